From an optimization exercise on the open Yosys and OpenROAD flow, aimed at small area; shortcuts taken in it are not production practice.
RTL that was checked went through simulation tests only; none was proved equivalent to the original.
Runs are listed by start time; runs that overlapped did not see each other's results, and the first one shown may already differ from the original design.
The series may have gaps, and a smaller design here may also do less where the tests do not look.
No functional check of the RTL was part of runs 1, 5 to 7, 12, 14, 17 and 18.
Power and IR drop assume default switching activity.

==> design.v <==
module dcpu16_alu ( 
   f_dto, g_dto, rwd, regR, regO, CC,
   regA, regB, opc, clk, rst, ena, pha
   );
   output [15:0] f_dto,
		 g_dto,
		 rwd;
   output [15:0] regR,
		 regO;
   output 	 CC;   
   input [15:0]  regA,
		 regB;   
   input [3:0] 	 opc;
   input 	 clk,
		 rst,
		 ena;
   input [1:0] 	 pha;   
   wire [15:0] 	 src,  
		 tgt;  
   reg			CC;
   reg [15:0]		regO;
   reg [15:0]		regR;
   reg 		c;
   reg [15:0] 	add;
   reg [33:0] 	mul;	
   reg [31:0] 	shl,
		shr;   
   assign f_dto = regR;
   assign g_dto = regR;   
   assign rwd = regR;   
   assign src = regA;
   assign tgt = regB;   
   always @( opc or src or tgt) begin
      {c,add} <= (~opc[0]) ? (src + tgt) : (src - tgt);
      mul <= {1'b0,src} * {1'b0,tgt};
      shl <= src << tgt;
      shr <= src >> tgt;      
   end
   always @(posedge clk)
     if (rst) begin
	CC <= 1'h0;
	regO <= 16'h0;
	regR <= 16'h0;
     end else if (ena) begin
	if (pha == 2'o0)
	  case (opc)
	    4'h2: regO <= {15'd0,c};
	    4'h3: regO <= {(16){c}};
	    4'h4: regO <= mul[31:16];
	    4'h7: regO <= shl[31:16];
	    4'h8: regO <= shr[15:0];
	    default: regO <= regO;	    
	  endcase  
	if (pha == 2'o0)
	  case (opc)
	    4'h0: regR <= src;
	    4'h1: regR <= tgt;
	    4'h2: regR <= add;
	    4'h3: regR <= add;
	    4'h4: regR <= mul[15:0];
	    4'h7: regR <= shl[15:0];
	    4'h8: regR <= shr[31:16];
	    4'h9: regR <= src & tgt;
	    4'hA: regR <= src | tgt;
	    4'hB: regR <= src ^ tgt;
	    default: regR <= 16'h0;	    
	  endcase  
	if (pha == 2'o0)
	  case (opc)
	    4'hC: CC <= (src == tgt);
	    4'hD: CC <= (src != tgt);
	    4'hE: CC <= (src > tgt);
	    4'hF: CC <= |(src & tgt);
	    default: CC <= 1'b1;	  
	  endcase  
     end
endmodule  
module dcpu16_ctl ( 
   ireg, pha, opc, rra, rwa, rwe, bra,
   CC, wpc, f_dti, f_ack, clk, ena, rst
   );
   output [15:0] ireg;   
   output [1:0]  pha;
   output [3:0]  opc;
   output [2:0]  rra,
		 rwa;
   output 	 rwe;
   output 	 bra;
   input 	 CC;   
   input 	 wpc;
   input [15:0]  f_dti;   
   input 	 f_ack;   
   input 	 clk,
		 ena,
		 rst;
   reg			bra;
   reg [15:0]		ireg;
   reg [3:0]		opc;
   reg [1:0]		pha;
   reg [2:0]		rra;
   reg [2:0]		rwa;
   reg			rwe;
   wire [5:0] 		decA, decB;
   wire [3:0] 		decO;   
   assign {decB, decA, decO} = ireg;   
   wire 		nop = 16'd1;  
   wire 		_skp = (decO == 4'h0);
   wire 		Fbra = (ireg[4:0] == 5'h10);   
   always @(posedge clk)
     if (rst) begin
	pha <= 2'h0;
     end else if (ena) begin
	pha <= pha + 1;		
     end
   always @(posedge clk)
     if (rst) begin
	ireg <= 16'h0;
	opc <= 4'h0;
     end else if (ena) begin
	case (pha)
	  2'o2: ireg <= (wpc | Fbra) ? nop : f_dti;  
	  default: ireg <= ireg;	  
	endcase  
	case (pha)
	  2'o2: opc <= ireg[3:0];	  
	  default: opc <= opc;
	endcase  
     end
   reg _bra;   
   always @(posedge clk)
     if (rst) begin
	_bra <= 1'h0;
	bra <= 1'h0;
     end else if (ena) begin
	case (pha)
	  2'o0: {bra, _bra} <= {_bra & CC, (ireg[5:0] == 5'h10)};	  
	  default: {bra, _bra} <= {1'b0, _bra};	  
	endcase  
     end
   reg [2:0] _rwa;
   reg 	     _rwe;   
   always @(posedge clk)
     if (rst) begin
	_rwa <= 3'h0;
	_rwe <= 1'h0;
	rra <= 3'h0;
	rwa <= 3'h0;
	rwe <= 1'h0;
     end else if (ena) begin
	case (pha)
	  2'o3: rra <= decA[2:0];
	  2'o1: rra <= decA[2:0];
	  2'o2: rra <= decB[2:0];
	  2'o0: rra <= decB[2:0];	  
	endcase  
	case (pha)
	  2'o0: {rwe} <= _rwe & CC & (opc[3:2] != 2'o3);	  
	  default: {rwe} <= {1'b0};	  
	endcase  
	case (pha)
	  2'o1: {rwa} <= {_rwa};	  
	  default: {rwa} <= {rwa};	  
	endcase  
	case (pha)
	  2'o0: begin
	     _rwa <= decA[2:0];
	     _rwe <= (decA[5:3] == 3'o0) & !_skp;	     
	  end
	  default: {_rwa, _rwe} <= {_rwa, _rwe};	  
	endcase  
     end
endmodule  
module dcpu16_mbus ( 
   g_adr, g_stb, g_wre, f_adr, f_stb, f_wre, ena, wpc, regA, regB,
   g_dti, g_ack, f_dti, f_ack, bra, CC, regR, rrd, ireg, regO, pha,
   clk, rst
   );
   output [15:0] g_adr;
   output 	 g_stb,
		 g_wre;
   input [15:0]  g_dti;
   input 	 g_ack;   
   output [15:0] f_adr;
   output 	 f_stb,
		 f_wre;
   input [15:0]  f_dti;
   input 	 f_ack;   
   output 	 ena;
   output 	 wpc;   
   output [15:0] regA,
		 regB;
   input 	 bra;
   input 	 CC;   
   input [15:0]  regR;   
   input [15:0]  rrd;
   input [15:0]  ireg;   
   input [15:0]  regO;   
   input [1:0] 	 pha;   
   input 	 clk,
		 rst;
   reg [15:0]		f_adr;
   reg			f_stb;
   reg			f_wre;
   reg [15:0]		g_adr;
   reg			g_stb;
   reg [15:0]		regA;
   reg [15:0]		regB;
   reg			wpc;
   reg 			wsp;   
   reg [15:0] 		regSP,
			regPC;
   assign ena = (f_stb ~^ f_ack) & (g_stb ~^ g_ack);  
   wire [5:0] 		decA, decB;
   wire [3:0] 		decO;   
   assign {decB, decA, decO} = ireg;   
   wire 		Fjsr = (ireg [4:0] == 5'h10);   
   wire [5:0] 		ed = (pha[0]) ? decB : decA;   
   wire 		Eind = (ed[5:3] == 3'o1);  
   wire 		Enwr = (ed[5:3] == 3'o2);  
   wire 		Epop = (ed[5:0] == 6'h18);  
   wire 		Epek = (ed[5:0] == 6'h19);  
   wire 		Epsh = (ed[5:0] == 6'h1A);  
   wire 		Ersp = (ed[5:0] == 6'h1B);  
   wire 		Erpc = (ed[5:0] == 6'h1C);  
   wire 		Erro = (ed[5:0] == 6'h1D);  
   wire 		Enwi = (ed[5:0] == 6'h1E);  
   wire 		Esht = ed[5];  
   wire [5:0] 		fg = (pha[0]) ? decA : decB;   
   wire 		Fdir = (fg[5:3] == 3'o0);  
   wire 		Find = (fg[5:3] == 3'o1);  
   wire 		Fnwr = (fg[5:3] == 3'o2);  
   wire 		Fspi = (fg[5:0] == 6'h18);  
   wire 		Fspr = (fg[5:0] == 6'h19);  
   wire 		Fspd = (fg[5:0] == 6'h1A);  
   wire 		Frsp = (fg[5:0] == 6'h1B);  
   wire 		Frpc = (fg[5:0] == 6'h1C);  
   wire 		Fnwi = (fg[5:0] == 6'h1E);  
   wire 		Fnwl = (fg[5:0] == 6'h1F);  
   reg [15:0] 		rpc;
   reg 			lpc;  
   always @(posedge clk)
     if (rst) begin
	regPC <= 16'h0;
	wpc <= 1'h0;
     end else if (ena) begin
	if (lpc)
	  regPC <= rpc;
	else
	  regPC <= regPC + 1;
       	case (pha)
	  2'o1: wpc <= Frpc & CC;
	  default: wpc <= wpc;	  
	endcase  
     end  
   always @( Fnwi or Fnwl or Fnwr or bra or pha or regB
	    or regPC or regR or wpc) begin      
      case (pha)
	2'o1: rpc <= (wpc) ? regR :
		     (bra) ? regB :
		     regPC;
	default: rpc <= regPC;	
      endcase  
      case (pha)
	2'o3: lpc <= ~(Fnwr | Fnwi | Fnwl);
	2'o0: lpc <= ~(Fnwr | Fnwi | Fnwl);
	2'o1: lpc <= 1'b1;	
	default: lpc <= 1'b0;	
      endcase  
   end  
   reg [15:0] _rSP;
   reg 	      lsp;
   reg [15:0] rsp;
   always @(posedge clk)
     if (rst) begin
	regSP <= 16'hFFFF;
	_rSP <= 16'h0;
	wsp <= 1'h0;
     end else if (ena) begin
	_rSP <= regSP;  
	if (lsp)  
	  regSP <= rsp;
	else if (fg[1] | Fjsr)
	  regSP <= regSP - 1;
	else
	  regSP <= regSP + 1;
	case (pha)  
	  2'o1: wsp <= Frsp & CC;	  
	  default: wsp <= wsp;	  
	endcase  
     end  
   always @( Fjsr or Fspd or Fspi or pha or regR or regSP
	    or wsp) begin
      case (pha)
	2'o3: lsp <= ~(Fspi | Fspd | Fjsr);	
	2'o0: lsp <= ~(Fspi | Fspd);
	default: lsp <= 1'b1;	
      endcase  
      case (pha)
	2'o1: rsp <= (wsp) ? regR :
		     regSP;	
	default: rsp <= regSP;	
      endcase  
   end  
   wire [15:0] 		nwr = rrd + g_dti;    
   reg [15:0] 		ea, 
			eb;
   reg [15:0] 		ec;  
   always @(posedge clk)
     if (rst) begin
	ea <= 16'h0;
	eb <= 16'h0;
     end else if (ena) begin
	case (pha)
	  2'o0: ea <= (Fjsr) ? regSP : ec;	  
	  default: ea <= ea;	  
	endcase  
	case (pha)
	  2'o1: eb <= ec;	  
	  default: eb <= eb;	  
	endcase  
     end  
   always @( Eind or Enwi or Enwr or Epek or Epop or Epsh
	    or _rSP or g_dti or nwr or regSP or rrd) begin
      ec <= (Eind) ? rrd :
	    (Enwr) ? nwr :
	    (Epsh) ? regSP :
	    (Epop | Epek) ? _rSP :
	    (Enwi) ? g_dti :
	    16'h0;      
   end
   assign g_wre = 1'b0;
   always @(posedge clk)
     if (rst) begin
	g_adr <= 16'h0;
	g_stb <= 1'h0;
     end else if (ena) begin
	case (pha)
	  2'o1: g_adr <= ea;
	  2'o2: g_adr <= eb;	  
	  default: g_adr <= regPC;	  
	endcase  
	case (pha)
	  2'o3: g_stb <= Fnwr | Fnwi | Fnwl;
	  2'o0: g_stb <= Fnwr | Fnwi | Fnwl;
	  2'o1: g_stb <= Find | Fnwr | Fspr | Fspi | Fspd | Fnwi;
	  2'o2: g_stb <= Find | Fnwr | Fspr | Fspi | Fspd | Fnwi;	  
	endcase  
     end  
   reg [15:0] _adr;
   reg 	      _stb, _wre;   
   always @(posedge clk)
     if (rst) begin
	_adr <= 16'h0;
	_stb <= 1'h0;
	_wre <= 1'h0;
     end else if (ena) begin
	case (pha)
	  2'o2: begin
	     _adr <= g_adr;
	     _stb <= g_stb | Fjsr;
	  end
	  default:begin
	     _adr <= _adr;
	     _stb <= _stb;	     
	  end
	endcase  
	case (pha)
	  2'o1: _wre <= Find | Fnwr | Fspr | Fspi | Fspd | Fnwi | Fjsr;	     
	  default: _wre <= _wre;	  
	endcase  
     end  
   always @(posedge clk)
     if (rst) begin
	f_adr <= 16'h0;
	f_stb <= 1'h0;
	f_wre <= 1'h0;
     end else if (ena) begin
	case (pha)
	  2'o1: f_adr <= (wpc) ? regR :
			 (bra) ? regB :
			 regPC;
	  2'o0: f_adr <= _adr;	  
	  default: f_adr <= 16'h0;	  
	endcase  
	case (pha)
	  2'o1: {f_stb,f_wre} <= (Fjsr) ? 2'o0 : 2'o2;
	  2'o0: {f_stb,f_wre} <= {_stb, _wre & CC};	  
	  default: {f_stb,f_wre} <= 2'o0;	  
	endcase  
     end  
   reg 			_rd;
   reg [15:0] 		opr;
   always @(posedge clk)
     if (rst) begin
	_rd <= 1'h0;
     end else if (ena)
       	case (pha)
	  2'o1: _rd <= Fdir;
	  2'o2: _rd <= Fdir;	  
	  default: _rd <= 1'b0;	  
	endcase  
   always @(posedge clk)
     if (rst) begin
	regA <= 16'h0;
	regB <= 16'h0;
     end else if (ena) begin
	case (pha)
	  2'o0: regA <= opr;	  
	  2'o2: regA <= (g_stb) ? g_dti :
			(Fjsr) ? regPC :
			(_rd) ? rrd :
			regA;	     
	  default: regA <= regA;
	endcase  
	case (pha)
	  2'o1: regB <= opr;	  
	  2'o3: regB <= (g_stb) ? g_dti :
			(_rd) ? rrd :
			regB;
	  default: regB <= regB;	  
	endcase  
     end  
   always @( Erpc or Erro or Ersp or Esht or ed or g_dti
	    or g_stb or regO or regPC or regSP) begin
      opr <= (g_stb) ? g_dti :
	     (Ersp) ? regSP :
	     (Erpc) ? regPC :
	     (Erro) ? regO :
	     (Esht) ? {11'd0,ed[4:0]} :
	     16'h0;
   end
endmodule  
module dcpu16_regs ( 
   rrd,
   rwd, rra, rwa, rwe, rst, ena, clk
   );
   output [15:0] rrd;  
   input [15:0]  rwd;  
   input [2:0] 	 rra,  
		 rwa;  
   input 	 rwe;  
   input 	 rst,
		 ena,
		 clk;      
   reg [15:0] 	 file [0:7];  
   reg [2:0] 	 r;
   assign rrd = file[rra];   
   always @(posedge clk)
     if (ena) begin
	r <= rra;	
	if (rwe) begin
	   file[rwa] <= rwd;	
	end
     end
endmodule  
module dcpu16_cpu ( 
   g_wre, g_stb, g_dto, g_adr, f_wre, f_stb, f_dto, f_adr,
   rst, g_dti, g_ack, f_dti, f_ack, clk
   );
   output [15:0]	f_adr;			 
   output [15:0]	f_dto;			 
   output		f_stb;			 
   output		f_wre;			 
   output [15:0]	g_adr;			 
   output [15:0]	g_dto;			 
   output		g_stb;			 
   output		g_wre;			 
   input		clk;			 
   input		f_ack;			 
   input [15:0]		f_dti;			 
   input		g_ack;			 
   input [15:0]		g_dti;			 
   input		rst;			 
   wire			CC;			 
   wire			bra;			 
   wire			ena;			 
   wire [15:0]		ireg;			 
   wire [3:0]		opc;			 
   wire [1:0]		pha;			 
   wire [15:0]		regA;			 
   wire [15:0]		regB;			 
   wire [15:0]		regO;			 
   wire [15:0]		regR;			 
   wire [2:0]		rra;			 
   wire [15:0]		rrd;			 
   wire [2:0]		rwa;			 
   wire [15:0]		rwd;			 
   wire			rwe;			 
   wire			wpc;			 
   dcpu16_ctl
     c0 ( 
	 .ireg				(ireg[15:0]),
	 .pha				(pha[1:0]),
	 .opc				(opc[3:0]),
	 .rra				(rra[2:0]),
	 .rwa				(rwa[2:0]),
	 .rwe				(rwe),
	 .bra				(bra),
	 .CC				(CC),
	 .wpc				(wpc),
	 .f_dti				(f_dti[15:0]),
	 .f_ack				(f_ack),
	 .clk				(clk),
	 .ena				(ena),
	 .rst				(rst));   
   dcpu16_mbus
     m0 ( 
	 .g_adr				(g_adr[15:0]),
	 .g_stb				(g_stb),
	 .g_wre				(g_wre),
	 .f_adr				(f_adr[15:0]),
	 .f_stb				(f_stb),
	 .f_wre				(f_wre),
	 .ena				(ena),
	 .wpc				(wpc),
	 .regA				(regA[15:0]),
	 .regB				(regB[15:0]),
	 .g_dti				(g_dti[15:0]),
	 .g_ack				(g_ack),
	 .f_dti				(f_dti[15:0]),
	 .f_ack				(f_ack),
	 .bra				(bra),
	 .CC				(CC),
	 .regR				(regR[15:0]),
	 .rrd				(rrd[15:0]),
	 .ireg				(ireg[15:0]),
	 .regO				(regO[15:0]),
	 .pha				(pha[1:0]),
	 .clk				(clk),
	 .rst				(rst));
   dcpu16_alu
     x0 ( 
	 .f_dto				(f_dto[15:0]),
	 .g_dto				(g_dto[15:0]),
	 .rwd				(rwd[15:0]),
	 .regR				(regR[15:0]),
	 .regO				(regO[15:0]),
	 .CC				(CC),
	 .regA				(regA[15:0]),
	 .regB				(regB[15:0]),
	 .opc				(opc[3:0]),
	 .clk				(clk),
	 .rst				(rst),
	 .ena				(ena),
	 .pha				(pha[1:0]));
   dcpu16_regs
     r0 ( 
	 .rrd				(rrd[15:0]),
	 .rwd				(rwd[15:0]),
	 .rra				(rra[2:0]),
	 .rwa				(rwa[2:0]),
	 .rwe				(rwe),
	 .rst				(rst),
	 .ena				(ena),
	 .clk				(clk));
endmodule  
==> run.sh <==
#!/bin/bash
# synth_recipe.tcl (not shown) runs the flow's synth.tcl, then flattens the netlist and writes it again
# the make line also repeats each setting of config.mk as NAME=value (left out here)
make -C /OpenROAD-flow-scripts/flow DESIGN_CONFIG=/design/flow/config.mk WORK_HOME=/design/flow/orfs CLKGATE_MAP_FILE= SYNTH_SCRIPT=/design/flow/synth_recipe.tcl finish
==> config.mk <==
export PLATFORM = sky130hd
export DESIGN_NAME = dcpu16_cpu
export DESIGN_NICKNAME = dcpu16_cpu
export VERILOG_FILES = /design/flow/design.v
export SDC_FILE = /design/flow/constraint.sdc
export NUM_CORES = 4
export LEC_CHECK = 0
export CAP_MARGIN = 20
export CORE_MARGIN = 2
export CORE_UTILIZATION = 40
export SLEW_MARGIN = 20
==> constraint.sdc <==
create_clock -name core_clock -period 10.0 [get_ports {clk}]
set_input_delay 2.0000 -clock core_clock [delete_from_list [all_inputs] [get_ports {clk}]]
set_output_delay 2.0000 -clock core_clock [all_outputs]
set_load 0.01 [all_outputs]
==> flow_summary_export.csv, run 1 <==
group,metric,value,unit
clocking,clock_latency,0.57,ns
sta,setup_viol,0,
logic_synthesis,syn_inst,3570,
power,p_per_area,155,mW/mm²
layout,fillCellCount,7604,
sta,rsz0062_at_grt,"false",
layout,regArea,0.00864,mm²
sta,skew,0.0294,ns
drt,vias,28000,
clocking,holdBufCountCts,0,
logic_synthesis,synth_cell_types,92,
logic_synthesis,synth_edf_count,128,
sta,fin_tns_setup,0,ns
sta,relSlewSlack,7.80,%
global_route,grt_pass1_wl,176,mm
global_route,grt_pass1_vias,26500,
sta,period_share,72.2,%
logic_synthesis,netlist_area,0.0307,mm²
critical_path,worstPathMaxFanout,38,
global_route,grt_overflow,0,
place,gp_congestion,1.00,
power,total_power,5.26,mW
clocking,clkSinkCount,367,
critical_path,criticalPathCategory,"reg2reg",
global_route,grt_start_max_net_pins,104,
global_route,grt_usage,29.8,%
logic_synthesis,ys_top_cells_by_area,"dfxtp_1 (16%), fa_1 (13%), edfxtp_1 (13%)",
die,dieHeight,281,µm
clocking,cts_tree,"done",
logic_synthesis,synth_area_leader_cell,"dfxtp_1",
critical_path,crit_arrival,7.65,ns
drt,drtIter0Drc,3823,
die,die_w,281,µm
power,leakagePower,12.9,nW
drt,ant_nets,0,
critical_path,endpoint_kind,"register",
sta,fmaxAchievable,139,MHz
layout,n_antenna_cell,0,
clocking,cts_setup_buffers,0,
global_route,antenna_found_initial,2,
logic_synthesis,ys_ff_latch,367,
drt,firstDrtPassIters,9,
die,io_pins,104,
layout,syn_to_final_growth,10.3,%
layout,multi_input_area,0.0197,mm²
critical_path,required,10.43,ns
drt,avgViaCountPerCell,6.12,
sta,drv_slew,0,
logic_synthesis,synth_top_area_share,15.6,%
logic_synthesis,async_flop_share,0,%
clocking,cts_buffers,40,
clocking,clockBufferDepth,3,
logic_synthesis,synth_flop_cell,"dfxtp_1",
outcome,status,"complete, no violations",
layout,utilization,44.6,%
sta,finalHoldViolCount,0,
die,die_area,0.0791,mm²
hold_path,hold_path.class,"reg2reg",
layout,num-nets-final,3940,
layout,drive_gt1_share,7.43,%
die,start_util,40.4,%
logic_synthesis,syn-num-nets,3990,
clocking,ctsResizeCount,0,
power,peakVddDrop,0.123,mV
logic_synthesis,postSynthAreaPerCell,8.61,µm²
place,io_buffers,102,
drt,finalWirelength,119,mm
sta,fin_crit,7.22,ns
flow_run,maxCapViolations,0,
drt,avgRoutedWirePerCell,25.9,µm
logic_synthesis,yosysWarningCount,4,
sta,holdWs,0.450,ns
place,dp.cells,4508,
clocking,cts-htree-levels,2,
clocking,clkSlewWorstSetupHoldPaths,0.07,ns
clocking,cts-root-buf,"clkbuf_16",
layout,final_cell_count_no_fill,4582,
place,dp_hpwl,85.9,mm
critical_path,cp-start-kind,"register",
die,coreArea,0.0761,mm²
drt,drc,0,
die,rows,101,
logic_synthesis,synth_sequential_area_ratio,28.1,%
sta,tightest_slew,1.37,ns
cell usage in the layout (no fill, tap or decap), types with 64 or more instances in the layout:
| cell type | count |
|---|---|
| a211oi_1 | 67 |
| fa_1 | 198 |
| edfxtp_1 | 128 |
| dfxtp_1 | 233 |
| nor2_1 | 370 |
| o211ai_1 | 64 |
| clkdlybuf4s50_1 | 101 |
| mux2i_1 | 75 |
| nand2_1 | 441 |
| buf_4 | 90 |
| nor3_1 | 92 |
| a22oi_1 | 71 |
| o21ai_0 | 143 |
| a21oi_1 | 256 |
| inv_1 | 320 |
| ha_1 | 185 |
cell usage after synthesis, types with 18 or more instances:
| library cell | count |
|---|---|
| xor2_1 | 20 |
| nor3_1 | 96 |
| a222oi_1 | 32 |
| buf_4 | 27 |
| inv_1 | 320 |
| a22oi_1 | 71 |
| a31oi_1 | 22 |
| dfxtp_1 | 239 |
| xnor2_1 | 36 |
| nand2_1 | 444 |
| buf_2 | 33 |
| edfxtp_1 | 128 |
| nor2_1 | 371 |
| a211oi_1 | 67 |
| a21o_1 | 33 |
| a221oi_1 | 35 |
| ha_1 | 186 |
| a21oi_1 | 256 |
| o21bai_1 | 18 |
| o21ai_0 | 143 |
| nand2b_1 | 34 |
| fa_1 | 198 |
| nand3_1 | 31 |
| mux2i_1 | 75 |
| o211ai_1 | 64 |
| nor4_1 | 22 |
| buf_1 | 27 |
| clkbuf_1 | 196 |
| mux4_2 | 51 |
state kept, by name (all words and copies together), names as in the netlist, 2 cells and up, named ones only:
| signal | flops |
|---|---|
| c0.pha | 2 |
| c0.ireg | 16 |
| m0.regPC | 16 |
| x0.regO | 16 |
| m0.regSP | 16 |
| m0._adr | 16 |
| x0.regR | 16 |
| m0.regB | 16 |
| c0.rra | 3 |
| m0.g_adr | 16 |
| m0._rSP | 16 |
| m0.regA | 16 |
| c0.rwa | 3 |
| c0._rwa | 3 |
| m0.f_adr | 16 |
| m0.ea | 16 |
| c0.opc | 4 |
| r0.file | 128 |
| m0.eb | 16 |
per-stage QoR:
step,worst slack [ns],area [µm²]
floorplan,3.32,30700
global placement,2.95,32600
detailed placement,2.90,32600
CTS,2.87,33900
global route,2.39,33900
finish,2.78,33900
final timing paths:
check,start,endpoint,slack [ns],cells after the start
min reg2reg,c0._rwa[1],c0.rwa[1],0.45,2
min,c0._rwa[1],c0.rwa[1],0.45,2
max reg2reg,m0.regB[1],x0.regO[13],2.78,21
max,m0.regB[1],x0.regO[13],2.78,21
report_power, final:
part / internal (mW) / total (mW) / switching [mW]
clock: 0.880 / 1.53 / 0.646
sequential: 1.64 / 1.80 / 0.162
combinational: 0.651 / 1.94 / 1.29
layout make-up:
type	count	share of cell area (%)
clock buffers	54	3.23
flip-flops and latches	367	25.5
multi-input cells	2590	58.2
inverters	329	3.64
well taps	1030	3.80
repair buffers	192	5.01
clock inverters	20	0.668
critical path, stage by stage (launching register included):
cell and delay [ns]:
dfxtp_2 0.74, buf_4 0.56, nand2_1 0.16, fa_1 0.53, fa_1 0.51, fa_1 0.51
inv_1 0.05, fa_1 0.48, fa_1 0.49, inv_1 0.05, fa_1 0.47, inv_1 0.04
ha_1 0.39, a21oi_1 0.20, o21bai_1 0.08, a41oi_1 0.19, o31ai_2 0.17, a311oi_1 0.66
o21ai_0 0.24, a21boi_0 0.26, xor2_1 0.16, o21ai_0 0.08
per-layer routing:
layer / track usage (%) / vias up / part of all wire (%)
met4: 11.2 / 2 / 4.3
li1: - / 12400 / -
met1: 42.2 / 13700 / 42
met2: 43.3 / 1629 / 42
met3: 7.71 / 291 / 11
met5: 0 / - / 0.0093
kinds of logic after synthesis:
kind of cell | count (synthesis) | share of synthesized area, %
AO/OA/AOI/OAI | 885 | 19.1
XOR/XNOR | 56 | 1.60
adder cells (fa/ha/maj) | 384 | 20.5
buffers and inverters | 613 | 7.95
flip-flops | 367 | 28.1
multiplexers | 135 | 6.51
other | 1 | 0.0122
AND/OR/NAND/NOR | 1129 | 16.3
==> run 2: changes to the inputs <==
==> design.v (replaced) <==
module dcpu16_alu ( 
   m,
   x, y, z
   );
   output [23:0] m;
   input [15:0]  x;
   input [7:0] 	 y;
   input [15:0]  z;
   assign m = x * y + z;
endmodule  
module dcpu16_ctl ( 
   ireg, pha, opc, rra, rwa, rwe, bra,
   CC, wpc, f_dti, clk, ena, rst
   );
   output [15:0] ireg;
   output [1:0]  pha;
   output [3:0]  opc;
   output [2:0]  rra,
		 rwa;
   output 	 rwe;
   output 	 bra;
   input 	 CC;
   input 	 wpc;
   input [15:0]  f_dti;
   input 	 clk,
		 ena,
		 rst;
   reg 			bra;
   reg [15:0] 		ireg;
   reg [3:0] 		opc;
   reg [1:0] 		pha;
   reg [2:0] 		rra;
   reg [2:0] 		rwa;
   reg 			rwe;
   wire [5:0] 		decA, decB;
   wire [3:0] 		decO;
   assign {decB, decA, decO} = ireg;
   wire 		Fbra = (ireg[4:0] == 5'h10);
   always @(posedge clk)
     if (rst)
       pha <= 2'h0;
     else if (ena)
       pha <= pha + 1;
   always @(posedge clk)
     if (rst) begin
	ireg <= 16'h0;
	opc <= 4'h0;
     end else if (ena & (pha == 2'o2)) begin
	ireg <= (wpc | Fbra) ? 16'd1 : f_dti;
	opc <= ireg[3:0];
     end
   reg _bra;
   always @(posedge clk)
     if (rst) begin
	_bra <= 1'h0;
	bra <= 1'h0;
     end else if (ena) begin
	if (pha == 2'o0)
	  {bra, _bra} <= {_bra & CC, (ireg[5:0] == 6'h10)};
	else
	  bra <= 1'b0;
     end
   reg _rwe;
   always @(posedge clk)
     if (rst) begin
	_rwe <= 1'h0;
	rra <= 3'h0;
	rwa <= 3'h0;
	rwe <= 1'h0;
     end else if (ena) begin
	rra <= pha[0] ? decA[2:0] : decB[2:0];
	rwe <= (pha == 2'o0) & _rwe & CC & (opc[3:2] != 2'o3);
	if (pha == 2'o2) begin
	   rwa <= decA[2:0];
	   _rwe <= (decA[5:3] == 3'o0) & (decO != 4'h0);
	end
     end
endmodule  
module dcpu16_mbus ( 
   g_adr, g_stb, g_wre, f_adr, f_stb, f_wre, f_dto, ena, wpc, rwd,
   g_dti, g_ack, f_dti, f_ack, bra, rrd, ireg, opc, pha, clk, rst, CC
   );
   output [15:0] g_adr;
   output 	 g_stb,
		 g_wre;
   input [15:0]  g_dti;
   input 	 g_ack;
   output [15:0] f_adr;
   output 	 f_stb,
		 f_wre;
   output [15:0] f_dto;
   input [15:0]  f_dti;
   input 	 f_ack;
   output 	 ena;
   output 	 wpc;
   output [15:0] rwd;
   output 	 CC;
   input 	 bra;
   input [15:0]  rrd;
   input [15:0]  ireg;
   input [3:0] 	 opc;
   input [1:0] 	 pha;
   input 	 clk,
		 rst;
   reg 			g_stb;
   reg 			f_stb;
   reg 			f_wre;
   reg [15:0] 		regA;
   reg [15:0] 		regB;
   reg 			wpc;
   reg 			wsp;
   reg [15:0] 		regSP,
			regPC;
   reg 			CC;
   reg [15:0] 		regO;
   reg [15:0] 		regR;
   assign ena = (f_stb ~^ f_ack) & (g_stb ~^ g_ack);  
   wire [5:0] 		decA, decB;
   wire [3:0] 		decO;
   assign {decB, decA, decO} = ireg;
   wire 		Fjsr = (ireg[4:0] == 5'h10);
   wire [5:0] 		ed = (pha[0]) ? decB : decA;
   wire 		Eind = (ed[5:3] == 3'o1);  
   wire 		Enwr = (ed[5:3] == 3'o2);  
   wire 		Epop = (ed[5:0] == 6'h18);  
   wire 		Epek = (ed[5:0] == 6'h19);  
   wire 		Epsh = (ed[5:0] == 6'h1A);  
   wire 		Ersp = (ed[5:0] == 6'h1B);  
   wire 		Erpc = (ed[5:0] == 6'h1C);  
   wire 		Erro = (ed[5:0] == 6'h1D);  
   wire 		Enwi = (ed[5:0] == 6'h1E);  
   wire 		Esht = ed[5];  
   wire [5:0] 		fg = (pha[0]) ? decA : decB;
   wire 		Fdir = (fg[5:3] == 3'o0);  
   wire 		Find = (fg[5:3] == 3'o1);  
   wire 		Fnwr = (fg[5:3] == 3'o2);  
   wire 		Fspi = (fg[5:0] == 6'h18);  
   wire 		Fspr = (fg[5:0] == 6'h19);  
   wire 		Fspd = (fg[5:0] == 6'h1A);  
   wire 		Frsp = (fg[5:0] == 6'h1B);  
   wire 		Frpc = (fg[5:0] == 6'h1C);  
   wire 		Fnwi = (fg[5:0] == 6'h1E);  
   wire 		Fnwl = (fg[5:0] == 6'h1F);  
   wire 		Fnw = Fnwr | Fnwi | Fnwl;  
   wire 		Fmem = Find | Fnwr | Fspr | Fspi | Fspd | Fnwi;
   wire [15:0] 		pcInc = regPC + 16'd1;
   wire [15:0] 		pcDec = regPC - 16'd1;
   wire [15:0] 		rpc = (wpc) ? regR : (bra) ? regB : regPC;
   always @(posedge clk)
     if (rst) begin
	regPC <= 16'h0;
	wpc <= 1'h0;
     end else if (ena) begin
	case (pha)
	  2'o1: regPC <= rpc;
	  2'o2: regPC <= pcInc;
	  default: if (Fnw) regPC <= pcInc;
	endcase
	if (pha == 2'o1)
	  wpc <= Frpc & CC;
     end
   wire [15:0] 		spInc = regSP + 16'd1;
   wire [15:0] 		spDec = regSP - 16'd1;
   always @(posedge clk)
     if (rst) begin
	regSP <= 16'hFFFF;
	wsp <= 1'h0;
     end else if (ena) begin
	case (pha)
	  2'o1: if (wsp) regSP <= regR;
	  2'o3: if (Fspi | Fspd | Fjsr) regSP <= (fg[1] | Fjsr) ? spDec : spInc;
	  2'o0: if (Fspi | Fspd) regSP <= (fg[1] | Fjsr) ? spDec : spInc;
	  default: ;
	endcase
	if (pha == 2'o1)
	  wsp <= Frsp & CC;
     end
   wire 		spUp = (ed == 6'h18) & ~(pha[0] & Fjsr);
   wire 		spDn = Fjsr & (pha[0] ? (ed == 6'h18) : (ed == 6'h19));
   wire [15:0] 		spPrev = spUp ? spDec : spDn ? spInc : regSP;
   wire [15:0] 		nxB = (g_stb) ? g_dti : (_rd) ? rrd : regB;
   wire 		sub = pha[1] & (opc[0] | opc[2]);
   wire [15:0] 		adA = (pha[1]) ? regA : rrd;
   wire [15:0] 		adB = nxB ^ {(16){sub}};
   wire [16:0] 		adS = {1'b0, adA} + {1'b0, adB} + {16'd0, sub};
   reg [15:0] 		ec;
   always @* begin
      ec = (Eind) ? rrd :
	   (Enwr) ? adS[15:0] :
	   (Epsh) ? regSP :
	   (Epop | Epek) ? spPrev :
	   (Enwi) ? g_dti :
	   16'h0;
   end
   reg [15:0] 		eaN, eaF;
   always @(posedge clk)
     if (rst) begin
	eaN <= 16'h0;
	eaF <= 16'h0;
     end else if (ena) begin
	case (pha)
	  2'o0: eaN <= (Fjsr) ? regSP : ec;
	  2'o1: begin
	     eaN <= ec;
	     eaF <= eaN;
	  end
	  default: ;
	endcase
     end
   assign g_wre = 1'b0;
   assign g_adr = (pha == 2'o2) ? eaF :
		  (pha == 2'o3) ? eaN :
		  pcDec;
   always @(posedge clk)
     if (rst)
       g_stb <= 1'h0;
     else if (ena)
       g_stb <= (pha[0] ^ pha[1]) ? Fmem : Fnw;
   reg 			_wre;
   always @(posedge clk)
     if (rst) begin
	_wre <= 1'h0;
	f_stb <= 1'h0;
	f_wre <= 1'h0;
     end else if (ena) begin
	if (pha == 2'o1)
	  _wre <= Fmem | Fjsr;
	case (pha)
	  2'o1: {f_stb,f_wre} <= (Fjsr) ? 2'o0 : 2'o2;
	  2'o0: {f_stb,f_wre} <= {_wre, _wre & CC};
	  default: {f_stb,f_wre} <= 2'o0;
	endcase
     end
   assign f_adr = (pha == 2'o1) ? eaF : regPC;
   reg 			_rd;
   reg [15:0] 		opr;
   always @(posedge clk)
     if (rst)
       _rd <= 1'h0;
     else if (ena)
       _rd <= (pha[0] ^ pha[1]) & Fdir;
   always @(posedge clk)
     if (rst) begin
	regA <= 16'h0;
	regB <= 16'h0;
     end else if (ena) begin
	case (pha)
	  2'o0: regA <= opr;
	  2'o2: regA <= (g_stb) ? g_dti :
			(Fjsr) ? regPC :
			(_rd) ? rrd :
			regA;
	  default: ;
	endcase
	case (pha)
	  2'o1: regB <= opr;
	  2'o3: regB <= nxB;
	  default: ;
	endcase
     end
   always @* begin
      opr = (g_stb) ? g_dti :
	    (Ersp) ? regSP :
	    (Erpc) ? regPC :
	    (Erro) ? regO :
	    (Esht) ? {11'd0,ed[4:0]} :
	    16'h0;
   end
   wire 		oShl = (opc == 4'h7);
   wire 		oShr = (opc == 4'h8);
   wire [3:0] 		sht = (pha[1]) ? nxB[3:0] : regB[3:0];
   wire [3:0] 		shs = (oShr) ? -sht : sht;
   wire [7:0] 		yOh = (8'd1 << shs[2:0]) & {(8){shs[3] ^ pha[1]}};
   wire [7:0] 		yB = (pha[1]) ? nxB[7:0] : regB[15:8];
   wire [7:0] 		mY = (oShl | oShr) ? yOh : yB;
   reg [23:0] 		P;
   wire [23:0] 		mM;
   dcpu16_alu
     x0 (.m(mM), .x(regA), .y(mY), .z((pha[1]) ? 16'd0 : P[23:8]));
   wire [31:0] 		prod = {mM, P[7:0]};
   wire 		addOp = (opc[3:1] == 3'b001) | (opc[3:2] == 2'b11);
   always @(posedge clk)
     if (ena & (pha == 2'o3))
       P <= (addOp) ? {7'd0, adS[16] ^ sub, adS[15:0]} : mM;
   wire 		c = P[16];
   wire 		z16 = (P[15:0] == 16'd0);
   wire 		shlBig = |regB[15:5];
   wire 		shrBig = |regB[15:4];
   assign f_dto = regR;
   assign rwd = regR;
   always @(posedge clk)
     if (rst) begin
	CC <= 1'h0;
	regO <= 16'h0;
	regR <= 16'h0;
     end else if (ena & (pha == 2'o0)) begin
	case (opc)
	  4'h2: regO <= {15'd0,c};
	  4'h3: regO <= {(16){c}};
	  4'h4: regO <= prod[31:16];
	  4'h7: regO <= (shlBig) ? 16'd0 : (regB[4]) ? prod[15:0] : prod[31:16];
	  4'h8: regO <= (shrBig) ? 16'd0 : (regB[3:0] == 4'd0) ? prod[15:0] : prod[31:16];
	  default: ;
	endcase
	case (opc)
	  4'h0: regR <= regA;
	  4'h1: regR <= regB;
	  4'h2: regR <= P[15:0];
	  4'h3: regR <= P[15:0];
	  4'h4: regR <= prod[15:0];
	  4'h7: regR <= (shlBig | regB[4]) ? 16'd0 : prod[15:0];
	  4'h9: regR <= regA & regB;
	  4'hA: regR <= regA | regB;
	  4'hB: regR <= regA ^ regB;
	  default: regR <= 16'h0;
	endcase
	case (opc)
	  4'hC: CC <= z16;
	  4'hD: CC <= ~z16;
	  4'hE: CC <= ~c & ~z16;
	  4'hF: CC <= |(regA & regB);
	  default: CC <= 1'b1;
	endcase
     end
endmodule  
module dcpu16_regs ( 
   rrd,
   rwd, rra, rwa, rwe, ena, clk
   );
   output [15:0] rrd;  
   input [15:0]  rwd;  
   input [2:0] 	 rra,  
		 rwa;  
   input 	 rwe;  
   input 	 ena,
		 clk;
   reg [15:0] 	 file [0:7];
   assign rrd = file[rra];
   always @(posedge clk)
     if (ena & rwe)
       file[rwa] <= rwd;
endmodule  
module dcpu16_cpu ( 
   g_wre, g_stb, g_dto, g_adr, f_wre, f_stb, f_dto, f_adr,
   rst, g_dti, g_ack, f_dti, f_ack, clk
   );
   output [15:0] f_adr;
   output [15:0] f_dto;
   output 	 f_stb;
   output 	 f_wre;
   output [15:0] g_adr;
   output [15:0] g_dto;
   output 	 g_stb;
   output 	 g_wre;
   input 	 clk;
   input 	 f_ack;
   input [15:0]  f_dti;
   input 	 g_ack;
   input [15:0]  g_dti;
   input 	 rst;
   wire 	 CC, bra, ena, rwe, wpc;
   wire [15:0] 	 ireg, rrd, rwd;
   wire [3:0] 	 opc;
   wire [1:0] 	 pha;
   wire [2:0] 	 rra, rwa;
   assign g_dto = f_dto;
   dcpu16_ctl
     c0 (.ireg(ireg), .pha(pha), .opc(opc), .rra(rra), .rwa(rwa), .rwe(rwe),
	 .bra(bra), .CC(CC), .wpc(wpc), .f_dti(f_dti), .clk(clk), .ena(ena),
	 .rst(rst));
   dcpu16_mbus
     m0 (.g_adr(g_adr), .g_stb(g_stb), .g_wre(g_wre), .f_adr(f_adr),
	 .f_stb(f_stb), .f_wre(f_wre), .f_dto(f_dto), .ena(ena), .wpc(wpc),
	 .rwd(rwd), .g_dti(g_dti), .g_ack(g_ack), .f_dti(f_dti), .f_ack(f_ack),
	 .bra(bra), .rrd(rrd), .ireg(ireg), .opc(opc), .pha(pha), .clk(clk),
	 .rst(rst), .CC(CC));
   dcpu16_regs
     r0 (.rrd(rrd), .rwd(rwd), .rra(rra), .rwa(rwa), .rwe(rwe), .ena(ena),
	 .clk(clk));
endmodule  
==> flow_summary_export.csv, run 2 <==
group,metric,value,unit
outcome,status,"complete, no violations",
clocking,cts_tree,"done",
die,die_w,251,µm
drt,avgRoutedWirePerCell,26.6,µm
logic_synthesis,synth_flop_cell,"dfxtp_1",
logic_synthesis,synth_area_leader_cell,"edfxtp_1",
logic_synthesis,ys_ff_latch,323,
layout,num-nets-final,3092,
sta,tightest_slew,1.11,ns
clocking,cts-root-buf,"clkbuf_16",
layout,layout_common_cells,"nand2_1 (341), nor2_1 (308), inv_1 (188)",
drt,top_layer,"met5",
sta,skew,0.0156,ns
clocking,clockBufferDepth,3,
critical_path,criticalPathCategory,"in2reg",
logic_synthesis,synth_edf_count,152,
logic_synthesis,postSynthAreaPerCell,8.60,µm²
place,dpl_worst_slack,-0.0814,ns
global_route,grt_overflow,0,
clocking,clock_latency,0.57,ns
clocking,clkSlewWorstSetupHoldPaths,0.06,ns
power,switchingPower,1.79,mW
global_route,grt_start_max_net_pins,74,
drt,wl_met1,40.5,mm
sta,finalHoldViolCount,0,
drt,vias,22800,
drt,wl_met2,42.7,mm
drt,wl_met3,8.97,mm
logic_synthesis,ys_top_cells_by_area,"edfxtp_1 (19%), dfxtp_1 (14%), fa_1 (8.3%)",
sta,fin_crit,9.35,ns
layout,final_cell_count_no_fill,3668,
die,rows,90,
sta,fin_tns_setup,0,ns
layout,top_regs,"r0.file: 128 flops, m0.P: 24 flops",
power,p_per_area,169,mW/mm²
logic_synthesis,synth_common_cells,"nand2_1 (341), nor2_1 (308), inv_1 (188), a21oi_1 (172), dfxtp_1 (171)",
sta,period_share,93.5,%
layout,drive_gt1_share,8.70,%
critical_path,endpoint_kind,"register",
logic_synthesis,async_flop_share,0,%
global_route,grt_pass1_wl,145,mm
die,coreArea,0.0605,mm²
logic_synthesis,yosysWarningCount,3,
layout,syn_to_final_growth,12.9,%
critical_path,cp_slowest_cell,"a31oi_1",
logic_synthesis,synth_cell_types,80,
logic_synthesis,yosysMostFrequentCell,"nand2_1",
flow_run,maxCapViolations,0,
clocking,cts_buffers,37,
sta,drv_slew,0,
die,dieHeight,251,µm
critical_path,cp-start-kind,"primary input",
logic_synthesis,netlist_area,0.0245,mm²
critical_path,required,10.45,ns
logic_synthesis,syn-num-nets,3084,
global_route,grt_pass1_vias,21800,
place,io_buffers,102,
critical_path,path_common_cell,"fa_1",
critical_path,slowest_delay,0.65,ns
die,start_util,40.5,%
critical_path,worstPathMaxFanout,16,
sta,setup_viol,0,
layout,largest_reg_flops,128,
drt,finalWirelength,97.6,mm
drt,firstDrtPassIters,6,
drt,drtIter0Drc,2512,
layout,utilization,45.7,%
clocking,cts-htree-levels,2,
drt,avgViaCountPerCell,6.22,
power,p_int,2.89,mW
power,clock_power_share,32.1,%
drt,drc,0,
power,power_frac_comb,34.9,%
clocking,clkSinkCount,323,
global_route,antenna_found_initial,3,
logic_synthesis,synth_sequential_area_ratio,32.6,%
power,seq_power_share,33.1,%
sta,setup_slack,0.654,ns
hold_path,hold_path.class,"reg2reg",
die,io_pins,104,
power,sw_frac_of_total,38.3,%
place,dp_hpwl,73.1,mm
layout,mostFrequentLayoutCell,"nand2_1",
global_route,grt_usage,30.7,%
place,gp_congestion,1.02,
power,leakagePower,10.4,nW
die,die_area,0.0632,mm²
logic_synthesis,syn_inst,2847,
power,peakVddDrop,0.115,mV
sta,fmaxAchievable,107,MHz
logic_synthesis,synth_top_area_share,18.6,%
place,dp.cells,3597,
critical_path,crit_arrival,9.79,ns
sta,rsz0062_at_grt,"false",
sta,relSlewSlack,23.7,%
hold_path,hold_start,"m0.f_wre",
layout,top_register,"r0.file",
critical_path,critPathLaunch,"g_dti[0]",
critical_path,rrSetupSlack,1.20,ns
drt,ant_nets,0,
## run 2: what timing repair did
action                                  4_1_cts  5_1_grt
resized for setup                             0        1
hold buffers                                  0        0
endpoints found under the setup margin        0        2
buffers inserted                              0        0
hold endpoints to repair                      0        0
## run 2: worst max-delay path: cells and delay by family
kind,cells,cell delay [ns]
buffers and inverters,5,0.95
adder cells (fa/ha/maj),6,2.56
AO/OA/AOI/OAI,11,3.16
AND/OR/NAND/NOR,7,1.11
## run 2: per-stage QoR
stage	power (mW)	instance area, µm²	hold WS, ns
finish	4.68	27600	0.457
floorplan	2.53	24500	0.432
global route	4.87	27600	0.496
CTS	4.65	27600	0.461
detailed placement	3.15	26300	0.449
global placement	3.14	26300	0.440
## run 2: cell families after synthesis
logic type	synth area share, %
flops	32.6
fa+ha+maj	13.4
xor+xnor	2.33
other cells	0.0153
buf+inv	6.60
simple gates	18.3
mux	6.34
compound gates	20.4
## run 2: path summary, 6_finish.rpt
kind / endpoint / cells past startpoint
setup reg to reg: m0.regO[12] / 27
setup / recovery: m0.regO[12] / 29
hold / removal: m0.f_wre / 2
hold reg to reg: m0.f_wre / 2
## run 2: final cells by class
type	instances	area, µm²
fill	5839	32800
clock buffer	44	993
timing repair buffer	188	1660
inverter	188	706
multi-input combinational	2117	15000
clock inverter	24	330
sequential	323	7990
antenna	2	5.00
tap	782	978
## run 2: per-layer routing
metal / global-route usage, % / vias to the layer above
met5: 0 / -
met4: 15.6 / 4
met3: 6.03 / 246
met2: 46.5 / 1176
met1: 41.7 / 11200
li1: - / 10200
## run 2: power groups by stage
stage	Sequential (mW)	Combinational (mW)	Clock (mW)
after CTS	1.54	1.59	1.52
after detailed placement	1.57	1.58	0
after global placement	1.57	1.57	0
after global routing	1.55	1.75	1.57
final	1.55	1.63	1.50
after floorplan	1.50	1.03	0
==> run 3: changes to the inputs <==
--- a/design.v
+++ b/design.v
@@ -146,4 +146,4 @@
    wire [15:0] 		pcInc = regPC + 16'd1;
-   wire [15:0] 		pcDec = regPC - 16'd1;
-   wire [15:0] 		rpc = (wpc) ? regR : (bra) ? regB : regPC;
+   wire 		pcUp = (pha == 2'o2) | (g_stb & ~pha[1]);
+   wire [15:0] 		rpc = (wpc) ? regR : (bra) ? regB : (pcUp) ? pcInc : regPC;
    always @(posedge clk)
@@ -153,7 +153,3 @@
      end else if (ena) begin
-	case (pha)
-	  2'o1: regPC <= rpc;
-	  2'o2: regPC <= pcInc;
-	  default: if (Fnw) regPC <= pcInc;
-	endcase
+	regPC <= (pha == 2'o1) ? rpc : (pcUp) ? pcInc : regPC;
 	if (pha == 2'o1)
@@ -161,4 +157,4 @@
      end
-   wire [15:0] 		spInc = regSP + 16'd1;
-   wire [15:0] 		spDec = regSP - 16'd1;
+   wire 		spDn = (pha == 2'o1) ? ~Fjsr : (fg[1] | Fjsr);
+   wire [15:0] 		spAdj = regSP + {{(15){spDn}}, 1'b1};
    always @(posedge clk)
@@ -170,4 +166,4 @@
 	  2'o1: if (wsp) regSP <= regR;
-	  2'o3: if (Fspi | Fspd | Fjsr) regSP <= (fg[1] | Fjsr) ? spDec : spInc;
-	  2'o0: if (Fspi | Fspd) regSP <= (fg[1] | Fjsr) ? spDec : spInc;
+	  2'o3: if (Fspi | Fspd | Fjsr) regSP <= spAdj;
+	  2'o0: if (Fspi | Fspd) regSP <= spAdj;
 	  default: ;
@@ -177,5 +173,2 @@
      end
-   wire 		spUp = (ed == 6'h18) & ~(pha[0] & Fjsr);
-   wire 		spDn = Fjsr & (pha[0] ? (ed == 6'h18) : (ed == 6'h19));
-   wire [15:0] 		spPrev = spUp ? spDec : spDn ? spInc : regSP;
    wire [15:0] 		nxB = (g_stb) ? g_dti : (_rd) ? rrd : regB;
@@ -189,4 +182,4 @@
 	   (Enwr) ? adS[15:0] :
-	   (Epsh) ? regSP :
-	   (Epop | Epek) ? spPrev :
+	   (Epsh | Epek) ? regSP :
+	   (Epop) ? spAdj :
 	   (Enwi) ? g_dti :
@@ -195,9 +188,8 @@
    reg [15:0] 		eaN, eaF;
+   wire 		aStk = (decA[5:1] == 5'b01100) & ~Fjsr;  
    always @(posedge clk)
-     if (rst) begin
-	eaN <= 16'h0;
-	eaF <= 16'h0;
-     end else if (ena) begin
+     if (ena) begin
 	case (pha)
-	  2'o0: eaN <= (Fjsr) ? regSP : ec;
+	  2'o3: eaN <= regSP;
+	  2'o0: if (~aStk) eaN <= (Fjsr) ? regSP : ec;
 	  2'o1: begin
@@ -212,3 +204,3 @@
 		  (pha == 2'o3) ? eaN :
-		  pcDec;
+		  regPC;
    always @(posedge clk)
==> flow_summary_export.csv, run 3 <==
group,metric,value,unit
die,die_area,0.0615,mm²
sta,skew,0.0375,ns
die,dieHeight,248,µm
drt,drc,0,
flow_run,maxCapViolations,0,
clocking,clkSinkCount,323,
layout,largest_reg_flops,128,
global_route,grt_pass1_wl,137,mm
critical_path,slowest_delay,0.70,ns
logic_synthesis,ys_ff_latch,323,
power,power_frac_comb,44.4,%
logic_synthesis,synth_area_leader_cell,"edfxtp_1",
logic_synthesis,syn-num-nets,2850,
logic_synthesis,postSynthAreaPerCell,9.15,µm²
clocking,cts-htree-levels,2,
sta,fmaxAchievable,104,MHz
place,dp_hpwl,71.9,mm
die,coreArea,0.0589,mm²
power,p_per_area,211,mW/mm²
logic_synthesis,yosysMostFrequentCell,"nand2_1",
logic_synthesis,yosysWarningCount,3,
drt,ant_nets,0,
clocking,cts_setup_buffers,0,
place,io_buffers,102,
die,io_pins,104,
power,peakVddDrop,0.108,mV
sta,finalHoldViolCount,0,
critical_path,required,10.31,ns
power,seq_power_share,30.4,%
global_route,grt_pass1_vias,19800,
logic_synthesis,synth_common_cells,"nand2_1 (317), nor2_1 (215), inv_1 (192), a21oi_1 (185), edfxtp_1 (184)",
outcome,status,"complete, no violations",
clocking,clock_latency,0.61,ns
layout,fin_area,0.0270,mm²
drt,avgViaCountPerCell,6.17,
clocking,cts_buffers,38,
clocking,cts-root-buf,"clkbuf_16",
sta,rsz0062_at_grt,"false",
logic_synthesis,synth_cell_types,87,
drt,drtIter0Drc,3094,
sta,period_share,96.1,%
sta,setup_viol,0,
power,p_int,3.17,mW
layout,drive_gt1_share,9.72,%
clocking,clockBufferDepth,3,
critical_path,criticalPathCategory,"in2reg",
clocking,ctsResizeCount,0,
logic_synthesis,synth_flop_cell,"edfxtp_1",
power,leakagePower,10.4,nW
global_route,grt_overflow,0,
place,dpl_cell_area,0.0257,mm²
logic_synthesis,async_flop_share,0,%
drt,finalWirelength,94.7,mm
die,die_w,248,µm
drt,vias,21200,
drt,firstDrtPassIters,7,
critical_path,worstPathMaxFanout,10,
layout,top_register,"r0.file",
critical_path,cp-start-kind,"primary input",
logic_synthesis,syn_inst,2601,
critical_path,endpoint_kind,"register",
global_route,grt_start_max_net_pins,56,
layout,num-nets-final,2884,
critical_path,crit_arrival,9.92,ns
hold_path,hold_path.class,"reg2reg",
logic_synthesis,synth_edf_count,184,
die,start_util,40.4,%
sta,drv_slew,0,
clocking,cts_tree,"done",
layout,mostFrequentLayoutCell,"nand2_1",
logic_synthesis,synth_top_area_share,23.2,%
power,total_power,5.68,mW
drt,avgRoutedWirePerCell,27.5,µm
logic_synthesis,synth_sequential_area_ratio,34.9,%
clocking,clkSlewWorstSetupHoldPaths,0.06,ns
critical_path,cp_slowest_cell,"a21boi_1",
layout,syn_to_final_growth,13.2,%
sta,tightest_slew,1.20,ns
layout,top_regs,"r0.file: 128 flops, m0.P: 24 flops",
place,gp_congestion,1.04,
sta,fin_crit,9.61,ns
global_route,grt_usage,30.9,%
logic_synthesis,ys_top_cells_by_area,"edfxtp_1 (23%), dfxtp_1 (12%), fa_1 (8.6%)",
power,switchingPower,2.51,mW
power,clock_power_share,25.3,%
die,rows,89,
logic_synthesis,netlist_area,0.0238,mm²
sta,relSlewSlack,19.5,%
power,sw_frac_of_total,44.2,%
clocking,holdBufCountCts,0,
global_route,antenna_found_initial,7,
layout,layout_common_cells,"nand2_1 (317), nor2_1 (213), inv_1 (192)",
layout,utilization,45.8,%
## run 3: cell count changes after synthesis, moves of 23 or more
cell      change
nand2_1      -24
nor2_1       -93
clkbuf_1     -33
nand3_1      -25
nor3_1       -34
and2_1       +23
dfxtp_1      -32
edfxtp_1     +32
## run 3: path summary, 6_finish.rpt
path	startpoint	to	slack [ns]	cells after the start
hold / removal	m0.eaN[4]	m0.eaF[4]	0.45	0
hold reg to reg	m0.eaN[4]	m0.eaF[4]	0.45	0
setup reg to reg	register	m0.P[23]	1.14	30
setup / recovery	g_dti[0]	m0.P[23]	0.39	30
## run 3: metrics by stage
step | setup TNS, ns | setup WS, ns | hold slack, ns | instances
2_1_floorplan | 0 | 1.41 | 0.425 | 2601
3_3_place_gp | 0 | 0.0752 | 0.433 | 3368
3_5_place_dp | -0.0398 | -0.0398 | 0.438 | 3368
4_1_cts | 0 | 0.519 | 0.451 | 3438
5_1_grt | 0 | 0.0555 | 0.464 | 3439
6_report | 0 | 0.391 | 0.448 | 3440
## run 3: cell type report
cell class              count  area [µm²]
diodes                      2        5.00
flip-flops and latches    323        8310
clock inverters            18         255
inverters                 195         732
clock buffers              52        1020
fillers                  5573       32000
repair buffers            182        1620
well taps                 773         967
multi-input cells        1895       14000
## run 3: kinds of logic (layout without fill, tap and decap cells)
group           after synthesis  after routing  share of synthesized area, %
compound gates              707            707                          19.5
buf+inv                     383            447                          6.49
simple gates                781            781                          14.9
flops                       323            323                          34.9
fa+ha+maj                   213            213                          14.4
xor+xnor                     69             69                          2.62
other cells                   1              3                        0.0158
mux                         124            124                          7.19
## run 3: critical path: cells and delay by family
kind,cells,cell delay (ns)
compound gates,11,3.35
xor+xnor,2,0.30
fa+ha+maj,6,2.56
buf+inv,6,1.03
simple gates,5,0.66
## run 3: power groups by stage
stage / clock, mW / sequential, mW / combinational (mW)
finish: 1.43 / 1.72 / 2.52
global route: 1.49 / 1.73 / 2.68
CTS: 1.44 / 1.72 / 2.42
detailed placement: 0 / 1.74 / 2.41
global placement: 0 / 1.74 / 2.39
floorplan: 0 / 1.60 / 1.57
## run 3: metal layers
metal,GRT usage [%],wire [µm]
met4,15.9,5380
met2,41.6,37500
met1,44.3,40400
met3,8.88,11400
met5,1.27,92
==> run 4: changes to the inputs <==
--- a/config.mk
+++ b/config.mk
@@ -10,2 +10,3 @@
 export CORE_UTILIZATION = 40
+export CTS_BUF_LIST = sky130_fd_sc_hd__clkbuf_4
 export SLEW_MARGIN = 20
==> flow_summary_export.csv, run 4 <==
group,metric,value,unit
drt,finalWirelength,95.5,mm
layout,utilization,45.6,%
sta,tightest_slew,1.24,ns
drt,top_layer,"met5",
die,die_area,0.0615,mm²
global_route,antenna_found_initial,8,
hold_path,hold_path.class,"reg2reg",
power,clock_power_share,22.8,%
clocking,clkSinkCount,323,
power,switchingPower,2.50,mW
critical_path,worst-path-buf-inv,6,
die,rows,89,
clocking,cts-root-buf,"clkbuf_4",
hold_path,hold_start,"m0.eaN[4]",
clocking,holdBufCountCts,0,
hold_path,min_to,"m0.eaF[4]",
critical_path,rr_endpoint,"m0.P[23]",
logic_synthesis,synth_sequential_area_ratio,34.9,%
layout,mostFrequentLayoutCell,"nand2_1",
place,dp.cells,3368,
place,io_buffers,102,
layout,drive_gt1_share,12.8,%
die,start_util,40.4,%
critical_path,worstRegToRegCells,29,
layout,syn_to_final_growth,12.9,%
logic_synthesis,yosysWarningCount,3,
sta,relSlewSlack,16.9,%
layout,largest_reg_flops,128,
clocking,cts_tree,"done",
die,die_w,248,µm
clocking,clkSlewWorstSetupHoldPaths,0.07,ns
sta,setup_slack,0.592,ns
place,dpl_cell_area,0.0257,mm²
sta,period_share,94.1,%
critical_path,endpoint_kind,"register",
logic_synthesis,synth_edf_count,184,
layout,num-nets-final,2937,
global_route,grt_overflow,0,
place,gp_congestion,1.04,
sta,fin_crit,9.41,ns
critical_path,criticalPathCategory,"in2reg",
die,coreArea,0.0589,mm²
outcome,status,"complete, no violations",
logic_synthesis,synth_area_leader_cell,"edfxtp_1",
logic_synthesis,synth_cell_types,87,
clocking,cts_setup_buffers,0,
sta,drv_slew,0,
clocking,ctsResizeCount,0,
drt,avgViaCountPerCell,6.11,
sta,fmaxAchievable,106,MHz
die,io_pins,104,
sta,rsz0062_at_grt,"false",
global_route,grt_start_max_net_pins,56,
place,dpl_worst_slack,-0.0398,ns
power,p_int,2.99,mW
hold_path,holdPathStages,0,
drt,wl_met3,12.2,mm
logic_synthesis,synth_top_area_share,23.2,%
layout,top_register,"r0.file",
drt,firstDrtPassIters,6,
clocking,cts-htree-levels,3,
critical_path,cp_slowest_cell,"a21boi_1",
logic_synthesis,netlist_area,0.0238,mm²
critical_path,required,10.55,ns
layout,layout_common_cells,"nand2_1 (317), nor2_1 (213), inv_1 (192)",
layout,final_cell_count_no_fill,3544,
sta,fin_tns_setup,0,ns
critical_path,crit_arrival,9.96,ns
logic_synthesis,async_flop_share,0,%
logic_synthesis,ys_top_cells_by_area,"edfxtp_1 (23%), dfxtp_1 (12%), fa_1 (8.6%)",
drt,drc,0,
drt,avgRoutedWirePerCell,26.9,µm
power,peakVddDrop,0.0873,mV
logic_synthesis,synth_flop_cell,"edfxtp_1",
drt,wl_met1,39.9,mm
critical_path,cp-start-kind,"primary input",
power,seq_power_share,31.4,%
power,total_power,5.49,mW
place,dp_hpwl,71.9,mm
die,dieHeight,248,µm
critical_path,rrSetupSlack,1.05,ns
critical_path,worstPathMaxFanout,10,
logic_synthesis,postSynthAreaPerCell,9.15,µm²
power,leakagePower,10.5,nW
sta,skew,0.0986,ns
power,sw_frac_of_total,45.6,%
global_route,grt_pass1_vias,20200,
global_route,grt_pass1_wl,138,mm
logic_synthesis,ys_ff_latch,323,
logic_synthesis,syn-num-nets,2850,
logic_synthesis,syn_inst,2601,
drt,wl_met2,37.9,mm
critical_path,slowest_delay,0.71,ns
sta,finalHoldViolCount,0,
layout,fin_area,0.0269,mm²
critical_path,crit_family,"compound AO/OA/AOI/OAI gates",
clocking,clockBufferDepth,3,
clocking,cts_buffers,91,
sta,setup_viol,0,
clocking,clock_latency,0.93,ns
drt,drtIter0Drc,3277,
flow_run,maxCapViolations,0,
sta,holdWs,0.431,ns
power,p_per_area,204,mW/mm²
layout,top_regs,"r0.file: 128 flops, m0.P: 24 flops",
logic_synthesis,yosysMostFrequentCell,"nand2_1",
drt,ant_nets,0,
power,power_frac_comb,45.8,%
logic_synthesis,synth_common_cells,"nand2_1 (317), nor2_1 (215), inv_1 (192), a21oi_1 (185), edfxtp_1 (184)",
drt,vias,21600,
global_route,grt_usage,31.2,%
run 4: changes by cell type in the layout (fill, tap and decap cells not counted), sizes merged:
cell and change:
clkbuf +85, clkinv +17, diode +4, bufinv -3, inv +2, clkinvlp -1
run 4: power groups by stage:
stage	Combinational [mW]	Sequential, mW	Clock [mW]
after floorplan	1.57	1.60	0
after global placement	2.39	1.74	0
after detailed placement	2.41	1.74	0
after CTS	2.42	1.72	1.28
after global routing	2.68	1.73	1.34
final	2.52	1.72	1.25
run 4: cell type report:
cell class	instances	area, µm²
fill	5636	32000
multi-input combinational	1895	14000
sequential	323	8310
timing repair buffer	182	1620
clock buffer	137	1030
tap	773	967
inverter	195	732
clock inverter	33	158
antenna	6	15.0
run 4: logic make-up (layout without fill, tap and decap cells):
logic type,after synthesis,after routing,share of synthesized area [%]
compound gates,707,707,19.5
xor+xnor,69,69,2.62
fa+ha+maj,213,213,14.4
buf+inv,383,547,6.49
flops,323,323,34.9
mux,124,124,7.19
other cells,1,7,0.0158
simple gates,781,781,14.9
run 4: worst max path at each step:
| stage | start | to | slack (ns) | depth (start not counted) |
|---|---|---|---|---|
| after floorplan | g_dti[0] | m0.P[23] | 1.41 | 29 |
| after global placement | g_dti[0] | m0.P[23] | 0.08 | 30 |
| after detailed placement | g_dti[0] | m0.P[23] | -0.04 | 30 |
| after CTS | g_dti[0] | m0.P[23] | 0.80 | 30 |
| after global routing | g_dti[0] | m0.P[23] | 0.33 | 30 |
| final | g_dti[0] | m0.P[23] | 0.59 | 30 |
run 4: routing by layer:
layer,global-route usage (%),up-vias
met2,41.9,1398
li1,-,9486
met1,44.2,10500
met4,15.9,6
met5,1.43,-
met3,9.92,275
==> run 5: changes to the inputs <==
--- a/design.v
+++ b/design.v
@@ -53,6 +53,3 @@
    always @(posedge clk)
-     if (rst) begin
-	_bra <= 1'h0;
-	bra <= 1'h0;
-     end else if (ena) begin
+     if (ena) begin
 	if (pha == 2'o0)
@@ -64,10 +61,9 @@
    always @(posedge clk)
-     if (rst) begin
-	_rwe <= 1'h0;
-	rra <= 3'h0;
-	rwa <= 3'h0;
-	rwe <= 1'h0;
-     end else if (ena) begin
+     if (rst)
+       rwe <= 1'h0;
+     else if (ena)
+       rwe <= (pha == 2'o0) & _rwe & CC & (opc[3:2] != 2'o3);
+   always @(posedge clk)
+     if (ena) begin
 	rra <= pha[0] ? decA[2:0] : decB[2:0];
-	rwe <= (pha == 2'o0) & _rwe & CC & (opc[3:2] != 2'o3);
 	if (pha == 2'o2) begin
@@ -174,6 +170,3 @@
    wire [15:0] 		nxB = (g_stb) ? g_dti : (_rd) ? rrd : regB;
-   wire 		sub = pha[1] & (opc[0] | opc[2]);
-   wire [15:0] 		adA = (pha[1]) ? regA : rrd;
-   wire [15:0] 		adB = nxB ^ {(16){sub}};
-   wire [16:0] 		adS = {1'b0, adA} + {1'b0, adB} + {16'd0, sub};
+   wire [15:0] 		nwr = rrd + g_dti;
    reg [15:0] 		ec;
@@ -181,3 +174,3 @@
       ec = (Eind) ? rrd :
-	   (Enwr) ? adS[15:0] :
+	   (Enwr) ? nwr :
 	   (Epsh | Epek) ? regSP :
@@ -229,11 +222,8 @@
    always @(posedge clk)
-     if (rst)
-       _rd <= 1'h0;
-     else if (ena)
+     if (ena)
        _rd <= (pha[0] ^ pha[1]) & Fdir;
    always @(posedge clk)
-     if (rst) begin
-	regA <= 16'h0;
-	regB <= 16'h0;
-     end else if (ena) begin
+     if (rst)
+       regA <= 16'h0;
+     else if (ena) begin
 	case (pha)
@@ -262,2 +252,6 @@
    wire 		oShr = (opc == 4'h8);
+   wire 		oMul = (opc == 4'h4);
+   wire 		oSub = (opc == 4'h3) | (opc[3:2] == 2'b11);
+   wire 		oOne = (opc == 4'h2) | oSub;
+   wire 		oZb = oOne;
    wire [3:0] 		sht = (pha[1]) ? nxB[3:0] : regB[3:0];
@@ -266,3 +260,7 @@
    wire [7:0] 		yB = (pha[1]) ? nxB[7:0] : regB[15:8];
-   wire [7:0] 		mY = (oShl | oShr) ? yOh : yB;
+   wire [7:0] 		mY = (oShl | oShr) ? yOh :
+			     (oMul) ? yB :
+			     {7'd0, oOne & pha[1]};
+   wire [15:0] 		mX = regA ^ {(16){oSub & pha[1]}};
+   wire [15:0] 		mZ = (pha[1]) ? (nxB & {(16){oZb}}) : P[23:8];
    reg [23:0] 		P;
@@ -270,10 +268,9 @@
    dcpu16_alu
-     x0 (.m(mM), .x(regA), .y(mY), .z((pha[1]) ? 16'd0 : P[23:8]));
+     x0 (.m(mM), .x(mX), .y(mY), .z(mZ));
    wire [31:0] 		prod = {mM, P[7:0]};
-   wire 		addOp = (opc[3:1] == 3'b001) | (opc[3:2] == 2'b11);
    always @(posedge clk)
      if (ena & (pha == 2'o3))
-       P <= (addOp) ? {7'd0, adS[16] ^ sub, adS[15:0]} : mM;
-   wire 		c = P[16];
-   wire 		z16 = (P[15:0] == 16'd0);
+       P <= mM;
+   wire 		c = prod[16];
+   wire 		zz = (prod[15:0] == 16'hFFFF);  
    wire 		shlBig = |regB[15:5];
@@ -299,5 +296,4 @@
 	  4'h1: regR <= regB;
-	  4'h2: regR <= P[15:0];
-	  4'h3: regR <= P[15:0];
-	  4'h4: regR <= prod[15:0];
+	  4'h2, 4'h4: regR <= prod[15:0];
+	  4'h3: regR <= ~prod[15:0];
 	  4'h7: regR <= (shlBig | regB[4]) ? 16'd0 : prod[15:0];
@@ -309,5 +305,5 @@
 	case (opc)
-	  4'hC: CC <= z16;
-	  4'hD: CC <= ~z16;
-	  4'hE: CC <= ~c & ~z16;
+	  4'hC: CC <= zz;
+	  4'hD: CC <= ~zz;
+	  4'hE: CC <= ~c & ~zz;
 	  4'hF: CC <= |(regA & regB);
==> flow/run.sh (new file) <==
#!/bin/bash
# Standard ORFS layout, with the port buffers made from the smallest buffer
# cell instead of the platform default. Each tool's output is logged by ORFS
# under orfs/logs; this script's own output goes to run_flow.log.
set -e
export BUFFER_PORTS_ARGS="-buffer_cell sky130_fd_sc_hd__buf_1"
bash standard.sh > run_flow.log 2>&1
==> standard.sh (new file) <==
#!/bin/bash
# synth_recipe.tcl (not shown) runs the flow's synth.tcl, then flattens the netlist and writes it again
# the make line also repeats each setting of config.mk as NAME=value (left out here)
make -C /OpenROAD-flow-scripts/flow DESIGN_CONFIG=/design/flow/config.mk WORK_HOME=/design/flow/orfs CLKGATE_MAP_FILE= SYNTH_SCRIPT=/design/flow/synth_recipe.tcl "${@:-finish}"
--- a/config.mk
+++ b/config.mk
@@ -10,3 +10,2 @@
 export CORE_UTILIZATION = 40
-export CTS_BUF_LIST = sky130_fd_sc_hd__clkbuf_4
 export SLEW_MARGIN = 20
removed: run.sh
==> flow_summary_export.csv, run 5 <==
group,metric,value,unit
outcome,status,"complete, no violations",
logic_synthesis,synth_xor_xnor_area_share,3.33,%
power,peakVddDrop,0.108,mV
logic_synthesis,synth_edf_count,210,
logic_synthesis,synth_common_cells,"nor2_1 (262), edfxtp_1 (210), nand2_1 (209), inv_1 (194), a21oi_1 (186)",
drt,ant_nets,0,
power,leakagePower,9.67,nW
logic_synthesis,postSynthAreaPerCell,9.60,µm²
clocking,cts_buffers,37,
layout,mostFrequentLayoutCell,"nor2_1",
sta,rsz0062_at_grt,"false",
hold_path,hold_path.class,"reg2reg",
logic_synthesis,synth_flop_cell,"edfxtp_1",
die,io_pins,104,
global_route,grt_pass1_vias,19700,
power,switchingPower,1.72,mW
logic_synthesis,synth_area_leader_cell,"edfxtp_1",
logic_synthesis,netlist_area,0.0234,mm²
layout,syn_to_final_growth,10.6,%
place,dp_hpwl,64.0,mm
logic_synthesis,synth_top_family_by_area,"compound AO/OA/AOI/OAI gates",
power,total_power,4.57,mW
clocking,cts-root-buf,"clkbuf_16",
critical_path,cp_slowest_cell,"o221ai_2",
sta,finalHoldViolCount,0,
clocking,clock_latency,0.57,ns
global_route,busiest_layer,"met2",
sta,fin_crit,8.91,ns
logic_synthesis,ys_top_cells_by_area,"edfxtp_1 (27%), dfxtp_1 (9.7%), fa_1 (8.7%)",
clocking,clkSlewWorstSetupHoldPaths,0.06,ns
clocking,cts_setup_buffers,0,
clocking,holdBufCountCts,0,
global_route,gr-usage-met1,38.0,%
layout,largest_reg_flops,128,
global_route,grt_overflow,0,
critical_path,path_common_cell,"fa_1",
critical_path,criticalPathCategory,"in2reg",
place,io_buffers,102,
critical_path,slowest_delay,0.69,ns
die,rows,88,
critical_path,cp-start-kind,"primary input",
layout,n_antenna_cell,0,
die,coreArea,0.0578,mm²
logic_synthesis,synth_cell_types,82,
sta,drv_slew,0,
critical_path,crit_family,"compound AO/OA/AOI/OAI gates",
logic_synthesis,yosysMostFrequentCell,"nor2_1",
critical_path,endpoint_kind,"register",
die,start_util,40.5,%
power,seq_power_share,35.6,%
global_route,grt_usage,28.4,%
clocking,cts-htree-levels,2,
drt,firstDrtPassIters,6,
global_route,grt_start_max_net_pins,70,
drt,drc,0,
layout,utilization,44.8,%
logic_synthesis,ys_ff_latch,323,
drt,vias,19900,
die,die_w,246,µm
drt,drtIter0Drc,2261,
die,dieHeight,246,µm
sta,fmaxAchievable,112,MHz
clocking,ctsResizeCount,0,
sta,skew,0.0148,ns
die,die_area,0.0605,mm²
global_route,grt_pass1_wl,128,mm
power,clock_power_share,30.1,%
layout,drive_gt1_share,9.62,%
flow_run,maxCapViolations,0,
layout,layout_common_cells,"nor2_1 (261), edfxtp_1 (210), nand2_1 (209)",
logic_synthesis,synthMuxAreaShare,7.36,%
logic_synthesis,synthAdderAreaFrac,14.7,%
clocking,clockBufferDepth,3,
power,p_per_area,177,mW/mm²
layout,top_regs,"r0.file: 128 flops, m0.P: 24 flops",
layout,top_register,"r0.file",
sta,tightest_slew,1.04,ns
drt,finalWirelength,85.5,mm
logic_synthesis,synth_sequential_area_ratio,36.6,%
layout,num-nets-final,2736,
logic_synthesis,syn-num-nets,2686,
logic_synthesis,synth-compound-area-share,18.5,%
critical_path,crit_arrival,9.37,ns
critical_path,worst-path-buf-inv,5,
drt,avgViaCountPerCell,6.07,
logic_synthesis,yosysWarningCount,3,
clocking,cts_tree,"done",
place,gp_congestion,0.995,
global_route,antenna_found_initial,0,
global_route,use_met3,3.94,%
power,sw_frac_of_total,37.5,%
critical_path,required,10.46,ns
sta,setup_viol,0,
sta,relSlewSlack,30.3,%
sta,fin_tns_setup,0,ns
logic_synthesis,yosys.area_share.simple,13.3,%
global_route,grt_use_met2,46.2,%
layout,fillCellCount,5554,
logic_synthesis,synth_top_area_share,26.9,%
sta,period_share,89.1,%
clocking,clkSinkCount,323,
critical_path,worstPathMaxFanout,16,
drt,avgRoutedWirePerCell,26.0,µm
logic_synthesis,syn_inst,2437,
power,power_frac_comb,34.3,%
logic_synthesis,async_flop_share,0,%
power,p_int,2.86,mW
==> run 5: power groups by stage <==
stage	Clock [mW]	Sequential (mW)	Combinational, mW
2_1_floorplan	0	1.58	1.10
3_3_place_gp	0	1.65	1.51
3_5_place_dp	0	1.65	1.53
4_1_cts	1.40	1.62	1.54
5_1_grt	1.44	1.63	1.70
6_report	1.38	1.63	1.57
==> run 5: cell families after synthesis <==
group	after synthesis
buffers and inverters	357
AOI/OAI and AO/OA	633
DFF	323
and+or+nand+nor	696
other	1
muxes	125
xor gates and xnor gates	89
adders and majority gates	213
==> run 5: per-stage QoR <==
stage	cell area, µm²	instances	setup WS [ns]	hold slack (ns)
global route	25900	3281	0.552	0.455
finish	25900	3281	1.09	0.446
floorplan	23400	2437	1.89	0.415
CTS	25900	3280	1.10	0.445
detailed placement	24600	3212	0.513	0.434
global placement	24600	3211	0.664	0.427
==> run 5: area by class of cell <==
type / instances / area [µm²] / area share [%]
clock inverters: 16 / 189 / 0.730
flip-flops and latches: 323 / 8570 / 33.1
repair buffers: 171 / 902 / 3.49
clock buffers: 52 / 1030 / 3.99
multi-input cells: 1757 / 13500 / 52.1
inverters: 197 / 739 / 2.86
well taps: 765 / 957 / 3.70
==> run 5: final timing paths <==
| path | endpoint | startpoint | slack (ns) | cells after the start |
|---|---|---|---|---|
| setup / recovery | m0.regO[15] | g_dti[0] | 1.09 | 26 |
| hold reg to reg | m0.eaF[7] | m0.eaN[7] | 0.45 | 0 |
| hold / removal | m0.eaF[7] | m0.eaN[7] | 0.45 | 0 |
| setup reg to reg | m0.regO[15] | register | 1.50 | 26 |
==> run 5: routing by layer <==
metal | share of wire (%) | routed length [µm]
met1 | 42 | 35700
met2 | 46 | 39700
met3 | 7.5 | 6400
met4 | 4.3 | 3680
met5 | 0 | 0
==> run 5: worst reg2reg max path, stage by stage, from the launching register on <==
cell	delay, ns
dfxtp_2	0.57
mux4_2	0.56
mux2i_1	0.68
o21ai_2	0.21
clkinv_1	0.23
ha_1	0.27
nand2_1	0.07
o21a_1	0.25
nand2_1	0.10
o221ai_2	0.71
nand2b_1	0.17
fa_1	0.55
inv_1	0.05
fa_1	0.50
fa_1	0.55
inv_1	0.05
fa_1	0.48
inv_1	0.04
ha_1	0.33
and3_1	0.25
and3_1	0.19
a211oi_1	0.19
o21ai_0	0.21
a41oi_1	0.45
a21boi_0	0.22
mux2i_1	0.16
a221o_1	0.34
==> run 6: changes to the inputs <==
==> run.sh (new file) <==
#!/bin/bash
# synth_recipe.tcl (not shown) runs the flow's synth.tcl, then flattens the netlist and writes it again
# the make line also repeats each setting of config.mk as NAME=value (left out here)
make -C /OpenROAD-flow-scripts/flow DESIGN_CONFIG=/design/flow/config.mk WORK_HOME=/design/flow/orfs CLKGATE_MAP_FILE= SYNTH_SCRIPT=/design/flow/synth_recipe.tcl finish
--- a/config.mk
+++ b/config.mk
@@ -10,2 +10,5 @@
 export CORE_UTILIZATION = 40
+export CTS_BUF_LIST = sky130_fd_sc_hd__clkbuf_16
+export CTS_CLUSTER_DIAMETER = 100
+export CTS_CLUSTER_SIZE = 20
 export SLEW_MARGIN = 20
removed: flow/run.sh
removed: standard.sh
==> flow_summary_export.csv, run 6 <==
group,metric,value,unit
power,total_power,4.13,mW
critical_path,cp-start-kind,"primary input",
drt,drc,0,
logic_synthesis,synth_top_area_share,26.9,%
logic_synthesis,syn-num-nets,2686,
die,start_util,40.5,%
sta,drv_slew,0,
layout,utilization,44.8,%
logic_synthesis,synth-compound-area-share,18.5,%
global_route,antenna_found_initial,0,
layout,syn_to_final_growth,10.6,%
logic_synthesis,yosys.area_share.simple,13.3,%
critical_path,crit_arrival,9.76,ns
logic_synthesis,ys_top_cells_by_area,"edfxtp_1 (27%), dfxtp_1 (9.7%), fa_1 (8.7%)",
clocking,cts-root-buf,"clkbuf_16",
drt,firstDrtPassIters,9,
logic_synthesis,synth_xor_xnor_area_share,3.33,%
logic_synthesis,yosysWarningCount,3,
logic_synthesis,synth_cell_types,82,
clocking,cts-htree-levels,1,
critical_path,worstPathMaxFanout,16,
drt,avgRoutedWirePerCell,26.3,µm
logic_synthesis,async_flop_share,0,%
logic_synthesis,synth_area_leader_cell,"edfxtp_1",
sta,tightest_slew,1.17,ns
clocking,cts_setup_buffers,0,
logic_synthesis,synth_edf_count,210,
global_route,grt_pass1_wl,127,mm
die,io_pins,104,
power,leakagePower,9.65,nW
clocking,cts_tree,"done",
clocking,cts_buffers,21,
sta,finalHoldViolCount,0,
drt,ant_nets,0,
sta,period_share,93.0,%
layout,fin_area,0.0259,mm²
logic_synthesis,synth_common_cells,"nor2_1 (262), edfxtp_1 (210), nand2_1 (209), inv_1 (194), a21oi_1 (186)",
place,dpl_cell_area,0.0253,mm²
logic_synthesis,synth_sequential_area_ratio,36.6,%
layout,final_cell_count_no_fill,3246,
logic_synthesis,synth_top_family_by_area,"compound AO/OA/AOI/OAI gates",
drt,vias,19900,
global_route,grt_usage,28.1,%
logic_synthesis,syn_inst,2437,
place,dp_hpwl,63.5,mm
layout,mostFrequentLayoutCell,"nor2_1",
clocking,clkSinkCount,323,
die,dieHeight,246,µm
die,die_w,246,µm
critical_path,endpoint_kind,"register",
global_route,grt_overflow,0,
power,peakVddDrop,0.141,mV
critical_path,rrSetupSlack,1.20,ns
logic_synthesis,synthMuxAreaShare,7.36,%
clocking,ctsResizeCount,0,
logic_synthesis,netlist_area,0.0234,mm²
drt,drtIter0Drc,2487,
sta,skew,0.0501,ns
layout,n_antenna_cell,0,
die,coreArea,0.0578,mm²
sta,fin_tns_setup,0,ns
flow_run,maxCapViolations,0,
power,p_per_area,160,mW/mm²
logic_synthesis,synth_flop_cell,"edfxtp_1",
layout,layout_common_cells,"nor2_1 (259), edfxtp_1 (210), nand2_1 (209)",
logic_synthesis,ys_ff_latch,323,
global_route,grt_start_max_net_pins,78,
sta,rsz0062_at_grt,"false",
place,gp_congestion,0.984,
sta,setup_viol,0,
logic_synthesis,synthAdderAreaFrac,14.7,%
global_route,grt_pass1_vias,19300,
die,die_area,0.0605,mm²
place,io_buffers,102,
layout,top_regs,"r0.file: 128 flops, m0.P: 24 flops",
sta,fin_crit,9.30,ns
clocking,clock_latency,0.58,ns
critical_path,criticalPathCategory,"in2reg",
critical_path,required,10.46,ns
sta,fmaxAchievable,107,MHz
logic_synthesis,postSynthAreaPerCell,9.60,µm²
layout,top_register,"r0.file",
logic_synthesis,yosysMostFrequentCell,"nor2_1",
outcome,status,"complete, no violations",
place,dp.cells,3208,
layout,num-nets-final,2715,
clocking,clkSlewWorstSetupHoldPaths,0.08,ns
layout,drive_gt1_share,8.54,%
drt,finalWirelength,85.3,mm
drt,avgViaCountPerCell,6.14,
layout,largest_reg_flops,128,
hold_path,hold_path.class,"reg2reg",
clocking,holdBufCountCts,0,
sta,relSlewSlack,21.6,%
clocking,clockBufferDepth,3,
die,rows,88,
==> run 6: cell count changes in the layout (fill, tap and decap cells not counted), moves of 5 or more <==
cell             previous run  this run
clkbuf_8                    5         0
buf_1                     101         0
clkdlybuf4s50_1             0       101
inv_1                     194       205
clkbuf_1                   10         0
clkbuf_16                  37        21
==> run 6: cells by family after synthesis <==
family	Yosys count
xor+xnor	89
fa+ha+maj	213
other cells	1
flops	323
buf+inv	357
mux	125
simple gates	696
compound gates	633
==> run 6: final timing paths <==
path	startpoint	to	cells after the start
min	c0.rra[2]	register	2
min reg2reg	c0.rra[2]	register	2
max reg2reg	register	m0.regO[15]	26
max	g_dti[0]	m0.regO[15]	27
==> run 6: routing by layer <==
metal	routed length (µm)	share of wire (%)	track usage, %	vias to the layer above
met5	0	0	0	-
met4	3900	4.6	11.0	0
met3	6950	8.1	2.95	176
met2	39700	47	46.4	1054
met1	34800	41	37.7	9846
li1	-	-	-	8847
==> run 6: per-stage QoR <==
step / setup slack (ns) / hold slack [ns]
global route: 0.225 / 0.471
CTS: 0.780 / 0.449
floorplan: 1.89 / 0.415
global placement: 0.327 / 0.422
detailed placement: 0.204 / 0.427
finish: 0.698 / 0.448
==> run 6: layout make-up <==
type / instances / area [µm²]
tap: 765 / 957
inverter: 197 / 739
sequential: 323 / 8570
clock buffer: 21 / 526
timing repair buffer: 166 / 1500
clock inverter: 17 / 98.8
multi-input combinational: 1757 / 13500
fill: 5486 / 31900
==> run 6: critical path, stage by stage <==
cell	delay, ns
clkdlybuf4s50_1	0.63
nand2_1	0.19
a2bb2oi_1	0.19
o21ai_2	0.13
clkinv_1	0.31
ha_1	0.29
nor2_1	0.12
xor2_1	0.29
nand2b_4	0.12
o221ai_2	0.69
nand2b_1	0.17
fa_1	0.54
inv_1	0.06
fa_1	0.48
fa_1	0.56
inv_1	0.05
fa_1	0.48
inv_1	0.04
ha_1	0.34
and3_1	0.24
and3_1	0.19
a211oi_1	0.21
o21ai_0	0.24
a41oi_1	0.46
a21boi_0	0.23
mux2i_1	0.15
a221o_1	0.34
==> run 6: report_power, final <==
part,internal [mW],leakage [nW],switching [mW]
clock network,0.394,0.346,0.503
logic,0.616,6.40,0.988
registers,1.50,2.91,0.132
total,2.51,9.65,1.62
==> run 7: changes to the inputs <==
--- a/design.v
+++ b/design.v
@@ -257,3 +257,3 @@
    wire [3:0] 		sht = (pha[1]) ? nxB[3:0] : regB[3:0];
-   wire [3:0] 		shs = (oShr) ? -sht : sht;
+   wire [3:0] 		shs = sht ^ {(4){oShr}};
    wire [7:0] 		yOh = (8'd1 << shs[2:0]) & {(8){shs[3] ^ pha[1]}};
@@ -290,3 +290,3 @@
 	  4'h7: regO <= (shlBig) ? 16'd0 : (regB[4]) ? prod[15:0] : prod[31:16];
-	  4'h8: regO <= (shrBig) ? 16'd0 : (regB[3:0] == 4'd0) ? prod[15:0] : prod[31:16];
+	  4'h8: regO <= (shrBig) ? 16'd0 : prod[30:15];
 	  default: ;
==> flow/run.sh (new file) <==
#!/bin/bash
# Standard ORFS layout, with the port buffers made from the smallest buffer
# cell instead of the platform default. Each tool's output is logged by ORFS
# under orfs/logs; this script's own output goes to run_flow.log.
set -e
export BUFFER_PORTS_ARGS="-buffer_cell sky130_fd_sc_hd__buf_1"
bash standard.sh > run_flow.log 2>&1
==> standard.sh (new file) <==
#!/bin/bash
# synth_recipe.tcl (not shown) runs the flow's synth.tcl, then flattens the netlist and writes it again
# the make line also repeats each setting of config.mk as NAME=value (left out here)
make -C /OpenROAD-flow-scripts/flow DESIGN_CONFIG=/design/flow/config.mk WORK_HOME=/design/flow/orfs CLKGATE_MAP_FILE= SYNTH_SCRIPT=/design/flow/synth_recipe.tcl "${@:-finish}"
removed: run.sh
==> flow_summary_export.csv, run 7 <==
group,metric,value,unit
outcome,status,"complete, no violations",
sta,period_share,84.4,%
drt,avgViaCountPerCell,6.06,
clocking,cts-root-buf,"clkbuf_16",
layout,layout_common_cells,"nand2_1 (248), nor2_1 (241), inv_1 (212)",
clocking,holdBufCountCts,0,
power,clock_power_share,20.8,%
sta,relSlewSlack,18.6,%
logic_synthesis,syn-num-nets,2733,
hold_path,hold_path.class,"reg2reg",
logic_synthesis,synth_common_cells,"nand2_1 (248), nor2_1 (243), edfxtp_1 (210), inv_1 (201), a21oi_1 (161)",
critical_path,crit_arrival,8.91,ns
critical_path,worstPathMaxFanout,12,
sta,skew,0.0547,ns
logic_synthesis,yosysMostFrequentCell,"nand2_1",
layout,largest_reg_flops,128,
logic_synthesis,async_flop_share,0,%
logic_synthesis,synth_sequential_area_ratio,36.3,%
clocking,clkSlewWorstSetupHoldPaths,0.09,ns
place,dp_hpwl,64.3,mm
global_route,grt_pass1_vias,19200,
drt,drc,0,
power,seq_power_share,39.1,%
clocking,clock_latency,0.58,ns
sta,fin_tns_setup,0,ns
logic_synthesis,synth_area_leader_cell,"edfxtp_1",
drt,vias,20000,
sta,rsz0062_at_grt,"false",
logic_synthesis,ys_ff_latch,323,
critical_path,required,10.47,ns
logic_synthesis,synth_top_area_share,26.7,%
clocking,clkSinkCount,323,
place,io_buffers,102,
clocking,cts_buffers,21,
drt,finalWirelength,84.7,mm
power,leakagePower,9.51,nW
layout,syn_to_final_growth,7.45,%
critical_path,slowest_delay,0.61,ns
critical_path,worstPathCellList,"buf_1 -> nand2_1 -> a2bb2oi_1 -> o21a_1 -> nor4_1 -> nand2b_1 -> o221ai_2 -> nand2_1 -> fa_1 -> inv_1 -> fa_1 -> fa_1 -> inv_1 -> fa_1 -> inv_1 -> ha_1 -> o211ai_1 -> o211ai_1 -> a41o_1 -> a21o_1 -> a21oi_1 -> o311ai_0 -> o21ai_0 -> a221oi_1",
sta,setup_viol,0,
die,rows,89,
die,die_w,247,µm
layout,top_regs,"r0.file: 128 flops, m0.P: 24 flops",
sta,drv_slew,0,
layout,num-nets-final,2751,
logic_synthesis,postSynthAreaPerCell,9.50,µm²
layout,fin_area,0.0254,mm²
global_route,grt_pass1_wl,125,mm
clocking,cts-htree-levels,1,
logic_synthesis,netlist_area,0.0236,mm²
logic_synthesis,synth_edf_count,210,
drt,ant_nets,0,
power,switchingPower,1.79,mW
drt,avgRoutedWirePerCell,25.7,µm
critical_path,cp_slowest_cell,"o221ai_2",
drt,firstDrtPassIters,9,
global_route,antenna_found_initial,3,
die,dieHeight,247,µm
drt,drtIter0Drc,2770,
critical_path,cp-start-kind,"primary input",
logic_synthesis,yosysWarningCount,3,
power,p_per_area,169,mW/mm²
die,coreArea,0.0587,mm²
critical_path,path_common_cell,"fa_1",
power,p_int,2.50,mW
global_route,grt_usage,27.5,%
critical_path,criticalPathCategory,"in2reg",
sta,fin_crit,8.44,ns
die,io_pins,104,
place,dpl_cell_area,0.0247,mm²
logic_synthesis,synth_flop_cell,"edfxtp_1",
sta,finalHoldViolCount,0,
clocking,cts_setup_buffers,0,
flow_run,maxCapViolations,0,
logic_synthesis,syn_inst,2485,
die,start_util,40.2,%
logic_synthesis,ys_top_cells_by_area,"edfxtp_1 (27%), dfxtp_1 (9.6%), fa_1 (8.6%)",
sta,fmaxAchievable,118,MHz
power,power_frac_comb,40.1,%
logic_synthesis,synth_cell_types,90,
place,gp_congestion,1.01,
layout,mostFrequentLayoutCell,"nand2_1",
global_route,grt_overflow,0,
clocking,cts_tree,"done",
clocking,clockBufferDepth,3,
global_route,grt_start_max_net_pins,63,
critical_path,endpoint_kind,"register",
layout,top_register,"r0.file",
layout,drive_gt1_share,7.70,%
die,die_area,0.0610,mm²
power,peakVddDrop,0.198,mV
sta,tightest_slew,1.22,ns
clocking,ctsResizeCount,0,
power,sw_frac_of_total,41.7,%
-- run 7: cell types whose count changed after synthesis, sizes merged, moves of 7 or more --
cell and change:
nor2 -20, xnor2 +7, mux2i +12, a21oi -25, nand2 +39, nor3 -19
o21ai +55, mux2 -7, o211ai +20, xor2 -9, a221o +14, inv +8
and2 -7, a222oi -8
-- run 7: worst paths after layout --
check | start | endpoint | slack [ns] | depth (start not counted)
worst max-delay path | g_dti[2] | m0.regO[8] | 1.56 | 24
worst min-delay path | m0.eaN[7] | m0.eaF[7] | 0.45 | 0
worst max register to register | register | m0.regO[8] | 1.56 | 24
worst min register to register | m0.eaN[7] | m0.eaF[7] | 0.45 | 0
-- run 7: power by group through the flow --
stage	sequential [mW]	clock, mW	combinational (mW)
6_report	1.68	0.893	1.72
5_1_grt	1.68	0.944	1.83
4_1_cts	1.67	0.903	1.67
3_5_place_dp	1.70	0	1.66
3_3_place_gp	1.70	0	1.64
2_1_floorplan	1.61	0	1.12
-- run 7: per-layer routing --
layer,GRT usage (%),share of wire (%)
met1,38.6,43
met2,42.7,44
met3,4.92,9.1
met4,8.91,3.9
met5,0,0.034
-- run 7: cell families (layout without fill, tap and decap cells) --
family                   Yosys count  after routing  synth area share (%)
buffers and inverters            371            404                  6.40
AND/OR/NAND/NOR                  694            694                  13.0
XOR/XNOR                          87             87                  3.26
multiplexers                     130            130                  7.50
AO/OA/AOI/OAI                    667            667                  19.0
flip-flops                       323            323                  36.3
other                              1              2                0.0159
adder cells (fa/ha/maj)          212            212                  14.5
-- run 7: area by class of cell --
type,count,area [µm²]
clock inverters,17,97.6
fillers,5650,33300
diodes,1,2.50
inverters,207,777
clock buffers,21,526
multi-input cells,1791,13600
flip-flops and latches,323,8570
repair buffers,159,815
well taps,773,967
-- run 7: metrics by stage --
step	cells	hold slack, ns	util (%)	power, mW	setup slack (ns)
after floorplan	2485	0.418	-	2.73	2.34
after global placement	3253	0.428	42.2	3.34	1.21
after detailed placement	3253	0.435	42.2	3.36	1.07
after CTS	3291	0.455	43.2	4.24	1.58
after global routing	3291	0.471	43.2	4.45	1.03
final	3292	0.453	43.2	4.29	1.56
-- run 7: worst max-delay path: cells and delay by family --
kind,cells,cell delay (ns)
AO/OA/AOI/OAI,11,3.08
AND/OR/NAND/NOR,4,0.99
buffers and inverters,4,0.43
adder cells (fa/ha/maj),5,2.39
==> run 8: changes to the inputs <==
--- a/design.v
+++ b/design.v
@@ -1,11 +1,19 @@
-module dcpu16_alu ( 
-   m,
-   x, y, z
-   );
-   output [23:0] m;
-   input [15:0]  x;
-   input [7:0] 	 y;
-   input [15:0]  z;
-   assign m = x * y + z;
-endmodule  
+module dcpu16_alu(output [23:0] m, input [15:0] x, input [7:0] y, input [15:0] z);
+  wire [23:0] s [0:8];
+  wire [23:0] c [0:8];
+  assign s[0] = {8'd0, z};
+  assign c[0] = 24'd0;
+  genvar j, i;
+  generate
+    for (j = 0; j < 8; j = j + 1) begin : row
+      wire [23:0] pp = {8'd0, x & {16{y[j]}}} << j;
+      for (i = 0; i < 24; i = i + 1) begin : col
+        wire a = s[j][i], b = pp[i], ci = (i > 0) ? c[j][i-1] : 1'b0;
+        assign s[j+1][i] = a ^ b ^ ci;
+        assign c[j+1][i] = (a & b) | (a & ci) | (b & ci);
+      end
+    end
+  endgenerate
+  assign m = s[8] + {c[8][22:0], 1'b0};
+endmodule
 module dcpu16_ctl ( 
==> flow_summary_export.csv, run 8 <==
group,metric,value,unit
critical_path,rr_endpoint,"m0.regO[14]",
drt,wl_met3,6.50,mm
clocking,cts_buffers,20,
power,peakVddDrop,0.114,mV
critical_path,rrSetupSlack,0.60,ns
drt,finalWirelength,83.6,mm
logic_synthesis,netlist_area,0.0227,mm²
logic_synthesis,syn_inst,2291,
drt,top_layer,"met5",
die,io_pins,104,
sta,period_share,95.7,%
layout,final_cell_count_no_fill,3160,
critical_path,endpoint_kind,"register",
clocking,cts_tree,"done",
logic_synthesis,syn-num-nets,2539,
drt,vias,19300,
sta,tightest_slew,1.09,ns
critical_path,worstRegToRegCells,29,
layout,layout_common_cells,"nor2_1 (284), edfxtp_1 (210), nand2_1 (184)",
power,p_per_area,163,mW/mm²
die,rows,87,
layout,top_register,"r0.file",
critical_path,cp_slowest_cell,"fa_1",
layout,num-nets-final,2637,
die,coreArea,0.0563,mm²
layout,top_regs,"r0.file: 128 flops, m0.P: 24 flops",
place,dp_hpwl,63.3,mm
flow_run,maxCapViolations,0,
logic_synthesis,ys_top_cells_by_area,"edfxtp_1 (28%), dfxtp_1 (10%), fa_1 (9.5%)",
logic_synthesis,ys_ff_latch,323,
sta,setup_viol,0,
die,start_util,40.4,%
clocking,cts-root-buf,"clkbuf_16",
clocking,clock_latency,0.58,ns
drt,ant_nets,0,
place,io_buffers,102,
hold_path,holdPathStages,2,
sta,fmaxAchievable,105,MHz
place,dp.cells,3123,
critical_path,criticalPathCategory,"in2reg",
logic_synthesis,synth_flop_cell,"edfxtp_1",
sta,fin_crit,9.57,ns
logic_synthesis,synth_top_area_share,27.8,%
global_route,grt_pass1_wl,124,mm
clocking,clkSlewWorstSetupHoldPaths,0.09,ns
critical_path,worstPathMaxFanout,4,
clocking,cts-htree-levels,1,
die,die_w,242,µm
clocking,holdBufCountCts,0,
sta,holdWs,0.456,ns
power,seq_power_share,39.9,%
critical_path,path_common_cell,"fa_1",
logic_synthesis,synth_edf_count,210,
drt,wl_met1,34.9,mm
drt,drtIter0Drc,2314,
logic_synthesis,yosysWarningCount,4,
logic_synthesis,postSynthAreaPerCell,9.91,µm²
power,p_int,2.45,mW
logic_synthesis,async_flop_share,0,%
sta,drv_slew,0,
logic_synthesis,yosysMostFrequentCell,"nor2_1",
logic_synthesis,synth_cell_types,79,
layout,mostFrequentLayoutCell,"nor2_1",
global_route,grt_overflow,0,
global_route,grt_start_max_net_pins,63,
clocking,cts_setup_buffers,0,
drt,avgViaCountPerCell,6.10,
power,leakagePower,9.53,nW
drt,avgRoutedWirePerCell,26.5,µm
clocking,clockBufferDepth,3,
power,switchingPower,1.63,mW
sta,skew,0.0355,ns
power,sw_frac_of_total,39.9,%
die,dieHeight,242,µm
global_route,antenna_found_initial,2,
hold_path,hold_start,"c0.rra[2]",
sta,rsz0062_at_grt,"false",
critical_path,required,10.46,ns
critical_path,slowest_delay,0.55,ns
layout,largest_reg_flops,128,
logic_synthesis,synth_area_leader_cell,"edfxtp_1",
outcome,status,"complete, no violations",
place,gp_congestion,0.981,
hold_path,hold_path.class,"reg2reg",
layout,fillCellCount,5425,
sta,finalHoldViolCount,0,
layout,syn_to_final_growth,10.3,%
logic_synthesis,synth_common_cells,"nor2_1 (286), edfxtp_1 (210), nand2_1 (184), a21oi_1 (139), inv_1 (122)",
critical_path,crit_arrival,10.02,ns
drt,wl_met2,38.8,mm
sta,relSlewSlack,27.2,%
global_route,grt_usage,28.0,%
drt,firstDrtPassIters,9,
power,clock_power_share,21.0,%
die,die_area,0.0587,mm²
drt,drc,0,
critical_path,cp-start-kind,"primary input",
global_route,grt_pass1_vias,18800,
logic_synthesis,synth_sequential_area_ratio,37.7,%
clocking,ctsResizeCount,0,
clocking,clkSinkCount,323,
power,power_frac_comb,39.1,%
layout,drive_gt1_share,11.2,%
-- run 8: cell count changes after synthesis, moves of 17 or more --
cell      previous run  this run
inv_1              201       122
nand2_1            248       184
o21ai_0            159       104
nor2_1             243       286
xnor2_1             70        47
a21oi_1            161       139
a221oi_1            23        41
nand2b_1            36        19
-- run 8: area by class of cell --
| class | instances | area [µm²] | area share, % |
|---|---|---|---|
| clock buffers | 20 | 500 | 2.00 |
| multi-input cells | 1687 | 13100 | 52.3 |
| diodes | 1 | 2.50 | 0.00999 |
| clock inverters | 16 | 97.6 | 0.390 |
| inverters | 125 | 469 | 1.87 |
| repair buffers | 232 | 1360 | 5.44 |
| flip-flops and latches | 323 | 8570 | 34.2 |
| well taps | 756 | 946 | 3.78 |
-- run 8: power groups by stage --
stage | combinational [mW] | clock, mW | sequential (mW)
2_1_floorplan | 1.06 | 0 | 1.58
3_3_place_gp | 1.53 | 0 | 1.65
3_5_place_dp | 1.54 | 0 | 1.65
4_1_cts | 1.55 | 0.866 | 1.62
5_1_grt | 1.70 | 0.911 | 1.63
6_report | 1.59 | 0.855 | 1.63
-- run 8: cells by family after synthesis --
group	share of synthesized area, %
AND/OR/NAND/NOR	13.0
AO/OA/AOI/OAI	19.2
other	0.0165
XOR/XNOR	2.51
buffers and inverters	5.05
multiplexers	7.27
flip-flops	37.7
adder cells (fa/ha/maj)	15.2
-- run 8: worst max-delay path: cells and delay by family --
kind,cells,cell delay [ns]
simple gates,4,0.55
compound gates,10,2.27
buf+inv,7,0.74
fa+ha+maj,10,4.45
-- run 8: through the flow --
stage	utilization, %	setup slack, ns	total power, mW	instance area (µm²)	setup TNS [ns]
6_report	44.5	0.434	4.07	25000	0
5_1_grt	44.5	0.00499	4.24	25000	0
3_5_place_dp	43.4	-0.340	3.20	24400	-0.895
2_1_floorplan	-	0.137	2.64	22700	0
3_3_place_gp	43.4	-0.195	3.18	24400	-0.338
4_1_cts	44.5	0.252	4.04	25000	0
-- run 8: layer usage --
metal	track usage (%)	vias up
li1	-	8596
met1	37.7	9664
met2	46.0	877
met3	3.98	143
met4	10.4	2
met5	0	-
-- run 8: worst max path at each step --
| stage | startpoint | to | cells past startpoint |
|---|---|---|---|
| global placement | g_dti[0] | m0.regO[15] | 34 |
| detailed placement | g_dti[0] | m0.regO[15] | 34 |
| finish | g_dti[3] | m0.regO[15] | 31 |
| CTS | g_dti[0] | m0.regO[15] | 34 |
| global route | g_dti[0] | m0.regO[15] | 34 |
| floorplan | g_dti[0] | m0.regO[15] | 32 |
==> run 9: changes to the inputs <==
--- a/config.mk
+++ b/config.mk
@@ -7,5 +7,5 @@
 export LEC_CHECK = 0
-export CAP_MARGIN = 20
+export CAP_MARGIN = 0
 export CORE_MARGIN = 2
-export CORE_UTILIZATION = 40
+export CORE_UTILIZATION = 60
 export CTS_BUF_LIST = sky130_fd_sc_hd__clkbuf_16
@@ -13,2 +13,2 @@
 export CTS_CLUSTER_SIZE = 20
-export SLEW_MARGIN = 20
+export SLEW_MARGIN = 0
==> flow_summary_export.csv, run 9 <==
group,metric,value,unit
outcome,status,"complete, no violations",
critical_path,rrSetupSlack,0.65,ns
critical_path,crit_path_end,"m0.regO[15]",
layout,top_regs,"r0.file: 128 flops, m0.P: 24 flops",
clocking,cts_setup_buffers,0,
sta,holdWs,0.454,ns
critical_path,endpoint_kind,"register",
place,dp.cells,2858,
drt,vias,19500,
sta,drv_slew,0,
drt,top_layer,"met4",
global_route,grt_start_max_net_pins,63,
logic_synthesis,synthAdderAreaFrac,15.2,%
layout,fin_area,0.0246,mm²
logic_synthesis,synth_sequential_area_ratio,37.7,%
logic_synthesis,synth_flop_cell,"edfxtp_1",
layout,num-nets-final,2617,
layout,n_antenna_cell,0,
power,total_power,4.11,mW
logic_synthesis,synth_area_leader_cell,"edfxtp_1",
clocking,cts_buffers,20,
die,io_pins,104,
clocking,clockBufferDepth,3,
global_route,grt_pass1_wl,118,mm
drt,avgRoutedWirePerCell,27.6,µm
logic_synthesis,synth_top_family_by_area,"compound AO/OA/AOI/OAI gates",
sta,fmaxAchievable,105,MHz
drt,wl_met1,30.8,mm
die,start_util,60.6,%
logic_synthesis,netlist_area,0.0227,mm²
layout,largest_reg_flops,128,
drt,wl_met3,8.53,mm
die,die_area,0.0394,mm²
logic_synthesis,ys_top_cells_by_area,"edfxtp_1 (28%), dfxtp_1 (10%), fa_1 (9.5%)",
layout,top_register,"r0.file",
place,dpl_cell_area,0.0240,mm²
critical_path,slowest_delay,0.54,ns
logic_synthesis,synth_cell_types,79,
layout,drive_gt1_share,10.3,%
sta,finalHoldViolCount,0,
drt,firstDrtPassIters,9,
sta,relSlewSlack,19.7,%
die,die_w,199,µm
critical_path,required,10.47,ns
drt,drtIter0Drc,2294,
logic_synthesis,synth-compound-area-share,19.2,%
layout,mostFrequentLayoutCell,"nor2_1",
sta,period_share,95.5,%
power,peakVddDrop,0.216,mV
place,dp_hpwl,59.7,mm
drt,finalWirelength,79.9,mm
sta,fin_crit,9.55,ns
die,rows,71,
logic_synthesis,synthMuxAreaShare,7.27,%
sta,rsz0062_at_grt,"false",
layout,syn_to_final_growth,8.25,%
logic_synthesis,synth_common_cells,"nor2_1 (286), edfxtp_1 (210), nand2_1 (184), a21oi_1 (139), inv_1 (122)",
die,dieHeight,199,µm
place,io_buffers,102,
logic_synthesis,yosys.area_share.simple,13.0,%
clocking,holdBufCountCts,0,
clocking,cts-htree-levels,1,
sta,setup_slack,0.451,ns
sta,tightest_slew,1.20,ns
clocking,clkSinkCount,323,
clocking,clock_latency,0.57,ns
logic_synthesis,syn-num-nets,2539,
sta,skew,0.0390,ns
logic_synthesis,ys_ff_latch,323,
flow_run,maxCapViolations,0,
hold_path,hold_path.class,"reg2reg",
clocking,ctsResizeCount,0,
power,p_per_area,167,mW/mm²
logic_synthesis,yosysWarningCount,4,
critical_path,path_common_cell,"fa_1",
critical_path,cp-start-kind,"primary input",
layout,final_cell_count_no_fill,2894,
critical_path,rr_endpoint,"m0.regO[15]",
clocking,clkSlewWorstSetupHoldPaths,0.10,ns
drt,drc,0,
critical_path,cp_slowest_cell,"fa_1",
global_route,grt_usage,40.8,%
drt,avgViaCountPerCell,6.72,
layout,layout_common_cells,"nor2_1 (286), edfxtp_1 (210), nand2_1 (184)",
logic_synthesis,syn_inst,2291,
logic_synthesis,synth_top_area_share,27.8,%
logic_synthesis,synth_xor_xnor_area_share,2.51,%
critical_path,worstRegToRegCells,32,
sta,setup_viol,0,
global_route,antenna_found_initial,2,
drt,wl_met2,35.3,mm
clocking,cts-root-buf,"clkbuf_16",
logic_synthesis,yosysMostFrequentCell,"nor2_1",
critical_path,criticalPathCategory,"in2reg",
critical_path,worstPathMaxFanout,6,
logic_synthesis,synth_edf_count,210,
critical_path,critPathLaunch,"g_dti[0]",
place,dpl_worst_slack,-0.264,ns
global_route,grt_pass1_vias,18400,
logic_synthesis,postSynthAreaPerCell,9.91,µm²
place,gp_congestion,1.04,
clocking,cts_tree,"done",
die,coreArea,0.0375,mm²
logic_synthesis,async_flop_share,0,%
critical_path,crit_arrival,10.02,ns
drt,ant_nets,0,
global_route,grt_overflow,0,
power,leakagePower,9.44,nW
run 9: cell counts after synthesis:
No cell type changed its count.
run 9: cell families (layout without fill, tap and decap cells):
logic type / count (synthesis) / count (layout)
adders and majority gates: 212 / 212
buffers and inverters: 281 / 373
AOI/OAI and AO/OA: 621 / 621
xor gates and xnor gates: 65 / 65
other: 1 / 1
DFF: 323 / 323
and+or+nand+nor: 667 / 667
muxes: 121 / 121
run 9: how the worst min path moves through the flow:
stage	start	endpoint	slack, ns	depth (start not counted)
floorplan	c0.rra[0]	register	0.42	2
global placement	m0.eaN[2]	m0.eaF[2]	0.43	0
detailed placement	m0.eaN[4]	m0.eaF[4]	0.44	0
CTS	m0.eaN[4]	m0.eaF[4]	0.45	0
global route	m0.eaN[2]	m0.eaF[2]	0.47	0
finish	m0.eaN[4]	m0.eaF[4]	0.45	0
run 9: final cells by class:
class | count | area (µm²)
clock inverter | 16 | 85.1
fill | 3001 | 12900
tap | 511 | 639
sequential | 323 | 8570
multi-input combinational | 1687 | 13100
timing repair buffer | 212 | 1230
inverter | 125 | 469
clock buffer | 20 | 500
run 9: report_power, final:
part	switching (mW)	leakage (nW)	internal [mW]	total (mW)
sequential	0.126	2.83	1.50	1.63
combinational	1.08	6.27	0.570	1.65
clock	0.466	0.330	0.371	0.837
total	1.67	9.44	2.44	4.11
run 9: critical path, delay by kind of cell:
kind | cells | cell delay (ns)
AO/OA/AOI/OAI | 10 | 2.32
adder cells (fa/ha/maj) | 10 | 4.40
buffers and inverters | 9 | 0.66
AND/OR/NAND/NOR | 4 | 0.62
run 9: metrics by stage:
stage | setup TNS, ns | util, %
after floorplan | 0 | -
after global placement | -0.0944 | 63.9
after detailed placement | -0.609 | 63.9
after CTS | 0 | 65.5
after global routing | 0 | 65.6
final | 0 | 65.6
run 9: metal layers:
metal | up-vias | GRT usage (%)
met5 | - | 0
met4 | 0 | 22.2
met3 | 263 | 7.80
met2 | 1131 | 63.2
met1 | 9485 | 54.3
li1 | 8572 | -
==> run 10: changes to the inputs <==
--- a/config.mk
+++ b/config.mk
@@ -9,3 +9,3 @@
 export CORE_MARGIN = 2
-export CORE_UTILIZATION = 60
+export CORE_UTILIZATION = 70
 export CTS_BUF_LIST = sky130_fd_sc_hd__clkbuf_16
==> flow_summary_export.csv, run 10 <==
group,metric,value,unit
outcome,status,"complete, no violations",
logic_synthesis,synth_top_area_share,27.8,%
power,peakVddDrop,0.194,mV
critical_path,crit_arrival,10.20,ns
layout,fillCellCount,2144,
critical_path,criticalPathCategory,"in2reg",
place,dpl_worst_slack,-0.399,ns
drt,drc,0,
logic_synthesis,synth_cell_types,79,
drt,vias,20200,
layout,syn_to_final_growth,7.33,%
logic_synthesis,netlist_area,0.0227,mm²
global_route,grt_overflow,0,
logic_synthesis,synthAdderAreaFrac,15.2,%
die,rows,65,
logic_synthesis,postSynthAreaPerCell,9.91,µm²
power,leakagePower,9.37,nW
layout,num-nets-final,2600,
die,io_pins,104,
logic_synthesis,yosys.area_share.simple,13.0,%
layout,mostFrequentLayoutCell,"nor2_1",
layout,layout_common_cells,"nor2_1 (286), edfxtp_1 (210), nand2_1 (183)",
global_route,grt_pass1_wl,117,mm
place,io_buffers,102,
sta,rsz0062_at_grt,"true",
logic_synthesis,syn_inst,2291,
logic_synthesis,synth-compound-area-share,19.2,%
clocking,cts-root-buf,"clkbuf_16",
sta,drv_slew,0,
sta,setup_slack,0.229,ns
die,start_util,71.6,%
sta,fmaxAchievable,102,MHz
critical_path,path_common_cell,"fa_1",
logic_synthesis,synth_flop_cell,"edfxtp_1",
sta,finalHoldViolCount,0,
sta,setup_viol,0,
drt,ant_nets,0,
logic_synthesis,synth_sequential_area_ratio,37.7,%
clocking,clkSlewWorstSetupHoldPaths,0.09,ns
drt,avgViaCountPerCell,7.30,
drt,avgRoutedWirePerCell,28.5,µm
clocking,clock_latency,0.54,ns
global_route,grt_usage,46.9,%
layout,drive_gt1_share,9.85,%
global_route,antenna_found_initial,2,
place,gp_congestion,1.07,
drt,finalWirelength,79.0,mm
clocking,clkSinkCount,323,
logic_synthesis,synth_edf_count,210,
sta,tightest_slew,1.39,ns
critical_path,endpoint_kind,"register",
clocking,cts_tree,"done",
logic_synthesis,ys_ff_latch,323,
critical_path,cp-start-kind,"primary input",
critical_path,required,10.43,ns
power,p_per_area,168,mW/mm²
drt,firstDrtPassIters,7,
die,die_area,0.0339,mm²
clocking,cts_buffers,20,
hold_path,hold_path.class,"reg2reg",
layout,top_regs,"r0.file: 128 flops, m0.P: 24 flops",
layout,top_register,"r0.file",
sta,skew,0.0227,ns
logic_synthesis,synth_common_cells,"nor2_1 (286), edfxtp_1 (210), nand2_1 (184), a21oi_1 (139), inv_1 (122)",
clocking,clockBufferDepth,3,
logic_synthesis,async_flop_share,0,%
logic_synthesis,yosysMostFrequentCell,"nor2_1",
critical_path,cp_slowest_cell,"fa_1",
place,dp_hpwl,58.3,mm
logic_synthesis,ys_top_cells_by_area,"edfxtp_1 (28%), dfxtp_1 (10%), fa_1 (9.5%)",
sta,period_share,97.7,%
sta,fin_crit,9.77,ns
drt,drtIter0Drc,3375,
sta,holdWs,0.455,ns
layout,largest_reg_flops,128,
logic_synthesis,synthMuxAreaShare,7.27,%
sta,fin_tns_setup,0,ns
critical_path,slowest_delay,0.60,ns
logic_synthesis,synth_xor_xnor_area_share,2.51,%
logic_synthesis,yosysWarningCount,4,
logic_synthesis,synth_top_family_by_area,"compound AO/OA/AOI/OAI gates",
die,dieHeight,184,µm
global_route,grt_pass1_vias,19200,
global_route,grt_start_max_net_pins,65,
sta,relSlewSlack,6.92,%
die,die_w,184,µm
logic_synthesis,synth_area_leader_cell,"edfxtp_1",
die,coreArea,0.0317,mm²
logic_synthesis,syn-num-nets,2539,
clocking,cts-htree-levels,1,
critical_path,worstPathMaxFanout,5,
flow_run,maxCapViolations,0,
[run 10: cell counts after synthesis]
Identical to the previous run, type by type.
[run 10: repair_timing]
action	4_1_cts	5_1_grt
endpoints found under the setup margin	0	11
hold buffers	0	0
setup buffers	0	1
endpoints found under the hold margin	0	0
gates resized for setup	0	11
[run 10: final cells by class]
type / instances / area (µm²) / share of cell area [%]
Multi-Input combinational cell: 1687 / 13100 / 53.8
Sequential cell: 323 / 8570 / 35.2
Timing Repair Buffer: 195 / 1120 / 4.59
Clock buffer: 21 / 526 / 2.16
Tap cell: 402 / 503 / 2.06
Inverter: 125 / 469 / 1.92
Clock inverter: 15 / 67.6 / 0.277
Antenna cell: 2 / 5.00 / 0.0205
[run 10: cell families (layout without fill, tap and decap cells)]
group                    count (synthesis)  count (layout)
flip-flops                             323             323
multiplexers                           121             121
buffers and inverters                  281             356
AO/OA/AOI/OAI                          621             621
AND/OR/NAND/NOR                        667             667
XOR/XNOR                                65              65
other                                    1               3
adder cells (fa/ha/maj)                212             212
[run 10: through the flow]
step	util, %	total power [mW]	std cells	area, µm²
after global routing	76.8	4.22	2768	24400
after global placement	74.8	3.14	2731	23700
final	76.9	4.10	2770	24400
after floorplan	-	2.64	2291	22700
after detailed placement	74.8	3.19	2731	23700
after CTS	76.6	4.01	2767	24300
[run 10: final timing paths]
check,from,to,slack (ns),cells past startpoint
worst max-delay path,g_dti[0],m0.regO[14],0.23,31
worst min-delay path,m0.eaN[0],m0.eaF[0],0.45,0
worst min register to register,m0.eaN[0],m0.eaF[0],0.45,0
worst max register to register,register,m0.regO[14],0.44,30
[run 10: per-layer routing]
metal	track usage, %	wire, µm	up-vias	share of wire [%]
li1	-	-	8548	-
met1	60.9	27500	9578	35
met2	69.6	33300	1687	42
met3	12.9	11400	405	14
met4	30.5	6690	0	8.5
met5	0	0	-	0
[run 10: power by group]
| group | switching (mW) | internal, mW | total (mW) |
|---|---|---|---|
| sequential | 0.128 | 1.50 | 1.63 |
| combinational | 1.06 | 0.570 | 1.63 |
| clock | 0.459 | 0.385 | 0.844 |
| total | 1.65 | 2.46 | 4.10 |
[run 10: worst max-delay path, delay by kind of cell]
kind,cells,cell delay [ns]
compound gates,9,2.09
buf+inv,8,0.77
fa+ha+maj,9,4.37
simple gates,5,0.98
==> run 11: changes to the inputs <==
==> flow/run.sh (replaced) <==
#!/bin/bash
# Standard ORFS layout (standard.sh) with two changes:
#  - port buffers use the smallest buffer cell instead of the platform default
#  - timing-driven global placement does not keep its virtual resizing
# Each tool's output is logged by ORFS under orfs/logs; this script's own
# output goes to run_flow.log.
set -e
export BUFFER_PORTS_ARGS="-buffer_cell sky130_fd_sc_hd__buf_1"
export GPL_KEEP_OVERFLOW=0
bash standard.sh > run_flow.log 2>&1
--- a/config.mk
+++ b/config.mk
@@ -9,3 +9,3 @@
 export CORE_MARGIN = 2
-export CORE_UTILIZATION = 70
+export CORE_UTILIZATION = 60
 export CTS_BUF_LIST = sky130_fd_sc_hd__clkbuf_16
==> flow_summary_export.csv, run 11 <==
group,metric,value,unit
critical_path,required,10.46,ns
clocking,cts_tree,"done",
logic_synthesis,postSynthAreaPerCell,9.91,µm²
place,dp_hpwl,57.8,mm
sta,relSlewSlack,-0.388,%
clocking,clkSlewWorstSetupHoldPaths,0.09,ns
logic_synthesis,syn-num-nets,2539,
logic_synthesis,synth_area_leader_cell,"edfxtp_1",
critical_path,slowest_delay,0.56,ns
global_route,grt_start_max_net_pins,61,
place,gp_congestion,1.05,
drt,drtIter0Drc,2346,
clocking,cts-htree-levels,1,
power,peakVddDrop,0.193,mV
logic_synthesis,yosysMostFrequentCell,"nor2_1",
clocking,holdBufCountCts,0,
global_route,busiest_layer,"met2",
global_route,grt_pass1_vias,18000,
die,io_pins,104,
logic_synthesis,syn_inst,2291,
layout,multi_input_area,0.0133,mm²
power,power_frac_comb,38.3,%
logic_synthesis,synth_top_area_share,27.8,%
layout,fin_area,0.0245,mm²
critical_path,path_common_cell,"fa_1",
power,clock_power_share,21.2,%
place,io_buffers,102,
logic_synthesis,synth_flop_cell,"edfxtp_1",
outcome,status,"failed layout checks",
global_route,grt_pass1_wl,115,mm
global_route,antenna_found_initial,3,
critical_path,crit_arrival,10.18,ns
sta,period_share,97.2,%
logic_synthesis,async_flop_share,0,%
clocking,cts_buffers,20,
logic_synthesis,synth_edf_count,210,
sta,drv_slew,1,
sta,fin_crit,9.72,ns
global_route,grt_use_met2,60.1,%
layout,regArea,0.00858,mm²
flow_run,maxCapViolations,1,
sta,setup_viol,0,
critical_path,worst-path-buf-inv,9,
die,rows,71,
critical_path,worstPathMaxFanout,5,
global_route,gr-usage-met1,52.5,%
logic_synthesis,ys_ff_latch,323,
clocking,clockBufferDepth,3,
layout,layout_common_cells,"nor2_1 (284), edfxtp_1 (210), nand2_1 (181)",
drt,finalWirelength,78.8,mm
sta,tightest_slew,1.46,ns
place,dpl_cell_area,0.0235,mm²
drt,drc,0,
drt,avgRoutedWirePerCell,27.9,µm
sta,skew,0.0315,ns
power,seq_power_share,40.5,%
power,p_int,2.47,mW
clocking,clkSinkCount,323,
logic_synthesis,synth_cell_types,79,
die,die_w,199,µm
power,leakagePower,9.23,nW
critical_path,criticalPathCategory,"in2reg",
layout,fillCellCount,3053,
die,dieHeight,199,µm
global_route,grt_usage,39.7,%
drt,vias,19400,
power,switchingPower,1.66,mW
global_route,use_met3,9.58,%
critical_path,cp-start-kind,"primary input",
power,p_per_area,169,mW/mm²
layout,n_antenna_cell,0,
die,start_util,60.6,%
clocking,cts-root-buf,"clkbuf_16",
logic_synthesis,synth_common_cells,"nor2_1 (286), edfxtp_1 (210), nand2_1 (184), a21oi_1 (139), inv_1 (122)",
critical_path,cp_slowest_cell,"fa_1",
critical_path,endpoint_kind,"register",
hold_path,hold_path.class,"reg2reg",
power,sw_frac_of_total,40.3,%
layout,top_regs,"r0.file: 128 flops, m0.P: 24 flops",
logic_synthesis,synth_sequential_area_ratio,37.7,%
logic_synthesis,yosysWarningCount,4,
sta,fin_tns_setup,0,ns
layout,largest_reg_flops,128,
clocking,clock_latency,0.57,ns
global_route,grt_overflow,0,
drt,avgViaCountPerCell,6.86,
die,die_area,0.0394,mm²
drt,firstDrtPassIters,6,
layout,syn_to_final_growth,7.84,%
logic_synthesis,netlist_area,0.0227,mm²
layout,num-nets-final,2544,
layout,top_register,"r0.file",
power,total_power,4.13,mW
sta,finalHoldViolCount,0,
layout,utilization,65.3,%
die,coreArea,0.0375,mm²
sta,fmaxAchievable,103,MHz
logic_synthesis,ys_top_cells_by_area,"edfxtp_1 (28%), dfxtp_1 (10%), fa_1 (9.5%)",
critical_path,crit_family,"adder cells",
layout,mostFrequentLayoutCell,"nor2_1",
outcome,so.violations,"capacitance limit, slew limit",
layout,drive_gt1_share,8.79,%
sta,holdWs,0.449,ns
drt,ant_nets,0,
[run 11: cell counts after synthesis]
Identical to the previous run, type by type.
[run 11: cells by family after synthesis]
| logic type | Yosys count | synth area share, % |
|---|---|---|
| and+or+nand+nor | 667 | 13.0 |
| adders and majority gates | 212 | 15.2 |
| DFF | 323 | 37.7 |
| muxes | 121 | 7.27 |
| buffers and inverters | 281 | 5.05 |
| xor gates and xnor gates | 65 | 2.51 |
| other | 1 | 0.0165 |
| AOI/OAI and AO/OA | 621 | 19.2 |
[run 11: tightest hold or removal path, delay by kind of cell (launching register included)]
kind | cells | cell delay [ns]
AND/OR/NAND/NOR | 1 | 0.04
flip-flops | 1 | 0.33
AO/OA/AOI/OAI | 1 | 0.05
[run 11: path summary, 6_finish.rpt]
| kind | depth (start not counted) | slack, ns | start | to |
|---|---|---|---|---|
| setup reg to reg | 32 | 0.37 | register | m0.regO[15] |
| hold reg to reg | 2 | 0.45 | c0.rra[1] | register |
| hold / removal | 2 | 0.45 | c0.rra[1] | register |
| setup / recovery | 33 | 0.28 | g_dti[0] | m0.regO[15] |
[run 11: per-stage QoR]
| stage | setup slack, ns | cells |
|---|---|---|
| 2_1_floorplan | 0.137 | 2291 |
| 5_1_grt | -0.0808 | 2821 |
| 3_3_place_gp | -2.32 | 2748 |
| 3_5_place_dp | -1.02 | 2768 |
| 4_1_cts | -0.0225 | 2806 |
| 6_report | 0.280 | 2821 |
[run 11: timing repair]
item | CTS | global route
gates resized for setup | 16 | 25
setup buffers | 2 | 11
gates cloned | 0 | 2
pin swaps | 1 | 6
endpoints found under the setup margin | 20 | 17
[run 11: power by group through the flow]
stage / sequential, mW / clock, mW / combinational (mW)
after detailed placement: 1.70 / 0 / 1.48
after floorplan: 1.58 / 0 / 1.06
final: 1.67 / 0.875 / 1.58
after global placement: 1.72 / 0 / 1.43
after CTS: 1.67 / 0.876 / 1.50
after global routing: 1.68 / 0.918 / 1.68
[run 11: cell type report]
type | count | share of cell area, %
multi-input combinational | 1688 | 54.4
sequential | 323 | 35.0
timing repair buffer | 137 | 3.49
tap | 511 | 2.61
clock buffer | 22 | 2.25
inverter | 125 | 1.94
clock inverter | 14 | 0.281
timing repair inverter | 1 | 0.0204
[run 11: layer usage]
metal	vias up	wire length, µm
li1	8442	-
met1	9487	30000
met2	1180	34400
met3	246	9030
met4	0	5350
met5	-	0
==> run 12: changes to the inputs <==
--- a/design.v
+++ b/design.v
@@ -18,2 +18,16 @@
 endmodule
+module dcpu16_add (s, a, b, ci);
+   output [15:0] s;
+   input [15:0]  a, b;
+   input 	 ci;
+   wire [16:0] 	 c;
+   assign c[0] = ci;
+   genvar 	 i;
+   generate
+      for (i = 0; i < 16; i = i + 1) begin : fa
+	 assign s[i] = a[i] ^ b[i] ^ c[i];
+	 assign c[i+1] = (a[i] & b[i]) | (a[i] & c[i]) | (b[i] & c[i]);
+      end
+   endgenerate
+endmodule  
 module dcpu16_ctl ( 
@@ -149,3 +163,4 @@
    wire 		Fmem = Find | Fnwr | Fspr | Fspi | Fspd | Fnwi;
-   wire [15:0] 		pcInc = regPC + 16'd1;
+   wire [15:0] 		pcInc;
+   dcpu16_add pc0 (.s(pcInc), .a(regPC), .b(16'd0), .ci(1'b1));
    wire 		pcUp = (pha == 2'o2) | (g_stb & ~pha[1]);
@@ -162,3 +177,4 @@
    wire 		spDn = (pha == 2'o1) ? ~Fjsr : (fg[1] | Fjsr);
-   wire [15:0] 		spAdj = regSP + {{(15){spDn}}, 1'b1};
+   wire [15:0] 		spAdj;
+   dcpu16_add sp0 (.s(spAdj), .a(regSP), .b({(16){spDn}}), .ci(~spDn));
    always @(posedge clk)
@@ -178,3 +194,4 @@
    wire [15:0] 		nxB = (g_stb) ? g_dti : (_rd) ? rrd : regB;
-   wire [15:0] 		nwr = rrd + g_dti;
+   wire [15:0] 		nwr;
+   dcpu16_add ea0 (.s(nwr), .a(rrd), .b(g_dti), .ci(1'b0));
    reg [15:0] 		ec;
==> flow/run.sh (replaced) <==
#!/bin/bash
# Standard ORFS layout, with the port buffers made from the smallest buffer
# cell instead of the platform default. Each tool's output is logged by ORFS
# under orfs/logs; this script's own output goes to run_flow.log.
set -e
export BUFFER_PORTS_ARGS="-buffer_cell sky130_fd_sc_hd__buf_1"
bash standard.sh > run_flow.log 2>&1
==> flow_summary_export.csv, run 12 <==
group,metric,value,unit
outcome,status,"complete, no violations",
critical_path,required,10.48,ns
die,io_pins,104,
layout,syn_to_final_growth,6.65,%
critical_path,rr_endpoint,"m0.regO[14]",
logic_synthesis,synthAdderAreaFrac,16.5,%
sta,finalHoldViolCount,0,
die,start_util,61.0,%
sta,period_share,94.7,%
layout,layout_common_cells,"nor2_1 (285), nand2_1 (241), edfxtp_1 (210)",
logic_synthesis,ys_ff_latch,323,
logic_synthesis,synth_top_family_by_area,"compound AO/OA/AOI/OAI gates",
drt,firstDrtPassIters,7,
layout,n_antenna_cell,0,
critical_path,worstPathMaxFanout,12,
place,gp_congestion,1.04,
critical_path,rrSetupSlack,0.62,ns
die,coreArea,0.0378,mm²
power,p_per_area,168,mW/mm²
global_route,grt_overflow,0,
global_route,grt_pass1_vias,18300,
logic_synthesis,synth_sequential_area_ratio,37.2,%
clocking,clkSlewWorstSetupHoldPaths,0.09,ns
drt,finalWirelength,78.0,mm
global_route,antenna_found_initial,1,
logic_synthesis,yosysWarningCount,4,
die,die_w,200,µm
logic_synthesis,yosysMostFrequentCell,"nor2_1",
sta,relSlewSlack,15.6,%
layout,multi_input_area,0.0132,mm²
die,die_area,0.0400,mm²
logic_synthesis,synth_edf_count,210,
layout,regArea,0.00857,mm²
layout,drive_gt1_share,8.61,%
drt,vias,19300,
power,peakVddDrop,0.195,mV
place,dp.cells,2879,
sta,fmaxAchievable,106,MHz
drt,avgViaCountPerCell,6.61,
place,dp_hpwl,58.7,mm
sta,setup_viol,0,
global_route,grt_start_max_net_pins,72,
sta,rsz0062_at_grt,"false",
layout,top_register,"r0.file",
drt,drtIter0Drc,2377,
clocking,clkSinkCount,323,
sta,fin_crit,9.47,ns
logic_synthesis,yosys.area_share.simple,12.3,%
logic_synthesis,syn-num-nets,2608,
global_route,grt_usage,39.3,%
layout,num-nets-final,2650,
hold_path,hold_start,"c0.rra[1]",
sta,tightest_slew,1.26,ns
logic_synthesis,synth_top_area_share,27.4,%
critical_path,crit_arrival,9.95,ns
logic_synthesis,synth-compound-area-share,18.7,%
drt,avgRoutedWirePerCell,26.7,µm
power,leakagePower,9.27,nW
critical_path,criticalPathCategory,"in2reg",
drt,drc,0,
clocking,clock_latency,0.56,ns
clocking,cts-root-buf,"clkbuf_16",
critical_path,cp-start-kind,"primary input",
logic_synthesis,synth_cell_types,92,
sta,drv_slew,0,
logic_synthesis,synthMuxAreaShare,8.11,%
logic_synthesis,ys_top_cells_by_area,"edfxtp_1 (27%), fa_1 (12%), dfxtp_1 (9.8%)",
clocking,cts-htree-levels,1,
logic_synthesis,synth_flop_cell,"edfxtp_1",
logic_synthesis,synth_common_cells,"nor2_1 (286), nand2_1 (241), edfxtp_1 (210), o21ai_0 (168), inv_1 (151)",
critical_path,worstRegToRegCells,25,
critical_path,endpoint_kind,"register",
die,dieHeight,200,µm
layout,fillCellCount,3087,
layout,mostFrequentLayoutCell,"nor2_1",
die,rows,71,
hold_path,holdPathStages,2,
place,dpl_worst_slack,0.0747,ns
clocking,cts_tree,"done",
layout,top_regs,"r0.file: 128 flops, m0.P: 24 flops",
sta,holdWs,0.452,ns
clocking,cts_buffers,20,
clocking,holdBufCountCts,0,
clocking,cts_setup_buffers,0,
sta,skew,0.0235,ns
logic_synthesis,synth_xor_xnor_area_share,1.37,%
flow_run,maxCapViolations,0,
layout,largest_reg_flops,128,
sta,setup_slack,0.525,ns
critical_path,critPathLaunch,"g_dti[0]",
layout,final_cell_count_no_fill,2915,
logic_synthesis,async_flop_share,0,%
logic_synthesis,synth_area_leader_cell,"edfxtp_1",
logic_synthesis,syn_inst,2348,
hold_path,hold_path.class,"reg2reg",
drt,ant_nets,0,
place,io_buffers,102,
logic_synthesis,netlist_area,0.0230,mm²
sta,fin_tns_setup,0,ns
clocking,clockBufferDepth,3,
logic_synthesis,postSynthAreaPerCell,9.80,µm²
global_route,grt_pass1_wl,116,mm
## run 12: worst max-delay path by stage
stage,to,slack (ns)
after CTS,m0.regO[14],0.57
after detailed placement,m0.regO[14],0.07
after floorplan,m0.eaN[15],0.84
after global placement,m0.regO[14],0.23
after global routing,m0.regO[14],0.03
final,m0.regO[14],0.53
## run 12: logic make-up (layout without fill, tap and decap cells)
group | Yosys count | count (layout)
AOI/OAI and AO/OA | 638 | 638
xor gates and xnor gates | 36 | 36
adders and majority gates | 224 | 224
buffers and inverters | 313 | 369
DFF | 323 | 323
muxes | 144 | 144
other | 1 | 1
and+or+nand+nor | 669 | 669
## run 12: metrics by stage
stage / cell area (µm²) / power, mW / utilization [%]
2_1_floorplan: 23000 / 2.74 / -
3_3_place_gp: 24000 / 3.24 / 63.5
3_5_place_dp: 24000 / 3.28 / 63.5
4_1_cts: 24600 / 4.10 / 65.0
5_1_grt: 24600 / 4.34 / 65.0
6_report: 24600 / 4.14 / 65.0
## run 12: final cells by class
cell class                      count  area share [%]
Sequential cell                   323            34.9
Clock buffer                       20            2.04
Clock inverter                     16           0.331
Timing Repair Buffer              176            3.89
Inverter                          157            2.40
Tap cell                          511            2.60
Multi-Input combinational cell   1712            53.8
## run 12: routing by layer
layer,wire length (µm),up-vias,track usage (%)
met5,0,-,0
met4,4610,0,20.7
met3,7930,222,6.80
met2,34500,1152,60.1
met1,30900,9379,54.1
li1,-,8518,-
## run 12: report_power, final
group | switching [mW] | internal, mW
sequential | 0.173 | 1.54
clock | 0.468 | 0.371
combinational | 0.997 | 0.591
total | 1.64 | 2.50
## run 12: repair_timing
| action | CTS | global route |
|---|---|---|
| setup endpoints to repair | 0 | 1 |
| gates resized for setup | 0 | 1 |
| hold endpoints to repair | 0 | 0 |
## run 12: worst max-delay path, stage by stage
cell and delay, ns:
buf_1 0.21, inv_1 0.20, a2bb2oi_2 0.12, o31ai_1 0.25, o221ai_1 0.31, nor2_4 0.49, nor2_1 0.11, ha_1 0.32
inv_1 0.05, fa_1 0.54, inv_1 0.06, fa_1 0.50, fa_1 0.52, fa_1 0.52, fa_1 0.52, fa_1 0.52
fa_1 0.54, ha_1 0.32, a21o_1 0.16, a21oi_1 0.29, o21ba_2 0.24, a2111oi_0 0.12, a211oi_1 0.60, a221oi_1 0.20
a211oi_1 0.23
==> run 13: changes to the inputs <==
--- a/design.v
+++ b/design.v
@@ -18,16 +18,2 @@
 endmodule
-module dcpu16_add (s, a, b, ci);
-   output [15:0] s;
-   input [15:0]  a, b;
-   input 	 ci;
-   wire [16:0] 	 c;
-   assign c[0] = ci;
-   genvar 	 i;
-   generate
-      for (i = 0; i < 16; i = i + 1) begin : fa
-	 assign s[i] = a[i] ^ b[i] ^ c[i];
-	 assign c[i+1] = (a[i] & b[i]) | (a[i] & c[i]) | (b[i] & c[i]);
-      end
-   endgenerate
-endmodule  
 module dcpu16_ctl ( 
@@ -163,4 +149,3 @@
    wire 		Fmem = Find | Fnwr | Fspr | Fspi | Fspd | Fnwi;
-   wire [15:0] 		pcInc;
-   dcpu16_add pc0 (.s(pcInc), .a(regPC), .b(16'd0), .ci(1'b1));
+   wire [15:0] 		pcInc = regPC + 16'd1;
    wire 		pcUp = (pha == 2'o2) | (g_stb & ~pha[1]);
@@ -177,4 +162,3 @@
    wire 		spDn = (pha == 2'o1) ? ~Fjsr : (fg[1] | Fjsr);
-   wire [15:0] 		spAdj;
-   dcpu16_add sp0 (.s(spAdj), .a(regSP), .b({(16){spDn}}), .ci(~spDn));
+   wire [15:0] 		spAdj = regSP + {{(15){spDn}}, 1'b1};
    always @(posedge clk)
@@ -194,4 +178,3 @@
    wire [15:0] 		nxB = (g_stb) ? g_dti : (_rd) ? rrd : regB;
-   wire [15:0] 		nwr;
-   dcpu16_add ea0 (.s(nwr), .a(rrd), .b(g_dti), .ci(1'b0));
+   wire [15:0] 		nwr = rrd + g_dti;
    reg [15:0] 		ec;
==> flow/run.sh (replaced) <==
#!/bin/bash
# Standard ORFS layout (standard.sh) with two changes:
#  - port buffers use the smallest buffer cell instead of the platform default
#  - timing-driven global placement does not keep its virtual resizing
# Each tool's output is logged by ORFS under orfs/logs; this script's own
# output goes to run_flow.log.
set -e
export BUFFER_PORTS_ARGS="-buffer_cell sky130_fd_sc_hd__buf_1"
export GPL_KEEP_OVERFLOW=0
bash standard.sh > run_flow.log 2>&1
--- a/config.mk
+++ b/config.mk
@@ -7,3 +7,3 @@
 export LEC_CHECK = 0
-export CAP_MARGIN = 0
+export CAP_MARGIN = 20
 export CORE_MARGIN = 2
@@ -13,2 +13,2 @@
 export CTS_CLUSTER_SIZE = 20
-export SLEW_MARGIN = 0
+export SLEW_MARGIN = 20
==> flow_summary_export.csv, run 13 <==
group,metric,value,unit
die,coreArea,0.0375,mm²
power,clock_power_share,21.1,%
power,seq_power_share,40.5,%
logic_synthesis,postSynthAreaPerCell,9.91,µm²
power,switchingPower,1.67,mW
hold_path,hold_path.class,"reg2reg",
die,die_area,0.0394,mm²
die,die_w,199,µm
critical_path,rrSetupSlack,0.33,ns
logic_synthesis,synth_top_area_share,27.8,%
layout,num-nets-final,2554,
power,p_per_area,169,mW/mm²
place,dp_hpwl,57.8,mm
power,power_frac_comb,38.3,%
drt,finalWirelength,79.2,mm
place,dpl_cell_area,0.0235,mm²
sta,relSlewSlack,20.6,%
flow_run,maxCapViolations,0,
layout,syn_to_final_growth,7.82,%
layout,final_cell_count_no_fill,2832,
power,leakagePower,9.24,nW
place,dp.cells,2774,
sta,fmaxAchievable,103,MHz
power,sw_frac_of_total,40.3,%
sta,setup_viol,0,
critical_path,cp-start-kind,"primary input",
power,p_int,2.47,mW
logic_synthesis,synth_sequential_area_ratio,37.7,%
logic_synthesis,netlist_area,0.0227,mm²
die,start_util,60.6,%
critical_path,criticalPathCategory,"in2reg",
sta,tightest_slew,1.16,ns
drt,ant_nets,0,
critical_path,required,10.45,ns
clocking,clockBufferDepth,3,
layout,drive_gt1_share,9.70,%
sta,fin_crit,9.73,ns
drt,avgRoutedWirePerCell,28.0,µm
logic_synthesis,async_flop_share,0,%
power,total_power,4.14,mW
drt,avgViaCountPerCell,6.81,
critical_path,crit_arrival,10.18,ns
drt,firstDrtPassIters,7,
drt,drc,0,
layout,fin_area,0.0245,mm²
clocking,cts-root-buf,"clkbuf_16",
drt,drtIter0Drc,2587,
global_route,grt_pass1_wl,116,mm
layout,top_regs,"r0.file: 128 flops, m0.P: 24 flops",
sta,holdWs,0.450,ns
sta,period_share,97.3,%
power,peakVddDrop,0.181,mV
logic_synthesis,ys_ff_latch,323,
clocking,cts-htree-levels,1,
sta,setup_slack,0.273,ns
global_route,grt_usage,40.0,%
sta,drv_slew,0,
place,io_buffers,102,
critical_path,worstPathMaxFanout,6,
die,io_pins,104,
drt,vias,19300,
place,gp_congestion,1.05,
layout,mostFrequentLayoutCell,"nor2_1",
logic_synthesis,syn_inst,2291,
logic_synthesis,yosysWarningCount,4,
logic_synthesis,syn-num-nets,2539,
layout,layout_common_cells,"nor2_1 (278), edfxtp_1 (210), nand2_1 (180)",
logic_synthesis,synth_edf_count,210,
global_route,antenna_found_initial,5,
logic_synthesis,synth_cell_types,79,
logic_synthesis,synth_common_cells,"nor2_1 (286), edfxtp_1 (210), nand2_1 (184), a21oi_1 (139), inv_1 (122)",
place,dpl_worst_slack,-0.949,ns
clocking,clkSlewWorstSetupHoldPaths,0.09,ns
logic_synthesis,yosysMostFrequentCell,"nor2_1",
logic_synthesis,ys_top_cells_by_area,"edfxtp_1 (28%), dfxtp_1 (10%), fa_1 (9.5%)",
layout,top_register,"r0.file",
global_route,grt_overflow,0,
logic_synthesis,synth_flop_cell,"edfxtp_1",
global_route,grt_pass1_vias,18300,
outcome,status,"complete, no violations",
die,rows,71,
critical_path,endpoint_kind,"register",
clocking,cts_buffers,20,
clocking,clock_latency,0.56,ns
sta,skew,0.0263,ns
layout,largest_reg_flops,128,
sta,finalHoldViolCount,0,
global_route,grt_start_max_net_pins,66,
logic_synthesis,synth_area_leader_cell,"edfxtp_1",
clocking,clkSinkCount,323,
clocking,cts_tree,"done",
die,dieHeight,199,µm
==> run 13: final cells by class <==
cell class,instances,area (µm²)
Multi-Input combinational cell,1689,13300
Fill cell,3034,13000
Sequential cell,323,8580
Timing Repair Buffer,146,830
Tap cell,511,639
Clock buffer,22,551
Inverter,125,475
Clock inverter,14,70.1
Timing Repair inverter,1,5.00
Antenna cell,1,2.50
==> run 13: worst paths after layout <==
kind / startpoint / to / depth (start not counted)
worst max-delay path: g_dti[2] / m0.regO[15] / 24
worst min-delay path: c0.rra[1] / register / 2
worst max register to register: register / m0.regO[15] / 27
worst min register to register: c0.rra[1] / register / 2
==> run 13: through the flow <==
step           utilization, %  TNS [ns]
2_1_floorplan               -         0
3_3_place_gp             61.5    -47.93
3_5_place_dp             62.7     -8.52
4_1_cts                  64.6   -0.0169
5_1_grt                  65.3   -0.0913
6_report                 65.3         0
==> run 13: worst max-delay path, stage by stage <==
cell and delay (ns):
buf_1 0.19, o311a_1 0.37, xnor2_2 0.44, nand2b_1 0.31, o211a_4 0.28, buf_4 0.19, nor2_1 0.06, ha_1 0.32
fa_1 0.55, fa_1 0.57, fa_1 0.53, fa_1 0.52, fa_1 0.52, fa_1 0.52, fa_1 0.49, ha_1 0.37
a21oi_1 0.25, a21boi_0 0.30, a311o_1 0.20, a41oi_2 0.13, a311oi_1 0.28, o31ai_1 0.14, a221o_1 0.35, a211o_1 0.29
==> run 13: cells by family (layout without fill, tap and decap cells) <==
family / count (synthesis) / count (layout) / share of synthesized area, %
XOR/XNOR: 65 / 65 / 2.51
AND/OR/NAND/NOR: 667 / 667 / 13.0
adder cells (fa/ha/maj): 212 / 212 / 15.2
flip-flops: 323 / 323 / 37.7
buffers and inverters: 281 / 308 / 5.05
other: 1 / 2 / 0.0165
multiplexers: 121 / 121 / 7.27
AO/OA/AOI/OAI: 621 / 623 / 19.2
==> run 13: routing by layer <==
layer	up-vias	track usage, %	routed length (µm)
met3	237	9.41	9230
li1	8465	-	-
met1	9368	52.6	30000
met4	8	23.3	5380
met2	1199	60.8	34600
met5	-	0	55
==> run 13: repair_timing <==
action	4_1_cts	5_1_grt
hold buffers	0	0
setup buffers	1	16
endpoints found under the setup margin	20	14
pin swaps	0	7
cloned	0	3
gates resized for setup	13	20
==> run 13: power by group through the flow <==
| stage | combinational [mW] | sequential [mW] | clock, mW |
|---|---|---|---|
| after floorplan | 1.06 | 1.58 | 0 |
| after global placement | 1.43 | 1.72 | 0 |
| after detailed placement | 1.48 | 1.71 | 0 |
| after CTS | 1.51 | 1.67 | 0.876 |
| after global routing | 1.69 | 1.68 | 0.916 |
| final | 1.59 | 1.68 | 0.875 |
==> run 14: changes to the inputs <==
--- a/design.v
+++ b/design.v
@@ -18,2 +18,16 @@
 endmodule
+module dcpu16_add (s, a, b, ci);
+   output [15:0] s;
+   input [15:0]  a, b;
+   input 	 ci;
+   wire [16:0] 	 c;
+   assign c[0] = ci;
+   genvar 	 i;
+   generate
+      for (i = 0; i < 16; i = i + 1) begin : fa
+	 assign s[i] = a[i] ^ b[i] ^ c[i];
+	 assign c[i+1] = (a[i] & b[i]) | (a[i] & c[i]) | (b[i] & c[i]);
+      end
+   endgenerate
+endmodule  
 module dcpu16_ctl ( 
@@ -149,3 +163,4 @@
    wire 		Fmem = Find | Fnwr | Fspr | Fspi | Fspd | Fnwi;
-   wire [15:0] 		pcInc = regPC + 16'd1;
+   wire [15:0] 		pcInc;
+   dcpu16_add pc0 (.s(pcInc), .a(regPC), .b(16'd0), .ci(1'b1));
    wire 		pcUp = (pha == 2'o2) | (g_stb & ~pha[1]);
@@ -162,3 +177,4 @@
    wire 		spDn = (pha == 2'o1) ? ~Fjsr : (fg[1] | Fjsr);
-   wire [15:0] 		spAdj = regSP + {{(15){spDn}}, 1'b1};
+   wire [15:0] 		spAdj;
+   dcpu16_add sp0 (.s(spAdj), .a(regSP), .b({(16){spDn}}), .ci(~spDn));
    always @(posedge clk)
@@ -178,3 +194,4 @@
    wire [15:0] 		nxB = (g_stb) ? g_dti : (_rd) ? rrd : regB;
-   wire [15:0] 		nwr = rrd + g_dti;
+   wire [15:0] 		nwr;
+   dcpu16_add ea0 (.s(nwr), .a(rrd), .b(g_dti), .ci(1'b0));
    reg [15:0] 		ec;
==> flow/run.sh (replaced) <==
#!/bin/bash
# Standard ORFS layout, with the port buffers made from the smallest buffer
# cell instead of the platform default. Each tool's output is logged by ORFS
# under orfs/logs; this script's own output goes to run_flow.log.
set -e
export BUFFER_PORTS_ARGS="-buffer_cell sky130_fd_sc_hd__buf_1"
bash standard.sh > run_flow.log 2>&1
==> config.mk (replaced) <==
export PLATFORM = sky130hd
export DESIGN_NAME = dcpu16_cpu
export DESIGN_NICKNAME = dcpu16_cpu
export VERILOG_FILES = /design/flow/design.v
export SDC_FILE = /design/flow/constraint.sdc
export NUM_CORES = 4
export LEC_CHECK = 0
export CAP_MARGIN = 0
export CORE_MARGIN = 2
export CORE_UTILIZATION = 60
export CTS_BUF_LIST = sky130_fd_sc_hd__clkbuf_8
export CTS_CLUSTER_DIAMETER = 60
export CTS_CLUSTER_SIZE = 12
export SLEW_MARGIN = 0
==> flow_summary_export.csv, run 14 <==
group,metric,value,unit
place,io_buffers,102,
critical_path,rrSetupSlack,0.67,ns
logic_synthesis,synth_sequential_area_ratio,37.2,%
power,power_frac_comb,36.9,%
logic_synthesis,async_flop_share,0,%
drt,drc,0,
critical_path,endpoint_kind,"register",
layout,multi_input_area,0.0132,mm²
power,peakVddDrop,0.176,mV
sta,finalHoldViolCount,0,
logic_synthesis,ys_top_cells_by_area,"edfxtp_1 (27%), fa_1 (12%), dfxtp_1 (9.8%)",
critical_path,worst-path-buf-inv,4,
layout,fillCellCount,3058,
logic_synthesis,syn-num-nets,2608,
logic_synthesis,postSynthAreaPerCell,9.80,µm²
logic_synthesis,yosysMostFrequentCell,"nor2_1",
critical_path,worstPathMaxFanout,12,
layout,layout_common_cells,"nor2_1 (285), nand2_1 (241), edfxtp_1 (210)",
logic_synthesis,synth_cell_types,92,
critical_path,required,10.55,ns
layout,syn_to_final_growth,7.70,%
logic_synthesis,synth_common_cells,"nor2_1 (286), nand2_1 (241), edfxtp_1 (210), o21ai_0 (168), inv_1 (151)",
sta,relSlewSlack,14.9,%
power,seq_power_share,39.5,%
layout,top_register,"r0.file",
die,io_pins,104,
clocking,clockBufferDepth,3,
layout,top_regs,"r0.file: 128 flops, m0.P: 24 flops",
clocking,clkSlewWorstSetupHoldPaths,0.08,ns
critical_path,crit_cells,26,
logic_synthesis,ys_ff_latch,323,
layout,drive_gt1_share,9.72,%
die,rows,71,
place,gp_congestion,1.04,
hold_path,hold_path.class,"reg2reg",
critical_path,rr_endpoint,"m0.regO[14]",
drt,avgRoutedWirePerCell,26.4,µm
drt,firstDrtPassIters,8,
sta,period_share,93.5,%
die,die_area,0.0400,mm²
critical_path,crit_path_end,"m0.regO[14]",
drt,drtIter0Drc,2452,
die,coreArea,0.0378,mm²
sta,rsz0062_at_grt,"false",
global_route,grt_overflow,0,
logic_synthesis,netlist_area,0.0230,mm²
layout,mostFrequentLayoutCell,"nor2_1",
layout,final_cell_count_no_fill,2950,
critical_path,worstRegToRegCells,25,
drt,finalWirelength,77.9,mm
power,p_per_area,174,mW/mm²
logic_synthesis,yosysWarningCount,4,
logic_synthesis,synth_area_leader_cell,"edfxtp_1",
sta,setup_viol,0,
clocking,holdBufCountCts,0,
sta,tightest_slew,1.27,ns
sta,drv_slew,0,
global_route,grt_usage,39.4,%
critical_path,crit_family,"adder cells",
power,total_power,4.32,mW
place,dp_hpwl,58.7,mm
die,start_util,61.0,%
power,leakagePower,9.41,nW
place,dpl_worst_slack,0.0747,ns
sta,fin_tns_setup,0,ns
critical_path,criticalPathCategory,"in2reg",
layout,utilization,65.7,%
outcome,status,"complete, no violations",
drt,vias,19500,
critical_path,critPathLaunch,"g_dti[3]",
critical_path,slowest_delay,0.58,ns
critical_path,cp-start-kind,"primary input",
clocking,clock_latency,0.64,ns
clocking,cts-root-buf,"clkbuf_8",
power,sw_frac_of_total,39.7,%
logic_synthesis,synth_edf_count,210,
sta,setup_slack,0.646,ns
global_route,grt_pass1_wl,115,mm
logic_synthesis,synth_top_area_share,27.4,%
critical_path,cp_slowest_cell,"a211oi_1",
die,dieHeight,200,µm
drt,avgViaCountPerCell,6.62,
power,p_int,2.61,mW
clocking,clkSinkCount,323,
sta,fmaxAchievable,107,MHz
power,switchingPower,1.71,mW
sta,fin_crit,9.35,ns
power,clock_power_share,23.6,%
layout,regArea,0.00857,mm²
layout,num-nets-final,2668,
place,dp.cells,2879,
drt,ant_nets,0,
clocking,cts_buffers,38,
die,die_w,200,µm
critical_path,path_common_cell,"fa_1",
clocking,cts-htree-levels,2,
layout,largest_reg_flops,128,
critical_path,crit_arrival,9.90,ns
global_route,grt_pass1_vias,18400,
logic_synthesis,syn_inst,2348,
clocking,cts_tree,"done",
logic_synthesis,synth_flop_cell,"edfxtp_1",
flow_run,maxCapViolations,0,
global_route,grt_start_max_net_pins,72,
global_route,antenna_found_initial,1,
sta,skew,0.0289,ns
==> run 14: worst min path at each step <==
stage | slack, ns | end | from | cells past startpoint
2_1_floorplan | 0.41 | c0.rwa[1] | c0.ireg[5] | 0
5_1_grt | 0.47 | m0.eaF[3] | m0.eaN[3] | 0
3_5_place_dp | 0.43 | m0.eaF[10] | m0.eaN[10] | 0
3_3_place_gp | 0.42 | register | c0.rra[1] | 2
4_1_cts | 0.45 | m0.eaF[10] | m0.eaN[10] | 0
6_report | 0.46 | m0.eaF[10] | m0.eaN[10] | 0
==> run 14: cells by family (layout without fill, tap and decap cells) <==
group / count (synthesis) / after routing / synth area share (%)
AND/OR/NAND/NOR: 669 / 669 / 12.3
AO/OA/AOI/OAI: 638 / 638 / 18.7
flip-flops: 323 / 323 / 37.2
buffers and inverters: 313 / 403 / 5.75
adder cells (fa/ha/maj): 224 / 224 / 16.5
multiplexers: 144 / 144 / 8.11
XOR/XNOR: 36 / 36 / 1.37
other: 1 / 2 / 0.0163
==> run 14: power by group through the flow <==
stage          clock (mW)  combinational (mW)  sequential (mW)
2_1_floorplan           0                1.09             1.64
4_1_cts              1.03                1.56             1.70
3_5_place_dp            0                1.55             1.73
5_1_grt              1.08                1.73             1.72
6_report             1.02                1.59             1.71
3_3_place_gp            0                1.52             1.72
==> run 14: timing repair <==
item | in CTS | in global routing
endpoints found under the setup margin | 0 | 1
resized for setup | 0 | 1
setup buffers | 0 | 0
==> run 14: worst reg2reg max path, stage by stage, from the launching register on <==
cell and delay, ns:
dfxtp_4 0.58, mux2_2 0.43, mux4_2 0.64, a2bb2oi_2 0.26
o31ai_1 0.22, o221ai_1 0.30, nor2_4 0.48, nor2_1 0.11
ha_1 0.32, inv_1 0.05, fa_1 0.54, inv_1 0.06
fa_1 0.50, fa_1 0.52, fa_1 0.52, fa_1 0.52
fa_1 0.52, fa_1 0.54, ha_1 0.32, a21o_1 0.17
a21oi_1 0.28, o21ba_2 0.24, a2111oi_0 0.12, a211oi_1 0.58
a221oi_1 0.20, a211oi_1 0.22
==> run 14: per-stage QoR <==
| stage | cell area (µm²) | hold slack [ns] |
|---|---|---|
| floorplan | 23000 | 0.406 |
| global placement | 24000 | 0.424 |
| detailed placement | 24000 | 0.435 |
| CTS | 24800 | 0.453 |
| global route | 24800 | 0.465 |
| finish | 24800 | 0.456 |
==> run 14: routing by layer <==
| metal | vias to the layer above | GRT usage [%] | part of all wire [%] |
|---|---|---|---|
| met2 | 1250 | 59.7 | 44 |
| li1 | 8574 | - | - |
| met1 | 9450 | 53.4 | 39 |
| met4 | 0 | 22.4 | 6.0 |
| met3 | 253 | 7.66 | 11 |
| met5 | - | 0 | 0 |
==> run 14: cell type report <==
cell class / count / share of cell area (%)
multi-input combinational: 1712 / 53.3
sequential: 323 / 34.6
timing repair buffer: 176 / 3.85
tap: 511 / 2.58
inverter: 157 / 2.38
clock buffer: 38 / 2.11
clock inverter: 32 / 1.20
antenna: 1 / 0.0101
==> run 15: changes to the inputs <==
--- a/design.v
+++ b/design.v
@@ -1,18 +1,37 @@
-module dcpu16_alu(output [23:0] m, input [15:0] x, input [7:0] y, input [15:0] z);
-  wire [23:0] s [0:8];
-  wire [23:0] c [0:8];
-  assign s[0] = {8'd0, z};
-  assign c[0] = 24'd0;
-  genvar j, i;
-  generate
-    for (j = 0; j < 8; j = j + 1) begin : row
-      wire [23:0] pp = {8'd0, x & {16{y[j]}}} << j;
-      for (i = 0; i < 24; i = i + 1) begin : col
-        wire a = s[j][i], b = pp[i], ci = (i > 0) ? c[j][i-1] : 1'b0;
-        assign s[j+1][i] = a ^ b ^ ci;
-        assign c[j+1][i] = (a & b) | (a & ci) | (b & ci);
-      end
-    end
-  endgenerate
-  assign m = s[8] + {c[8][22:0], 1'b0};
+module dcpu16_alu (m, x, y, z);
+  output [23:0] m;
+  input [15:0] x;
+  input [7:0] y;
+  input [15:0] z;
+  wire [23:0] p0 = {8'd0, x & {16{y[0]}}} << 0;
+  wire [23:0] p1 = {8'd0, x & {16{y[1]}}} << 1;
+  wire [23:0] p2 = {8'd0, x & {16{y[2]}}} << 2;
+  wire [23:0] p3 = {8'd0, x & {16{y[3]}}} << 3;
+  wire [23:0] p4 = {8'd0, x & {16{y[4]}}} << 4;
+  wire [23:0] p5 = {8'd0, x & {16{y[5]}}} << 5;
+  wire [23:0] p6 = {8'd0, x & {16{y[6]}}} << 6;
+  wire [23:0] p7 = {8'd0, x & {16{y[7]}}} << 7;
+  wire [23:0] zz = {8'd0, z};
+  wire [23:0] s1 = zz ^ p0 ^ p1;
+  wire [23:0] c1 = (zz & p0) | (zz & p1) | (p0 & p1);
+  wire [23:0] k1 = {c1[22:0], 1'b0};
+  wire [23:0] s2 = s1 ^ k1 ^ p2;
+  wire [23:0] c2 = (s1 & k1) | (s1 & p2) | (k1 & p2);
+  wire [23:0] k2 = {c2[22:0], 1'b0};
+  wire [23:0] s3 = s2 ^ k2 ^ p3;
+  wire [23:0] c3 = (s2 & k2) | (s2 & p3) | (k2 & p3);
+  wire [23:0] k3 = {c3[22:0], 1'b0};
+  wire [23:0] s4 = s3 ^ k3 ^ p4;
+  wire [23:0] c4 = (s3 & k3) | (s3 & p4) | (k3 & p4);
+  wire [23:0] k4 = {c4[22:0], 1'b0};
+  wire [23:0] s5 = s4 ^ k4 ^ p5;
+  wire [23:0] c5 = (s4 & k4) | (s4 & p5) | (k4 & p5);
+  wire [23:0] k5 = {c5[22:0], 1'b0};
+  wire [23:0] s6 = s5 ^ k5 ^ p6;
+  wire [23:0] c6 = (s5 & k5) | (s5 & p6) | (k5 & p6);
+  wire [23:0] k6 = {c6[22:0], 1'b0};
+  wire [23:0] s7 = s6 ^ k6 ^ p7;
+  wire [23:0] c7 = (s6 & k6) | (s6 & p7) | (k6 & p7);
+  wire [23:0] k7 = {c7[22:0], 1'b0};
+  assign m = s7 + k7;
 endmodule
--- a/config.mk
+++ b/config.mk
@@ -10,5 +10,5 @@
 export CORE_UTILIZATION = 60
-export CTS_BUF_LIST = sky130_fd_sc_hd__clkbuf_8
-export CTS_CLUSTER_DIAMETER = 60
-export CTS_CLUSTER_SIZE = 12
+export CTS_BUF_LIST = sky130_fd_sc_hd__clkbuf_16
+export CTS_CLUSTER_DIAMETER = 100
+export CTS_CLUSTER_SIZE = 20
 export SLEW_MARGIN = 0
==> flow_summary_export.csv, run 15 <==
group,metric,value,unit
sta,drv_slew,0,
clocking,clockBufferDepth,3,
critical_path,crit_arrival,9.90,ns
sta,finalHoldViolCount,0,
hold_path,hold_path.class,"reg2reg",
sta,rsz0062_at_grt,"false",
layout,num-nets-final,2572,
layout,multi_input_area,0.0130,mm²
hold_path,min_to,"m0.eaF[0]",
logic_synthesis,synth_top_area_share,27.7,%
critical_path,required,10.33,ns
global_route,grt_usage,38.8,%
clocking,cts-htree-levels,1,
hold_path,hold_start,"m0.eaN[0]",
die,dieHeight,199,µm
layout,top_register,"r0.file",
global_route,grt_pass1_vias,18000,
place,io_buffers,102,
die,start_util,60.7,%
clocking,clock_latency,0.57,ns
layout,n_antenna_cell,0,
layout,layout_common_cells,"nand2_1 (245), edfxtp_1 (210), nor2_1 (198)",
logic_synthesis,synth_sequential_area_ratio,37.6,%
critical_path,slowest_delay,0.55,ns
die,die_w,199,µm
layout,syn_to_final_growth,6.90,%
place,dpl_worst_slack,-0.0116,ns
layout,largest_reg_flops,128,
sta,period_share,95.7,%
layout,regArea,0.00857,mm²
logic_synthesis,yosysMostFrequentCell,"nand2_1",
power,leakagePower,8.68,nW
sta,setup_viol,0,
global_route,grt_pass1_wl,114,mm
layout,drive_gt1_share,9.18,%
critical_path,rrSetupSlack,0.65,ns
clocking,cts_setup_buffers,0,
drt,finalWirelength,75.9,mm
logic_synthesis,synth_cell_types,82,
power,seq_power_share,41.8,%
drt,ant_nets,0,
logic_synthesis,ys_ff_latch,323,
logic_synthesis,syn_inst,2289,
drt,avgRoutedWirePerCell,26.6,µm
critical_path,cp_slowest_cell,"fa_1",
logic_synthesis,synth_edf_count,210,
logic_synthesis,syn-num-nets,2534,
power,p_int,2.46,mW
power,clock_power_share,21.3,%
sta,skew,0.0329,ns
sta,fmaxAchievable,104,MHz
power,sw_frac_of_total,38.1,%
place,dp_hpwl,56.8,mm
clocking,cts_tree,"done",
critical_path,rr_endpoint,"m0.P[23]",
sta,relSlewSlack,19.6,%
logic_synthesis,ys_top_cells_by_area,"edfxtp_1 (28%), fa_1 (12%), dfxtp_1 (9.9%)",
global_route,antenna_found_initial,1,
sta,setup_slack,0.429,ns
place,gp_congestion,1.01,
clocking,clkSlewWorstSetupHoldPaths,0.09,ns
layout,mostFrequentLayoutCell,"nand2_1",
critical_path,crit_family,"adder cells",
critical_path,path_common_cell,"fa_1",
clocking,ctsResizeCount,0,
logic_synthesis,synth_common_cells,"nand2_1 (245), edfxtp_1 (210), nor2_1 (199), a21oi_1 (166), inv_1 (154)",
logic_synthesis,netlist_area,0.0228,mm²
sta,tightest_slew,1.17,ns
drt,vias,18900,
critical_path,worst-path-buf-inv,5,
logic_synthesis,postSynthAreaPerCell,9.95,µm²
drt,drc,0,
die,rows,71,
clocking,clkSinkCount,323,
power,switchingPower,1.51,mW
clocking,cts-root-buf,"clkbuf_16",
sta,fin_crit,9.57,ns
global_route,grt_start_max_net_pins,64,
flow_run,maxCapViolations,0,
critical_path,critPathLaunch,"g_dti[3]",
drt,avgViaCountPerCell,6.62,
die,io_pins,104,
logic_synthesis,async_flop_share,0,%
power,power_frac_comb,36.9,%
global_route,grt_overflow,0,
critical_path,endpoint_kind,"register",
hold_path,holdPathStages,0,
layout,top_regs,"r0.file: 128 flops, m0.P: 24 flops",
logic_synthesis,synth_flop_cell,"edfxtp_1",
logic_synthesis,yosysWarningCount,3,
critical_path,criticalPathCategory,"in2reg",
critical_path,worstPathMaxFanout,8,
layout,fillCellCount,3055,
outcome,status,"complete, no violations",
logic_synthesis,synth_area_leader_cell,"edfxtp_1",
critical_path,cp-start-kind,"primary input",
power,p_per_area,163,mW/mm²
clocking,cts_buffers,20,
drt,firstDrtPassIters,6,
clocking,holdBufCountCts,0,
die,coreArea,0.0375,mm²
power,peakVddDrop,0.209,mV
power,total_power,3.97,mW
critical_path,worstRegToRegCells,24,
die,die_area,0.0395,mm²
drt,drtIter0Drc,2066,
==> run 15: metrics by stage <==
step / hold slack (ns) / std cells / cell area, µm² / setup TNS, ns / util, %
6_report: 0.454 / 2852 / 24300 / 0 / 64.9
5_1_grt: 0.467 / 2852 / 24300 / 0 / 64.9
3_5_place_dp: 0.435 / 2816 / 23700 / -0.0116 / 63.3
2_1_floorplan: 0.406 / 2289 / 22800 / 0 / -
4_1_cts: 0.454 / 2852 / 24300 / 0 / 64.9
3_3_place_gp: 0.425 / 2816 / 23700 / 0 / 63.3
==> run 15: kinds of logic (layout without fill, tap and decap cells) <==
group                      count (synthesis)  count (layout)  synth area share, %
AOI/OAI and AO/OA                        595             595                 18.1
other                                      1               1               0.0165
and+or+nand+nor                          646             646                 12.6
buffers and inverters                    320             372                 5.71
xor gates and xnor gates                  50              50                 1.92
DFF                                      323             323                 37.6
muxes                                    145             145                 8.11
adders and majority gates                209             209                 15.9
==> run 15: power by group through the flow <==
stage	clock, mW	combinational, mW	sequential, mW
after floorplan	0	1.04	1.62
after detailed placement	0	1.43	1.68
after global placement	0	1.41	1.68
after CTS	0.856	1.44	1.65
final	0.844	1.46	1.66
after global routing	0.897	1.59	1.67
==> run 15: final cells by class <==
| type | count | area share [%] |
|---|---|---|
| clock buffer | 20 | 2.06 |
| sequential | 323 | 35.2 |
| clock inverter | 16 | 0.411 |
| tap | 511 | 2.63 |
| multi-input combinational | 1646 | 53.3 |
| inverter | 155 | 2.39 |
| timing repair buffer | 181 | 4.02 |
==> run 15: worst max-delay path by stage <==
stage,end,slack [ns],depth (start not counted)
finish,m0.P[23],0.43,26
global route,m0.P[23],0.05,26
CTS,m0.P[23],0.53,26
detailed placement,m0.P[23],-0.01,25
global placement,m0.P[23],0.17,26
floorplan,m0.P[23],0.57,25
==> run 15: worst register-to-register path, stage by stage (launching register included) <==
cell and delay [ns]:
dfxtp_2 0.45, buf_4 0.38, buf_4 0.37, mux4_2 0.54, mux2i_1 0.89, a211oi_1 0.22
a21oi_1 0.33, o2bb2ai_1 0.14, fa_1 0.50, inv_1 0.06, fa_1 0.45, fa_1 0.55
fa_1 0.45, fa_1 0.51, fa_1 0.42, fa_1 0.49, inv_1 0.06, fa_1 0.45
a211oi_1 0.41, nor2_1 0.13, a21o_1 0.21, o41a_1 0.38, a41oi_1 0.44, nand2b_1 0.10
a21o_1 0.18
==> run 15: layer usage <==
layer | wire (µm) | global-route usage (%) | vias to the layer above
met2 | 33200 | 58.6 | 1029
met1 | 31300 | 54.5 | 9324
met3 | 6960 | 6.38 | 193
met5 | 13 | 0 | -
met4 | 4490 | 19.2 | 2
li1 | - | - | 8323
==> run 16: changes to the inputs <==
==> flow/run.sh (replaced) <==
#!/bin/bash
# Standard ORFS layout (standard.sh) with two changes:
#  - port buffers use the smallest buffer cell instead of the platform default
#  - timing-driven global placement does not keep its virtual resizing
# Each tool's output is logged by ORFS under orfs/logs; this script's own
# output goes to run_flow.log.
set -e
export BUFFER_PORTS_ARGS="-buffer_cell sky130_fd_sc_hd__buf_1"
export GPL_KEEP_OVERFLOW=0
bash standard.sh > run_flow.log 2>&1
--- a/config.mk
+++ b/config.mk
@@ -7,3 +7,3 @@
 export LEC_CHECK = 0
-export CAP_MARGIN = 0
+export CAP_MARGIN = 20
 export CORE_MARGIN = 2
@@ -13,2 +13,2 @@
 export CTS_CLUSTER_SIZE = 20
-export SLEW_MARGIN = 0
+export SLEW_MARGIN = 20
==> flow_summary_export.csv, run 16 <==
group,metric,value,unit
outcome,status,"complete, no violations",
die,dieHeight,199,µm
layout,drive_gt1_share,9.15,%
layout,mostFrequentLayoutCell,"nand2_1",
die,start_util,60.7,%
logic_synthesis,ys_top_cells_by_area,"edfxtp_1 (28%), fa_1 (12%), dfxtp_1 (9.9%)",
sta,rsz0062_at_grt,"false",
drt,firstDrtPassIters,8,
sta,tightest_slew,1.19,ns
sta,period_share,97.2,%
clocking,clock_latency,0.57,ns
drt,avgRoutedWirePerCell,27.5,µm
power,leakagePower,8.68,nW
logic_synthesis,yosysMostFrequentCell,"nand2_1",
critical_path,worstPathMaxFanout,31,
sta,relSlewSlack,18.3,%
layout,top_regs,"r0.file: 128 flops, m0.P: 24 flops",
flow_run,maxCapViolations,0,
critical_path,crit_arrival,10.05,ns
sta,fin_crit,9.72,ns
logic_synthesis,synth_flop_cell,"edfxtp_1",
place,dpl_cell_area,0.0237,mm²
global_route,grt_start_max_net_pins,84,
logic_synthesis,postSynthAreaPerCell,9.95,µm²
clocking,cts_buffers,20,
clocking,clockBufferDepth,3,
logic_synthesis,synth_cell_types,82,
logic_synthesis,synth_top_area_share,27.7,%
logic_synthesis,netlist_area,0.0228,mm²
layout,num-nets-final,2538,
global_route,grt_pass1_vias,18100,
sta,holdWs,0.456,ns
drt,ant_nets,0,
drt,drtIter0Drc,2250,
critical_path,endpoint_kind,"register",
drt,vias,18900,
hold_path,hold_path.class,"reg2reg",
power,clock_power_share,21.0,%
logic_synthesis,ys_ff_latch,323,
sta,setup_viol,0,
logic_synthesis,syn_inst,2289,
layout,n_antenna_cell,0,
layout,layout_common_cells,"nand2_1 (242), edfxtp_1 (210), nor2_1 (195)",
place,io_buffers,102,
die,rows,71,
drt,avgViaCountPerCell,6.70,
global_route,grt_pass1_wl,116,mm
critical_path,criticalPathCategory,"reg2reg",
power,sw_frac_of_total,38.8,%
layout,largest_reg_flops,128,
sta,finalHoldViolCount,0,
die,coreArea,0.0375,mm²
critical_path,required,10.33,ns
place,gp_congestion,0.991,
die,die_area,0.0395,mm²
layout,fin_area,0.0245,mm²
drt,drc,0,
power,p_int,2.49,mW
logic_synthesis,synth_sequential_area_ratio,37.6,%
place,dp_hpwl,58.6,mm
place,dpl_worst_slack,-1.47,ns
clocking,cts_tree,"done",
logic_synthesis,syn-num-nets,2534,
clocking,clkSinkCount,323,
logic_synthesis,yosysWarningCount,3,
layout,top_register,"r0.file",
critical_path,cp-start-kind,"register",
sta,skew,0.0273,ns
global_route,grt_usage,39.8,%
die,io_pins,104,
power,seq_power_share,42.0,%
global_route,antenna_found_initial,2,
layout,syn_to_final_growth,7.40,%
logic_synthesis,synth_area_leader_cell,"edfxtp_1",
clocking,cts-htree-levels,1,
clocking,cts-root-buf,"clkbuf_16",
power,power_frac_comb,37.0,%
global_route,grt_overflow,0,
clocking,clkSlewWorstSetupHoldPaths,0.10,ns
logic_synthesis,synth_common_cells,"nand2_1 (245), edfxtp_1 (210), nor2_1 (199), a21oi_1 (166), inv_1 (154)",
sta,fmaxAchievable,103,MHz
logic_synthesis,synth_edf_count,210,
sta,setup_slack,0.283,ns
drt,finalWirelength,77.6,mm
sta,drv_slew,0,
power,switchingPower,1.58,mW
power,peakVddDrop,0.148,mV
power,p_per_area,166,mW/mm²
die,die_w,199,µm
logic_synthesis,async_flop_share,0,%
## run 16: cell counts after synthesis
Identical to the previous run, type by type.
## run 16: kinds of logic after synthesis
| family | count (synthesis) | synth area share, % |
|---|---|---|
| AOI/OAI and AO/OA | 595 | 18.1 |
| other | 1 | 0.0165 |
| adders and majority gates | 209 | 15.9 |
| buffers and inverters | 320 | 5.71 |
| DFF | 323 | 37.6 |
| and+or+nand+nor | 646 | 12.6 |
| xor gates and xnor gates | 50 | 1.92 |
| muxes | 145 | 8.11 |
## run 16: worst paths after layout
path	start	cells past startpoint	end	slack (ns)
setup reg to reg	c0.pha[1]	26	m0.eaN[15]	0.28
hold / removal	m0.eaN[9]	0	m0.eaF[9]	0.46
setup / recovery	c0.pha[1]	26	m0.eaN[15]	0.28
hold reg to reg	m0.eaN[9]	0	m0.eaF[9]	0.46
## run 16: power by group through the flow
stage	Sequential, mW	Combinational (mW)	Clock, mW
6_report	1.71	1.50	0.854
3_5_place_dp	1.73	1.45	0
4_1_cts	1.71	1.46	0.857
5_1_grt	1.72	1.63	0.899
3_3_place_gp	1.78	1.33	0
2_1_floorplan	1.62	1.04	0
## run 16: critical path: stages, from the launching register on
cell        delay, ns
dfxtp_4          0.62
clkinvlp_4       0.20
ha_2             0.35
a211oi_2         0.33
a21oi_4          0.19
inv_1            0.15
fa_1             0.18
inv_1            0.06
fa_1             0.42
fa_1             0.45
fa_1             0.45
fa_1             0.43
fa_1             0.44
fa_1             0.43
fa_1             0.44
fa_1             0.43
fa_1             0.42
fa_1             0.43
fa_1             0.43
fa_1             0.46
fa_1             0.56
a31o_2           0.27
o221ai_1         0.37
nor3_1           0.14
a2111oi_4        0.38
a211oi_1         0.11
a211o_1          0.32
## run 16: final cells by class
type / count / area [µm²]
clock buffer: 20 / 500
inverter: 155 / 586
tap: 511 / 639
multi-input combinational: 1646 / 13100
fill: 3050 / 13000
clock inverter: 16 / 98.8
sequential: 323 / 8590
timing repair buffer: 146 / 913
timing repair inverter: 1 / 5.00
## run 16: timing repair
| action | in CTS | in global routing |
|---|---|---|
| hold buffers | 0 | 0 |
| buffers inserted | 2 | 1 |
| setup endpoints to repair | 7 | 9 |
| resized for setup | 8 | 5 |
| pin swaps | 1 | 0 |
| endpoints found under the hold margin | 0 | 0 |
| gates cloned | 1 | 0 |
## run 16: layer usage
metal	wire length [µm]	track usage (%)	vias to the layer above
met3	8740	7.73	177
met2	34600	61.4	1077
li1	-	-	8271
met5	11	0	-
met1	30500	55.4	9360
met4	3750	15.9	2
## run 16: stage by stage
stage / std cells / power, mW / setup TNS, ns / utilization [%]
2_1_floorplan: 2289 / 2.66 / 0 / -
3_3_place_gp: 2737 / 3.11 / -96.14 / 61.6
3_5_place_dp: 2775 / 3.18 / -10.75 / 63.3
4_1_cts: 2814 / 4.03 / 0 / 65.0
5_1_grt: 2818 / 4.25 / 0 / 65.2
6_report: 2818 / 4.07 / 0 / 65.2
==> run 17: changes to the inputs <==
--- a/design.v
+++ b/design.v
@@ -302,3 +302,7 @@
    wire [3:0] 		shs = sht ^ {(4){oShr}};
-   wire [7:0] 		yOh = (8'd1 << shs[2:0]) & {(8){shs[3] ^ pha[1]}};
+   wire 		shlBig = |regB[15:5];
+   wire 		shrBig = |regB[15:4];
+   wire 		shBig = (pha[1]) ? ((oShr) ? |nxB[15:4] : |nxB[15:5]) :
+			((oShr) ? shrBig : shlBig);
+   wire [7:0] 		yOh = (8'd1 << shs[2:0]) & {(8){(shs[3] ^ pha[1]) & ~shBig}};
    wire [7:0] 		yB = (pha[1]) ? nxB[7:0] : regB[15:8];
@@ -319,4 +323,2 @@
    wire 		zz = (prod[15:0] == 16'hFFFF);  
-   wire 		shlBig = |regB[15:5];
-   wire 		shrBig = |regB[15:4];
    assign f_dto = regR;
@@ -333,4 +335,4 @@
 	  4'h4: regO <= prod[31:16];
-	  4'h7: regO <= (shlBig) ? 16'd0 : (regB[4]) ? prod[15:0] : prod[31:16];
-	  4'h8: regO <= (shrBig) ? 16'd0 : prod[30:15];
+	  4'h7: regO <= (regB[4]) ? prod[15:0] : prod[31:16];
+	  4'h8: regO <= prod[30:15];
 	  default: ;
@@ -342,3 +344,3 @@
 	  4'h3: regR <= ~prod[15:0];
-	  4'h7: regR <= (shlBig | regB[4]) ? 16'd0 : prod[15:0];
+	  4'h7: regR <= (regB[4]) ? 16'd0 : prod[15:0];
 	  4'h9: regR <= regA & regB;
==> flow/run.sh (replaced) <==
#!/bin/bash
# Standard ORFS layout, with the port buffers made from the smallest buffer
# cell instead of the platform default. Each tool's output is logged by ORFS
# under orfs/logs; this script's own output goes to run_flow.log.
set -e
export BUFFER_PORTS_ARGS="-buffer_cell sky130_fd_sc_hd__buf_1"
bash standard.sh > run_flow.log 2>&1
--- a/config.mk
+++ b/config.mk
@@ -7,3 +7,4 @@
 export LEC_CHECK = 0
-export CAP_MARGIN = 20
+export ABC_AREA = 1
+export CAP_MARGIN = 0
 export CORE_MARGIN = 2
@@ -13,2 +14,2 @@
 export CTS_CLUSTER_SIZE = 20
-export SLEW_MARGIN = 20
+export SLEW_MARGIN = 0
==> flow_summary_export.csv, run 17 <==
group,metric,value,unit
place,dp.cells,3369,
layout,syn_to_final_growth,5.49,%
die,coreArea,0.0384,mm²
clocking,cts_setup_buffers,0,
drt,avgRoutedWirePerCell,25.5,µm
sta,setup_slack,0.621,ns
logic_synthesis,ys_top_cells_by_area,"edfxtp_1 (27%), nand2_1 (12%), fa_1 (12%)",
critical_path,worstRegToRegCells,36,
critical_path,rr_endpoint,"m0.regO[11]",
sta,setup_viol,0,
clocking,clkSinkCount,323,
clocking,holdBufCountCts,0,
sta,holdWs,0.464,ns
drt,drtIter0Drc,3145,
global_route,antenna_found_initial,0,
critical_path,slowest_delay,0.64,ns
flow_run,maxCapViolations,0,
drt,drc,0,
die,die_area,0.0402,mm²
critical_path,rrSetupSlack,0.62,ns
sta,relSlewSlack,22.7,%
critical_path,worstPathMaxFanout,50,
sta,drv_slew,0,
logic_synthesis,synth_flop_cell,"edfxtp_1",
critical_path,worst-path-buf-inv,6,
power,total_power,3.52,mW
logic_synthesis,netlist_area,0.0232,mm²
logic_synthesis,synth_sequential_area_ratio,36.9,%
clocking,cts-root-buf,"clkbuf_16",
logic_synthesis,synth_area_leader_cell,"edfxtp_1",
sta,fin_crit,9.38,ns
critical_path,criticalPathCategory,"reg2reg",
layout,drive_gt1_share,4.95,%
layout,multi_input_area,0.0125,mm²
layout,largest_reg_flops,128,
place,gp_congestion,1.07,
logic_synthesis,postSynthAreaPerCell,8.11,µm²
layout,num-nets-final,3119,
hold_path,hold_path.class,"reg2reg",
sta,fmaxAchievable,107,MHz
critical_path,crit_arrival,9.86,ns
power,p_per_area,144,mW/mm²
sta,tightest_slew,1.15,ns
layout,top_regs,"r0.file: 128 flops, m0.P: 24 flops",
outcome,status,"complete, no violations",
drt,vias,21800,
logic_synthesis,syn-num-nets,3103,
critical_path,crit_family,"adder cells",
place,io_buffers,102,
critical_path,endpoint_kind,"register",
sta,rsz0062_at_grt,"false",
logic_synthesis,synth_top_area_share,27.2,%
layout,top_register,"r0.file",
layout,final_cell_count_no_fill,3406,
power,peakVddDrop,0.143,mV
clocking,cts_buffers,20,
drt,ant_nets,0,
die,start_util,60.4,%
global_route,grt_pass1_wl,128,mm
clocking,clkSlewWorstSetupHoldPaths,0.09,ns
global_route,grt_pass1_vias,20300,
sta,finalHoldViolCount,0,
logic_synthesis,synth_edf_count,210,
layout,layout_common_cells,"nand2_1 (765), inv_1 (372), edfxtp_1 (210)",
clocking,clockBufferDepth,3,
power,leakagePower,9.84,nW
critical_path,cp_slowest_cell,"inv_2",
logic_synthesis,async_flop_share,0,%
clocking,ctsResizeCount,0,
clocking,clock_latency,0.57,ns
die,io_pins,104,
sta,fin_tns_setup,0,ns
layout,fillCellCount,3360,
layout,mostFrequentLayoutCell,"nand2_1",
place,dpl_worst_slack,0.470,ns
sta,period_share,93.8,%
global_route,grt_usage,42.6,%
critical_path,crit_cells,36,
logic_synthesis,ys_ff_latch,323,
logic_synthesis,syn_inst,2858,
drt,firstDrtPassIters,7,
die,dieHeight,201,µm
logic_synthesis,yosysMostFrequentCell,"nand2_1",
clocking,cts_tree,"done",
logic_synthesis,yosysWarningCount,3,
layout,n_antenna_cell,0,
clocking,cts-htree-levels,1,
logic_synthesis,synth_cell_types,55,
logic_synthesis,synth_common_cells,"nand2_1 (765), inv_1 (360), edfxtp_1 (210), a21oi_1 (198), o21ai_0 (186)",
global_route,grt_overflow,0,
drt,finalWirelength,86.8,mm
place,dp_hpwl,65.5,mm
layout,regArea,0.00857,mm²
sta,skew,0.0245,ns
global_route,grt_start_max_net_pins,65,
die,die_w,201,µm
critical_path,required,10.49,ns
die,rows,72,
critical_path,cp-start-kind,"register",
critical_path,path_common_cell,"nand2_1",
critical_path,crit_path_end,"m0.regO[11]",
drt,avgViaCountPerCell,6.40,
-- run 17: cell types whose count changed after synthesis, sizes merged, moves of 30 or more --
| cell | before | now |
|---|---|---|
| o21ai | 99 | 191 |
| a21oi | 166 | 215 |
| inv | 154 | 364 |
| a22oi | 41 | 4 |
| mux2 | 30 | 0 |
| o211ai | 27 | 71 |
| mux2i | 87 | 0 |
| nand2 | 246 | 779 |
| nor2 | 209 | 149 |
| clkbuf | 122 | 91 |
| nor3 | 56 | 12 |
| nand3 | 24 | 154 |
| xnor2 | 43 | 6 |
-- run 17: where the power goes --
group          switching [mW]  internal (mW)  total [mW]
clock network           0.484          0.389       0.873
registers              0.0892           1.49        1.58
logic                   0.775          0.295        1.07
-- run 17: worst min-delay path by stage --
stage | start | to | depth (start not counted)
detailed placement | m0.eaN[2] | m0.eaF[2] | 0
floorplan | c0.rra[0] | register | 2
global placement | c0.rra[2] | register | 2
CTS | m0.eaN[2] | m0.eaF[2] | 0
global route | m0.eaN[2] | m0.eaF[2] | 0
finish | m0.eaN[2] | m0.eaF[2] | 0
-- run 17: metrics by stage --
| step | utilization [%] | area [µm²] |
|---|---|---|
| after CTS | 63.7 | 24500 |
| after global placement | 62.1 | 23800 |
| after floorplan | - | 23200 |
| after global routing | 63.8 | 24500 |
| after detailed placement | 62.1 | 23800 |
| final | 63.8 | 24500 |
-- run 17: kinds of logic after synthesis --
kind of cell / count (synthesis) / synth area share [%]
buffers and inverters: 531 / 9.45
adder cells (fa/ha/maj): 209 / 15.6
XOR/XNOR: 34 / 1.28
AND/OR/NAND/NOR: 1134 / 20.1
flip-flops: 323 / 36.9
other: 1 / 0.0162
AO/OA/AOI/OAI: 626 / 16.5
-- run 17: metal layers --
metal  track usage [%]  wire, µm  up-vias
li1                  -         -     9536
met3              11.8     12300      282
met5                 0         0        -
met1              59.6     33400    10400
met2              61.9     36400     1596
met4              19.0      4650        0
-- run 17: cell type report --
type                       instances  area share (%)
clock buffer                      21            2.15
clock inverter                    15           0.368
inverter                         369            5.66
multi-input combinational       2004            50.9
sequential                       323            35.0
tap                              518            2.65
timing repair buffer             156            3.25
==> run 18: changes to the inputs <==
--- a/config.mk
+++ b/config.mk
@@ -7,3 +7,2 @@
 export LEC_CHECK = 0
-export ABC_AREA = 1
 export CAP_MARGIN = 0
==> flow_summary_export.csv, run 18 <==
group,metric,value,unit
clocking,cts-htree-levels,1,
logic_synthesis,postSynthAreaPerCell,9.94,µm²
sta,finalHoldViolCount,0,
hold_path,holdPathStages,2,
clocking,clockBufferDepth,3,
global_route,grt_usage,40.3,%
sta,fin_crit,9.46,ns
power,peakVddDrop,0.166,mV
layout,mostFrequentLayoutCell,"nand2_1",
critical_path,worstRegToRegCells,28,
drt,drtIter0Drc,2559,
logic_synthesis,syn_inst,2274,
global_route,gr-usage-met1,56.3,%
layout,utilization,64.6,%
logic_synthesis,async_flop_share,0,%
logic_synthesis,synth_edf_count,210,
clocking,clkSinkCount,323,
global_route,grt_overflow,0,
global_route,antenna_found_initial,0,
place,dp_hpwl,58.7,mm
place,io_buffers,102,
sta,holdWs,0.449,ns
sta,period_share,94.6,%
clocking,cts_setup_buffers,0,
place,dpl_worst_slack,0.125,ns
logic_synthesis,synth_sequential_area_ratio,37.9,%
clocking,clock_latency,0.57,ns
layout,largest_reg_flops,128,
critical_path,rrSetupSlack,0.64,ns
critical_path,endpoint_kind,"register",
critical_path,path_common_cell,"fa_1",
critical_path,worstPathMaxFanout,5,
sta,rsz0062_at_grt,"false",
place,dpl_cell_area,0.0236,mm²
logic_synthesis,syn-num-nets,2519,
logic_synthesis,netlist_area,0.0226,mm²
layout,drive_gt1_share,8.72,%
critical_path,required,10.43,ns
drt,avgViaCountPerCell,6.69,
die,start_util,60.4,%
global_route,grt_pass1_wl,116,mm
die,rows,71,
sta,tightest_slew,1.19,ns
place,gp_congestion,1.03,
sta,relSlewSlack,20.9,%
drt,drc,0,
drt,ant_nets,0,
critical_path,rr_endpoint,"m0.regO[15]",
critical_path,crit_arrival,9.89,ns
logic_synthesis,ys_ff_latch,323,
logic_synthesis,yosysWarningCount,3,
die,coreArea,0.0374,mm²
critical_path,slowest_delay,0.54,ns
die,io_pins,104,
global_route,grt_start_max_net_pins,71,
drt,vias,19100,
global_route,grt_use_met2,60.2,%
logic_synthesis,ys_top_cells_by_area,"edfxtp_1 (28%), fa_1 (12%), dfxtp_1 (10%)",
layout,layout_common_cells,"nand2_1 (245), nor2_1 (227), edfxtp_1 (210)",
logic_synthesis,synth_area_leader_cell,"edfxtp_1",
clocking,clkSlewWorstSetupHoldPaths,0.09,ns
layout,num-nets-final,2571,
hold_path,hold_start,"c0.rra[0]",
global_route,busiest_layer,"met2",
logic_synthesis,synth_cell_types,82,
global_route,grt_pass1_vias,17800,
sta,fin_tns_setup,0,ns
layout,top_regs,"r0.file: 128 flops, m0.P: 24 flops",
logic_synthesis,synth_flop_cell,"edfxtp_1",
sta,fmaxAchievable,106,MHz
drt,avgRoutedWirePerCell,27.5,µm
clocking,holdBufCountCts,0,
critical_path,cp_slowest_cell,"fa_1",
flow_run,maxCapViolations,0,
drt,firstDrtPassIters,13,
die,dieHeight,198,µm
clocking,cts_tree,"done",
logic_synthesis,synth_common_cells,"nand2_1 (245), nor2_1 (227), edfxtp_1 (210), a21oi_1 (162), inv_1 (160)",
critical_path,critPathLaunch,"g_dti[3]",
sta,setup_slack,0.542,ns
power,p_per_area,170,mW/mm²
layout,fillCellCount,3053,
die,die_area,0.0392,mm²
layout,top_register,"r0.file",
drt,finalWirelength,78.5,mm
die,die_w,198,µm
critical_path,cp-start-kind,"primary input",
clocking,ctsResizeCount,0,
clocking,cts_buffers,20,
global_route,use_met3,9.15,%
sta,setup_viol,0,
layout,fin_area,0.0242,mm²
logic_synthesis,yosysMostFrequentCell,"nand2_1",
clocking,cts-root-buf,"clkbuf_16",
sta,drv_slew,0,
power,leakagePower,8.80,nW
logic_synthesis,synth_top_area_share,27.9,%
hold_path,hold_path.class,"reg2reg",
layout,syn_to_final_growth,6.91,%
critical_path,criticalPathCategory,"in2reg",
sta,skew,0.0436,ns
outcome,status,"complete, no violations",
-- run 18: changes by cell type in the layout (fill, tap and decap cells not counted), sizes merged, moves of 27 or more --
cell    before  now
nand2      779  245
inv        378  173
nand3      154   14
a21oi      215  163
a22oi        4   43
mux2         0   27
o211ai      71   10
buf        154  184
mux2i        0  118
and2         3   30
nor2       149  228
nor3        12   39
xnor2        6   44
o21ai      191  102
-- run 18: cell families (layout without fill, tap and decap cells) --
logic type / after synthesis / count (layout) / share of synthesized area [%]
buffers and inverters: 316 / 382 / 6.02
multiplexers: 153 / 153 / 7.54
AND/OR/NAND/NOR: 648 / 648 / 12.7
XOR/XNOR: 50 / 50 / 1.94
AO/OA/AOI/OAI: 574 / 574 / 17.9
adder cells (fa/ha/maj): 209 / 209 / 16.0
flip-flops: 323 / 323 / 37.9
other: 1 / 2 / 0.0166
-- run 18: per-stage QoR --
step / power (mW) / cells
2_1_floorplan: 2.67 / 2274
3_3_place_gp: 3.20 / 2815
3_5_place_dp: 3.23 / 2815
4_1_cts: 4.06 / 2851
5_1_grt: 4.27 / 2851
6_report: 4.10 / 2852
-- run 18: power breakdown --
part / switching (mW) / total, mW / internal [mW]
logic: 0.963 / 1.52 / 0.556
clock network: 0.469 / 0.853 / 0.384
registers: 0.196 / 1.73 / 1.54
total: 1.63 / 4.10 / 2.48
-- run 18: routing by layer --
layer  part of all wire, %  wire, µm  vias to the layer above
met2                    43     33700                     1211
met5                     0         0                        -
met1                    39     30900                     9383
li1                      -         -                     8232
met3                    12      9480                      248
met4                   5.7      4450                        0
-- run 18: how the worst max path moves through the flow --
stage                       end  slack (ns)  depth (start not counted)
floorplan           m0.regO[15]        0.91                         27
global placement    m0.regO[15]        0.23                         24
detailed placement  m0.regO[15]        0.13                         24
CTS                 m0.regO[15]        0.67                         24
global route        m0.regO[13]        0.16                         27
finish              m0.regO[15]        0.54                         29
-- run 18: critical path: cells and delay by family --
family / cells / cell delay [ns]
fa+ha+maj: 9 / 3.93
simple gates: 4 / 0.47
compound gates: 12 / 2.95
buf+inv: 4 / 0.54
-- run 18: cell type report --
cell class / count / area, µm² / share of cell area [%]
diodes: 1 / 2.50 / 0.0104
clock buffers: 21 / 526 / 2.18
clock inverters: 15 / 67.6 / 0.280
inverters: 161 / 604 / 2.50
multi-input cells: 1635 / 12700 / 52.7
flip-flops and latches: 323 / 8570 / 35.5
well taps: 511 / 639 / 2.65
repair buffers: 185 / 1010 / 4.18
==> run 19: changes to the inputs <==
--- a/design.v
+++ b/design.v
@@ -58,4 +58,4 @@
    output [3:0]  opc;
-   output [2:0]  rra,
-		 rwa;
+   output [7:0]  rra;  
+   output [2:0]  rwa;
    output 	 rwe;
@@ -72,3 +72,3 @@
    reg [1:0] 		pha;
-   reg [2:0] 		rra;
+   reg [7:0] 		rra;
    reg [2:0] 		rwa;
@@ -108,3 +108,3 @@
      if (ena) begin
-	rra <= pha[0] ? decA[2:0] : decB[2:0];
+	rra <= 8'd1 << (pha[0] ? decA[2:0] : decB[2:0]);
 	if (pha == 2'o2) begin
@@ -365,4 +365,4 @@
    input [15:0]  rwd;  
-   input [2:0] 	 rra,  
-		 rwa;  
+   input [7:0] 	 rra;  
+   input [2:0] 	 rwa;  
    input 	 rwe;  
@@ -371,3 +371,6 @@
    reg [15:0] 	 file [0:7];
-   assign rrd = file[rra];
+   assign rrd = ({(16){rra[0]}} & file[0]) | ({(16){rra[1]}} & file[1]) |
+		({(16){rra[2]}} & file[2]) | ({(16){rra[3]}} & file[3]) |
+		({(16){rra[4]}} & file[4]) | ({(16){rra[5]}} & file[5]) |
+		({(16){rra[6]}} & file[6]) | ({(16){rra[7]}} & file[7]);
    always @(posedge clk)
@@ -398,3 +401,4 @@
    wire [1:0] 	 pha;
-   wire [2:0] 	 rra, rwa;
+   wire [7:0] 	 rra;
+   wire [2:0] 	 rwa;
    assign g_dto = f_dto;
==> flow_summary_export.csv, run 19 <==
group,metric,value,unit
outcome,status,"complete, no violations",
critical_path,worstRegToRegCells,27,
power,p_per_area,158,mW/mm²
die,die_w,199,µm
power,leakagePower,8.98,nW
logic_synthesis,postSynthAreaPerCell,9.78,µm²
power,switchingPower,1.48,mW
drt,finalWirelength,78.2,mm
clocking,clock_latency,0.55,ns
global_route,grt_pass1_vias,18900,
clocking,cts_buffers,20,
sta,fin_crit,9.49,ns
hold_path,holdPathStages,0,
critical_path,crit_arrival,9.88,ns
critical_path,endpoint_kind,"register",
global_route,grt_start_max_net_pins,86,
critical_path,slowest_delay,0.53,ns
place,io_buffers,102,
logic_synthesis,synth_edf_count,215,
die,io_pins,104,
logic_synthesis,synth_flop_cell,"edfxtp_1",
critical_path,worst-path-buf-inv,5,
sta,fmaxAchievable,105,MHz
global_route,grt_pass1_wl,117,mm
clocking,cts-htree-levels,1,
critical_path,worstPathMaxFanout,7,
clocking,cts_tree,"done",
die,start_util,60.6,%
critical_path,rr_endpoint,"m0.regO[15]",
logic_synthesis,yosysWarningCount,3,
logic_synthesis,synth_cell_types,74,
layout,layout_common_cells,"nand2_1 (232), nor2_1 (222), edfxtp_1 (215)",
flow_run,maxCapViolations,0,
critical_path,cp_slowest_cell,"fa_1",
sta,drv_slew,0,
die,die_area,0.0394,mm²
sta,holdWs,0.454,ns
logic_synthesis,netlist_area,0.0227,mm²
logic_synthesis,synth_area_leader_cell,"edfxtp_1",
clocking,clockBufferDepth,3,
layout,num-nets-final,2664,
power,power_frac_comb,34.4,%
drt,drc,0,
power,p_int,2.43,mW
layout,n_antenna_cell,0,
critical_path,required,10.39,ns
logic_synthesis,synth_sequential_area_ratio,38.1,%
sta,rsz0062_at_grt,"false",
logic_synthesis,syn-num-nets,2566,
drt,firstDrtPassIters,13,
sta,finalHoldViolCount,0,
sta,fin_tns_setup,0,ns
die,rows,71,
critical_path,cp-start-kind,"primary input",
hold_path,hold_start,"m0.eaN[8]",
critical_path,crit_cells,27,
hold_path,hold_path.class,"reg2reg",
sta,skew,0.0178,ns
global_route,grt_overflow,0,
global_route,antenna_found_initial,0,
critical_path,path_common_cell,"fa_1",
power,clock_power_share,21.5,%
logic_synthesis,async_flop_share,0,%
power,seq_power_share,44.0,%
clocking,clkSinkCount,325,
clocking,ctsResizeCount,0,
logic_synthesis,synth_common_cells,"nand2_1 (232), nor2_1 (223), edfxtp_1 (215), a21oi_1 (152), inv_1 (138)",
drt,avgViaCountPerCell,6.83,
sta,tightest_slew,1.33,ns
clocking,clkSlewWorstSetupHoldPaths,0.09,ns
logic_synthesis,syn_inst,2321,
layout,top_regs,"r0.file: 128 flops, m0.P: 24 flops",
die,dieHeight,199,µm
hold_path,min_to,"m0.eaF[8]",
critical_path,worstReg2RegStart,"c0.rra[5]",
drt,vias,20100,
place,gp_congestion,1.04,
clocking,holdBufCountCts,0,
critical_path,crit_family,"adder cells",
clocking,cts-root-buf,"clkbuf_16",
logic_synthesis,ys_top_cells_by_area,"edfxtp_1 (28%), fa_1 (12%), dfxtp_1 (9.7%)",
sta,period_share,94.9,%
drt,avgRoutedWirePerCell,26.6,µm
clocking,cts_setup_buffers,0,
global_route,grt_usage,39.9,%
layout,syn_to_final_growth,9.05,%
logic_synthesis,ys_ff_latch,325,
layout,mostFrequentLayoutCell,"nand2_1",
critical_path,rrSetupSlack,0.53,ns
drt,ant_nets,0,
logic_synthesis,synth_top_area_share,28.4,%
sta,relSlewSlack,10.9,%
layout,largest_reg_flops,128,
sta,setup_viol,0,
power,sw_frac_of_total,37.9,%
layout,top_register,"r0.file",
logic_synthesis,yosysMostFrequentCell,"nand2_1",
layout,drive_gt1_share,9.41,%
die,coreArea,0.0375,mm²
drt,drtIter0Drc,2871,
power,peakVddDrop,0.148,mV
critical_path,criticalPathCategory,"in2reg",
place,dp_hpwl,59.4,mm
[run 19: cell types whose count changed after synthesis, moves of 21 or more]
cell / delta
a22oi_1: +55
mux2i_1: -33
a41oi_1: +31
o22ai_1: +25
a221oi_1: +23
inv_1: -22
clkbuf_1: +21
[run 19: worst register-to-register path, delay by kind of cell, from the launching register on]
kind | cells | cell delay, ns
AOI/OAI and AO/OA | 10 | 3.14
buffers and inverters | 4 | 0.52
and+or+nand+nor | 4 | 0.94
adders and majority gates | 9 | 3.98
DFF | 1 | 0.73
[run 19: layer usage]
metal	routed length (µm)	track usage, %
met1	30800	55.9
met4	3270	14.9
met2	34900	61.6
met5	0	0.639
met3	9240	8.04
[run 19: worst max-delay path by stage]
| stage | from | endpoint |
|---|---|---|
| after floorplan | g_dti[7] | m0.regO[15] |
| final | g_dti[2] | m0.regO[15] |
| after global routing | g_dti[2] | m0.regO[15] |
| after CTS | g_dti[2] | m0.regO[15] |
| after global placement | g_dti[2] | m0.regO[15] |
| after detailed placement | g_dti[2] | m0.regO[15] |
[run 19: cells by family after synthesis]
kind of cell | count (synthesis) | synth area share, %
XOR/XNOR | 56 | 2.22
multiplexers | 108 | 4.90
AND/OR/NAND/NOR | 638 | 12.4
flip-flops | 325 | 38.1
AO/OA/AOI/OAI | 668 | 20.7
adder cells (fa/ha/maj) | 209 | 15.9
other | 1 | 0.0165
buffers and inverters | 316 | 5.75
[run 19: cell type report]
class,count,area (µm²)
clock buffer,21,526
clock inverter,15,65.1
fill,3059,12700
inverter,140,526
multi-input combinational,1680,12800
sequential,325,8660
tap,511,639
timing repair buffer,252,1530
[run 19: metrics by stage]
step	utilization, %	cells	total power, mW	cell area, µm²	setup WS [ns]
finish	66.0	2944	3.91	24800	0.507
global route	66.0	2944	4.07	24800	0.109
CTS	66.0	2944	3.87	24800	0.553
detailed placement	64.5	2908	3.05	24200	0.0542
global placement	64.5	2908	3.02	24200	0.146
floorplan	-	2321	2.54	22700	0.463
[run 19: power by group through the flow]
stage          Clock [mW]  Combinational (mW)  Sequential, mW
2_1_floorplan           0               0.885            1.66
3_3_place_gp            0                1.28            1.74
3_5_place_dp            0                1.30            1.75
4_1_cts             0.845                1.31            1.72
5_1_grt             0.888                1.44            1.73
6_report            0.843                1.35            1.72
==> run 20: changes to the inputs <==
--- a/config.mk
+++ b/config.mk
@@ -7,2 +7,3 @@
 export LEC_CHECK = 0
+export ABC_AREA = 1
 export CAP_MARGIN = 0
@@ -11,4 +12,4 @@
 export CTS_BUF_LIST = sky130_fd_sc_hd__clkbuf_16
-export CTS_CLUSTER_DIAMETER = 100
-export CTS_CLUSTER_SIZE = 20
+export CTS_CLUSTER_DIAMETER = 50
+export CTS_CLUSTER_SIZE = 30
 export SLEW_MARGIN = 0
==> flow_summary_export.csv, run 20 <==
group,metric,value,unit
power,leakagePower,9.91,nW
critical_path,critPathLaunch,"c0.pha[0]",
logic_synthesis,synth_common_cells,"nand2_1 (862), inv_1 (288), edfxtp_1 (215), a21oi_1 (210), o21ai_0 (187)",
global_route,grt_usage,42.6,%
sta,fin_tns_setup,0,ns
die,die_area,0.0398,mm²
clocking,cts_tree,"done",
sta,period_share,91.1,%
layout,utilization,65.2,%
critical_path,required,10.32,ns
critical_path,rrSetupSlack,0.89,ns
place,dp_hpwl,62.7,mm
sta,rsz0062_at_grt,"false",
drt,drtIter0Drc,2609,
place,gp_congestion,0.994,
power,power_frac_comb,22.3,%
outcome,status,"complete, no violations",
logic_synthesis,async_flop_share,0,%
hold_path,hold_path.class,"reg2reg",
power,p_int,2.44,mW
logic_synthesis,synth_flop_cell,"edfxtp_1",
drt,drc,0,
clocking,cts-htree-levels,2,
logic_synthesis,synth_area_leader_cell,"edfxtp_1",
power,clock_power_share,35.8,%
global_route,grt_pass1_wl,124,mm
critical_path,worstPathMaxFanout,51,
global_route,grt_start_max_net_pins,70,
die,coreArea,0.0377,mm²
sta,tightest_slew,1.23,ns
power,seq_power_share,41.9,%
critical_path,slowest_delay,0.83,ns
power,switchingPower,1.33,mW
sta,skew,0.0466,ns
logic_synthesis,yosysMostFrequentCell,"nand2_1",
logic_synthesis,ys_ff_latch,325,
layout,drive_gt1_share,5.49,%
logic_synthesis,syn_inst,2791,
critical_path,path_common_cell,"fa_1",
drt,vias,21200,
power,peakVddDrop,0.146,mV
global_route,grt_overflow,0,
global_route,antenna_found_initial,2,
die,start_util,60.9,%
critical_path,cp-start-kind,"register",
power,sw_frac_of_total,35.2,%
clocking,clkSlewWorstSetupHoldPaths,0.08,ns
logic_synthesis,synth_edf_count,215,
clocking,cts_setup_buffers,0,
flow_run,maxCapViolations,0,
layout,layout_common_cells,"nand2_1 (862), inv_1 (288), edfxtp_1 (215)",
critical_path,rr_endpoint,"m0.eaN[15]",
layout,largest_reg_flops,128,
power,p_per_area,154,mW/mm²
drt,firstDrtPassIters,6,
logic_synthesis,synth_top_area_share,28.2,%
layout,syn_to_final_growth,7.13,%
critical_path,worstRegToRegCells,28,
layout,mostFrequentLayoutCell,"nand2_1",
clocking,holdBufCountCts,0,
layout,num-nets-final,3061,
sta,fmaxAchievable,110,MHz
drt,avgRoutedWirePerCell,24.9,µm
drt,finalWirelength,83.3,mm
critical_path,worstReg2RegStart,"c0.pha[0]",
critical_path,crit_arrival,9.43,ns
place,io_buffers,102,
die,die_w,199,µm
logic_synthesis,ys_top_cells_by_area,"edfxtp_1 (28%), nand2_1 (14%), fa_1 (12%)",
critical_path,criticalPathCategory,"reg2reg",
die,dieHeight,199,µm
critical_path,cp_slowest_cell,"dfxtp_1",
drt,avgViaCountPerCell,6.34,
sta,drv_slew,0,
sta,finalHoldViolCount,0,
critical_path,endpoint_kind,"register",
sta,fin_crit,9.11,ns
logic_synthesis,synth_cell_types,56,
logic_synthesis,yosysWarningCount,3,
logic_synthesis,netlist_area,0.0229,mm²
clocking,cts_buffers,35,
layout,top_regs,"r0.file: 128 flops, m0.P: 24 flops",
global_route,grt_pass1_vias,20500,
sta,relSlewSlack,17.7,%
die,io_pins,104,
critical_path,crit_path_end,"m0.eaN[15]",
die,rows,71,
clocking,cts-root-buf,"clkbuf_16",
logic_synthesis,syn-num-nets,3036,
clocking,clkSinkCount,325,
logic_synthesis,synth_sequential_area_ratio,37.8,%
layout,n_antenna_cell,0,
drt,ant_nets,0,
clocking,clock_latency,0.58,ns
sta,setup_viol,0,
clocking,ctsResizeCount,0,
layout,top_register,"r0.file",
logic_synthesis,postSynthAreaPerCell,8.21,µm²
clocking,clockBufferDepth,3,
run 20: per-stage QoR:
stage | cell area (µm²) | hold slack, ns | setup WS, ns | power (mW) | cells
2_1_floorplan | 22900 | 0.427 | 1.32 | 2.12 | 2791
3_3_place_gp | 23400 | 0.430 | 0.934 | 2.39 | 3290
3_5_place_dp | 23400 | 0.436 | 0.834 | 2.41 | 3290
4_1_cts | 24600 | 0.452 | 0.975 | 3.74 | 3353
5_1_grt | 24600 | 0.460 | 0.477 | 3.90 | 3353
6_report | 24600 | 0.456 | 0.892 | 3.77 | 3353
run 20: area by class of cell:
| class | instances | area, µm² |
|---|---|---|
| well taps | 511 | 639 |
| clock inverters | 28 | 313 |
| repair buffers | 136 | 639 |
| multi-input cells | 2019 | 12300 |
| clock buffers | 35 | 876 |
| flip-flops and latches | 325 | 8660 |
| fillers | 3260 | 13100 |
| inverters | 299 | 1120 |
run 20: cells by family (layout without fill, tap and decap cells):
group	Yosys count	count (layout)	synth area share (%)
simple gates	1178	1178	21.0
flops	325	325	37.8
fa+ha+maj	209	209	15.8
xor+xnor	34	34	1.30
buf+inv	447	498	8.61
other cells	1	1	0.0164
compound gates	597	597	15.5
run 20: power groups by stage:
| stage | Sequential (mW) | Clock (mW) | Combinational (mW) |
|---|---|---|---|
| after floorplan | 1.56 | 0 | 0.561 |
| after global placement | 1.60 | 0 | 0.786 |
| after detailed placement | 1.60 | 0 | 0.806 |
| after CTS | 1.57 | 1.35 | 0.810 |
| after global routing | 1.58 | 1.40 | 0.916 |
| final | 1.58 | 1.35 | 0.842 |
run 20: routing by layer:
metal	part of all wire, %	track usage (%)
met2	44	64.3
met3	12	11.2
met1	38	56.3
met4	6.0	22.9
met5	0.017	0
run 20: worst min-delay path by stage:
stage | depth (start not counted) | to | start
2_1_floorplan | 0 | m0.eaF[0] | m0.eaN[0]
3_3_place_gp | 0 | m0.eaF[7] | m0.eaN[7]
3_5_place_dp | 0 | m0.eaF[7] | m0.eaN[7]
4_1_cts | 0 | m0.eaF[8] | m0.eaN[8]
5_1_grt | 0 | m0.eaF[8] | m0.eaN[8]
6_report | 0 | m0.eaF[9] | m0.eaN[9]
run 20: critical path, delay by kind of cell, from the launching register on:
family / cells / cell delay (ns)
flip-flops: 1 / 0.83
AO/OA/AOI/OAI: 1 / 0.13
adder cells (fa/ha/maj): 15 / 6.28
buffers and inverters: 4 / 0.86
AND/OR/NAND/NOR: 6 / 0.41
XOR/XNOR: 2 / 0.33
==> run 21: changes to the inputs <==
--- a/config.mk
+++ b/config.mk
@@ -10,6 +10,6 @@
 export CORE_MARGIN = 2
-export CORE_UTILIZATION = 60
+export CORE_UTILIZATION = 70
 export CTS_BUF_LIST = sky130_fd_sc_hd__clkbuf_16
-export CTS_CLUSTER_DIAMETER = 50
-export CTS_CLUSTER_SIZE = 30
+export CTS_CLUSTER_DIAMETER = 100
+export CTS_CLUSTER_SIZE = 20
 export SLEW_MARGIN = 0
==> flow_summary_export.csv, run 21 <==
group,metric,value,unit
outcome,status,"complete, no violations",
clocking,clkSlewWorstSetupHoldPaths,0.08,ns
drt,ant_nets,0,
logic_synthesis,synthAdderAreaFrac,15.8,%
clocking,cts-root-buf,"clkbuf_16",
critical_path,worstPathMaxFanout,12,
layout,final_cell_count_no_fill,3256,
sta,setup_viol,0,
place,io_buffers,102,
global_route,grt_pass1_wl,127,mm
clocking,cts_tree,"done",
sta,rsz0062_at_grt,"false",
global_route,grt_pass1_vias,21200,
layout,syn_to_final_growth,4.14,%
global_route,grt_overflow,0,
sta,fmaxAchievable,111,MHz
logic_synthesis,synth_area_leader_cell,"edfxtp_1",
logic_synthesis,synth_common_cells,"nand2_1 (862), inv_1 (288), edfxtp_1 (215), a21oi_1 (210), o21ai_0 (187)",
drt,drtIter0Drc,3779,
critical_path,slowest_delay,0.52,ns
clocking,cts_setup_buffers,0,
power,total_power,3.31,mW
critical_path,required,10.47,ns
place,dp_hpwl,63.0,mm
critical_path,path_common_cell,"fa_1",
logic_synthesis,synth-compound-area-share,15.5,%
layout,mostFrequentLayoutCell,"nand2_1",
layout,top_regs,"r0.file: 128 flops, m0.P: 24 flops",
critical_path,cp-start-kind,"primary input",
global_route,grt_usage,50.6,%
sta,finalHoldViolCount,0,
die,dieHeight,185,µm
drt,firstDrtPassIters,9,
logic_synthesis,async_flop_share,0,%
logic_synthesis,syn_inst,2791,
place,dp.cells,3216,
logic_synthesis,synth_top_area_share,28.2,%
logic_synthesis,synth_sequential_area_ratio,37.8,%
die,io_pins,104,
layout,num-nets-final,3041,
clocking,clkSinkCount,325,
place,dpl_cell_area,0.0232,mm²
flow_run,maxCapViolations,0,
die,die_area,0.0342,mm²
critical_path,crit_arrival,9.51,ns
logic_synthesis,postSynthAreaPerCell,8.21,µm²
power,peakVddDrop,0.149,mV
critical_path,criticalPathCategory,"in2reg",
place,gp_congestion,1.08,
layout,fin_area,0.0239,mm²
sta,tightest_slew,1.24,ns
drt,drc,0,
power,p_per_area,139,mW/mm²
sta,skew,0.0526,ns
clocking,cts-htree-levels,1,
drt,avgViaCountPerCell,6.86,
logic_synthesis,yosysWarningCount,3,
clocking,clockBufferDepth,3,
clocking,ctsResizeCount,0,
die,coreArea,0.0324,mm²
drt,avgRoutedWirePerCell,26.6,µm
logic_synthesis,synth_cell_types,56,
sta,fin_crit,9.04,ns
sta,period_share,90.4,%
hold_path,hold_path.class,"reg2reg",
logic_synthesis,ys_ff_latch,325,
logic_synthesis,synth_top_family_by_area,"simple AND/OR/NAND/NOR gates",
clocking,cts_buffers,20,
drt,finalWirelength,86.8,mm
logic_synthesis,synthMuxAreaShare,0,%
layout,largest_reg_flops,128,
sta,fin_tns_setup,0,ns
critical_path,rrSetupSlack,1.05,ns
clocking,holdBufCountCts,0,
die,die_w,185,µm
drt,vias,22300,
clocking,clock_latency,0.57,ns
logic_synthesis,synth_flop_cell,"edfxtp_1",
power,leakagePower,9.66,nW
logic_synthesis,netlist_area,0.0229,mm²
layout,top_register,"r0.file",
layout,layout_common_cells,"nand2_1 (862), inv_1 (301), edfxtp_1 (215)",
die,start_util,70.8,%
sta,drv_slew,0,
logic_synthesis,ys_top_cells_by_area,"edfxtp_1 (28%), nand2_1 (14%), fa_1 (12%)",
sta,relSlewSlack,17.3,%
critical_path,endpoint_kind,"register",
layout,drive_gt1_share,4.09,%
logic_synthesis,syn-num-nets,3036,
logic_synthesis,synth_xor_xnor_area_share,1.30,%
logic_synthesis,yosysMostFrequentCell,"nand2_1",
critical_path,cp_slowest_cell,"fa_1",
die,rows,66,
logic_synthesis,yosys.area_share.simple,21.0,%
global_route,grt_start_max_net_pins,70,
logic_synthesis,synth_edf_count,215,
global_route,antenna_found_initial,5,
-- run 21: worst paths after layout --
| check | startpoint | endpoint | depth (start not counted) |
|---|---|---|---|
| worst max register to register | m0.g_stb | m0.regO[8] | 32 |
| worst max-delay path | g_dti[13] | m0.regO[8] | 32 |
| worst min register to register | m0.eaN[10] | m0.eaF[10] | 0 |
| worst min-delay path | m0.eaN[10] | m0.eaF[10] | 0 |
-- run 21: logic make-up after synthesis --
logic type | Yosys count
AOI/OAI and AO/OA | 597
other | 1
and+or+nand+nor | 1178
DFF | 325
adders and majority gates | 209
buffers and inverters | 447
xor gates and xnor gates | 34
-- run 21: through the flow --
step	hold slack (ns)	setup WS (ns)	util, %
finish	0.465	0.956	73.7
global route	0.468	0.690	73.7
CTS	0.460	1.20	73.7
detailed placement	0.437	0.645	71.8
global placement	0.430	0.819	71.8
floorplan	0.427	1.32	-
-- run 21: worst max-delay path: cells and delay by family --
family | cells | cell delay, ns
xor+xnor | 1 | 0.37
fa+ha+maj | 9 | 4.08
buf+inv | 4 | 0.30
simple gates | 14 | 1.66
compound gates | 4 | 1.07
-- run 21: layout make-up --
class | instances | area [µm²]
well taps | 442 | 553
fillers | 2327 | 8500
repair buffers | 131 | 602
diodes | 4 | 10.0
clock buffers | 22 | 551
multi-input cells | 2019 | 12300
flip-flops and latches | 325 | 8660
inverters | 299 | 1120
clock inverters | 14 | 65.1
-- run 21: routing by layer --
metal / global-route usage [%] / routed length, µm / up-vias
li1: - / - / 9290
met1: 64.3 / 29500 / 10300
met2: 73.9 / 36400 / 2204
met3: 17.5 / 14100 / 532
met4: 32.3 / 6700 / 4
met5: 1.78 / 92 / -
-- run 21: report_power, final --
| part | total, mW | internal [mW] | switching, mW |
|---|---|---|---|
| Sequential | 1.59 | 1.49 | 0.0973 |
| Combinational | 0.855 | 0.242 | 0.613 |
| Clock | 0.870 | 0.400 | 0.470 |
==> run 22: changes to the inputs <==
--- a/config.mk
+++ b/config.mk
@@ -10,3 +10,3 @@
 export CORE_MARGIN = 2
-export CORE_UTILIZATION = 70
+export CORE_UTILIZATION = 60
 export CTS_BUF_LIST = sky130_fd_sc_hd__clkbuf_16
==> flow_summary_export.csv, run 22 <==
group,metric,value,unit
power,total_power,3.26,mW
die,start_util,60.9,%
global_route,grt_start_max_net_pins,70,
layout,largest_reg_flops,128,
logic_synthesis,synth_common_cells,"nand2_1 (862), inv_1 (288), edfxtp_1 (215), a21oi_1 (210), o21ai_0 (187)",
sta,fin_tns_setup,0,ns
logic_synthesis,synth_top_area_share,28.2,%
sta,finalHoldViolCount,0,
power,seq_power_share,48.4,%
drt,top_layer,"met5",
sta,drv_slew,0,
power,clock_power_share,25.8,%
power,peakVddDrop,0.167,mV
die,coreArea,0.0377,mm²
power,leakagePower,9.65,nW
drt,finalWirelength,82.9,mm
die,rows,71,
critical_path,rrSetupSlack,0.88,ns
logic_synthesis,syn_inst,2791,
drt,vias,21300,
clocking,clkSinkCount,325,
die,dieHeight,199,µm
logic_synthesis,netlist_area,0.0229,mm²
power,p_int,2.10,mW
logic_synthesis,synth_edf_count,215,
logic_synthesis,postSynthAreaPerCell,8.21,µm²
logic_synthesis,syn-num-nets,3036,
critical_path,critPathLaunch,"c0.pha[0]",
layout,num-nets-final,3046,
clocking,holdBufCountCts,0,
sta,rsz0062_at_grt,"false",
critical_path,criticalPathCategory,"reg2reg",
sta,fin_crit,9.12,ns
critical_path,worstPathMaxFanout,51,
drt,wl_met3,10.4,mm
drt,firstDrtPassIters,6,
critical_path,path_common_cell,"fa_1",
drt,drtIter0Drc,2749,
global_route,antenna_found_initial,3,
drt,ant_nets,0,
die,die_area,0.0398,mm²
sta,period_share,91.2,%
power,sw_frac_of_total,35.6,%
layout,top_register,"r0.file",
layout,top_regs,"r0.file: 128 flops, m0.P: 24 flops",
sta,setup_viol,0,
clocking,cts_tree,"done",
critical_path,cp-start-kind,"register",
global_route,grt_pass1_vias,20200,
global_route,grt_overflow,0,
clocking,cts_setup_buffers,0,
drt,drc,0,
critical_path,worstRegToRegCells,28,
flow_run,maxCapViolations,0,
layout,mostFrequentLayoutCell,"nand2_1",
drt,wl_met2,36.1,mm
clocking,cts_buffers,20,
power,power_frac_comb,25.8,%
critical_path,rr_endpoint,"m0.eaN[15]",
critical_path,crit_path_end,"m0.eaN[15]",
logic_synthesis,ys_ff_latch,325,
global_route,grt_usage,41.9,%
hold_path,hold_path.class,"reg2reg",
outcome,status,"complete, no violations",
sta,tightest_slew,1.23,ns
clocking,cts-root-buf,"clkbuf_16",
sta,skew,0.0313,ns
sta,fmaxAchievable,110,MHz
clocking,cts-htree-levels,1,
layout,syn_to_final_growth,4.50,%
critical_path,crit_arrival,9.43,ns
critical_path,cp_slowest_cell,"dfxtp_1",
clocking,ctsResizeCount,0,
clocking,clkSlewWorstSetupHoldPaths,0.10,ns
layout,layout_common_cells,"nand2_1 (862), inv_1 (299), edfxtp_1 (215)",
critical_path,endpoint_kind,"register",
layout,drive_gt1_share,4.26,%
logic_synthesis,synth_area_leader_cell,"edfxtp_1",
die,io_pins,104,
logic_synthesis,synth_cell_types,56,
clocking,clockBufferDepth,3,
power,p_per_area,136,mW/mm²
logic_synthesis,async_flop_share,0,%
clocking,clock_latency,0.56,ns
power,switchingPower,1.16,mW
drt,avgRoutedWirePerCell,24.9,µm
logic_synthesis,ys_top_cells_by_area,"edfxtp_1 (28%), nand2_1 (14%), fa_1 (12%)",
drt,avgViaCountPerCell,6.39,
global_route,grt_pass1_wl,123,mm
logic_synthesis,synth_sequential_area_ratio,37.8,%
logic_synthesis,yosysWarningCount,3,
drt,wl_met1,31.6,mm
sta,relSlewSlack,17.9,%
critical_path,slowest_delay,0.84,ns
die,die_w,199,µm
logic_synthesis,synth_flop_cell,"edfxtp_1",
place,gp_congestion,0.994,
critical_path,worstReg2RegStart,"c0.pha[0]",
critical_path,required,10.32,ns
place,io_buffers,102,
logic_synthesis,yosysMostFrequentCell,"nand2_1",
place,dp_hpwl,62.7,mm
run 22: cell counts after synthesis:
No cell type changed its count.
run 22: how the worst min path moves through the flow:
stage	startpoint	cells after the start	endpoint	slack [ns]
floorplan	m0.eaN[0]	0	m0.eaF[0]	0.43
global placement	m0.eaN[7]	0	m0.eaF[7]	0.43
detailed placement	m0.eaN[7]	0	m0.eaF[7]	0.44
CTS	m0.eaN[8]	0	m0.eaF[8]	0.46
global route	m0.eaN[8]	0	m0.eaF[8]	0.47
finish	m0.eaN[8]	0	m0.eaF[8]	0.46
run 22: final cells by class:
| cell class | count | area, µm² |
|---|---|---|
| inverters | 299 | 1120 |
| repair buffers | 136 | 639 |
| clock buffers | 20 | 500 |
| flip-flops and latches | 325 | 8660 |
| fillers | 3354 | 13700 |
| clock inverters | 16 | 82.6 |
| multi-input cells | 2019 | 12300 |
| diodes | 1 | 2.50 |
| well taps | 511 | 639 |
run 22: critical path, delay by kind of cell (launching register included):
family	cells	cell delay (ns)
AO/OA/AOI/OAI	1	0.13
flip-flops	1	0.84
buffers and inverters	4	0.87
AND/OR/NAND/NOR	6	0.40
XOR/XNOR	2	0.31
adder cells (fa/ha/maj)	15	6.28
run 22: per-stage QoR:
step / instances / hold slack [ns] / cell area (µm²) / setup WS (ns) / util [%]
after floorplan: 2791 / 0.427 / 22900 / 1.32 / -
after global placement: 3290 / 0.430 / 23400 / 0.934 / 62.0
after detailed placement: 3290 / 0.436 / 23400 / 0.834 / 62.0
after CTS: 3326 / 0.459 / 24000 / 0.977 / 63.6
after global routing: 3326 / 0.470 / 24000 / 0.451 / 63.6
final: 3327 / 0.463 / 24000 / 0.880 / 63.6
run 22: layer usage:
| layer | global-route usage (%) | vias up |
|---|---|---|
| met2 | 64.1 | 1418 |
| met5 | 0 | - |
| met3 | 9.77 | 302 |
| met1 | 56.5 | 10200 |
| li1 | - | 9305 |
| met4 | 20.2 | 4 |
run 22: power groups by stage:
stage          sequential [mW]  combinational (mW)  clock, mW
6_report                  1.58               0.842      0.843
5_1_grt                   1.58               0.916      0.880
4_1_cts                   1.57               0.809      0.839
3_5_place_dp              1.60               0.806          0
3_3_place_gp              1.60               0.786          0
2_1_floorplan             1.56               0.561          0
run 22: kinds of logic (layout without fill, tap and decap cells):
kind of cell | Yosys count | count (layout) | synth area share (%)
compound gates | 597 | 597 | 15.5
buf+inv | 447 | 471 | 8.61
simple gates | 1178 | 1178 | 21.0
other cells | 1 | 2 | 0.0164
fa+ha+maj | 209 | 209 | 15.8
flops | 325 | 325 | 37.8
xor+xnor | 34 | 34 | 1.30
==> run 23: changes to the inputs <==
--- a/design.v
+++ b/design.v
@@ -214,11 +214,9 @@
    wire [15:0] 		nwr;
-   dcpu16_add ea0 (.s(nwr), .a(rrd), .b(g_dti), .ci(1'b0));
+   dcpu16_add ea0 (.s(nwr), .a(rrd & {(16){Eind | Enwr}}),
+		   .b(g_dti & {(16){Enwr | Enwi}}), .ci(1'b0));
    reg [15:0] 		ec;
    always @* begin
-      ec = (Eind) ? rrd :
-	   (Enwr) ? nwr :
-	   (Epsh | Epek) ? regSP :
+      ec = (Epsh | Epek) ? regSP :
 	   (Epop) ? spAdj :
-	   (Enwi) ? g_dti :
-	   16'h0;
+	   nwr;
    end
--- a/config.mk
+++ b/config.mk
@@ -12,4 +12,4 @@
 export CTS_BUF_LIST = sky130_fd_sc_hd__clkbuf_16
-export CTS_CLUSTER_DIAMETER = 100
-export CTS_CLUSTER_SIZE = 20
+export CTS_CLUSTER_DIAMETER = 110
+export CTS_CLUSTER_SIZE = 24
 export SLEW_MARGIN = 0
==> flow_summary_export.csv, run 23 <==
group,metric,value,unit
outcome,status,"complete, no violations",
power,power_frac_comb,25.5,%
drt,drtIter0Drc,2940,
power,p_int,2.05,mW
critical_path,required,10.32,ns
layout,top_regs,"r0.file: 128 flops, m0.P: 24 flops",
critical_path,worstReg2RegStart,"c0.pha[0]",
logic_synthesis,syn-num-nets,3022,
global_route,grt_start_max_net_pins,65,
drt,vias,20800,
hold_path,min_to,"m0.eaF[0]",
die,die_area,0.0392,mm²
sta,setup_viol,0,
critical_path,path_common_cell,"fa_1",
drt,wl_met1,31.4,mm
clocking,clockBufferDepth,3,
logic_synthesis,async_flop_share,0,%
layout,fin_area,0.0236,mm²
logic_synthesis,ys_ff_latch,325,
place,gp_congestion,1.07,
drt,avgRoutedWirePerCell,24.9,µm
global_route,antenna_found_initial,0,
drt,wl_met2,35.2,mm
die,io_pins,104,
clocking,clkSinkCount,325,
logic_synthesis,netlist_area,0.0226,mm²
critical_path,slowest_delay,0.96,ns
logic_synthesis,yosysMostFrequentCell,"nand2_1",
power,p_per_area,134,mW/mm²
layout,drive_gt1_share,3.50,%
logic_synthesis,synth_area_leader_cell,"edfxtp_1",
place,io_buffers,102,
die,rows,71,
global_route,grt_pass1_vias,19500,
logic_synthesis,synth_top_area_share,28.6,%
layout,layout_common_cells,"nand2_1 (847), inv_1 (271), o21ai_0 (237)",
drt,finalWirelength,82.4,mm
die,dieHeight,198,µm
logic_synthesis,synth_common_cells,"nand2_1 (847), inv_1 (262), o21ai_0 (238), edfxtp_1 (215), a21oi_1 (214)",
hold_path,hold_start,"m0.eaN[0]",
sta,skew,0.0282,ns
sta,period_share,92.5,%
clocking,holdBufCountCts,0,
critical_path,rrSetupSlack,0.75,ns
layout,final_cell_count_no_fill,3314,
logic_synthesis,synth_cell_types,54,
hold_path,hold_path.class,"reg2reg",
drt,wl_met3,10.4,mm
global_route,grt_usage,42.3,%
power,switchingPower,1.12,mW
global_route,grt_pass1_wl,121,mm
power,clock_power_share,24.2,%
drt,avgViaCountPerCell,6.27,
place,dp_hpwl,62.3,mm
clocking,cts_setup_buffers,0,
power,leakagePower,9.18,nW
logic_synthesis,synth_edf_count,215,
critical_path,cp-start-kind,"register",
critical_path,rr_endpoint,"m0.eaN[15]",
drt,ant_nets,0,
sta,finalHoldViolCount,0,
drt,firstDrtPassIters,6,
logic_synthesis,yosysWarningCount,3,
clocking,clock_latency,0.56,ns
sta,rsz0062_at_grt,"false",
critical_path,critPathLaunch,"c0.pha[0]",
layout,syn_to_final_growth,4.48,%
sta,fmaxAchievable,108,MHz
power,sw_frac_of_total,35.4,%
die,die_w,198,µm
clocking,clkSlewWorstSetupHoldPaths,0.12,ns
layout,num-nets-final,3037,
power,total_power,3.17,mW
sta,relSlewSlack,14.7,%
logic_synthesis,syn_inst,2777,
clocking,cts_tree,"done",
place,dpl_cell_area,0.0231,mm²
die,start_util,60.4,%
logic_synthesis,postSynthAreaPerCell,8.13,µm²
layout,n_antenna_cell,0,
clocking,cts_buffers,17,
critical_path,crit_arrival,9.58,ns
layout,utilization,63.1,%
drt,top_layer,"met4",
layout,largest_reg_flops,128,
logic_synthesis,synth_sequential_area_ratio,38.3,%
layout,mostFrequentLayoutCell,"nand2_1",
logic_synthesis,synth_flop_cell,"edfxtp_1",
die,coreArea,0.0374,mm²
logic_synthesis,ys_top_cells_by_area,"edfxtp_1 (29%), nand2_1 (14%), fa_1 (12%)",
critical_path,criticalPathCategory,"reg2reg",
place,dp.cells,3284,
global_route,grt_overflow,0,
critical_path,cp_slowest_cell,"dfxtp_1",
clocking,cts-htree-levels,1,
layout,top_register,"r0.file",
sta,tightest_slew,1.28,ns
critical_path,worstPathMaxFanout,30,
flow_run,maxCapViolations,0,
power,peakVddDrop,0.125,mV
critical_path,endpoint_kind,"register",
sta,fin_tns_setup,0,ns
clocking,ctsResizeCount,0,
power,seq_power_share,50.3,%
sta,drv_slew,0,
drt,drc,0,
clocking,cts-root-buf,"clkbuf_16",
critical_path,worstRegToRegCells,38,
hold_path,holdPathStages,0,
sta,fin_crit,9.25,ns
## run 23: kinds of logic after synthesis
logic type               synth area share, %
buffers and inverters                   7.92
XOR/XNOR                                1.12
adder cells (fa/ha/maj)                 16.0
flip-flops                              38.3
multiplexers                          0.0443
AND/OR/NAND/NOR                         21.1
AO/OA/AOI/OAI                           15.4
other                                 0.0166
## run 23: worst max-delay path by stage
stage	endpoint	slack (ns)	cells past startpoint
floorplan	m0.eaN[15]	1.29	31
global placement	m0.eaN[15]	0.87	32
detailed placement	m0.regO[12]	0.71	33
CTS	m0.eaN[15]	0.80	38
global route	m0.eaN[15]	0.1	38
finish	m0.eaN[15]	0.75	38
## run 23: stage by stage
stage | hold slack, ns | worst slack [ns]
after floorplan | 0.427 | 1.29
after global placement | 0.430 | 0.866
after detailed placement | 0.435 | 0.708
after CTS | 0.459 | 0.798
after global routing | 0.475 | 0.0999
final | 0.461 | 0.746
## run 23: area by class of cell
cell class | count | area [µm²]
fill | 3330 | 13800
clock inverter | 13 | 60.1
tap | 511 | 639
multi-input combinational | 2041 | 12200
inverter | 271 | 1020
sequential | 325 | 8660
timing repair buffer | 136 | 639
clock buffer | 17 | 425
## run 23: worst max-delay path, delay by kind of cell, from the launching register on
| family | cells | cell delay [ns] |
|---|---|---|
| compound gates | 1 | 0.11 |
| fa+ha+maj | 15 | 5.64 |
| buf+inv | 9 | 1.09 |
| flops | 1 | 0.96 |
| simple gates | 13 | 1.24 |
## run 23: routing by layer
| layer | GRT usage [%] | vias to the layer above |
|---|---|---|
| met5 | 0 | - |
| met4 | 23.0 | 0 |
| met3 | 9.67 | 275 |
| met2 | 63.4 | 1440 |
| met1 | 57.3 | 9851 |
| li1 | - | 9222 |
## run 23: power by group through the flow
| stage | clock network (mW) | registers (mW) | logic (mW) |
|---|---|---|---|
| floorplan | 0 | 1.56 | 0.540 |
| global placement | 0 | 1.62 | 0.756 |
| detailed placement | 0 | 1.62 | 0.771 |
| CTS | 0.765 | 1.59 | 0.776 |
| global route | 0.807 | 1.60 | 0.874 |
| finish | 0.767 | 1.59 | 0.808 |
==> run 24: changes to the inputs <==
--- a/config.mk
+++ b/config.mk
@@ -12,4 +12,4 @@
 export CTS_BUF_LIST = sky130_fd_sc_hd__clkbuf_16
-export CTS_CLUSTER_DIAMETER = 110
-export CTS_CLUSTER_SIZE = 24
+export CTS_CLUSTER_DIAMETER = 100
+export CTS_CLUSTER_SIZE = 20
 export SLEW_MARGIN = 0
==> flow_summary_export.csv, run 24 <==
group,metric,value,unit
sta,rsz0062_at_grt,"false",
logic_synthesis,synth_cell_types,54,
logic_synthesis,ys_ff_latch,325,
sta,drv_slew,0,
drt,ant_nets,0,
logic_synthesis,yosysWarningCount,3,
layout,regArea,0.00866,mm²
global_route,grt_usage,42.4,%
place,gp_congestion,1.07,
layout,syn_to_final_growth,4.93,%
logic_synthesis,syn_inst,2777,
sta,setup_slack,0.771,ns
sta,period_share,92.3,%
layout,drive_gt1_share,3.60,%
sta,setup_viol,0,
die,dieHeight,198,µm
layout,largest_reg_flops,128,
clocking,clockBufferDepth,3,
flow_run,maxCapViolations,0,
clocking,holdBufCountCts,0,
critical_path,slowest_delay,0.96,ns
clocking,clock_latency,0.56,ns
logic_synthesis,ys_top_cells_by_area,"edfxtp_1 (29%), nand2_1 (14%), fa_1 (12%)",
global_route,grt_start_max_net_pins,65,
sta,tightest_slew,1.26,ns
critical_path,cp_slowest_cell,"dfxtp_1",
outcome,status,"complete, no violations",
place,io_buffers,102,
die,rows,71,
logic_synthesis,synth_top_area_share,28.6,%
critical_path,cp-start-kind,"register",
layout,fillCellCount,3313,
sta,finalHoldViolCount,0,
drt,avgRoutedWirePerCell,24.9,µm
critical_path,path_common_cell,"fa_1",
logic_synthesis,synth_area_leader_cell,"edfxtp_1",
sta,relSlewSlack,15.8,%
place,dpl_worst_slack,0.708,ns
drt,drc,0,
critical_path,endpoint_kind,"register",
logic_synthesis,synth_common_cells,"nand2_1 (847), inv_1 (262), o21ai_0 (238), edfxtp_1 (215), a21oi_1 (214)",
logic_synthesis,yosysMostFrequentCell,"nand2_1",
layout,top_register,"r0.file",
die,coreArea,0.0374,mm²
logic_synthesis,synth_edf_count,215,
clocking,cts_buffers,20,
drt,avgViaCountPerCell,6.26,
global_route,grt_pass1_wl,122,mm
global_route,antenna_found_initial,2,
logic_synthesis,async_flop_share,0,%
place,dp_hpwl,62.3,mm
drt,finalWirelength,82.6,mm
drt,drtIter0Drc,2875,
sta,fin_crit,9.23,ns
layout,layout_common_cells,"nand2_1 (847), inv_1 (273), o21ai_0 (237)",
die,start_util,60.4,%
clocking,cts-root-buf,"clkbuf_16",
clocking,cts_tree,"done",
critical_path,crit_family,"adder cells",
sta,holdWs,0.454,ns
critical_path,required,10.31,ns
power,leakagePower,9.23,nW
clocking,ctsResizeCount,0,
clocking,clkSlewWorstSetupHoldPaths,0.10,ns
die,die_area,0.0392,mm²
clocking,cts_setup_buffers,0,
drt,firstDrtPassIters,9,
power,p_per_area,137,mW/mm²
logic_synthesis,synth_flop_cell,"edfxtp_1",
logic_synthesis,postSynthAreaPerCell,8.13,µm²
critical_path,crit_arrival,9.54,ns
layout,mostFrequentLayoutCell,"nand2_1",
clocking,cts-htree-levels,1,
critical_path,worstPathMaxFanout,30,
sta,fmaxAchievable,108,MHz
layout,multi_input_area,0.0122,mm²
global_route,grt_overflow,0,
logic_synthesis,synth_sequential_area_ratio,38.3,%
power,peakVddDrop,0.134,mV
die,io_pins,104,
global_route,grt_pass1_vias,19500,
sta,skew,0.0305,ns
hold_path,hold_path.class,"reg2reg",
logic_synthesis,netlist_area,0.0226,mm²
critical_path,criticalPathCategory,"reg2reg",
sta,fin_tns_setup,0,ns
logic_synthesis,syn-num-nets,3022,
layout,num-nets-final,3040,
critical_path,worst-path-buf-inv,9,
layout,top_regs,"r0.file: 128 flops, m0.P: 24 flops",
die,die_w,198,µm
clocking,clkSinkCount,325,
drt,vias,20800,
## run 24: cell types whose count changed in the layout (fill, tap and decap cells not counted), sizes merged
cell      change
inv           +1
diode         +2
clkbuf        +3
clkinv        +1
clkinvlp      +1
## run 24: worst paths after layout
check | startpoint | slack (ns) | to | cells after the start
worst max-delay path | c0.pha[0] | 0.77 | m0.eaN[15] | 38
worst min-delay path | m0.eaN[11] | 0.45 | m0.eaF[11] | 0
worst max register to register | c0.pha[0] | 0.77 | m0.eaN[15] | 38
worst min register to register | m0.eaN[11] | 0.45 | m0.eaF[11] | 0
## run 24: power breakdown
group          switching [mW]  total [mW]  internal [mW]  leakage, nW
Clock                   0.469       0.839          0.370        0.324
Sequential              0.101        1.60           1.49         2.88
Combinational           0.574       0.808          0.235         6.02
## run 24: area by class of cell
type	instances	share of cell area [%]
clock buffer	20	2.11
antenna	2	0.0211
clock inverter	16	0.343
sequential	325	36.5
timing repair buffer	136	2.70
tap	511	2.70
multi-input combinational	2041	51.3
inverter	271	4.29
## run 24: through the flow
| step | util [%] | power (mW) | std cells | cell area, µm² |
|---|---|---|---|---|
| 6_report | 63.4 | 3.24 | 3322 | 23700 |
| 5_1_grt | 63.4 | 3.35 | 3320 | 23700 |
| 4_1_cts | 63.4 | 3.20 | 3320 | 23700 |
| 3_5_place_dp | 61.8 | 2.39 | 3284 | 23100 |
| 3_3_place_gp | 61.8 | 2.38 | 3284 | 23100 |
| 2_1_floorplan | - | 2.10 | 2777 | 22600 |
## run 24: metal layers
| metal | track usage, % | routed length, µm | vias up |
|---|---|---|---|
| li1 | - | - | 9234 |
| met1 | 56.6 | 31500 | 9866 |
| met2 | 63.1 | 35200 | 1404 |
| met3 | 10.8 | 10600 | 275 |
| met4 | 23.5 | 5400 | 2 |
| met5 | 0 | 15 | - |
## run 24: kinds of logic (layout without fill, tap and decap cells)
| family | Yosys count | count (layout) | share of synthesized area (%) |
|---|---|---|---|
| adders and majority gates | 209 | 209 | 16.0 |
| muxes | 1 | 1 | 0.0443 |
| AOI/OAI and AO/OA | 617 | 617 | 15.4 |
| other | 1 | 3 | 0.0166 |
| buffers and inverters | 411 | 443 | 7.92 |
| and+or+nand+nor | 1184 | 1184 | 21.1 |
| xor gates and xnor gates | 29 | 29 | 1.12 |
| DFF | 325 | 325 | 38.3 |
==> run 25: changes to the inputs <==
--- a/config.mk
+++ b/config.mk
@@ -12,4 +12,5 @@
 export CTS_BUF_LIST = sky130_fd_sc_hd__clkbuf_16
-export CTS_CLUSTER_DIAMETER = 100
-export CTS_CLUSTER_SIZE = 20
+export CTS_CLUSTER_DIAMETER = 110
+export CTS_CLUSTER_SIZE = 24
+export PLACE_DENSITY = 0.8
 export SLEW_MARGIN = 0
==> flow_summary_export.csv, run 25 <==
group,metric,value,unit
outcome,status,"complete, no violations",
die,dieHeight,198,µm
die,start_util,60.4,%
logic_synthesis,synth_cell_types,54,
layout,largest_reg_flops,128,
power,total_power,3.20,mW
clocking,cts-htree-levels,1,
drt,avgViaCountPerCell,6.31,
layout,regArea,0.00866,mm²
global_route,grt_overflow,0,
logic_synthesis,synth_sequential_area_ratio,38.3,%
drt,ant_nets,0,
critical_path,cp-start-kind,"register",
global_route,grt_usage,43.2,%
drt,finalWirelength,85.0,mm
critical_path,slowest_delay,1.00,ns
sta,finalHoldViolCount,0,
critical_path,cp_slowest_cell,"dfxtp_1",
logic_synthesis,netlist_area,0.0226,mm²
logic_synthesis,yosysMostFrequentCell,"nand2_1",
global_route,antenna_found_initial,1,
clocking,cts_setup_buffers,0,
power,clock_power_share,24.2,%
power,switchingPower,1.15,mW
flow_run,maxCapViolations,0,
critical_path,rrSetupSlack,0.80,ns
clocking,holdBufCountCts,0,
layout,utilization,63.4,%
clocking,cts_buffers,17,
layout,fin_area,0.0237,mm²
critical_path,crit_arrival,9.51,ns
sta,fmaxAchievable,109,MHz
logic_synthesis,async_flop_share,0,%
critical_path,crit_cells,37,
layout,top_regs,"r0.file: 128 flops, m0.P: 24 flops",
sta,period_share,92.0,%
place,io_buffers,102,
logic_synthesis,synth_common_cells,"nand2_1 (847), inv_1 (262), o21ai_0 (238), edfxtp_1 (215), a21oi_1 (214)",
critical_path,endpoint_kind,"register",
layout,multi_input_area,0.0122,mm²
logic_synthesis,syn_inst,2777,
critical_path,crit_family,"adder cells",
die,coreArea,0.0374,mm²
critical_path,worstRegToRegCells,37,
place,dp_hpwl,64.5,mm
power,power_frac_comb,26.6,%
layout,fillCellCount,3205,
sta,drv_slew,0,
logic_synthesis,synth_edf_count,215,
drt,firstDrtPassIters,8,
sta,tightest_slew,1.21,ns
layout,num-nets-final,3051,
hold_path,hold_start,"m0.eaN[2]",
drt,vias,21000,
place,dpl_cell_area,0.0232,mm²
logic_synthesis,synth_top_area_share,28.6,%
global_route,grt_pass1_wl,124,mm
critical_path,worstReg2RegStart,"c0.pha[0]",
logic_synthesis,syn-num-nets,3022,
die,io_pins,104,
clocking,clkSinkCount,325,
sta,relSlewSlack,19.1,%
logic_synthesis,postSynthAreaPerCell,8.13,µm²
clocking,cts_tree,"done",
power,seq_power_share,49.3,%
critical_path,path_common_cell,"fa_1",
critical_path,worst-path-buf-inv,8,
die,rows,71,
critical_path,rr_endpoint,"m0.eaN[15]",
layout,top_register,"r0.file",
hold_path,hold_path.class,"reg2reg",
sta,rsz0062_at_grt,"false",
critical_path,required,10.30,ns
layout,mostFrequentLayoutCell,"nand2_1",
power,sw_frac_of_total,35.8,%
clocking,cts-root-buf,"clkbuf_16",
drt,drtIter0Drc,2739,
sta,fin_tns_setup,0,ns
hold_path,min_to,"m0.eaF[2]",
layout,layout_common_cells,"nand2_1 (847), inv_1 (270), o21ai_0 (236)",
place,gp_congestion,1.06,
layout,syn_to_final_growth,4.95,%
logic_synthesis,synth_flop_cell,"edfxtp_1",
hold_path,holdPathStages,0,
critical_path,worstPathMaxFanout,30,
critical_path,criticalPathCategory,"reg2reg",
global_route,grt_start_max_net_pins,66,
sta,setup_viol,0,
power,p_int,2.05,mW
power,peakVddDrop,0.113,mV
logic_synthesis,ys_ff_latch,325,
power,leakagePower,9.29,nW
sta,holdWs,0.461,ns
power,p_per_area,135,mW/mm²
clocking,clockBufferDepth,3,
drt,drc,0,
global_route,grt_pass1_vias,19600,
layout,drive_gt1_share,3.98,%
sta,skew,0.0231,ns
clocking,clkSlewWorstSetupHoldPaths,0.11,ns
clocking,clock_latency,0.55,ns
logic_synthesis,yosysWarningCount,3,
die,die_w,198,µm
sta,fin_crit,9.20,ns
die,die_area,0.0392,mm²
clocking,ctsResizeCount,0,
logic_synthesis,ys_top_cells_by_area,"edfxtp_1 (29%), nand2_1 (14%), fa_1 (12%)",
logic_synthesis,synth_area_leader_cell,"edfxtp_1",
drt,avgRoutedWirePerCell,25.5,µm
run 25: worst max-delay path by stage:
stage,startpoint,endpoint,slack (ns)
finish,c0.pha[0],m0.eaN[15],0.80
global route,c0.pha[0],m0.eaN[15],0.11
CTS,c0.pha[0],m0.eaN[15],0.88
detailed placement,g_dti[3],m0.regO[10],0.72
global placement,g_dti[3],m0.regO[10],0.78
floorplan,g_dti[0],m0.eaN[15],1.29
run 25: power by group through the flow:
| stage | clock network [mW] | logic (mW) | registers [mW] |
|---|---|---|---|
| after floorplan | 0 | 0.540 | 1.56 |
| after global placement | 0 | 0.797 | 1.60 |
| after detailed placement | 0 | 0.814 | 1.60 |
| after CTS | 0.766 | 0.818 | 1.57 |
| after global routing | 0.804 | 0.914 | 1.58 |
| final | 0.773 | 0.849 | 1.58 |
run 25: cell type report:
cell class / count / share of cell area [%]
sequential: 325 / 36.5
inverter: 271 / 4.29
tap: 511 / 2.70
antenna: 1 / 0.0106
multi-input combinational: 2041 / 51.3
clock buffer: 17 / 1.79
clock inverter: 11 / 0.227
timing repair buffer: 150 / 3.14
run 25: cells by family after synthesis:
family / after synthesis / synth area share, %
AO/OA/AOI/OAI: 617 / 15.4
flip-flops: 325 / 38.3
multiplexers: 1 / 0.0443
AND/OR/NAND/NOR: 1184 / 21.1
adder cells (fa/ha/maj): 209 / 16.0
XOR/XNOR: 29 / 1.12
other: 1 / 0.0166
buffers and inverters: 411 / 7.92
run 25: stage by stage:
step | worst slack [ns] | instances
after floorplan | 1.29 | 2777
after global placement | 0.777 | 3298
after detailed placement | 0.720 | 3298
after CTS | 0.880 | 3326
after global routing | 0.114 | 3326
final | 0.796 | 3327
run 25: layer usage:
metal	vias up	track usage [%]	part of all wire, %
met3	259	12.3	13
li1	9272	-	-
met4	0	20.0	5.4
met2	1465	65.7	44
met5	-	0	0
met1	10000	57.5	37
==> run 26: changes to the inputs <==
==> flow/run.sh (replaced) <==
#!/bin/bash
# Standard ORFS layout (standard.sh) with two changes:
#  - port buffers use the smallest buffer cell instead of the platform default
#  - timing-driven global placement does not keep its virtual resizing
# Each tool's output is logged by ORFS under orfs/logs; this script's own
# output goes to run_flow.log.
set -e
export BUFFER_PORTS_ARGS="-buffer_cell sky130_fd_sc_hd__buf_1"
export GPL_KEEP_OVERFLOW=0
bash standard.sh > run_flow.log 2>&1
--- a/config.mk
+++ b/config.mk
@@ -8,3 +8,3 @@
 export ABC_AREA = 1
-export CAP_MARGIN = 0
+export CAP_MARGIN = 10
 export CORE_MARGIN = 2
@@ -14,3 +14,2 @@
 export CTS_CLUSTER_SIZE = 24
-export PLACE_DENSITY = 0.8
-export SLEW_MARGIN = 0
+export SLEW_MARGIN = 10
==> flow_summary_export.csv, run 26 <==
group,metric,value,unit
outcome,status,"complete, no violations",
clocking,cts-htree-levels,1,
die,start_util,60.4,%
drt,drtIter0Drc,2987,
sta,finalHoldViolCount,0,
place,dpl_worst_slack,0.497,ns
sta,drv_slew,0,
layout,top_regs,"r0.file: 128 flops, m0.P: 24 flops",
logic_synthesis,ys_top_cells_by_area,"edfxtp_1 (29%), nand2_1 (14%), fa_1 (12%)",
place,gp_congestion,1.08,
global_route,grt_pass1_vias,19200,
global_route,antenna_found_initial,3,
drt,avgViaCountPerCell,6.30,
drt,finalWirelength,84.1,mm
layout,drive_gt1_share,3.48,%
place,dp_hpwl,64.1,mm
logic_synthesis,yosysWarningCount,3,
sta,fin_crit,9.60,ns
drt,ant_nets,0,
power,p_per_area,135,mW/mm²
die,dieHeight,198,µm
die,io_pins,104,
logic_synthesis,synth_area_leader_cell,"edfxtp_1",
die,die_w,198,µm
power,peakVddDrop,0.124,mV
logic_synthesis,yosysMostFrequentCell,"nand2_1",
logic_synthesis,synth_cell_types,54,
sta,fin_tns_setup,0,ns
drt,avgRoutedWirePerCell,25.5,µm
global_route,grt_overflow,0,
logic_synthesis,synth_edf_count,215,
global_route,grt_usage,42.9,%
layout,num-nets-final,3021,
sta,tightest_slew,1.33,ns
logic_synthesis,synth_sequential_area_ratio,38.3,%
sta,setup_viol,0,
clocking,cts_tree,"done",
critical_path,criticalPathCategory,"reg2reg",
drt,firstDrtPassIters,6,
place,io_buffers,102,
critical_path,worstPathMaxFanout,17,
logic_synthesis,async_flop_share,0,%
layout,layout_common_cells,"nand2_1 (847), inv_1 (270), o21ai_0 (236)",
clocking,clockBufferDepth,3,
drt,drc,0,
clocking,cts-root-buf,"clkbuf_16",
critical_path,crit_arrival,9.92,ns
logic_synthesis,synth_common_cells,"nand2_1 (847), inv_1 (262), o21ai_0 (238), edfxtp_1 (215), a21oi_1 (214)",
global_route,grt_pass1_wl,123,mm
critical_path,worstReg2RegStart,"c0.pha[1]",
logic_synthesis,synth_top_area_share,28.6,%
logic_synthesis,netlist_area,0.0226,mm²
layout,mostFrequentLayoutCell,"nand2_1",
layout,top_register,"r0.file",
power,leakagePower,9.13,nW
sta,fmaxAchievable,104,MHz
flow_run,maxCapViolations,0,
layout,fillCellCount,3269,
critical_path,rr_endpoint,"m0.eaN[15]",
clocking,clkSlewWorstSetupHoldPaths,0.12,ns
critical_path,cp-start-kind,"register",
critical_path,crit_path_end,"m0.eaN[15]",
layout,syn_to_final_growth,4.76,%
drt,vias,20800,
hold_path,hold_path.class,"reg2reg",
die,rows,71,
logic_synthesis,syn-num-nets,3022,
logic_synthesis,syn_inst,2777,
die,coreArea,0.0374,mm²
clocking,cts_buffers,17,
sta,relSlewSlack,11.2,%
critical_path,rrSetupSlack,0.40,ns
logic_synthesis,ys_ff_latch,325,
clocking,clkSinkCount,325,
sta,rsz0062_at_grt,"false",
logic_synthesis,synth_flop_cell,"edfxtp_1",
sta,skew,0.0215,ns
layout,largest_reg_flops,128,
sta,holdWs,0.458,ns
clocking,clock_latency,0.55,ns
critical_path,worstRegToRegCells,24,
die,die_area,0.0392,mm²
critical_path,required,10.32,ns
logic_synthesis,postSynthAreaPerCell,8.13,µm²
critical_path,critPathLaunch,"c0.pha[1]",
sta,setup_slack,0.403,ns
sta,period_share,96.0,%
critical_path,endpoint_kind,"register",
global_route,grt_start_max_net_pins,47,
## run 26: stage by stage
stage	cells	power (mW)	utilization, %	instance area (µm²)
floorplan	2777	2.10	-	22600
CTS	3297	3.14	63.2	23600
finish	3300	3.19	63.3	23700
detailed placement	3267	2.40	61.9	23200
global placement	3250	2.37	61.1	22800
global route	3298	3.29	63.3	23700
## run 26: cell families after synthesis
| group | after synthesis | share of synthesized area, % |
|---|---|---|
| AO/OA/AOI/OAI | 617 | 15.4 |
| XOR/XNOR | 29 | 1.12 |
| adder cells (fa/ha/maj) | 209 | 16.0 |
| buffers and inverters | 411 | 7.92 |
| flip-flops | 325 | 38.3 |
| multiplexers | 1 | 0.0443 |
| other | 1 | 0.0166 |
| AND/OR/NAND/NOR | 1184 | 21.1 |
## run 26: final cells by class
cell class / instances / area (µm²) / area share [%]
Antenna cell: 2 / 5.00 / 0.0211
Clock buffer: 17 / 425 / 1.80
Clock inverter: 13 / 60.1 / 0.254
Inverter: 271 / 1020 / 4.31
Multi-Input combinational cell: 2041 / 12200 / 51.6
Sequential cell: 325 / 8660 / 36.6
Tap cell: 511 / 639 / 2.70
Timing Repair Buffer: 119 / 648 / 2.74
Timing Repair inverter: 1 / 5.00 / 0.0211
## run 26: how the worst min path moves through the flow
stage	from	end	slack [ns]	depth (start not counted)
6_report	m0.eaN[2]	m0.eaF[2]	0.46	0
5_1_grt	m0.eaN[8]	m0.eaF[8]	0.47	0
4_1_cts	m0.eaN[8]	m0.eaF[8]	0.46	0
3_5_place_dp	m0.eaN[8]	m0.eaF[8]	0.43	0
3_3_place_gp	m0.eaN[13]	m0.eaF[13]	0.43	0
2_1_floorplan	m0.eaN[0]	m0.eaF[0]	0.43	0
## run 26: power breakdown
part / switching [mW] / internal (mW) / total [mW]
Sequential: 0.104 / 1.49 / 1.60
Combinational: 0.578 / 0.237 / 0.815
Clock: 0.457 / 0.317 / 0.774
Total: 1.14 / 2.05 / 3.19
## run 26: what timing repair did
item | CTS | global route
setup endpoints to repair | 0 | 1
hold buffers | 0 | 0
setup buffers | 0 | 0
resized for setup | 0 | 2
## run 26: layer usage
metal / up-vias / part of all wire (%) / track usage [%]
li1: 9201 / - / -
met1: 9832 / 38 / 58.2
met2: 1472 / 43 / 64.9
met3: 274 / 13 / 10.9
met4: 2 / 6.1 / 20.1
met5: - / 0.015 / 0
## run 26: worst max-delay path, cell delays in order (launching register included)
cell	delay, ns
dfxtp_1	0.85
clkinvlp_4	0.66
ha_2	0.46
o21ai_2	0.32
inv_1	0.44
fa_1	0.59
fa_1	0.44
fa_1	0.42
fa_1	0.44
fa_1	0.44
fa_1	0.42
fa_1	0.43
fa_1	0.43
fa_1	0.43
fa_1	0.43
fa_1	0.42
fa_1	0.46
fa_1	0.44
xor2_1	0.19
xor2_1	0.21
a21oi_1	0.10
nand2_1	0.10
nand2_1	0.07
nand2_1	0.07
nand3_1	0.07
==> run 27: changes to the inputs <==
--- a/config.mk
+++ b/config.mk
@@ -8,3 +8,3 @@
 export ABC_AREA = 1
-export CAP_MARGIN = 10
+export CAP_MARGIN = 20
 export CORE_MARGIN = 2
@@ -14,2 +14,2 @@
 export CTS_CLUSTER_SIZE = 24
-export SLEW_MARGIN = 10
+export SLEW_MARGIN = 20
==> flow_summary_export.csv, run 27 <==
group,metric,value,unit
drt,firstDrtPassIters,8,
logic_synthesis,synth_area_leader_cell,"edfxtp_1",
layout,num-nets-final,3022,
layout,n_antenna_cell,0,
critical_path,criticalPathCategory,"reg2reg",
critical_path,required,10.30,ns
flow_run,maxCapViolations,0,
global_route,grt_pass1_vias,19400,
logic_synthesis,yosys.area_share.simple,21.1,%
die,rows,71,
logic_synthesis,synth_common_cells,"nand2_1 (847), inv_1 (262), o21ai_0 (238), edfxtp_1 (215), a21oi_1 (214)",
sta,fin_tns_setup,0,ns
layout,drive_gt1_share,3.62,%
die,coreArea,0.0374,mm²
logic_synthesis,ys_ff_latch,325,
critical_path,cp-start-kind,"register",
hold_path,holdPathStages,0,
layout,top_register,"r0.file",
clocking,cts_buffers,17,
die,die_area,0.0392,mm²
drt,avgRoutedWirePerCell,25.4,µm
die,dieHeight,198,µm
die,start_util,60.4,%
drt,avgViaCountPerCell,6.32,
layout,utilization,63.4,%
sta,drv_slew,0,
clocking,clockBufferDepth,3,
layout,largest_reg_flops,128,
layout,mostFrequentLayoutCell,"nand2_1",
power,peakVddDrop,0.115,mV
power,total_power,3.19,mW
clocking,clkSinkCount,325,
power,p_per_area,134,mW/mm²
logic_synthesis,netlist_area,0.0226,mm²
drt,vias,20900,
clocking,cts_tree,"done",
logic_synthesis,synth-compound-area-share,15.4,%
clocking,cts-htree-levels,1,
logic_synthesis,syn-num-nets,3022,
sta,rsz0062_at_grt,"false",
place,dpl_cell_area,0.0232,mm²
logic_synthesis,async_flop_share,0,%
drt,ant_nets,0,
critical_path,rr_endpoint,"m0.eaN[15]",
sta,fmaxAchievable,104,MHz
hold_path,hold_start,"m0.eaN[2]",
die,die_w,198,µm
drt,drtIter0Drc,2881,
global_route,grt_start_max_net_pins,39,
drt,drc,0,
logic_synthesis,yosysMostFrequentCell,"nand2_1",
logic_synthesis,synth_flop_cell,"edfxtp_1",
logic_synthesis,postSynthAreaPerCell,8.13,µm²
logic_synthesis,synth_edf_count,215,
logic_synthesis,synthMuxAreaShare,0.0443,%
layout,final_cell_count_no_fill,3299,
clocking,clkSlewWorstSetupHoldPaths,0.11,ns
global_route,grt_pass1_wl,123,mm
global_route,grt_overflow,0,
sta,holdWs,0.460,ns
logic_synthesis,synth_top_area_share,28.6,%
place,dpl_worst_slack,0.111,ns
drt,finalWirelength,83.8,mm
place,dp.cells,3268,
logic_synthesis,synth_cell_types,54,
sta,finalHoldViolCount,0,
logic_synthesis,syn_inst,2777,
sta,tightest_slew,1.17,ns
hold_path,hold_path.class,"reg2reg",
die,io_pins,104,
global_route,grt_usage,42.9,%
place,gp_congestion,1.08,
critical_path,crit_arrival,9.94,ns
sta,skew,0.0277,ns
place,dp_hpwl,64.2,mm
hold_path,min_to,"m0.eaF[2]",
global_route,antenna_found_initial,0,
logic_synthesis,ys_top_cells_by_area,"edfxtp_1 (29%), nand2_1 (14%), fa_1 (12%)",
power,leakagePower,9.16,nW
critical_path,worstReg2RegStart,"c0.pha[1]",
sta,fin_crit,9.64,ns
sta,period_share,96.4,%
sta,relSlewSlack,21.4,%
critical_path,worstRegToRegCells,24,
logic_synthesis,synthAdderAreaFrac,16.0,%
clocking,cts-root-buf,"clkbuf_16",
sta,setup_slack,0.361,ns
logic_synthesis,synth_sequential_area_ratio,38.3,%
critical_path,rrSetupSlack,0.36,ns
clocking,clock_latency,0.55,ns
logic_synthesis,synth_top_family_by_area,"simple AND/OR/NAND/NOR gates",
sta,setup_viol,0,
outcome,status,"complete, no violations",
layout,top_regs,"r0.file: 128 flops, m0.P: 24 flops",
critical_path,critPathLaunch,"c0.pha[1]",
logic_synthesis,yosysWarningCount,3,
layout,fin_area,0.0237,mm²
critical_path,endpoint_kind,"register",
logic_synthesis,synth_xor_xnor_area_share,1.12,%
layout,layout_common_cells,"nand2_1 (847), inv_1 (267), o21ai_0 (236)",
place,io_buffers,102,
critical_path,worstPathMaxFanout,28,
layout,syn_to_final_growth,4.97,%
-- run 27: cell families after synthesis --
kind of cell / count (synthesis)
AO/OA/AOI/OAI: 617
multiplexers: 1
adder cells (fa/ha/maj): 209
other: 1
flip-flops: 325
buffers and inverters: 411
XOR/XNOR: 29
AND/OR/NAND/NOR: 1184
-- run 27: report_power, final --
group	switching, mW	leakage (nW)	internal, mW
Sequential	0.103	2.88	1.49
Combinational	0.579	6.00	0.241
Clock	0.455	0.270	0.317
Total	1.14	9.16	2.05
-- run 27: what timing repair did --
| item | CTS | global route |
|---|---|---|
| endpoints found under the setup margin | 0 | 2 |
| endpoints found under the hold margin | 0 | 0 |
| hold buffers | 0 | 0 |
| gates resized for setup | 0 | 1 |
| setup buffers | 0 | 0 |
-- run 27: how the worst max path moves through the flow --
stage | cells past startpoint | end
floorplan | 31 | m0.eaN[15]
global placement | 25 | m0.eaN[15]
detailed placement | 25 | m0.eaN[15]
CTS | 25 | m0.eaN[15]
global route | 24 | m0.eaN[15]
finish | 24 | m0.eaN[15]
-- run 27: layout make-up --
type	instances	area [µm²]
Clock inverter	13	58.8
Clock buffer	17	425
Timing Repair Buffer	121	697
Sequential cell	325	8660
Tap cell	511	639
Fill cell	3223	13700
Inverter	271	1020
Multi-Input combinational cell	2041	12200
-- run 27: critical path, stage by stage (launching register included) --
cell,delay (ns)
dfxtp_1,0.78
clkinv_1,0.54
ha_2,0.58
o21ai_2,0.42
inv_1,0.45
fa_1,0.58
fa_1,0.43
fa_1,0.42
fa_1,0.44
fa_1,0.44
fa_1,0.43
fa_1,0.43
fa_1,0.43
fa_1,0.43
fa_1,0.43
fa_1,0.42
fa_1,0.46
fa_1,0.45
xor2_1,0.18
xor2_1,0.20
a21oi_1,0.10
nand2_1,0.10
nand2_1,0.07
nand2_1,0.06
nand3_1,0.08
-- run 27: routing by layer --
layer,track usage [%],wire length [µm],up-vias
met1,58.4,31700,9895
li1,-,-,9190
met2,64.4,36100,1492
met4,21.4,5110,0
met5,0,0,-
met3,10.1,10900,281

afterwards: timing with drivers on the ports:
In the flow no input, the clock included, has a driving cell. The finished layouts below were timed again as built, in two steps.
Step 1 (the two cells are an assumption about what drives the block):
set clk [get_ports {clk}]
set_driving_cell -lib_cell sky130_fd_sc_hd__clkbuf_16 $clk
set_driving_cell -lib_cell sky130_fd_sc_hd__buf_2 [delete_from_list [all_inputs] $clk]
Step 2 also shifts input and output timing later by t, the mid clock arrival at the registers, as if the neighbouring blocks saw the same clock.
Three values: ideal ports, drivers, drivers and shift; two values: the first two.
| run | shift t [ns] | setup slack, ns | latest minus earliest clock arrival (ns) | worst data-port slew with drivers (ns) | pins driven straight from the clock port |
|---|---|---|---|---|---|
| run 1 | 0.606 | 2.782 / 2.782 / 2.782 | 0.030 / 0.030 | 0.06 | 1 |
| run 2 | 0.630 | 0.654 / 0.688 / 0.058 | 0.016 / 0.016 | 0.04 | 1 |
| run 3 | 0.643 | 0.391 / 0.377 / -0.267 | 0.037 / 0.037 | 0.07 | 1 |
| run 4 | 0.929 | 0.592 / 0.576 / -0.354 | 0.099 / 0.099 | 0.07 | 1 |
| run 5 | 0.621 | 1.086 / 1.111 / 0.490 | 0.016 / 0.016 | 0.04 | 1 |
| run 6 | 0.618 | 0.698 / 0.730 / 0.112 | 0.051 / 0.050 | 0.05 | 1 |
| run 7 | 0.618 | 1.558 / 1.559 / 0.974 | 0.056 / 0.056 | 0.04 | 1 |
| run 8 | 0.625 | 0.434 / 0.468 / -0.157 | 0.035 / 0.035 | 0.05 | 1 |
| run 9 | 0.607 | 0.451 / 0.477 / -0.130 | 0.039 / 0.039 | 0.04 | 1 |
| run 10 | 0.589 | 0.229 / 0.256 / -0.332 | 0.023 / 0.023 | 0.06 | 1 |
| run 11 | 0.611 | 0.280 / 0.310 / -0.302 | 0.033 / 0.033 | 0.08 | 1 |
| run 12 | 0.606 | 0.525 / 0.534 / -0.072 | 0.026 / 0.026 | 0.05 | 1 |
| run 13 | 0.608 | 0.273 / 0.271 / -0.337 | 0.026 / 0.026 | 0.08 | 1 |
| run 14 | 0.676 | 0.646 / 0.641 / -0.035 | 0.029 / 0.029 | 0.05 | 1 |
| run 15 | 0.615 | 0.429 / 0.425 / -0.190 | 0.033 / 0.033 | 0.06 | 1 |
| run 16 | 0.619 | 0.283 / 0.283 / -0.225 | 0.029 / 0.029 | 0.07 | 1 |
| run 17 | 0.614 | 0.621 / 0.621 / 0.319 | 0.025 / 0.026 | 0.04 | 1 |
| run 18 | 0.601 | 0.542 / 0.570 / -0.031 | 0.044 / 0.043 | 0.07 | 1 |
| run 19 | 0.604 | 0.507 / 0.531 / -0.059 | 0.018 / 0.018 | 0.04 | 1 |
| run 20 | 0.615 | 0.892 / 0.892 / 0.643 | 0.047 / 0.047 | 0.05 | 1 |
| run 21 | 0.599 | 0.956 / 0.985 / 0.386 | 0.054 / 0.053 | 0.04 | 1 |
| run 22 | 0.605 | 0.880 / 0.880 / 0.685 | 0.032 / 0.031 | 0.04 | 1 |
| run 23 | 0.602 | 0.746 / 0.746 / 0.635 | 0.029 / 0.028 | 0.04 | 1 |
| run 24 | 0.608 | 0.771 / 0.771 / 0.636 | 0.031 / 0.030 | 0.04 | 1 |
| run 25 | 0.595 | 0.796 / 0.796 / 0.668 | 0.023 / 0.024 | 0.05 | 1 |
| run 26 | 0.600 | 0.403 / 0.403 / 0.403 | 0.021 / 0.022 | 0.04 | 1 |
| run 27 | 0.602 | 0.361 / 0.361 / 0.361 | 0.029 / 0.028 | 0.03 | 1 |
The setup slack of run 4, which loses most, moves by -0.016 ns with the drivers and by -0.946 ns with both steps.
